From an optimization exercise on the open Yosys and OpenROAD flow, aimed at small area, a short achievable clock period and few clock cycles; shortcuts taken in it are not production practice.
RTL that was checked went through simulation tests only; none was proved equivalent to the original.
The runs stand in the order in which they began. Some may have run side by side, so a run need not build on the results above it, and the first need not be the original design.
Not every run is shown, and edits may drop behaviour that the tests do not exercise.
For run 3, only the layout was checked, not whether the RTL still works.

==> design.v <==
 module fft_twiddle_rom #(
    parameter DATA_WIDTH = 16,      
    parameter FFT_POINTS = 64,      
    parameter ADDR_WIDTH = 6        
)(
    input                      clk,           
    input  [ADDR_WIDTH-1:0]    addr,          
    output [DATA_WIDTH-1:0]    twiddle_real,  
    output [DATA_WIDTH-1:0]    twiddle_imag   
);
    reg [DATA_WIDTH-1:0] rom_real;
    reg [DATA_WIDTH-1:0] rom_imag;
    reg [DATA_WIDTH-1:0] twiddle_real_reg;
    reg [DATA_WIDTH-1:0] twiddle_imag_reg;
    always @(*) begin
        case (addr[4:0])
            5'd0: begin rom_real = 16'h7FFF; rom_imag = 16'h0000; end
            5'd1: begin rom_real = 16'h7F62; rom_imag = 16'hF374; end
            5'd2: begin rom_real = 16'h7D8A; rom_imag = 16'hE707; end
            5'd3: begin rom_real = 16'h7A7D; rom_imag = 16'hDAD8; end
            5'd4: begin rom_real = 16'h7642; rom_imag = 16'hCF04; end
            5'd5: begin rom_real = 16'h70E3; rom_imag = 16'hC3A9; end
            5'd6: begin rom_real = 16'h6A6E; rom_imag = 16'hB8E3; end
            5'd7: begin rom_real = 16'h62F2; rom_imag = 16'hAECC; end
            5'd8: begin rom_real = 16'h5A82; rom_imag = 16'hA57E; end
            5'd9: begin rom_real = 16'h5134; rom_imag = 16'h9D0E; end
            5'd10: begin rom_real = 16'h471D; rom_imag = 16'h9592; end
            5'd11: begin rom_real = 16'h3C57; rom_imag = 16'h8F1D; end
            5'd12: begin rom_real = 16'h30FC; rom_imag = 16'h89BE; end
            5'd13: begin rom_real = 16'h2528; rom_imag = 16'h8583; end
            5'd14: begin rom_real = 16'h18F9; rom_imag = 16'h8276; end
            5'd15: begin rom_real = 16'h0C8C; rom_imag = 16'h809E; end
            5'd16: begin rom_real = 16'h0000; rom_imag = 16'h8000; end
            5'd17: begin rom_real = 16'hF374; rom_imag = 16'h809E; end
            5'd18: begin rom_real = 16'hE707; rom_imag = 16'h8276; end
            5'd19: begin rom_real = 16'hDAD8; rom_imag = 16'h8583; end
            5'd20: begin rom_real = 16'hCF04; rom_imag = 16'h89BE; end
            5'd21: begin rom_real = 16'hC3A9; rom_imag = 16'h8F1D; end
            5'd22: begin rom_real = 16'hB8E3; rom_imag = 16'h9592; end
            5'd23: begin rom_real = 16'hAECC; rom_imag = 16'h9D0E; end
            5'd24: begin rom_real = 16'hA57E; rom_imag = 16'hA57E; end
            5'd25: begin rom_real = 16'h9D0E; rom_imag = 16'hAECC; end
            5'd26: begin rom_real = 16'h9592; rom_imag = 16'hB8E3; end
            5'd27: begin rom_real = 16'h8F1D; rom_imag = 16'hC3A9; end
            5'd28: begin rom_real = 16'h89BE; rom_imag = 16'hCF04; end
            5'd29: begin rom_real = 16'h8583; rom_imag = 16'hDAD8; end
            5'd30: begin rom_real = 16'h8276; rom_imag = 16'hE707; end
            5'd31: begin rom_real = 16'h809E; rom_imag = 16'hF374; end
        endcase
    end
    always @(posedge clk) begin
        twiddle_real_reg <= rom_real;
        twiddle_imag_reg <= rom_imag;
    end
    assign twiddle_real = twiddle_real_reg;
    assign twiddle_imag = twiddle_imag_reg;
endmodule
 module fft_butterfly #(
    parameter DATA_WIDTH = 16      
)(
    input                      clk,             
    input                      rst_n,           
    input                      en,              
    input  [DATA_WIDTH-1:0]    data_a_real,     
    input  [DATA_WIDTH-1:0]    data_a_imag,     
    input  [DATA_WIDTH-1:0]    data_b_real,     
    input  [DATA_WIDTH-1:0]    data_b_imag,     
    input  [DATA_WIDTH-1:0]    twiddle_real,    
    input  [DATA_WIDTH-1:0]    twiddle_imag,    
    output [DATA_WIDTH-1:0]    out_a_real,      
    output [DATA_WIDTH-1:0]    out_a_imag,      
    output [DATA_WIDTH-1:0]    out_b_real,      
    output [DATA_WIDTH-1:0]    out_b_imag       
);
    localparam FRAC_BITS = DATA_WIDTH - 1;
    reg [DATA_WIDTH-1:0]    out_a_real_reg;
    reg [DATA_WIDTH-1:0]    out_a_imag_reg;
    reg [DATA_WIDTH-1:0]    out_b_real_reg;
    reg [DATA_WIDTH-1:0]    out_b_imag_reg;
    reg  [2*DATA_WIDTH-1:0] mult_temp_real;
    reg  [2*DATA_WIDTH-1:0] mult_temp_imag;
    wire [DATA_WIDTH-1:0]   b_twiddle_real;
    wire [DATA_WIDTH-1:0]   b_twiddle_imag;
    assign out_a_real = out_a_real_reg;
    assign out_a_imag = out_a_imag_reg;
    assign out_b_real = out_b_real_reg;
    assign out_b_imag = out_b_imag_reg;
    always @(*) begin
        mult_temp_real = ($signed(data_b_real) * $signed(twiddle_real) - 
                          $signed(data_b_imag) * $signed(twiddle_imag)) >>> FRAC_BITS;
        mult_temp_imag = ($signed(data_b_real) * $signed(twiddle_imag) + 
                          $signed(data_b_imag) * $signed(twiddle_real)) >>> FRAC_BITS;
    end
    function [DATA_WIDTH-1:0] saturate;
        input [2*DATA_WIDTH-1:0] value;
        begin
            if (value[2*DATA_WIDTH-1] == 0 && |value[2*DATA_WIDTH-2:DATA_WIDTH-1] != 0) begin
                saturate = {1'b0, {(DATA_WIDTH-1){1'b1}}};  
            end
            else if (value[2*DATA_WIDTH-1] == 1 && &value[2*DATA_WIDTH-2:DATA_WIDTH-1] != 1) begin
                saturate = {1'b1, {(DATA_WIDTH-1){1'b0}}};  
            end
            else begin
                saturate = value[DATA_WIDTH-1:0];
            end
        end
    endfunction
    assign b_twiddle_real = saturate(mult_temp_real);
    assign b_twiddle_imag = saturate(mult_temp_imag);
    always @(posedge clk or negedge rst_n) begin
        if (!rst_n) begin
            out_a_real_reg <= 0;
            out_a_imag_reg <= 0;
            out_b_real_reg <= 0;
            out_b_imag_reg <= 0;
        end else if (en) begin
            out_a_real_reg <= $signed(data_a_real) + $signed(b_twiddle_real);
            out_a_imag_reg <= $signed(data_a_imag) + $signed(b_twiddle_imag);
            out_b_real_reg <= $signed(data_a_real) - $signed(b_twiddle_real);
            out_b_imag_reg <= $signed(data_a_imag) - $signed(b_twiddle_imag);
        end
    end
endmodule
 module fft_memory #(
    parameter DATA_WIDTH = 16,      
    parameter FFT_POINTS = 64,      
    parameter ADDR_WIDTH = 6        
)(
    input                      clk,            
    input                      we,             
    input  [ADDR_WIDTH-1:0]    addr_in,        
    input  [ADDR_WIDTH-1:0]    addr_out,       
    input  [DATA_WIDTH-1:0]    data_in_real,   
    input  [DATA_WIDTH-1:0]    data_in_imag,   
    output [DATA_WIDTH-1:0]    data_out_real,  
    output [DATA_WIDTH-1:0]    data_out_imag   
);
    reg [DATA_WIDTH-1:0] mem_real [0:FFT_POINTS-1];
    reg [DATA_WIDTH-1:0] mem_imag [0:FFT_POINTS-1];
    reg [DATA_WIDTH-1:0] data_out_real_reg;
    reg [DATA_WIDTH-1:0] data_out_imag_reg;
    always @(posedge clk) begin
        if (we) begin
            mem_real[addr_in] <= data_in_real;
            mem_imag[addr_in] <= data_in_imag;
        end
    end
    always @(posedge clk) begin
        data_out_real_reg <= mem_real[addr_out];
        data_out_imag_reg <= mem_imag[addr_out];
    end
    assign data_out_real = data_out_real_reg;
    assign data_out_imag = data_out_imag_reg;
endmodule
 module fft_controller #(
    parameter DATA_WIDTH = 16,      
    parameter FFT_POINTS = 64,      
    parameter ADDR_WIDTH = 6        
)(
    input                       clk,               
    input                       rst_n,             
    input                       start,             
    input                       data_valid,        
    input  [DATA_WIDTH-1:0]     data_in_real,      
    input  [DATA_WIDTH-1:0]     data_in_imag,      
    input  [ADDR_WIDTH-1:0]     addr_in,           
    input                       rd_en,             
    input  [ADDR_WIDTH-1:0]     addr_out,          
    input  [DATA_WIDTH-1:0]     memory_data_out_real,  
    input  [DATA_WIDTH-1:0]     memory_data_out_imag,  
    output reg                  busy,              
    output reg                  done,              
    output reg                  memory_we,         
    output reg [ADDR_WIDTH-1:0] memory_addr_in,    
    output reg [ADDR_WIDTH-1:0] memory_addr_out,   
    output reg [DATA_WIDTH-1:0] memory_data_in_real,  
    output reg [DATA_WIDTH-1:0] memory_data_in_imag,  
    output reg [DATA_WIDTH-1:0] data_out_real,     
    output reg [DATA_WIDTH-1:0] data_out_imag      
);
    localparam IDLE = 3'd0;
    localparam LOAD = 3'd1;
    localparam COMPUTE = 3'd2;
    localparam OUTPUT = 3'd4;
    reg [2:0]               state;
    reg [2:0]               next_state;
    reg [2:0]               stage;
    reg [ADDR_WIDTH-2:0]    butterfly_count;
    reg [2:0]               phase;
    reg                     butterfly_en;
    reg [ADDR_WIDTH-1:0]    twiddle_addr;
    wire [ADDR_WIDTH-1:0]   butterfly_addr_a;
    wire [ADDR_WIDTH-1:0]   butterfly_addr_b;
    wire [ADDR_WIDTH-1:0]   butterfly_twiddle;
    wire [DATA_WIDTH-1:0]   butterfly_out_a_real;
    wire [DATA_WIDTH-1:0]   butterfly_out_a_imag;
    wire [DATA_WIDTH-1:0]   butterfly_out_b_real;
    wire [DATA_WIDTH-1:0]   butterfly_out_b_imag;
    wire [DATA_WIDTH-1:0]   twiddle_real;
    wire [DATA_WIDTH-1:0]   twiddle_imag;
    reg [DATA_WIDTH-1:0]    data_a_real;
    reg [DATA_WIDTH-1:0]    data_a_imag;
    reg [DATA_WIDTH-1:0]    data_b_real;
    reg [DATA_WIDTH-1:0]    data_b_imag;
    reg                     rd_d1;
    reg                     rd_d2;
    wire last_butterfly = (butterfly_count == FFT_POINTS/2 - 1);
    wire last_stage     = (stage == ADDR_WIDTH - 1);
    fft_twiddle_rom #(
        .DATA_WIDTH(DATA_WIDTH),
        .FFT_POINTS(FFT_POINTS),
        .ADDR_WIDTH(ADDR_WIDTH)
    ) twiddle_rom_inst (
        .clk(clk),
        .addr(twiddle_addr),
        .twiddle_real(twiddle_real),
        .twiddle_imag(twiddle_imag)
    );
    fft_butterfly #(
        .DATA_WIDTH(DATA_WIDTH)
    ) butterfly_inst (
        .clk(clk),
        .rst_n(rst_n),
        .en(butterfly_en),
        .data_a_real(data_a_real),
        .data_a_imag(data_a_imag),
        .data_b_real(data_b_real),
        .data_b_imag(data_b_imag),
        .twiddle_real(twiddle_real),
        .twiddle_imag(twiddle_imag),
        .out_a_real(butterfly_out_a_real),
        .out_a_imag(butterfly_out_a_imag),
        .out_b_real(butterfly_out_b_real),
        .out_b_imag(butterfly_out_b_imag)
    );
    function [ADDR_WIDTH-1:0] bit_reverse;
        input [ADDR_WIDTH-1:0] addr;
        integer i;
        begin
            bit_reverse = 0;
            for (i = 0; i < ADDR_WIDTH; i = i + 1) begin
                bit_reverse[ADDR_WIDTH-1-i] = addr[i];
            end
        end
    endfunction
    function [ADDR_WIDTH-1:0] insert_bit;
        input [ADDR_WIDTH-2:0] idx;
        input [2:0]            pos;
        input                  val;
        integer i;
        begin
            insert_bit = 0;
            for (i = 0; i < ADDR_WIDTH; i = i + 1) begin
                if (i < pos)
                    insert_bit[i] = idx[i];
                else if (i == pos)
                    insert_bit[i] = val;
                else
                    insert_bit[i] = idx[i-1];
            end
        end
    endfunction
    function [ADDR_WIDTH-1:0] twiddle_index;
        input [ADDR_WIDTH-2:0] idx;
        input [2:0]            pos;
        integer i;
        begin
            twiddle_index = 0;
            for (i = 0; i < ADDR_WIDTH - 1; i = i + 1) begin
                if (i < pos)
                    twiddle_index[i + ADDR_WIDTH - 1 - pos] = idx[i];
            end
        end
    endfunction
    assign butterfly_addr_a  = insert_bit(butterfly_count, stage, 1'b0);
    assign butterfly_addr_b  = insert_bit(butterfly_count, stage, 1'b1);
    assign butterfly_twiddle = twiddle_index(butterfly_count, stage);
    always @(posedge clk or negedge rst_n) begin
        if (!rst_n) begin
            state <= IDLE;
        end else begin
            state <= next_state;
        end
    end
    always @(*) begin
        next_state = state;
        case (state)
            IDLE: begin
                if (start) begin
                    next_state = LOAD;
                end
            end
            LOAD: begin
                if (!data_valid) begin
                    next_state = COMPUTE;
                end
            end
            COMPUTE: begin
                if (phase == 3'd6 && last_butterfly && last_stage) begin
                    next_state = OUTPUT;
                end
            end
            OUTPUT: begin
                if (start) begin
                    next_state = LOAD;
                end
            end
            default: next_state = IDLE;
        endcase
    end
    always @(posedge clk or negedge rst_n) begin
        if (!rst_n) begin
            busy <= 0;
            done <= 0;
            memory_we <= 0;
            memory_addr_in <= 0;
            memory_addr_out <= 0;
            memory_data_in_real <= 0;
            memory_data_in_imag <= 0;
            data_out_real <= 0;
            data_out_imag <= 0;
            stage <= 0;
            butterfly_count <= 0;
            phase <= 0;
            butterfly_en <= 0;
            twiddle_addr <= 0;
            data_a_real <= 0;
            data_a_imag <= 0;
            data_b_real <= 0;
            data_b_imag <= 0;
            rd_d1 <= 0;
            rd_d2 <= 0;
        end else begin
            memory_we <= 0;
            butterfly_en <= 0;
            rd_d1 <= (state == OUTPUT) && rd_en;
            rd_d2 <= rd_d1;
            if (rd_d2) begin
                data_out_real <= memory_data_out_real;
                data_out_imag <= memory_data_out_imag;
            end
            case (state)
                IDLE, OUTPUT: begin
                    stage <= 0;
                    butterfly_count <= 0;
                    phase <= 0;
                    if (start) begin
                        busy <= 1;
                        done <= 0;
                    end else if (state == OUTPUT && rd_en) begin
                        memory_addr_out <= addr_out;
                    end
                end
                LOAD: begin
                    if (data_valid) begin
                        memory_we <= 1;
                        memory_addr_in <= bit_reverse(addr_in);
                        memory_data_in_real <= data_in_real;
                        memory_data_in_imag <= data_in_imag;
                    end
                end
                COMPUTE: begin
                    case (phase)
                        3'd0: begin
                            memory_addr_out <= butterfly_addr_a;
                            twiddle_addr <= butterfly_twiddle;
                        end
                        3'd1: begin
                            memory_addr_out <= butterfly_addr_b;
                        end
                        3'd2: begin
                            data_a_real <= memory_data_out_real;
                            data_a_imag <= memory_data_out_imag;
                        end
                        3'd3: begin
                            data_b_real <= memory_data_out_real;
                            data_b_imag <= memory_data_out_imag;
                            butterfly_en <= 1;
                        end
                        3'd5: begin
                            memory_we <= 1;
                            memory_addr_in <= butterfly_addr_a;
                            memory_data_in_real <= butterfly_out_a_real;
                            memory_data_in_imag <= butterfly_out_a_imag;
                        end
                        3'd6: begin
                            memory_we <= 1;
                            memory_addr_in <= butterfly_addr_b;
                            memory_data_in_real <= butterfly_out_b_real;
                            memory_data_in_imag <= butterfly_out_b_imag;
                        end
                        default: ;
                    endcase
                    if (phase == 3'd6) begin
                        phase <= 0;
                        butterfly_count <= butterfly_count + 1;
                        if (last_butterfly) begin
                            stage <= stage + 1;
                            if (last_stage) begin
                                busy <= 0;
                                done <= 1;
                            end
                        end
                    end else begin
                        phase <= phase + 1;
                    end
                end
                default: ;
            endcase
        end
    end
endmodule
 module fft_top #(
    parameter DATA_WIDTH = 16,      
    parameter FFT_POINTS = 64,      
    parameter ADDR_WIDTH = 6        
)(
    input                       clk,           
    input                       rst_n,         
    input                       start,         
    input                       data_valid,    
    input  [DATA_WIDTH-1:0]     data_in_real,  
    input  [DATA_WIDTH-1:0]     data_in_imag,  
    input  [ADDR_WIDTH-1:0]     addr_in,       
    input                       rd_en,         
    input  [ADDR_WIDTH-1:0]     addr_out,      
    output                      busy,          
    output                      done,          
    output [DATA_WIDTH-1:0]     data_out_real, 
    output [DATA_WIDTH-1:0]     data_out_imag  
);
    wire                      memory_we;
    wire [ADDR_WIDTH-1:0]     memory_addr_in;
    wire [ADDR_WIDTH-1:0]     memory_addr_out;
    wire [DATA_WIDTH-1:0]     memory_data_in_real;
    wire [DATA_WIDTH-1:0]     memory_data_in_imag;
    wire [DATA_WIDTH-1:0]     memory_data_out_real;
    wire [DATA_WIDTH-1:0]     memory_data_out_imag;
    fft_controller #(
        .DATA_WIDTH(DATA_WIDTH),
        .FFT_POINTS(FFT_POINTS),
        .ADDR_WIDTH(ADDR_WIDTH)
    ) controller_inst (
        .clk(clk),
        .rst_n(rst_n),
        .start(start),
        .data_valid(data_valid),
        .data_in_real(data_in_real),
        .data_in_imag(data_in_imag),
        .addr_in(addr_in),
        .rd_en(rd_en),
        .addr_out(addr_out),
        .memory_data_out_real(memory_data_out_real),
        .memory_data_out_imag(memory_data_out_imag),
        .busy(busy),
        .done(done),
        .memory_we(memory_we),
        .memory_addr_in(memory_addr_in),
        .memory_addr_out(memory_addr_out),
        .memory_data_in_real(memory_data_in_real),
        .memory_data_in_imag(memory_data_in_imag),
        .data_out_real(data_out_real),
        .data_out_imag(data_out_imag)
    );
    fft_memory #(
        .DATA_WIDTH(DATA_WIDTH),
        .FFT_POINTS(FFT_POINTS),
        .ADDR_WIDTH(ADDR_WIDTH)
    ) memory_inst (
        .clk(clk),
        .we(memory_we),
        .addr_in(memory_addr_in),
        .addr_out(memory_addr_out),
        .data_in_real(memory_data_in_real),
        .data_in_imag(memory_data_in_imag),
        .data_out_real(memory_data_out_real),
        .data_out_imag(memory_data_out_imag)
    );
endmodule
==> run.sh <==
#!/bin/bash
# synth_recipe.tcl (not shown) runs the flow's synth.tcl, then flattens the netlist and writes it again
# the make line also repeats each setting of config.mk as NAME=value (left out here)
make -C /OpenROAD-flow-scripts/flow DESIGN_CONFIG=/design/flow/config.mk WORK_HOME=/design/flow/orfs CLKGATE_MAP_FILE= SYNTH_SCRIPT=/design/flow/synth_recipe.tcl finish
==> config.mk <==
export PLATFORM = sky130hd
export DESIGN_NAME = fft_top
export DESIGN_NICKNAME = fft_top
export VERILOG_FILES = /design/flow/design.v
export SDC_FILE = /design/flow/constraint.sdc
export NUM_CORES = 4
export LEC_CHECK = 0
export CAP_MARGIN = 20
export CORE_MARGIN = 2
export CORE_UTILIZATION = 40
export PLACE_DENSITY = 0.6
export SLEW_MARGIN = 20
==> constraint.sdc <==
create_clock -name core_clock -period 11.0 [get_ports {clk}]
set_input_delay 2.2000 -clock core_clock [delete_from_list [all_inputs] [get_ports {clk}]]
set_output_delay 2.2000 -clock core_clock [all_outputs]
set_load 0.01 [all_outputs]
==> results of run 1 <==
==> how the worst min path moves through the flow <==
stage,from,end,slack [ns],depth (start not counted)
after CTS,controller_inst.rd_d1,controller_inst.rd_d2,0.36,0
after global routing,controller_inst.rd_d1,controller_inst.rd_d2,0.36,0
after floorplan,controller_inst.rd_d1,controller_inst.rd_d2,0.33,0
final,controller_inst.rd_d1,controller_inst.rd_d2,0.35,0
after global placement,controller_inst.rd_d1,controller_inst.rd_d2,0.33,0
after detailed placement,controller_inst.rd_d1,controller_inst.rd_d2,0.35,0
==> metrics by stage <==
step           setup TNS, ns  instances  setup WS, ns  area (µm²)   util
5_1_grt                    0      13376       0.00643      147000  0.449
6_report                   0      13383         0.445      147000  0.449
4_1_cts                    0      13371        0.0338      147000  0.448
3_3_place_gp               0      12945       0.00839      139000  0.425
3_5_place_dp          -0.386      12945        -0.135      139000  0.425
2_1_floorplan              0       8719         0.748      132000      -
==> routing by layer <==
layer | share of wire | vias up | global-route usage
met5 | 0 | - | 0
met3 | 0.051 | 477 | 0.0220
li1 | - | 30570 | -
met1 | 0.39 | 38541 | 0.268
met2 | 0.52 | 2067 | 0.364
met4 | 0.040 | 0 | 0.0761
==> area by class of cell <==
type | instances | area share
Timing Repair Buffer | 339 | 0.0207
Clock buffer | 288 | 0.0420
Clock inverter | 138 | 0.0105
Sequential cell | 2339 | 0.466
Antenna cell | 9 | 0.000153
Tap cell | 4346 | 0.0369
Multi-Input combinational cell | 4705 | 0.393
Inverter | 1219 | 0.0311
==> critical path, delay by kind of cell, from the launching register on <==
family	cells	cell delay, ns
flip-flops	1	0.72
buffers and inverters	3	0.66
multiplexers	1	0.26
AND/OR/NAND/NOR	4	0.72
AO/OA/AOI/OAI	13	3.13
XOR/XNOR	1	0.27
adder cells (fa/ha/maj)	10	4.60
==> timing repair <==
item                       4_1_cts  5_1_grt
gates resized for setup          3       36
setup buffers                    0        2
setup endpoints to repair        4       16
cloned                           0        0
pin swaps                        0        1
hold buffers                     0        0
==> kinds of logic (layout without fill, tap and decap cells) <==
kind of cell | count (synthesis) | after routing | synth area share
buffers and inverters | 1675 | 1984 | 0.0478
multiplexers | 825 | 825 | 0.127
AND/OR/NAND/NOR | 1627 | 1627 | 0.0573
XOR/XNOR | 145 | 145 | 0.0105
other | 0 | 9 | 0
adder cells (fa/ha/maj) | 1577 | 1577 | 0.214
flip-flops | 2339 | 2339 | 0.518
AO/OA/AOI/OAI | 531 | 531 | 0.0247
==> placed cells by master, fill, tap and decap left out, types with 14 or more instances in the layout <==
master	n
a21o_1	30
a21oi_1	190
a31oi_1	15
and2_1	369
buf_12	20
buf_4	226
bufinv_16	31
clkbuf_1	43
clkbuf_16	235
clkdlybuf4s50_1	81
clkinv_1	46
clkinv_2	38
dfrtp_1	202
dfxtp_1	62
edfxtp_1	2048
fa_1	1152
ha_1	395
inv_1	1216
maj3_1	29
mux2_2	138
mux2i_1	21
mux4_2	665
nand2_1	798
nand2b_1	59
nand3_1	23
nor2_1	178
nor2_4	65
nor2b_1	24
nor3_1	30
o211ai_1	14
o21a_1	21
o21ai_0	133
xnor2_1	104
xor2_1	32
==> flow_summary.toml, run 1 <==
[yosys]
netlist_top_cells_count = "edfxtp_1, inv_1, fa_1, nand2_1, mux4_2"
ys_types = 84
async_reset_ff_frac = 0.0971
synth_edf_count = 2048
synth_area_per_cell_um2 = 15.1
synth_cells = 8719
yosysTopAreaCellShare = 0.466
synth_area_leader_cell = "edfxtp_1"
synth-seq-area-share = 0.518
synth_ff_type = "edfxtp_1"
synth_most_common_cell = "edfxtp_1"
ys_seq_elements = 2339
syn_area_um2 = 132000
synth_area_leaders = "edfxtp_1, fa_1, mux4_2"
synth.yosys.warnings = 8

[die]
chipWidth_um = 579
core.rowCount = 210
pin_count = 83
die_y_um = 579
start_util = 0.403
die_area_um2 = 335000
fp.coreArea_um2 = 328000

[setup_path]
rrSetupSlack_ns = 0.44
critPathMaxFanout = 19
worst_ep_arrival_time_ns = 11.32
crit_path_end_kind = "flip-flop"
cp_slowest_stage_delay_ns = 0.72
worstSetupPathType = "reg2reg"
worstSetupStartpoint = "controller_inst.data_b_imag[4]"
cp-start-kind = "flip-flop"
cp.required_ns = 11.77
r2r-start = "controller_inst.data_b_imag[4]"
cp_slowest_cell = "dfrtp_1"
ff2ff_path_depth = 32
path_common_cell = "fa_1"

[cells_and_area]
layout-drive-gt1-share = 0.170
fillCellCount = 28700
multi_input_area_um2 = 57900
regArea_um2 = 68500
area_delta_synth_final_pct = 11.5
final_nets = 10435

[job]
drv_cap = 0

[routing]
via_per_inst = 5.35
vias = 71655
antenna_left = 0
avgRoutedWirePerCell_um = 25.5
drt_iter0_drc = 6435
dr.pass1.iters = 6
drc = 0
wirelength_mm = 342

[clock_tree]
root_buffer = "clkbuf_16"
cts_made_buffers = 234
cts_tree = "built"
clkTransAtPathRegs_ns = 0.07
clock-sinks = 2339
clock_path_buffers = 4
clk-insertion-delay-late_ns = 0.90
h-tree-depth = 4

[sta]
finalHoldViolCount = 0
max-slew-margin-rel = 0.253
fin_skew_ns = 0.0485
period_needed_ns = 10.56
fmax_mhz = 94.7
finalSetupViolCount = 0
rsz0062_at_grt = "false"
hold_ws_ns = 0.351
fin_crit_sh = 0.960
maxSlewViolCount = 0
worstMarginPinSlew_ns = 1.12

[run_status]
status = "no timing/DRC/antenna violations"

[placed_design]
dp_hpwl_mm = 227
port-buffer-count = 82
gp_congestion = 0.890

[hold_path]
hp-class = "reg2reg"

[grt]
grt_pass1_vias = 76355
gr-usage-all-layers = 0.208
grt_max_degree = 135
overflow = 0
grt_pass1_wl_mm = 512
antenna_found_initial = 24
Testbench counts, summed over its fixed seeds: cycles 47,208.
Power of run 1 is not shown: default switching activity piles up to over one toggle a cycle in this logic, so the estimate is an artifact.
## Run 2: large edit since run 1, in outline
design.v: 479 -> 1899 lines; modules unchanged: 0
  fft_twiddle_rom: edited, 57 -> 44 lines
  fft_butterfly: edited, 66 -> 1595 lines, shown in part
  fft_memory: edited, 31 -> 20 lines
  fft_controller: edited, 258 -> 191 lines
  fft_top: edited, 67 -> 49 lines
==> module fft_twiddle_rom as of run 2 <==
module fft_twiddle_rom (
    input      [4:0]  addr,
    output reg [23:0] d_wr,    
    output reg [23:0] d_wi,    
    output reg [23:0] d_nwi    
);
    always @(*) begin
        case (addr)
            5'd0: begin d_wr = 24'h400005; d_wi = 24'h000000; d_nwi = 24'h000000; end  
            5'd1: begin d_wr = 24'h40558e; d_wi = 24'h14d548; d_nwi = 24'h069c68; end  
            5'd2: begin d_wr = 24'h42ac6e; d_wi = 24'h195015; d_nwi = 24'h0b1031; end  
            5'd3: begin d_wr = 24'h42e429; d_wi = 24'haadab0; d_nwi = 24'h389390; end  
            5'd4: begin d_wr = 24'h55620e; d_wi = 24'ha45008; d_nwi = 24'h341028; end  
            5'd5: begin d_wr = 24'h54118d; d_wi = 24'ha08b71; d_nwi = 24'h228255; end  
            5'd6: begin d_wr = 24'h56e546; d_wi = 24'ha3118d; d_nwi = 24'h2150a9; end  
            5'd7: begin d_wr = 24'h58d14e; d_wi = 24'hb45a68; d_nwi = 24'h241348; end  
            5'd8: begin d_wr = 24'h2adc0e; d_wi = 24'hb89406; d_nwi = 24'h2adc02; end  
            5'd9: begin d_wr = 24'h241348; d_wi = 24'hca9046; d_nwi = 24'h58d142; end  
            5'd10: begin d_wr = 24'h2150a9; d_wi = 24'hc4ac4e; d_nwi = 24'h56e56a; end  
            5'd11: begin d_wr = 24'h228255; d_wi = 24'hc450a9; d_nwi = 24'h54118d; end  
            5'd12: begin d_wr = 24'h341028; d_wi = 24'hc72a06; d_nwi = 24'h556202; end  
            5'd13: begin d_wr = 24'h389370; d_wi = 24'hc0ac0d; d_nwi = 24'h42e429; end  
            5'd14: begin d_wr = 24'h0b1031; d_wi = 24'hc0e556; d_nwi = 24'h42ac72; end  
            5'd15: begin d_wr = 24'h069c68; d_wi = 24'hc01c86; d_nwi = 24'h405582; end  
            5'd16: begin d_wr = 24'h000000; d_wi = 24'hc00000; d_nwi = 24'h400000; end  
            5'd17: begin d_wr = 24'h14d548; d_wi = 24'hc01c86; d_nwi = 24'h405582; end  
            5'd18: begin d_wr = 24'h195015; d_wi = 24'hc0e556; d_nwi = 24'h42ac72; end  
            5'd19: begin d_wr = 24'haadab0; d_wi = 24'hc0ac0d; d_nwi = 24'h42e429; end  
            5'd20: begin d_wr = 24'ha45008; d_wi = 24'hc72a06; d_nwi = 24'h556202; end  
            5'd21: begin d_wr = 24'ha08b71; d_wi = 24'hc450a9; d_nwi = 24'h54118d; end  
            5'd22: begin d_wr = 24'ha3118d; d_wi = 24'hc4ac4e; d_nwi = 24'h56e56a; end  
            5'd23: begin d_wr = 24'hb45a68; d_wi = 24'hca9046; d_nwi = 24'h58d142; end  
            5'd24: begin d_wr = 24'hb89406; d_wi = 24'hb89406; d_nwi = 24'h2adc02; end  
            5'd25: begin d_wr = 24'hca9046; d_wi = 24'hb45a68; d_nwi = 24'h241348; end  
            5'd26: begin d_wr = 24'hc4ac4e; d_wi = 24'ha3118d; d_nwi = 24'h2150a9; end  
            5'd27: begin d_wr = 24'hc450a9; d_wi = 24'ha08b71; d_nwi = 24'h228255; end  
            5'd28: begin d_wr = 24'hc72a06; d_wi = 24'ha45008; d_nwi = 24'h341028; end  
            5'd29: begin d_wr = 24'hc0ac0d; d_wi = 24'haadab0; d_nwi = 24'h389390; end  
            5'd30: begin d_wr = 24'hc0e556; d_wi = 24'h195015; d_nwi = 24'h0b1031; end  
            5'd31: begin d_wr = 24'hc01c86; d_wi = 24'h14d548; d_nwi = 24'h069c68; end  
            default: begin d_wr = 24'h0; d_wi = 24'h0; d_nwi = 24'h0; end
        endcase
    end
endmodule
==> module fft_butterfly, changes in run 2, first 40 of 1659 lines <==
@@ -1,66 +1,1595 @@
- module fft_butterfly #(
-    parameter DATA_WIDTH = 16      
-)(
-    input                      clk,             
-    input                      rst_n,           
-    input                      en,              
-    input  [DATA_WIDTH-1:0]    data_a_real,     
-    input  [DATA_WIDTH-1:0]    data_a_imag,     
-    input  [DATA_WIDTH-1:0]    data_b_real,     
-    input  [DATA_WIDTH-1:0]    data_b_imag,     
-    input  [DATA_WIDTH-1:0]    twiddle_real,    
-    input  [DATA_WIDTH-1:0]    twiddle_imag,    
-    output [DATA_WIDTH-1:0]    out_a_real,      
-    output [DATA_WIDTH-1:0]    out_a_imag,      
-    output [DATA_WIDTH-1:0]    out_b_real,      
-    output [DATA_WIDTH-1:0]    out_b_imag       
+module fft_butterfly (
+    input             clk,
+    input      [15:0] ar, ai, br, bi,
+    input      [23:0] d_wr, d_wi, d_nwi,
+    output     [15:0] oar, oai, obr, obi
 );
-    localparam FRAC_BITS = DATA_WIDTH - 1;
-    reg [DATA_WIDTH-1:0]    out_a_real_reg;
-    reg [DATA_WIDTH-1:0]    out_a_imag_reg;
-    reg [DATA_WIDTH-1:0]    out_b_real_reg;
-    reg [DATA_WIDTH-1:0]    out_b_imag_reg;
-    reg  [2*DATA_WIDTH-1:0] mult_temp_real;
-    reg  [2*DATA_WIDTH-1:0] mult_temp_imag;
-    wire [DATA_WIDTH-1:0]   b_twiddle_real;
-    wire [DATA_WIDTH-1:0]   b_twiddle_imag;
-    assign out_a_real = out_a_real_reg;
-    assign out_a_imag = out_a_imag_reg;
-    assign out_b_real = out_b_real_reg;
-    assign out_b_imag = out_b_imag_reg;
-    always @(*) begin
-        mult_temp_real = ($signed(data_b_real) * $signed(twiddle_real) - 
-                          $signed(data_b_imag) * $signed(twiddle_imag)) >>> FRAC_BITS;
-        mult_temp_imag = ($signed(data_b_real) * $signed(twiddle_imag) + 
==> module fft_memory as of run 2 <==
module fft_memory (
    input          clk,
    input  [3:0]   we,      
    input  [15:0]  wa,      
    input  [127:0] wd,      
    input  [15:0]  ra,      
    output [127:0] rd       
);
    genvar b;
    generate
        for (b = 0; b < 4; b = b + 1) begin : bank
            reg [31:0] mem [0:15];
            always @(posedge clk) begin
                if (we[b])
                    mem[wa[4*b +: 4]] <= wd[32*b +: 32];
            end
            assign rd[32*b +: 32] = mem[ra[4*b +: 4]];
        end
    endgenerate
endmodule
==> module fft_controller as of run 2 <==
module fft_controller (
    input              clk,
    input              rst_n,
    input              start,
    input              data_valid,
    input      [15:0]  data_in_real,
    input      [15:0]  data_in_imag,
    input      [5:0]   addr_in,
    input              rd_en,
    input      [5:0]   addr_out,
    input      [127:0] mem_rd,
    output reg         busy,
    output reg         done,
    output reg [3:0]   mem_we,
    output reg [15:0]  mem_wa,
    output reg [127:0] mem_wd,
    output reg [15:0]  mem_ra,
    output reg [15:0]  data_out_real,
    output reg [15:0]  data_out_imag
);
    localparam IDLE = 2'd0, LOAD = 2'd1, COMP = 2'd2, DONE = 2'd3;
    reg  [1:0]  state;
    reg  [6:0]  cnt;              
    reg  [6:0]  cnt1, cnt2;       
    reg         v1, v2;           
    reg         in_v;
    reg  [5:0]  in_a;             
    reg  [31:0] in_d;
    reg  [5:0]  ha;               
    reg  [31:0] rd_q [0:3];       
    function [5:0] bitrev6;
        input [5:0] x;
        bitrev6 = {x[0], x[1], x[2], x[3], x[4], x[5]};
    endfunction
    function [1:0] bank_of;
        input [5:0] x;
        bank_of = {x[5], ^x};
    endfunction
    function [5:0] slot_addr;
        input [6:0] sc;
        input [1:0] k;
        reg   [4:0] j;
        reg   [2:0] s;
        integer i;
        begin
            j = {k[1], sc[3:0]};
            s = sc[6:4];
            for (i = 0; i < 6; i = i + 1) begin
                if (i < s)
                    slot_addr[i] = j[i];
                else if (i == s)
                    slot_addr[i] = k[0];
                else
                    slot_addr[i] = j[i-1];
            end
        end
    endfunction
    function [4:0] tw_index;
        input [6:0] sc;
        input       u;
        reg   [4:0] j;
        begin
            j = {u, sc[3:0]};
            case (sc[6:4])
                3'd0: tw_index = 5'd0;
                3'd1: tw_index = {j[0], 4'b0};
                3'd2: tw_index = {j[1:0], 3'b0};
                3'd3: tw_index = {j[2:0], 2'b0};
                3'd4: tw_index = {j[3:0], 1'b0};
                default: tw_index = j;
            endcase
        end
    endfunction
    always @(posedge clk or negedge rst_n) begin
        if (!rst_n) begin
            state <= IDLE;
            busy  <= 1'b0;
            done  <= 1'b0;
            cnt   <= 7'd0;
            cnt1  <= 7'd0;
            cnt2  <= 7'd0;
            v1    <= 1'b0;
            v2    <= 1'b0;
            in_v  <= 1'b0;
        end else begin
            in_v <= (state == LOAD) && data_valid;
            v1   <= (state == COMP) && !(cnt[6] && cnt[5]);
            v2   <= v1;
            cnt1 <= cnt;
            cnt2 <= cnt1;
            case (state)
                IDLE, DONE: begin
                    if (start) begin
                        state <= LOAD;
                        busy  <= 1'b1;
                        done  <= 1'b0;
                    end
                end
                LOAD: begin
                    cnt <= 7'd0;
                    if (!data_valid)
                        state <= COMP;
                end
                default: begin  
                    cnt <= cnt + 7'd1;
                    if (cnt == 7'd96) begin
                        state <= DONE;
                        busy  <= 1'b0;
                        done  <= 1'b1;
                    end
                end
            endcase
        end
    end
    always @(posedge clk) begin
        in_a <= bitrev6(addr_in);
        in_d <= {data_in_real, data_in_imag};
        ha   <= addr_out;
    end
    reg [5:0] ra_slot [0:3];
    reg [1:0] rb_slot [0:3];
    integer k, b;
    always @(*) begin
        for (k = 0; k < 4; k = k + 1) begin
            ra_slot[k] = slot_addr(cnt, k[1:0]);
            rb_slot[k] = bank_of(ra_slot[k]);
        end
        if (state == DONE) begin
            rb_slot[0] = bank_of(ha);
            mem_ra = {4{ha[3:0]}};
        end else begin
            mem_ra = 16'd0;
            for (k = 0; k < 4; k = k + 1)
                for (b = 0; b < 4; b = b + 1)
                    if (rb_slot[k] == b)
                        mem_ra[4*b +: 4] = ra_slot[k][3:0];
        end
    end
    always @(posedge clk) begin
        for (k = 0; k < 4; k = k + 1)
            rd_q[k] <= mem_rd[32*rb_slot[k] +: 32];
        data_out_real <= rd_q[0][31:16];
        data_out_imag <= rd_q[0][15:0];
    end
    wire [23:0] d_wr0, d_wi0, d_nwi0, d_wr1, d_wi1, d_nwi1;
    wire [15:0] o_ar [0:1];
    wire [15:0] o_ai [0:1];
    wire [15:0] o_br [0:1];
    wire [15:0] o_bi [0:1];
    fft_twiddle_rom rom0 (.addr(tw_index(cnt1, 1'b0)), .d_wr(d_wr0), .d_wi(d_wi0), .d_nwi(d_nwi0));
    fft_twiddle_rom rom1 (.addr(tw_index(cnt1, 1'b1)), .d_wr(d_wr1), .d_wi(d_wi1), .d_nwi(d_nwi1));
    fft_butterfly bf0 (
        .clk(clk),
        .ar(rd_q[0][31:16]), .ai(rd_q[0][15:0]), .br(rd_q[1][31:16]), .bi(rd_q[1][15:0]),
        .d_wr(d_wr0), .d_wi(d_wi0), .d_nwi(d_nwi0),
        .oar(o_ar[0]), .oai(o_ai[0]), .obr(o_br[0]), .obi(o_bi[0])
    );
    fft_butterfly bf1 (
        .clk(clk),
        .ar(rd_q[2][31:16]), .ai(rd_q[2][15:0]), .br(rd_q[3][31:16]), .bi(rd_q[3][15:0]),
        .d_wr(d_wr1), .d_wi(d_wi1), .d_nwi(d_nwi1),
        .oar(o_ar[1]), .oai(o_ai[1]), .obr(o_br[1]), .obi(o_bi[1])
    );
    reg [31:0] res   [0:3];
    reg [5:0]  wa_slot [0:3];
    always @(*) begin
        res[0] = {o_ar[0], o_ai[0]};
        res[1] = {o_br[0], o_bi[0]};
        res[2] = {o_ar[1], o_ai[1]};
        res[3] = {o_br[1], o_bi[1]};
        for (k = 0; k < 4; k = k + 1)
            wa_slot[k] = slot_addr(cnt2, k[1:0]);
        if (in_v) begin
            for (b = 0; b < 4; b = b + 1) begin
                mem_we[b] = (bank_of(in_a) == b);
                mem_wa[4*b +: 4] = in_a[3:0];
                mem_wd[32*b +: 32] = in_d;
            end
        end else begin
            mem_we = {4{v2}};
            mem_wa = 16'd0;
            mem_wd = 128'd0;
            for (k = 0; k < 4; k = k + 1)
                for (b = 0; b < 4; b = b + 1)
                    if (bank_of(wa_slot[k]) == b) begin
                        mem_wa[4*b +: 4] = wa_slot[k][3:0];
                        mem_wd[32*b +: 32] = res[k];
                    end
        end
    end
endmodule
==> module fft_top as of run 2 <==
module fft_top (
    input         clk,
    input         rst_n,
    input         start,
    input         data_valid,
    input  [15:0] data_in_real,
    input  [15:0] data_in_imag,
    input  [5:0]  addr_in,
    input         rd_en,
    input  [5:0]  addr_out,
    output        busy,
    output        done,
    output [15:0] data_out_real,
    output [15:0] data_out_imag
);
    wire [3:0]   mem_we;
    wire [15:0]  mem_wa;
    wire [127:0] mem_wd;
    wire [15:0]  mem_ra;
    wire [127:0] mem_rd;
    fft_controller controller_inst (
        .clk(clk),
        .rst_n(rst_n),
        .start(start),
        .data_valid(data_valid),
        .data_in_real(data_in_real),
        .data_in_imag(data_in_imag),
        .addr_in(addr_in),
        .rd_en(rd_en),
        .addr_out(addr_out),
        .mem_rd(mem_rd),
        .busy(busy),
        .done(done),
        .mem_we(mem_we),
        .mem_wa(mem_wa),
        .mem_wd(mem_wd),
        .mem_ra(mem_ra),
        .data_out_real(data_out_real),
        .data_out_imag(data_out_imag)
    );
    fft_memory memory_inst (
        .clk(clk),
        .we(mem_we),
        .wa(mem_wa),
        .wd(mem_wd),
        .ra(mem_ra),
        .rd(mem_rd)
    );
endmodule
==> flow_summary.toml, run 2 <==
[yosys]
synth_edf_count = 2048
synth_area_per_cell_um2 = 11.4
synth_ff_type = "edfxtp_1"
synth_cells = 13786
ys_seq_elements = 2568
async_reset_ff_frac = 0.0109
synth_area_leader_cell = "edfxtp_1"
netlist_top_cells_count = "edfxtp_1, a22oi_1, fa_1, nand2_1, inv_1"
syn_area_um2 = 158000
synth-seq-area-share = 0.457
ys_types = 94
synth_area_leaders = "edfxtp_1, fa_1, dfxtp_1"
synth.yosys.warnings = 46
synth_most_common_cell = "edfxtp_1"
yosysTopAreaCellShare = 0.390

[clock_tree]
cts_tree = "built"
root_buffer = "clkbuf_16"
clock_path_buffers = 4
cts_made_buffers = 290
cts.repair.resized = 0
clock-sinks = 2568
clkTransAtPathRegs_ns = 0.07
cts_hold_buf = 0
cts_setup_buffers = 0
h-tree-depth = 5
clk-insertion-delay-late_ns = 0.96

[cells_and_area]
finalInstanceArea_um2 = 175000
largest_register_ffs = 2048
final_cell_mix = "edfxtp_1, a22oi_1, fa_1"
final_nets = 14810
area_delta_synth_final_pct = 11.2
layout-drive-gt1-share = 0.110
fillCellCount = 36175
final_common_cell = "edfxtp_1"

[die]
core.rowCount = 230
fp.coreArea_um2 = 392000
start_util = 0.402
die_area_um2 = 399000
pin_count = 83
die_y_um = 632
chipWidth_um = 632

[setup_path]
cp-start-kind = "flip-flop"
path_buf_inv = 1
worstSetupPathType = "reg2reg"
cp.required_ns = 11.50
worstSetupStartpoint = "controller_inst.bf1.pi_s_q[1]"
cp_slowest_cell = "a311oi_1"
r2r-start = "controller_inst.bf1.pi_s_q[1]"
cp_slowest_stage_delay_ns = 0.93
worst_ep_arrival_time_ns = 10.19
critPathTopFamily = "compound AO/OA/AOI/OAI gates"
crit_path_end_kind = "flip-flop"
critPathMaxFanout = 19

[sta]
fin_tns_setup_ns = 0
rsz0062_at_grt = "false"
period_needed_ns = 9.69
fin_skew_ns = 0.110
max-slew-margin-rel = 0.125
fmax_mhz = 103
fin_crit_sh = 0.881
worstMarginPinSlew_ns = 1.30
finalHoldViolCount = 0
setup_ws_ns = 1.31
maxSlewViolCount = 0
finalSetupViolCount = 0

[placed_design]
gp_congestion = 0.980
dp_hpwl_mm = 352
dp_slack_ns = 1.73
port-buffer-count = 81
placed_area_um2 = 166000

[job]
drv_cap = 0

[grt]
grt_pass1_vias = 113408
grt_max_degree = 186
grt_pass1_wl_mm = 804
antenna_found_initial = 20
gr-usage-all-layers = 0.276
overflow = 0

[routing]
dr.pass1.iters = 9
antenna_left = 0
drc = 0
via_per_inst = 6.10
vias = 115856
drt_iter0_drc = 13448
avgRoutedWirePerCell_um = 29.7
wirelength_mm = 564

[hold_path]
hold_start = "controller_inst.rd_q[0][25]"
hp-class = "reg2reg"

[run_status]
status = "no timing/DRC/antenna violations"
-- run 2: changes by cell type in the layout (fill, tap and decap cells not counted), sizes merged, moves of 393 or more --
cell   previous run  this run
a22oi             8       998
xnor2           105       707
mux4            665         1
dfxtp            64       492
mux2i            21       630
o21ai           137       562
inv            1223       830
nor2            243       792
xor2             32       501
-- run 2: worst register-to-register path, delay by kind of cell (launching register included) --
kind	cells	cell delay, ns
AO/OA/AOI/OAI	16	5.40
adder cells (fa/ha/maj)	4	1.70
AND/OR/NAND/NOR	5	0.92
XOR/XNOR	1	0.51
flip-flops	1	0.30
buffers and inverters	1	0.26
multiplexers	1	0.24
-- run 2: area by class of cell --
cell class	instances	area, µm²	area share
antenna	25	62.6	0.000357
clock buffer	378	7950	0.0454
clock inverter	146	1550	0.00884
inverter	821	3080	0.0176
multi-input combinational	9287	79600	0.454
sequential	2568	72100	0.411
tap	5220	6530	0.0373
timing repair buffer	536	4370	0.0249
-- run 2: metal layers --
metal  GRT usage  wire (µm)
met1       0.368     225000
met2       0.418     246000
met3      0.0578      55200
met4       0.154      37200
met5           0         88
-- run 2: metrics by stage --
stage / hold slack [ns] / util / cells
after global placement: 0.310 / 0.422 / 18429
after floorplan: 0.310 / - / 13786
final: 0.307 / 0.447 / 18981
after detailed placement: 0.312 / 0.422 / 18431
after CTS: 0.308 / 0.446 / 18955
after global routing: 0.316 / 0.446 / 18969
-- run 2: cells by family (layout without fill, tap and decap cells) --
family | after synthesis | after routing | share of synthesized area
multiplexers | 945 | 945 | 0.0628
AND/OR/NAND/NOR | 2620 | 2620 | 0.0774
other | 0 | 25 | 0
adder cells (fa/ha/maj) | 1257 | 1257 | 0.141
flip-flops | 2568 | 2568 | 0.457
XOR/XNOR | 1213 | 1213 | 0.0682
AO/OA/AOI/OAI | 3252 | 3252 | 0.144
buffers and inverters | 1931 | 1881 | 0.0490
-- run 2: final timing paths --
kind | end | slack [ns] | cells past startpoint
max in group asynchronous | controller_inst.in_v | 9.19 | 1
min | controller_inst.data_out_real[9] | 0.31 | 0
min reg2reg | controller_inst.data_out_real[9] | 0.31 | 0
max | memory_inst.bank[2].mem[12][14] | 1.31 | 28
min in group asynchronous | controller_inst.busy | 1.31 | 1
max reg2reg | memory_inst.bank[2].mem[12][14] | 1.31 | 28
Testbench counts for the RTL of run 2, summed over its fixed seeds: cycles 7,304.
Power of run 2 is left out for the same reason.
==> run 3: changes to the inputs <==
--- a/design.v
+++ b/design.v
@@ -1628,14 +1628,32 @@
         pi_s_q <= pi_s; pi_c_q <= pi_c;
         ar_q <= ar; ai_q <= ai;
     end
-    wire [31:0] pr = pr_s_q + pr_c_q;
-    wire [31:0] pi = pi_s_q + pi_c_q;
-    wire [15:0] vr = (pr[31] != pr[30]) ? {pr[31], {15{~pr[31]}}} : pr[30:15];
-    wire [15:0] vi = (pi[31] != pi[30]) ? {pi[31], {15{~pi[31]}}} : pi[30:15];
-    assign oar = ar_q + vr;
-    assign oai = ai_q + vi;
-    assign obr = ar_q - vr;
-    assign obi = ai_q - vi;
+    fft_bf_half hr (.a(ar_q), .s(pr_s_q), .c(pr_c_q), .oa(oar), .ob(obr));
+    fft_bf_half hi (.a(ai_q), .s(pi_s_q), .c(pi_c_q), .oa(oai), .ob(obi));
+endmodule
+module fft_bf_half (
+    input  [15:0] a,
+    input  [31:0] s, c,
+    output [15:0] oa, ob
+);
+    wire [31:0] p   = s + c;
+    wire        ovf = p[31] ^ p[30];
+    wire [31:0] xa  = {1'b0, a, 15'b0};
+    wire [31:0] sa  = s ^ c ^ xa;
+    wire [31:0] ca  = {((s[30:0] & c[30:0]) | (s[30:0] & xa[30:0]) | (c[30:0] & xa[30:0])), 1'b0};
+    wire [31:0] qa  = sa + ca;
+    wire [31:0] xb  = {1'b0, a, 15'h7fff};
+    wire [31:0] ns  = ~s;
+    wire [31:0] nc  = ~c;
+    wire [31:0] sb  = ns ^ nc ^ xb;
+    wire [31:0] cb  = {((ns[30:0] & nc[30:0]) | (ns[30:0] & xb[30:0]) | (nc[30:0] & xb[30:0])), 1'b1};
+    wire [31:0] qb  = sb + cb + 32'd1;
+    wire [15:0] a_m1 = a - 16'd1;
+    wire [15:0] a_p1 = a + 16'd1;
+    wire [15:0] sat_a = p[31] ? a : a_m1;
+    wire [15:0] sat_b = p[31] ? a : a_p1;
+    assign oa = ovf ? {~sat_a[15], sat_a[14:0]} : qa[30:15];
+    assign ob = ovf ? {~sat_b[15], sat_b[14:0]} : qb[30:15];
 endmodule
 module fft_memory (
     input          clk,
@@ -1806,18 +1824,23 @@
     wire [15:0] o_ai [0:1];
     wire [15:0] o_br [0:1];
     wire [15:0] o_bi [0:1];
-    fft_twiddle_rom rom0 (.addr(tw_index(cnt1, 1'b0)), .d_wr(d_wr0), .d_wi(d_wi0), .d_nwi(d_nwi0));
-    fft_twiddle_rom rom1 (.addr(tw_index(cnt1, 1'b1)), .d_wr(d_wr1), .d_wi(d_wi1), .d_nwi(d_nwi1));
+    fft_twiddle_rom rom0 (.addr(tw_index(cnt, 1'b0)), .d_wr(d_wr0), .d_wi(d_wi0), .d_nwi(d_nwi0));
+    fft_twiddle_rom rom1 (.addr(tw_index(cnt, 1'b1)), .d_wr(d_wr1), .d_wi(d_wi1), .d_nwi(d_nwi1));
+    reg [23:0] q_wr0, q_wi0, q_nwi0, q_wr1, q_wi1, q_nwi1;
+    always @(posedge clk) begin
+        q_wr0 <= d_wr0; q_wi0 <= d_wi0; q_nwi0 <= d_nwi0;
+        q_wr1 <= d_wr1; q_wi1 <= d_wi1; q_nwi1 <= d_nwi1;
+    end
     fft_butterfly bf0 (
         .clk(clk),
         .ar(rd_q[0][31:16]), .ai(rd_q[0][15:0]), .br(rd_q[1][31:16]), .bi(rd_q[1][15:0]),
-        .d_wr(d_wr0), .d_wi(d_wi0), .d_nwi(d_nwi0),
+        .d_wr(q_wr0), .d_wi(q_wi0), .d_nwi(q_nwi0),
         .oar(o_ar[0]), .oai(o_ai[0]), .obr(o_br[0]), .obi(o_bi[0])
     );
     fft_butterfly bf1 (
         .clk(clk),
         .ar(rd_q[2][31:16]), .ai(rd_q[2][15:0]), .br(rd_q[3][31:16]), .bi(rd_q[3][15:0]),
-        .d_wr(d_wr1), .d_wi(d_wi1), .d_nwi(d_nwi1),
+        .d_wr(q_wr1), .d_wi(q_wi1), .d_nwi(q_nwi1),
         .oar(o_ar[1]), .oai(o_ai[1]), .obr(o_br[1]), .obi(o_bi[1])
     );
     reg [31:0] res   [0:3];
--- a/config.mk
+++ b/config.mk
@@ -5,8 +5,10 @@
 export SDC_FILE = /design/flow/constraint.sdc
 export NUM_CORES = 4
 export LEC_CHECK = 0
+export ABC_CLOCK_PERIOD_IN_PS = 4000
 export CAP_MARGIN = 20
 export CORE_MARGIN = 2
 export CORE_UTILIZATION = 40
 export PLACE_DENSITY = 0.6
+export SETUP_SLACK_MARGIN = 5
 export SLEW_MARGIN = 20
==> flow_summary.toml, run 3 <==
[run_status]
status = "no timing/DRC/antenna violations"

[yosys]
synth-seq-area-share = 0.453
ys_seq_elements = 2678
synth_most_common_cell = "edfxtp_1"
async_reset_ff_frac = 0.0105
synth_area_leader_cell = "edfxtp_1"
synth_area_per_cell_um2 = 11.7
synth_edf_count = 2048
ys_types = 92
syn_area_um2 = 164000
yosysTopAreaCellShare = 0.375
synth.yosys.warnings = 46
synth_ff_type = "edfxtp_1"
netlist_top_cells_count = "edfxtp_1, nand2_1, inv_1, fa_1, a22oi_1"
synth_area_leaders = "edfxtp_1, fa_1, dfxtp_1"
synth_cells = 13993

[sta]
finalHoldViolCount = 0
fin_tns_setup_ns = 0
max-slew-margin-rel = 0.168
fin_skew_ns = 0.0815
fmax_mhz = 166
period_needed_ns = 6.02
fin_crit_sh = 0.547
worstMarginPinSlew_ns = 1.22
finalSetupViolCount = 0
maxSlewViolCount = 0
rsz0062_at_grt = "false"

[cells_and_area]
final_nets = 15451
fillCellCount = 37469
multi_input_area_um2 = 82900
regArea_um2 = 74300
area_delta_synth_final_pct = 11.1
layout-drive-gt1-share = 0.108
final_common_cell = "edfxtp_1"
final_cell_mix = "edfxtp_1, nand2_1, inv_1"
largest_register_ffs = 2048

[setup_path]
cp_cell_sequence = "ha_1 > inv_1 > fa_1 > a21boi_0 > a311o_1 > a211o_1 > a31oi_1 > or4_1 > and2_1 > xnor2_1 > buf_4 > o21ai_0 > a22oi_1 > a21oi_4"
cp_slowest_stage_delay_ns = 0.75
cp.required_ns = 11.61
cp-start-kind = "flip-flop"
worst_ep_arrival_time_ns = 6.63
critPathMaxFanout = 20
rrSetupSlack_ns = 4.98
r2r_end = "memory_inst.bank[0].mem[14][14]"
crit_path_end_kind = "flip-flop"
path_buf_inv = 2
worstSetupPathType = "reg2reg"
ff2ff_path_depth = 14
cp_slowest_cell = "o21ai_0"
critPathTopFamily = "compound AO/OA/AOI/OAI gates"
r2r-start = "controller_inst.bf0.pi_c_q[2]"

[routing]
vias = 116295
drt_iter0_drc = 14717
via_per_inst = 5.97
route.layer.met1.wl_mm = 227
dr.pass1.iters = 8
wirelength_mm = 582
wl_met2_mm = 253
drc = 0
antenna_left = 0
met3_length_mm = 62.5
avgRoutedWirePerCell_um = 29.9
maxUsedRoutingLayer = "met5"

[die]
chipWidth_um = 644
fp.coreArea_um2 = 409000
die_y_um = 644
core.rowCount = 235
pin_count = 83
start_util = 0.401
die_area_um2 = 415000

[grt]
gr-usage-all-layers = 0.275
grt_pass1_vias = 114490
grt_max_degree = 159
grt_pass1_wl_mm = 828
antenna_found_initial = 29
overflow = 0

[job]
drv_cap = 0

[hold_path]
hold_path_end = "controller_inst.data_out_real[15]"
hp-class = "reg2reg"
hold_path_depth = 0
hold_start = "controller_inst.rd_q[0][31]"

[clock_tree]
clock_path_buffers = 4
clock-sinks = 2678
cts_tree = "built"
clkTransAtPathRegs_ns = 0.07
root_buffer = "clkbuf_16"
clk-insertion-delay-late_ns = 0.96
h-tree-depth = 5
cts_hold_buf = 0
cts_made_buffers = 291

[placed_design]
dp_hpwl_mm = 374
gp_congestion = 1.01
port-buffer-count = 81
==> run 3: routing by layer <==
metal	vias up	global-route usage
li1	49281	-
met3	1533	0.0674
met1	58933	0.366
met4	2	0.155
met2	6546	0.412
met5	-	0
==> run 3: cells by family after synthesis <==
kind of cell | Yosys count | share of synthesized area
DFF | 2678 | 0.453
and+or+nand+nor | 2772 | 0.0764
buffers and inverters | 2136 | 0.0498
xor gates and xnor gates | 1262 | 0.0677
adders and majority gates | 1608 | 0.170
muxes | 649 | 0.0621
AOI/OAI and AO/OA | 2888 | 0.120
==> run 3: metrics by stage <==
stage	instance area [µm²]	hold slack, ns	util	setup slack (ns)	cells
global route	182000	0.330	0.445	5.01	19481
CTS	182000	0.323	0.444	5.00	19463
finish	182000	0.323	0.445	4.98	19490
floorplan	164000	0.310	-	6.15	13993
global placement	172000	0.310	0.421	4.47	18931
detailed placement	172000	0.312	0.421	4.68	18935
==> run 3: worst max-delay path by stage <==
| stage | endpoint | cells after the start | from | slack, ns |
|---|---|---|---|---|
| after CTS | memory_inst.bank[0].mem[10][5] | 13 | controller_inst.bf1.pi_c_q[27] | 5.00 |
| after detailed placement | memory_inst.bank[1].mem[15][23] | 13 | controller_inst.bf0.pr_c_q[6] | 4.68 |
| after global placement | memory_inst.bank[0].mem[6][14] | 13 | controller_inst.bf0.pi_c_q[3] | 4.47 |
| after global routing | memory_inst.bank[0].mem[4][8] | 14 | controller_inst.bf0.pi_c_q[3] | 5.01 |
| final | memory_inst.bank[0].mem[14][14] | 14 | controller_inst.bf0.pi_c_q[2] | 4.98 |
| after floorplan | memory_inst.bank[0].mem[0][31] | 13 | controller_inst.bf1.ar_q[0] | 6.15 |
==> run 3: cell type report <==
cell class | instances | share of cell area
well taps | 5451 | 0.0375
inverters | 1096 | 0.0226
clock buffers | 376 | 0.0431
repair buffers | 548 | 0.0251
flip-flops and latches | 2678 | 0.408
diodes | 12 | 0.000165
multi-input cells | 9179 | 0.455
clock inverters | 150 | 0.00795
==> run 3: what timing repair did <==
action                     in CTS  in global routing
buffers inserted                2                  8
pin swaps                       3                  5
gates resized for setup        10                 23
setup endpoints to repair     213                623
cloned                          0                  1
Power of run 3 is left out for the same reason.
==> run 4: changes to the inputs <==
--- a/design.v
+++ b/design.v
@@ -1698,8 +1698,8 @@
     localparam IDLE = 2'd0, LOAD = 2'd1, COMP = 2'd2, DONE = 2'd3;
     reg  [1:0]  state;
     reg  [6:0]  cnt;              
-    reg  [6:0]  cnt1, cnt2;       
-    reg         v1, v2;           
+    reg  [6:0]  cnt1, cnt2, cnt3;  
+    reg         v1, v2, v3;       
     reg         in_v;
     reg  [5:0]  in_a;             
     reg  [31:0] in_d;
@@ -1756,15 +1756,19 @@
             cnt   <= 7'd0;
             cnt1  <= 7'd0;
             cnt2  <= 7'd0;
+            cnt3  <= 7'd0;
             v1    <= 1'b0;
             v2    <= 1'b0;
+            v3    <= 1'b0;
             in_v  <= 1'b0;
         end else begin
             in_v <= (state == LOAD) && data_valid;
             v1   <= (state == COMP) && !(cnt[6] && cnt[5]);
             v2   <= v1;
+            v3   <= v2;
             cnt1 <= cnt;
             cnt2 <= cnt1;
+            cnt3 <= cnt2;
             case (state)
                 IDLE, DONE: begin
                     if (start) begin
@@ -1780,7 +1784,7 @@
                 end
                 default: begin  
                     cnt <= cnt + 7'd1;
-                    if (cnt == 7'd96) begin
+                    if (cnt == 7'd97) begin
                         state <= DONE;
                         busy  <= 1'b0;
                         done  <= 1'b1;
@@ -1845,13 +1849,15 @@
     );
     reg [31:0] res   [0:3];
     reg [5:0]  wa_slot [0:3];
+    always @(posedge clk) begin
+        res[0] <= {o_ar[0], o_ai[0]};
+        res[1] <= {o_br[0], o_bi[0]};
+        res[2] <= {o_ar[1], o_ai[1]};
+        res[3] <= {o_br[1], o_bi[1]};
+    end
     always @(*) begin
-        res[0] = {o_ar[0], o_ai[0]};
-        res[1] = {o_br[0], o_bi[0]};
-        res[2] = {o_ar[1], o_ai[1]};
-        res[3] = {o_br[1], o_bi[1]};
         for (k = 0; k < 4; k = k + 1)
-            wa_slot[k] = slot_addr(cnt2, k[1:0]);
+            wa_slot[k] = slot_addr(cnt3, k[1:0]);
         if (in_v) begin
             for (b = 0; b < 4; b = b + 1) begin
                 mem_we[b] = (bank_of(in_a) == b);
@@ -1859,7 +1865,7 @@
                 mem_wd[32*b +: 32] = in_d;
             end
         end else begin
-            mem_we = {4{v2}};
+            mem_we = {4{v3}};
             mem_wa = 16'd0;
             mem_wd = 128'd0;
             for (k = 0; k < 4; k = k + 1)
==> flow_summary.toml, run 4 <==
[run_status]
status = "no timing/DRC/antenna violations"

[routing]
wirelength_mm = 554
drc = 0
via_per_inst = 5.87
avgRoutedWirePerCell_um = 28.7
vias = 113396
drt_iter0_drc = 14515
dr.pass1.iters = 6
antenna_left = 0

[yosys]
synth_area_per_cell_um2 = 11.9
synth_ff_type = "edfxtp_1"
netlist_top_cells_count = "edfxtp_1, nand2_1, a22oi_1, fa_1, inv_1"
synth.yosys.warnings = 46
synth_area_leader_cell = "edfxtp_1"
ys_types = 99
synth-seq-area-share = 0.468
synth_area_leaders = "edfxtp_1, fa_1, dfxtp_1"
synth_edf_count = 2048
yosysTopAreaCellShare = 0.373
syn_area_um2 = 165000
ys_seq_elements = 2814
async_reset_ff_frac = 0.0128
synth_cells = 13796
synth_most_common_cell = "edfxtp_1"

[die]
start_util = 0.402
pin_count = 83
fp.coreArea_um2 = 410000
die_y_um = 646
die_area_um2 = 417000
chipWidth_um = 646
core.rowCount = 235

[clock_tree]
clkTransAtPathRegs_ns = 0.06
cts_made_buffers = 310
cts_tree = "built"
cts_hold_buf = 0
cts.repair.resized = 0
clk-insertion-delay-late_ns = 0.98
clock_path_buffers = 4
cts_setup_buffers = 0
clock-sinks = 2814
h-tree-depth = 5
root_buffer = "clkbuf_16"

[sta]
hold_ws_ns = 0.327
fmax_mhz = 171
period_needed_ns = 5.85
fin_tns_setup_ns = 0
rsz0062_at_grt = "false"
fin_crit_sh = 0.532
worstMarginPinSlew_ns = 1.40
max-slew-margin-rel = 0.0694
maxSlewViolCount = 0
finalSetupViolCount = 0
fin_skew_ns = 0.0809
finalHoldViolCount = 0

[grt]
grt_pass1_wl_mm = 792
grt_pass1_vias = 110185
overflow = 0
grt_max_degree = 148
antenna_found_initial = 34
gr-usage-all-layers = 0.261

[cells_and_area]
finalInstanceArea_um2 = 183000
layout-drive-gt1-share = 0.107
largest_register_ffs = 2048
final_common_cell = "edfxtp_1"
fillCellCount = 37550
final_nets = 15195
final_cell_mix = "edfxtp_1, nand2_1, a22oi_1"
fin_util = 0.445
area_delta_synth_final_pct = 10.8

[placed_design]
dp_hpwl_mm = 363
gp_congestion = 0.975
port-buffer-count = 81
placed_area_um2 = 172000

[setup_path]
worstSetupPathType = "reg2reg"
cp-start-kind = "flip-flop"
worst_ep_arrival_time_ns = 6.67
cp.required_ns = 11.82
crit_path_end_kind = "flip-flop"
critPathMaxFanout = 66

[hold_path]
hp-class = "reg2reg"

[job]
drv_cap = 0
[run 4: cell types whose count changed in the layout (fill, tap and decap cells not counted), sizes merged, moves of 115 or more]
cell    previous run  this run
nor2             409       749
nand3            428       260
a211oi           293       146
dfxtp            602       730
a22oi            973      1093
a21oi            444       329
[run 4: kinds of logic (layout without fill, tap and decap cells)]
| group | after synthesis | after routing | synth area share |
|---|---|---|---|
| AND/OR/NAND/NOR | 2710 | 2710 | 0.0715 |
| XOR/XNOR | 1278 | 1278 | 0.0682 |
| adder cells (fa/ha/maj) | 1588 | 1588 | 0.168 |
| other | 0 | 28 | 0 |
| flip-flops | 2814 | 2814 | 0.468 |
| buffers and inverters | 2041 | 2071 | 0.0489 |
| multiplexers | 656 | 656 | 0.0617 |
| AO/OA/AOI/OAI | 2709 | 2709 | 0.114 |
[run 4: layer usage]
layer | GRT usage | vias to the layer above | routed length, µm
met2 | 0.390 | 6194 | 241000
met3 | 0.0628 | 1205 | 57800
met1 | 0.353 | 57591 | 221000
met5 | 0.00127 | - | 141
li1 | - | 48394 | -
met4 | 0.138 | 12 | 34200
[run 4: metrics by stage]
step | worst slack, ns | instances
after detailed placement | 5.13 | 18696
after global routing | 5.01 | 19286
final | 5.15 | 19305
after floorplan | 6.48 | 13796
after CTS | 5.07 | 19272
after global placement | 5.14 | 18695
[run 4: worst paths after layout]
kind | cells past startpoint | start | end | slack [ns]
max | 12 | controller_inst.cnt[0] | controller_inst.rd_q[0][13] | 5.15
min | 0 | controller_inst.rd_q[0][24] | controller_inst.data_out_real[8] | 0.33
min reg2reg | 0 | controller_inst.rd_q[0][24] | controller_inst.data_out_real[8] | 0.33
max in group asynchronous | 1 | rst_n | controller_inst.in_v | 8.98
max reg2reg | 12 | controller_inst.cnt[0] | controller_inst.rd_q[0][13] | 5.15
min in group asynchronous | 1 | rst_n | controller_inst.done | 1.35
[run 4: layout make-up]
class | instances | area [µm²] | share of cell area
inverters | 1003 | 3760 | 0.0206
multi-input cells | 8941 | 80600 | 0.441
diodes | 28 | 70.1 | 0.000384
clock inverters | 182 | 2020 | 0.0110
flip-flops and latches | 2814 | 77000 | 0.422
well taps | 5451 | 6820 | 0.0374
clock buffers | 394 | 8280 | 0.0454
repair buffers | 492 | 3970 | 0.0217
[run 4: worst max-delay path, stage by stage, from the launching register on]
cell and delay, ns:
dfrtp_1 0.72, xnor3_2 0.47, xor2_4 0.49, buf_4 0.47, a21oi_1 0.17, o221ai_4 0.16
buf_4 0.52, buf_6 0.52, o21ai_0 0.59, mux4_2 0.64, nor2_1 0.44, a211oi_1 0.13
a211oi_2 0.24
Testbench counts for the RTL of run 4, summed over its fixed seeds: cycles 7,336.
Power of run 4 is left out for the same reason.
## Run 5: large edit since run 4, in outline
design.v: 1928 -> 1828 lines; modules unchanged: 3
  fft_twiddle_rom: edited, 44 -> 43 lines
  fft_butterfly: edited, 1589 -> 1472 lines, shown in part
  fft_controller: edited, 202 -> 220 lines
==> module fft_twiddle_rom as of run 5 <==
module fft_twiddle_rom (
    input      [4:0]  addr,
    output reg [23:0] d_wr,    
    output reg [23:0] d_wi     
);
    always @(*) begin
        case (addr)
            5'd0: begin d_wr = 24'h400005; d_wi = 24'h000000; end  
            5'd1: begin d_wr = 24'h40558e; d_wi = 24'h14d548; end  
            5'd2: begin d_wr = 24'h42ac6e; d_wi = 24'h195015; end  
            5'd3: begin d_wr = 24'h42e429; d_wi = 24'haadab0; end  
            5'd4: begin d_wr = 24'h55620e; d_wi = 24'ha45008; end  
            5'd5: begin d_wr = 24'h54118d; d_wi = 24'ha08b71; end  
            5'd6: begin d_wr = 24'h56e546; d_wi = 24'ha3118d; end  
            5'd7: begin d_wr = 24'h58d14e; d_wi = 24'hb45a68; end  
            5'd8: begin d_wr = 24'h2adc0e; d_wi = 24'hb89406; end  
            5'd9: begin d_wr = 24'h241348; d_wi = 24'hca9046; end  
            5'd10: begin d_wr = 24'h2150a9; d_wi = 24'hc4ac4e; end  
            5'd11: begin d_wr = 24'h228255; d_wi = 24'hc450a9; end  
            5'd12: begin d_wr = 24'h341028; d_wi = 24'hc72a06; end  
            5'd13: begin d_wr = 24'h389370; d_wi = 24'hc0ac0d; end  
            5'd14: begin d_wr = 24'h0b1031; d_wi = 24'hc0e556; end  
            5'd15: begin d_wr = 24'h069c68; d_wi = 24'hc01c86; end  
            5'd16: begin d_wr = 24'h000000; d_wi = 24'hc00000; end  
            5'd17: begin d_wr = 24'h14d548; d_wi = 24'hc01c86; end  
            5'd18: begin d_wr = 24'h195015; d_wi = 24'hc0e556; end  
            5'd19: begin d_wr = 24'haadab0; d_wi = 24'hc0ac0d; end  
            5'd20: begin d_wr = 24'ha45008; d_wi = 24'hc72a06; end  
            5'd21: begin d_wr = 24'ha08b71; d_wi = 24'hc450a9; end  
            5'd22: begin d_wr = 24'ha3118d; d_wi = 24'hc4ac4e; end  
            5'd23: begin d_wr = 24'hb45a68; d_wi = 24'hca9046; end  
            5'd24: begin d_wr = 24'hb89406; d_wi = 24'hb89406; end  
            5'd25: begin d_wr = 24'hca9046; d_wi = 24'hb45a68; end  
            5'd26: begin d_wr = 24'hc4ac4e; d_wi = 24'ha3118d; end  
            5'd27: begin d_wr = 24'hc450a9; d_wi = 24'ha08b71; end  
            5'd28: begin d_wr = 24'hc72a06; d_wi = 24'ha45008; end  
            5'd29: begin d_wr = 24'hc0ac0d; d_wi = 24'haadab0; end  
            5'd30: begin d_wr = 24'hc0e556; d_wi = 24'h195015; end  
            5'd31: begin d_wr = 24'hc01c86; d_wi = 24'h14d548; end  
            default: begin d_wr = 24'h0; d_wi = 24'h0; end
        endcase
    end
endmodule
==> module fft_butterfly as of run 5, first 31 of 1472 lines <==
module fft_butterfly (
    input             clk,
    input      [15:0] ar, ai, br, bi,
    input      [23:0] d_wr, d_wi,
    output     [15:0] oar, oai, obr, obi
);
    wire [23:0] d_nwi = d_wi ^ 24'o44444444;
    wire [31:0] pr_s, pr_c, pr_t, pi_s, pi_c, pi_t;
    wire t_0 = (d_wr[0] & br[0]) ^ d_wr[2];
    wire t_1 = ((d_wr[0] & br[1]) | (d_wr[1] & br[0])) ^ d_wr[2];
    wire t_2 = ((d_wr[0] & br[2]) | (d_wr[1] & br[1])) ^ d_wr[2];
    wire t_3 = ((d_wr[0] & br[3]) | (d_wr[1] & br[2])) ^ d_wr[2];
    wire t_4 = ((d_wr[0] & br[4]) | (d_wr[1] & br[3])) ^ d_wr[2];
    wire t_5 = ((d_wr[0] & br[5]) | (d_wr[1] & br[4])) ^ d_wr[2];
    wire t_6 = ((d_wr[0] & br[6]) | (d_wr[1] & br[5])) ^ d_wr[2];
    wire t_7 = ((d_wr[0] & br[7]) | (d_wr[1] & br[6])) ^ d_wr[2];
    wire t_8 = ((d_wr[0] & br[8]) | (d_wr[1] & br[7])) ^ d_wr[2];
    wire t_9 = ((d_wr[0] & br[9]) | (d_wr[1] & br[8])) ^ d_wr[2];
    wire t_10 = ((d_wr[0] & br[10]) | (d_wr[1] & br[9])) ^ d_wr[2];
    wire t_11 = ((d_wr[0] & br[11]) | (d_wr[1] & br[10])) ^ d_wr[2];
    wire t_12 = ((d_wr[0] & br[12]) | (d_wr[1] & br[11])) ^ d_wr[2];
    wire t_13 = ((d_wr[0] & br[13]) | (d_wr[1] & br[12])) ^ d_wr[2];
    wire t_14 = ((d_wr[0] & br[14]) | (d_wr[1] & br[13])) ^ d_wr[2];
    wire t_15 = ((d_wr[0] & br[15]) | (d_wr[1] & br[14])) ^ d_wr[2];
    wire t_16 = ~(((d_wr[0] & br[15]) | (d_wr[1] & br[15])) ^ d_wr[2]);
    wire t_17 = (d_wr[3] & br[0]) ^ d_wr[5];
    wire t_18 = ((d_wr[3] & br[1]) | (d_wr[4] & br[0])) ^ d_wr[5];
    wire t_19 = ((d_wr[3] & br[2]) | (d_wr[4] & br[1])) ^ d_wr[5];
    wire t_20 = ((d_wr[3] & br[3]) | (d_wr[4] & br[2])) ^ d_wr[5];
    wire t_21 = ((d_wr[3] & br[4]) | (d_wr[4] & br[3])) ^ d_wr[5];
    wire t_22 = ((d_wr[3] & br[5]) | (d_wr[4] & br[4])) ^ d_wr[5];
==> module fft_controller as of run 5 <==
module fft_controller (
    input              clk,
    input              rst_n,
    input              start,
    input              data_valid,
    input      [15:0]  data_in_real,
    input      [15:0]  data_in_imag,
    input      [5:0]   addr_in,
    input              rd_en,
    input      [5:0]   addr_out,
    input      [127:0] mem_rd,
    output reg         busy,
    output reg         done,
    output reg [3:0]   mem_we,
    output reg [15:0]  mem_wa,
    output reg [127:0] mem_wd,
    output reg [15:0]  mem_ra,
    output reg [15:0]  data_out_real,
    output reg [15:0]  data_out_imag
);
    localparam IDLE = 2'd0, LOAD = 2'd1, COMP = 2'd2, DONE = 2'd3;
    reg  [1:0]  state;
    reg  [6:0]  cnt;              
    reg  [6:0]  cnt1, cnt2;       
    reg         v1, v2, v3;       
    reg         in_v;
    reg  [5:0]  in_a;             
    reg  [31:0] in_d;
    reg  [31:0] rd_q [0:3];       
    function [5:0] bitrev6;
        input [5:0] x;
        bitrev6 = {x[0], x[1], x[2], x[3], x[4], x[5]};
    endfunction
    function [1:0] bank_of;
        input [5:0] x;
        bank_of = {x[5], ^x};
    endfunction
    function [5:0] slot_addr;
        input [6:0] sc;
        input [1:0] k;
        reg   [4:0] j;
        reg   [2:0] s;
        integer i;
        begin
            j = {k[1], sc[3:0]};
            s = sc[6:4];
            for (i = 0; i < 6; i = i + 1) begin
                if (i < s)
                    slot_addr[i] = j[i];
                else if (i == s)
                    slot_addr[i] = k[0];
                else
                    slot_addr[i] = j[i-1];
            end
        end
    endfunction
    function [4:0] tw_index;
        input [6:0] sc;
        input       u;
        reg   [4:0] j;
        begin
            j = {u, sc[3:0]};
            case (sc[6:4])
                3'd0: tw_index = 5'd0;
                3'd1: tw_index = {j[0], 4'b0};
                3'd2: tw_index = {j[1:0], 3'b0};
                3'd3: tw_index = {j[2:0], 2'b0};
                3'd4: tw_index = {j[3:0], 1'b0};
                default: tw_index = j;
            endcase
        end
    endfunction
    always @(posedge clk or negedge rst_n) begin
        if (!rst_n) begin
            state <= IDLE;
            busy  <= 1'b0;
            done  <= 1'b0;
            cnt   <= 7'd0;
            cnt1  <= 7'd0;
            cnt2  <= 7'd0;
            v1    <= 1'b0;
            v2    <= 1'b0;
            v3    <= 1'b0;
            in_v  <= 1'b0;
        end else begin
            in_v <= (state == LOAD) && data_valid;
            v1   <= (state == COMP) && !(cnt[6] && cnt[5]);
            v2   <= v1;
            v3   <= v2;
            cnt1 <= cnt;
            cnt2 <= cnt1;
            case (state)
                IDLE, DONE: begin
                    if (start) begin
                        state <= LOAD;
                        busy  <= 1'b1;
                        done  <= 1'b0;
                    end
                end
                LOAD: begin
                    cnt <= 7'd0;
                    if (!data_valid)
                        state <= COMP;
                end
                default: begin  
                    cnt <= cnt + 7'd1;
                    if (cnt == 7'd97) begin
                        state <= DONE;
                        busy  <= 1'b0;
                        done  <= 1'b1;
                    end
                end
            endcase
        end
    end
    always @(posedge clk) begin
        in_a <= bitrev6(addr_in);
        in_d <= {data_in_real, data_in_imag};
    end
    reg [15:0] ra_q;              
    reg [1:0]  rsel_q [0:3];      
    reg [6:0]  nc;
    reg [5:0]  na [0:3];
    reg [1:0]  nb [0:3];
    reg [15:0] nra;
    integer k, b;
    always @(*) begin
        nc = (state == COMP) ? cnt + 7'd1 : 7'd0;
        for (k = 0; k < 4; k = k + 1) begin
            na[k] = slot_addr(nc, k[1:0]);
            nb[k] = bank_of(na[k]);
        end
        nra = 16'd0;
        for (k = 0; k < 4; k = k + 1)
            for (b = 0; b < 4; b = b + 1)
                if (nb[k] == b)
                    nra[4*b +: 4] = na[k][3:0];
        if (state == DONE) begin
            nb[0] = bank_of(addr_out);
            nra   = {4{addr_out[3:0]}};
        end
    end
    always @(posedge clk) begin
        ra_q <= nra;
        for (k = 0; k < 4; k = k + 1)
            rsel_q[k] <= nb[k];
    end
    always @(*) mem_ra = ra_q;
    always @(posedge clk) begin
        for (k = 0; k < 4; k = k + 1)
            rd_q[k] <= mem_rd[32*rsel_q[k] +: 32];
        data_out_real <= rd_q[0][31:16];
        data_out_imag <= rd_q[0][15:0];
    end
    wire [23:0] d_wr0, d_wi0, d_wr1, d_wi1;
    wire [15:0] o_ar [0:1];
    wire [15:0] o_ai [0:1];
    wire [15:0] o_br [0:1];
    wire [15:0] o_bi [0:1];
    fft_twiddle_rom rom0 (.addr(tw_index(cnt, 1'b0)), .d_wr(d_wr0), .d_wi(d_wi0));
    fft_twiddle_rom rom1 (.addr(tw_index(cnt, 1'b1)), .d_wr(d_wr1), .d_wi(d_wi1));
    reg [23:0] q_wr0, q_wi0, q_wr1, q_wi1;
    always @(posedge clk) begin
        q_wr0 <= d_wr0; q_wi0 <= d_wi0;
        q_wr1 <= d_wr1; q_wi1 <= d_wi1;
    end
    fft_butterfly bf0 (
        .clk(clk),
        .ar(rd_q[0][31:16]), .ai(rd_q[0][15:0]), .br(rd_q[1][31:16]), .bi(rd_q[1][15:0]),
        .d_wr(q_wr0), .d_wi(q_wi0),
        .oar(o_ar[0]), .oai(o_ai[0]), .obr(o_br[0]), .obi(o_bi[0])
    );
    fft_butterfly bf1 (
        .clk(clk),
        .ar(rd_q[2][31:16]), .ai(rd_q[2][15:0]), .br(rd_q[3][31:16]), .bi(rd_q[3][15:0]),
        .d_wr(q_wr1), .d_wi(q_wi1),
        .oar(o_ar[1]), .oai(o_ai[1]), .obr(o_br[1]), .obi(o_bi[1])
    );
    reg [31:0] res   [0:3];
    reg [15:0] wa_q;              
    reg [1:0]  wsel_q [0:3];      
    reg [5:0]  wa_slot [0:3];
    reg [1:0]  nws [0:3];
    reg [15:0] nwa;
    always @(*) begin
        for (k = 0; k < 4; k = k + 1)
            wa_slot[k] = slot_addr(cnt2, k[1:0]);
        nwa = 16'd0;
        for (b = 0; b < 4; b = b + 1)
            nws[b] = 2'd0;
        for (k = 0; k < 4; k = k + 1)
            for (b = 0; b < 4; b = b + 1)
                if (bank_of(wa_slot[k]) == b) begin
                    nwa[4*b +: 4] = wa_slot[k][3:0];
                    nws[b] = k[1:0];
                end
    end
    always @(posedge clk) begin
        res[0] <= {o_ar[0], o_ai[0]};
        res[1] <= {o_br[0], o_bi[0]};
        res[2] <= {o_ar[1], o_ai[1]};
        res[3] <= {o_br[1], o_bi[1]};
        wa_q   <= nwa;
        for (b = 0; b < 4; b = b + 1)
            wsel_q[b] <= nws[b];
    end
    always @(*) begin
        for (b = 0; b < 4; b = b + 1) begin
            if (in_v) begin
                mem_we[b] = (bank_of(in_a) == b);
                mem_wa[4*b +: 4] = in_a[3:0];
                mem_wd[32*b +: 32] = in_d;
            end else begin
                mem_we[b] = v3;
                mem_wa[4*b +: 4] = wa_q[4*b +: 4];
                mem_wd[32*b +: 32] = res[wsel_q[b]];
            end
        end
    end
endmodule
==> flow_summary.toml, run 5 <==
[cells_and_area]
area_delta_synth_final_pct = 10.6
largest_register_ffs = 2048
fillCellCount = 37518
layout-drive-gt1-share = 0.148
final_cell_mix = "edfxtp_1, inv_1, xnor2_1"
final_common_cell = "edfxtp_1"
final_nets = 13875

[setup_path]
critPathMaxFanout = 45
path_buf_inv = 3
ff2ff_path_depth = 14
path_common_cell = "buf_4"
worstSetupPathType = "reg2reg"
cp-start-kind = "flip-flop"
cp_slowest_stage_delay_ns = 0.71
worst_ep_arrival_time_ns = 6.28
cp_cell_sequence = "inv_1 > fa_1 > xnor2_1 > or3_1 > or4_1 > nor4_2 > o21ai_1 > and3b_1 > a21oi_2 > xnor2_2 > buf_4 > xnor2_4 > buf_4 > mux2i_1"
crit_path_end_kind = "flip-flop"
cp_slowest_cell = "fa_1"
cp.required_ns = 11.74
critPathTopFamily = "simple AND/OR/NAND/NOR gates"
cp.depth = 14

[sta]
maxSlewViolCount = 0
fin_crit_sh = 0.504
finalSetupViolCount = 0
finalHoldViolCount = 0
setup_ws_ns = 5.46
rsz0062_at_grt = "false"
period_needed_ns = 5.54
fin_skew_ns = 0.0766
worstMarginPinSlew_ns = 1.16
max-slew-margin-rel = 0.220
fmax_mhz = 181
hold_ws_ns = 0.284
fin_tns_setup_ns = 0

[grt]
overflow = 0
antenna_found_initial = 23
grt_pass1_wl_mm = 777
grt_pass1_vias = 107434
grt_max_degree = 102
gr-usage-all-layers = 0.254

[die]
fp.coreArea_um2 = 416000
die_y_um = 651
chipWidth_um = 651
core.rowCount = 237
pin_count = 83
die_area_um2 = 423000
start_util = 0.402

[routing]
dr.pass1.iters = 6
avgRoutedWirePerCell_um = 29.9
drt_iter0_drc = 13502
vias = 107436
antenna_left = 0
maxUsedRoutingLayer = "met4"
drc = 0
route.layer.met1.wl_mm = 208
wl_met2_mm = 245
met3_length_mm = 57.6
via_per_inst = 5.90
wirelength_mm = 545

[clock_tree]
cts_made_buffers = 316
h-tree-depth = 5
cts_tree = "built"
clock_path_buffers = 4
root_buffer = "clkbuf_16"
cts_hold_buf = 0
clk-insertion-delay-late_ns = 0.95
clkTransAtPathRegs_ns = 0.06
cts_setup_buffers = 0
clock-sinks = 2950
cts.repair.resized = 0

[run_status]
status = "no timing/DRC/antenna violations"

[placed_design]
dp_slack_ns = 5.72
dp_hpwl_mm = 354
gp_congestion = 0.926
port-buffer-count = 81

[yosys]
synth_ff_type = "edfxtp_1"
async_reset_ff_frac = 0.00983
synth_edf_count = 2048
netlist_top_cells_count = "edfxtp_1, inv_1, xnor2_1, a22oi_1, fa_1"
syn_area_um2 = 167000
synth-seq-area-share = 0.477
synth_area_per_cell_um2 = 13.2
synth_cells = 12630
synth_area_leaders = "edfxtp_1, mux4_2, fa_1"
yosysTopAreaCellShare = 0.368
synth_area_leader_cell = "edfxtp_1"
ys_seq_elements = 2950
ys_types = 93
synth.yosys.warnings = 52
synth_most_common_cell = "edfxtp_1"

[hold_path]
hold_path_depth = 0
hp-class = "reg2reg"

[job]
drv_cap = 0
run 5: changes by cell type in the layout (fill, tap and decap cells not counted), sizes merged, moves of 143 or more:
cell,change
nor2,-372
mux4,+582
o21ai,-175
inv,+427
xor2,-267
dfxtp,+143
mux2i,-247
nand3,-174
nand2,-589
xnor2,+385
run 5: area by class of cell:
type,count,area (µm²),area share
flip-flops and latches,2950,79800,0.431
multi-input cells,7366,79300,0.429
clock buffers,410,8780,0.0475
well taps,5497,6880,0.0372
inverters,1433,5380,0.0291
repair buffers,375,3080,0.0166
clock inverters,162,1770,0.00959
diodes,8,20.0,0.000108
run 5: metrics by stage:
step | cells | util | instance area [µm²]
4_1_cts | 18191 | 0.444 | 185000
6_report | 18201 | 0.444 | 185000
3_5_place_dp | 17619 | 0.419 | 174000
2_1_floorplan | 12630 | - | 167000
3_3_place_gp | 17619 | 0.419 | 174000
5_1_grt | 18197 | 0.444 | 185000
run 5: final timing paths:
path / startpoint / to / slack [ns]
min: controller_inst.rd_q[2][15] / controller_inst.bf1.ai_q[15] / 0.28
max reg2reg: controller_inst.bf0.pi_s_q[19] / controller_inst.res[1][4] / 5.46
max: controller_inst.bf0.pi_s_q[19] / controller_inst.res[1][4] / 5.46
min reg2reg: controller_inst.rd_q[2][15] / controller_inst.bf1.ai_q[15] / 0.28
max in group asynchronous: rst_n / controller_inst.in_v / 9.16
min in group asynchronous: rst_n / controller_inst.done / 1.35
run 5: cells by family (layout without fill, tap and decap cells):
family,after synthesis,in the layout,synth area share
simple gates,1491,1491,0.0402
buf+inv,2314,2380,0.0522
other cells,0,8,0
fa+ha+maj,1443,1443,0.150
mux,997,997,0.125
compound gates,2038,2038,0.0830
xor+xnor,1397,1397,0.0735
flops,2950,2950,0.477
run 5: per-layer routing:
metal | track usage | vias to the layer above
li1 | - | 44711
met2 | 0.389 | 5929
met4 | 0.137 | 0
met5 | 0 | -
met1 | 0.334 | 55475
met3 | 0.0592 | 1321
Testbench counts for the RTL of run 5, summed over its fixed seeds: cycles 7,336.
Power of run 5 is not shown: the default activity estimate is doubtful for this run.
## Run 6: large edit since run 5, in outline
design.v: 1828 -> 2352 lines; modules unchanged: 2
  fft_twiddle_rom: edited, 43 -> 64 lines
  fft_butterfly: edited, 1472 -> 1972 lines, shown in part
  fft_bf_half: edited, 24 -> 30 lines
  fft_fa: new, 7 lines
  fft_ha: new, 7 lines
  fft_controller: edited, 220 -> 203 lines
==> module fft_twiddle_rom as of run 6 <==
module fft_twiddle_rom (
    input      [6:0]  sc,
    output     [23:0] d_wr0,   
    output     [23:0] d_wi0,   
    output     [23:0] d_wr1,   
    output     [23:0] d_wi1    
);
    function [47:0] rom;
        input [4:0] m;
        case (m)
            5'd0: rom = {24'h400005, 24'h000000};  
            5'd1: rom = {24'h40558e, 24'h14d548};  
            5'd2: rom = {24'h42ac6e, 24'h195015};  
            5'd3: rom = {24'h42e429, 24'haadab0};  
            5'd4: rom = {24'h55620e, 24'ha45008};  
            5'd5: rom = {24'h54118d, 24'ha08b71};  
            5'd6: rom = {24'h56e546, 24'ha3118d};  
            5'd7: rom = {24'h58d14e, 24'hb45a68};  
            5'd8: rom = {24'h2adc0e, 24'hb89406};  
            5'd9: rom = {24'h241348, 24'hca9046};  
            5'd10: rom = {24'h2150a9, 24'hc4ac4e};  
            5'd11: rom = {24'h228255, 24'hc450a9};  
            5'd12: rom = {24'h341028, 24'hc72a06};  
            5'd13: rom = {24'h389370, 24'hc0ac0d};  
            5'd14: rom = {24'h0b1031, 24'hc0e556};  
            5'd15: rom = {24'h069c68, 24'hc01c86};  
            5'd16: rom = {24'h000000, 24'hc00000};  
            5'd17: rom = {24'h14d548, 24'hc01c86};  
            5'd18: rom = {24'h195015, 24'hc0e556};  
            5'd19: rom = {24'haadab0, 24'hc0ac0d};  
            5'd20: rom = {24'ha45008, 24'hc72a06};  
            5'd21: rom = {24'ha08b71, 24'hc450a9};  
            5'd22: rom = {24'ha3118d, 24'hc4ac4e};  
            5'd23: rom = {24'hb45a68, 24'hca9046};  
            5'd24: rom = {24'hb89406, 24'hb89406};  
            5'd25: rom = {24'hca9046, 24'hb45a68};  
            5'd26: rom = {24'hc4ac4e, 24'ha3118d};  
            5'd27: rom = {24'hc450a9, 24'ha08b71};  
            5'd28: rom = {24'hc72a06, 24'ha45008};  
            5'd29: rom = {24'hc0ac0d, 24'haadab0};  
            5'd30: rom = {24'hc0e556, 24'h195015};  
            5'd31: rom = {24'hc01c86, 24'h14d548};  
            default: rom = 48'h0;
        endcase
    endfunction
    function [4:0] tw_index;
        input [6:0] sc;
        input       u;
        reg   [4:0] j;
        begin
            j = {u, sc[3:0]};
            case (sc[6:4])
                3'd0: tw_index = 5'd0;
                3'd1: tw_index = {j[0], 4'b0};
                3'd2: tw_index = {j[1:0], 3'b0};
                3'd3: tw_index = {j[2:0], 2'b0};
                3'd4: tw_index = {j[3:0], 1'b0};
                default: tw_index = j;
            endcase
        end
    endfunction
    assign {d_wr0, d_wi0} = rom(tw_index(sc, 1'b0));
    assign {d_wr1, d_wi1} = rom(tw_index(sc, 1'b1));
endmodule
==> module fft_butterfly as of run 6, first 31 of 1972 lines <==
module fft_butterfly (
    input             clk,
    input      [15:0] ar, ai, br, bi,
    input      [23:0] d_wr, d_wi,
    output     [15:0] oar, oai, obr, obi
);
    wire [23:0] d_nwi = d_wi ^ 24'o44444444;
    wire [31:0] pr_s, pr_c, pr_t, pi_s, pi_c, pi_t;
    wire t_0 = (d_wr[0] & br[0]) ^ d_wr[2];
    wire t_1 = ((d_wr[0] & br[1]) | (d_wr[1] & br[0])) ^ d_wr[2];
    wire t_2 = ((d_wr[0] & br[2]) | (d_wr[1] & br[1])) ^ d_wr[2];
    wire t_3 = ((d_wr[0] & br[3]) | (d_wr[1] & br[2])) ^ d_wr[2];
    wire t_4 = ((d_wr[0] & br[4]) | (d_wr[1] & br[3])) ^ d_wr[2];
    wire t_5 = ((d_wr[0] & br[5]) | (d_wr[1] & br[4])) ^ d_wr[2];
    wire t_6 = ((d_wr[0] & br[6]) | (d_wr[1] & br[5])) ^ d_wr[2];
    wire t_7 = ((d_wr[0] & br[7]) | (d_wr[1] & br[6])) ^ d_wr[2];
    wire t_8 = ((d_wr[0] & br[8]) | (d_wr[1] & br[7])) ^ d_wr[2];
    wire t_9 = ((d_wr[0] & br[9]) | (d_wr[1] & br[8])) ^ d_wr[2];
    wire t_10 = ((d_wr[0] & br[10]) | (d_wr[1] & br[9])) ^ d_wr[2];
    wire t_11 = ((d_wr[0] & br[11]) | (d_wr[1] & br[10])) ^ d_wr[2];
    wire t_12 = ((d_wr[0] & br[12]) | (d_wr[1] & br[11])) ^ d_wr[2];
    wire t_13 = ((d_wr[0] & br[13]) | (d_wr[1] & br[12])) ^ d_wr[2];
    wire t_14 = ((d_wr[0] & br[14]) | (d_wr[1] & br[13])) ^ d_wr[2];
    wire t_15 = ((d_wr[0] & br[15]) | (d_wr[1] & br[14])) ^ d_wr[2];
    wire t_16 = ~(((d_wr[0] & br[15]) | (d_wr[1] & br[15])) ^ d_wr[2]);
    wire t_17 = (d_wr[3] & br[0]) ^ d_wr[5];
    wire t_18 = ((d_wr[3] & br[1]) | (d_wr[4] & br[0])) ^ d_wr[5];
    wire t_19 = ((d_wr[3] & br[2]) | (d_wr[4] & br[1])) ^ d_wr[5];
    wire t_20 = ((d_wr[3] & br[3]) | (d_wr[4] & br[2])) ^ d_wr[5];
    wire t_21 = ((d_wr[3] & br[4]) | (d_wr[4] & br[3])) ^ d_wr[5];
    wire t_22 = ((d_wr[3] & br[5]) | (d_wr[4] & br[4])) ^ d_wr[5];
==> module fft_bf_half as of run 6 <==
module fft_bf_half (
    input  [15:0] a,
    input  [31:0] s, c,
    output [15:0] oa, ob
);
    wire [31:0] p   = s + c;
    wire        ovf = p[31] ^ p[30];
    wire [31:0] xa  = {1'b0, a, 15'b0};
    wire [31:0] sa, cah;
    assign sa[14:0]  = s[14:0] ^ c[14:0];
    assign cah[14:0] = s[14:0] & c[14:0];
    fft_fa csa_a [16:0] (.a(s[31:15]), .b(c[31:15]), .c(xa[31:15]), .s(sa[31:15]), .co(cah[31:15]));
    wire [31:0] ca  = {cah[30:0], 1'b0};
    wire [31:0] qa  = sa + ca;
    wire [31:0] xb  = {1'b0, a, 15'h7fff};
    wire [31:0] ns  = ~s;
    wire [31:0] nc  = ~c;
    wire [31:0] sb, cbh;
    assign sb[14:0]  = ~(ns[14:0] ^ nc[14:0]);
    assign cbh[14:0] = ns[14:0] | nc[14:0];
    fft_fa csa_b [16:0] (.a(ns[31:15]), .b(nc[31:15]), .c(xb[31:15]), .s(sb[31:15]), .co(cbh[31:15]));
    wire [31:0] cb  = {cbh[30:0], 1'b1};
    wire [31:0] qb  = sb + cb + 32'd1;
    wire [15:0] a_m1 = a - 16'd1;
    wire [15:0] a_p1 = a + 16'd1;
    wire [15:0] sat_a = p[31] ? a : a_m1;
    wire [15:0] sat_b = p[31] ? a : a_p1;
    assign oa = ovf ? {~sat_a[15], sat_a[14:0]} : qa[30:15];
    assign ob = ovf ? {~sat_b[15], sat_b[14:0]} : qb[30:15];
endmodule
==> module fft_fa as of run 6 <==
module fft_fa (
    input  a, b, c,
    output s, co
);
    assign s  = a ^ b ^ c;
    assign co = (a & b) | (a & c) | (b & c);
endmodule
==> module fft_ha as of run 6 <==
module fft_ha (
    input  a, b,
    output s, co
);
    assign s  = a ^ b;
    assign co = a & b;
endmodule
==> module fft_controller, changes in run 6 <==
@@ -54,22 +54,6 @@
             end
         end
     endfunction
-    function [4:0] tw_index;
-        input [6:0] sc;
-        input       u;
-        reg   [4:0] j;
-        begin
-            j = {u, sc[3:0]};
-            case (sc[6:4])
-                3'd0: tw_index = 5'd0;
-                3'd1: tw_index = {j[0], 4'b0};
-                3'd2: tw_index = {j[1:0], 3'b0};
-                3'd3: tw_index = {j[2:0], 2'b0};
-                3'd4: tw_index = {j[3:0], 1'b0};
-                default: tw_index = j;
-            endcase
-        end
-    endfunction
     always @(posedge clk or negedge rst_n) begin
         if (!rst_n) begin
             state <= IDLE;
@@ -157,8 +141,7 @@
     wire [15:0] o_ai [0:1];
     wire [15:0] o_br [0:1];
     wire [15:0] o_bi [0:1];
-    fft_twiddle_rom rom0 (.addr(tw_index(cnt, 1'b0)), .d_wr(d_wr0), .d_wi(d_wi0));
-    fft_twiddle_rom rom1 (.addr(tw_index(cnt, 1'b1)), .d_wr(d_wr1), .d_wi(d_wi1));
+    fft_twiddle_rom rom (.sc(cnt), .d_wr0(d_wr0), .d_wi0(d_wi0), .d_wr1(d_wr1), .d_wi1(d_wi1));
     reg [23:0] q_wr0, q_wi0, q_wr1, q_wi1;
     always @(posedge clk) begin
         q_wr0 <= d_wr0; q_wi0 <= d_wi0;
--- a/config.mk
+++ b/config.mk
@@ -12,3 +12,5 @@
 export PLACE_DENSITY = 0.6
 export SETUP_SLACK_MARGIN = 5
 export SLEW_MARGIN = 20
+export SYNTH_HIERARCHICAL = 1
+export SYNTH_MINIMUM_KEEP_SIZE = 0
==> flow_summary.toml, run 6 <==
[clock_tree]
cts_hold_buf = 0
cts_made_buffers = 323
clk-insertion-delay-late_ns = 0.98
cts_tree = "built"
clock-sinks = 2982
root_buffer = "clkbuf_16"
h-tree-depth = 5
clock_path_buffers = 4
cts_setup_buffers = 0
clkTransAtPathRegs_ns = 0.06
cts.repair.resized = 0

[sta]
fin_tns_setup_ns = 0
maxSlewViolCount = 0
finalHoldViolCount = 0
fin_crit_sh = 0.483
fmax_mhz = 188
worstMarginPinSlew_ns = 1.34
max-slew-margin-rel = 0.0953
rsz0062_at_grt = "false"
period_needed_ns = 5.31
finalSetupViolCount = 0
fin_skew_ns = 0.0908

[yosys]
synth_most_common_cell = "edfxtp_1"
synth_edf_count = 2048
synth.yosys.warnings = 58
synth_area_per_cell_um2 = 14.2
yosysTopAreaCellShare = 0.351
synth_area_leaders = "edfxtp_1, fa_1, dfxtp_1"
synth_cells = 12310
async_reset_ff_frac = 0.00973
synth_area_leader_cell = "edfxtp_1"
synth_ff_type = "edfxtp_1"
synth-seq-area-share = 0.459
ys_seq_elements = 2982
ys_types = 127
netlist_top_cells_count = "edfxtp_1, xnor2_1, fa_1, dfxtp_1, mux4_2"
syn_area_um2 = 175000

[die]
die_y_um = 666
core.rowCount = 242
die_area_um2 = 443000
fp.coreArea_um2 = 435000
start_util = 0.402
pin_count = 83
chipWidth_um = 666

[cells_and_area]
area_delta_synth_final_pct = 9.38
multi_input_area_um2 = 87000
fillCellCount = 38689
regArea_um2 = 80500
final_cell_mix = "edfxtp_1, xnor2_1, fa_1"
final_common_cell = "edfxtp_1"
largest_register_ffs = 2048
final_nets = 13871
layout-drive-gt1-share = 0.213

[setup_path]
worstSetupPathType = "reg2reg"
cp-start-kind = "flip-flop"
rrSetupSlack_ns = 5.69
worst_ep_arrival_time_ns = 6.16
ff2ff_path_depth = 12
r2r-start = "controller_inst.bf0.pr_s_q[13]"
crit_path_end_kind = "flip-flop"
critPathMaxFanout = 33
cp.required_ns = 11.84
r2r_end = "controller_inst.res[1][18]"

[routing]
avgRoutedWirePerCell_um = 32.0
antenna_left = 0
via_per_inst = 6.10
vias = 111543
wirelength_mm = 585
drt_iter0_drc = 13915
drc = 0
dr.pass1.iters = 5

[grt]
gr-usage-all-layers = 0.260
grt_pass1_vias = 112219
grt_pass1_wl_mm = 829
overflow = 0
antenna_found_initial = 43
grt_max_degree = 157

[placed_design]
port-buffer-count = 81
dp_hpwl_mm = 386
gp_congestion = 0.967

[hold_path]
hp-class = "reg2reg"
hold_start = "controller_inst.rd_q[2][3]"
hold_path_depth = 0
hold_path_end = "controller_inst.bf1.ai_q[3]"

[run_status]
status = "no timing/DRC/antenna violations"

[job]
drv_cap = 0
run 6: modules after synthesis (local to each module, per instance), a selection:
module / times used / cells / flip-flops and latches
fft_memory: 1 / 3224 / 2048
fft_controller: 1 / 1464 / 498
fft_butterfly: 2 / 1631 / 218
fft_bf_half: 4 / 717 / 0
fft_twiddle_rom: 1 / 368 / 0
fft_fa: 1036 / 1 / 0
fft_ha: 88 / 1 / 0
run 6: stage by stage:
step	instances	hold slack [ns]	utilization	setup slack, ns	instance area, µm²
2_1_floorplan	12326	0.310	-	6.73	175000
3_3_place_gp	17627	0.313	0.415	5.78	181000
3_5_place_dp	17627	0.315	0.415	5.77	181000
4_1_cts	18217	0.331	0.440	5.78	191000
5_1_grt	18242	0.335	0.440	5.40	191000
6_report	18272	0.328	0.440	5.69	191000
run 6: logic make-up (layout without fill, tap and decap cells):
kind of cell               count (synthesis)  count (layout)  synth area share
xor gates and xnor gates                1324            1324            0.0671
AOI/OAI and AO/OA                       2692            2692             0.124
muxes                                    840             840             0.101
other                                      4              73         0.0000857
DFF                                     2982            2982             0.459
buffers and inverters                   1467            1626            0.0489
and+or+nand+nor                         1395            1395            0.0388
adders and majority gates               1606            1606             0.161
run 6: cell type report:
cell class / count / area share
multi-input cells: 7877 / 0.454
flip-flops and latches: 2982 / 0.421
clock buffers: 395 / 0.0445
well taps: 5734 / 0.0375
repair buffers: 471 / 0.0198
clock inverters: 195 / 0.0114
inverters: 565 / 0.0112
diodes: 53 / 0.000693
run 6: worst max-delay path by stage:
stage,from,cells after the start,to
detailed placement,controller_inst.bf0.pr_s_q[6],12,controller_inst.res[1][18]
floorplan,controller_inst.in_a[5],6,memory_inst.bank[3].mem[0][0]
global route,controller_inst.bf0.pr_s_q[13],12,controller_inst.res[1][18]
global placement,controller_inst.bf0.pr_s_q[6],11,controller_inst.res[1][28]
CTS,controller_inst.bf0.pr_s_q[6],12,controller_inst.res[1][18]
finish,controller_inst.bf0.pr_s_q[13],12,controller_inst.res[1][18]
run 6: metal layers:
metal,global-route usage,share of wire,vias to the layer above
met5,0,0.00018,-
met4,0.131,0.058,14
met3,0.0626,0.10,1305
met2,0.390,0.44,6112
met1,0.352,0.40,58329
li1,-,-,45783
run 6: critical path, stage by stage (launching register included):
cell	delay [ns]
dfxtp_1	0.32
fa_1	0.56
ha_1	0.52
nand4_1	0.20
nor3_1	0.21
a31oi_1	0.16
o21ai_0	0.87
a21oi_1	0.19
o211ai_2	0.79
nand2_2	0.64
nand2_4	0.38
nor2_1	0.09
a221o_1	0.28
Testbench counts for the RTL of run 6, summed over its fixed seeds: cycles 7,336.
Power of run 6 is left out: the tool's default activity adds up to more than one toggle a clock period on the data nets, which glitch-free logic cannot reach.
==> run 7: changes to the inputs <==
==> flow/run.sh (new file) <==
#!/bin/bash
# Layout flow: the standard flow (standard.sh: the same synthesis and
# steps) run with a larger setup margin for the resizer's timing repair, so
# that repair keeps improving paths that already meet the clock period.
# The clock period and constraints are the standard flow's, unchanged.
# Each tool's output goes to a log file in this folder.
set -o pipefail
sed 's/SETUP_SLACK_MARGIN=[0-9.]*/SETUP_SLACK_MARGIN=6.8/' standard.sh > standard_margin.sh
cp standard_margin.sh standard_margin_sh.log
bash standard_margin.sh > standard.log 2>&1
==> standard.sh (new file) <==
#!/bin/bash
# synth_recipe.tcl (not shown) runs the flow's synth.tcl, then flattens the netlist and writes it again
# the make line also repeats each setting of config.mk as NAME=value (left out here)
make -C /OpenROAD-flow-scripts/flow DESIGN_CONFIG=/design/flow/config.mk WORK_HOME=/design/flow/orfs CLKGATE_MAP_FILE= SYNTH_SCRIPT=/design/flow/synth_recipe.tcl "${@:-finish}"
removed: run.sh
==> flow_summary.toml, run 7 <==
[run_status]
status = "no timing/DRC/antenna violations"

[cells_and_area]
final_common_cell = "edfxtp_1"
largest_register_ffs = 2048
final_cell_mix = "edfxtp_1, xnor2_1, fa_1"
layout-drive-gt1-share = 0.229
area_delta_synth_final_pct = 10.5
final_nets = 13920

[die]
fp.coreArea_um2 = 435000
die_y_um = 666
core.rowCount = 242
chipWidth_um = 666
pin_count = 83
die_area_um2 = 443000
start_util = 0.402

[clock_tree]
cts_tree = "built"
root_buffer = "clkbuf_16"
clk-insertion-delay-late_ns = 0.99
clock_path_buffers = 4
cts_hold_buf = 0
clock-sinks = 2982
cts_made_buffers = 319
clkTransAtPathRegs_ns = 0.07
h-tree-depth = 5

[routing]
vias = 110977
via_per_inst = 6.07
dr.pass1.iters = 9
drt_iter0_drc = 13189
drc = 0
avgRoutedWirePerCell_um = 31.9
antenna_left = 0
wirelength_mm = 583

[grt]
grt_pass1_wl_mm = 827
grt_pass1_vias = 112258
gr-usage-all-layers = 0.259
overflow = 0
antenna_found_initial = 44
grt_max_degree = 90

[sta]
max-slew-margin-rel = 0.171
maxSlewViolCount = 0
fin_skew_ns = 0.0881
fin_crit_sh = 0.379
worstMarginPinSlew_ns = 1.23
rsz0062_at_grt = "true"
hold_ws_ns = 0.330
fmax_mhz = 240
finalSetupViolCount = 0
period_needed_ns = 4.17
finalHoldViolCount = 0
fin_tns_setup_ns = 0

[setup_path]
cp_slowest_cell = "fa_1"
cp_slowest_stage_delay_ns = 0.68
ff2ff_path_depth = 15
r2r-start = "controller_inst.bf1.pr_s_q[13]"
cp-start-kind = "flip-flop"
critPathMaxFanout = 5
critPathTopFamily = "adder cells"
cp.required_ns = 11.79
worst_ep_arrival_time_ns = 4.96
worstSetupStartpoint = "controller_inst.bf1.pr_s_q[13]"
cp.depth = 15
endpoint = "controller_inst.res[2][24]"
rrSetupSlack_ns = 6.83
path_buf_inv = 3
worstSetupPathType = "reg2reg"
crit_path_end_kind = "flip-flop"
cp_cell_sequence = "fa_1 > ha_2 > inv_1 > fa_1 > inv_1 > nand4_1 > a2111oi_2 > a32oi_2 > buf_4 > a21oi_4 > a21o_1 > a21oi_1 > xor2_1 > a21oi_1 > o22a_1"
r2r_end = "controller_inst.res[2][24]"

[yosys]
synth_most_common_cell = "edfxtp_1"
yosysTopAreaCellShare = 0.351
ys_types = 127
synth_ff_type = "edfxtp_1"
synth.yosys.warnings = 58
netlist_top_cells_count = "edfxtp_1, xnor2_1, fa_1, dfxtp_1, mux4_2"
synth_cells = 12310
synth_area_leader_cell = "edfxtp_1"
synth_area_per_cell_um2 = 14.2
synth-seq-area-share = 0.459
synth_area_leaders = "edfxtp_1, fa_1, dfxtp_1"
async_reset_ff_frac = 0.00973
syn_area_um2 = 175000
ys_seq_elements = 2982
synth_edf_count = 2048

[hold_path]
hp-class = "reg2reg"

[placed_design]
gp_congestion = 0.954
dp_hpwl_mm = 384
port-buffer-count = 81

[job]
drv_cap = 0
## run 7: cell count changes in the layout (fill, tap and decap cells not counted), sizes merged
cell	change
clkinvlp	-9
inv	-8
nand2b	+4
clkinv	-10
buf	+49
clkbuf	+10
diode	-31
bufinv	+7
## run 7: how the worst min path moves through the flow
| stage | startpoint | end | slack, ns | depth (start not counted) |
|---|---|---|---|---|
| floorplan | controller_inst.rd_q[2][0] | controller_inst.bf1.ai_q[0] | 0.31 | 0 |
| global placement | controller_inst.rd_q[2][29] | controller_inst.bf1.ar_q[13] | 0.31 | 0 |
| detailed placement | controller_inst.rd_q[2][0] | controller_inst.bf1.ai_q[0] | 0.32 | 0 |
| CTS | controller_inst.rd_q[2][29] | controller_inst.bf1.ar_q[13] | 0.33 | 0 |
| global route | controller_inst.rd_q[2][29] | controller_inst.bf1.ar_q[13] | 0.33 | 0 |
| finish | controller_inst.rd_q[2][29] | controller_inst.bf1.ar_q[13] | 0.33 | 0 |
## run 7: kinds of logic (layout without fill, tap and decap cells)
group,count (synthesis),after routing,synth area share
DFF,2982,2982,0.459
AOI/OAI and AO/OA,2692,2692,0.124
adders and majority gates,1606,1606,0.161
buffers and inverters,1467,1665,0.0489
and+or+nand+nor,1395,1399,0.0388
xor gates and xnor gates,1324,1324,0.0671
muxes,840,840,0.101
other,4,42,0.0000857
## run 7: cell type report
cell class              count  area (µm²)
repair buffers            520        4380
flip-flops and latches   2982       80600
diodes                     22        55.1
clock inverters           175        2340
fillers                 38710      242000
inverters                 565        2150
well taps                5734        7170
multi-input cells        7881       88100
clock buffers             405        8620
## run 7: timing repair
item / in CTS / in global routing
buffers inserted: 18 / 45
gates resized for setup: 115 / 167
pin swaps: 15 / 37
cloned: 1 / 3
endpoints found under the setup margin: 1029 / 336
## run 7: per-stage QoR
| stage | instance area [µm²] | utilization | setup WS [ns] | cells |
|---|---|---|---|---|
| floorplan | 175000 | - | 7.00 | 12326 |
| global placement | 180000 | 0.415 | 5.86 | 17613 |
| detailed placement | 181000 | 0.415 | 5.88 | 17615 |
| CTS | 192000 | 0.442 | 6.76 | 18214 |
| global route | 193000 | 0.444 | 6.77 | 18266 |
| finish | 193000 | 0.444 | 6.83 | 18284 |
## run 7: per-layer routing
layer	track usage	vias to the layer above	share of wire
li1	-	45803	-
met1	0.346	58273	0.40
met2	0.392	5625	0.44
met3	0.0614	1242	0.099
met4	0.138	34	0.062
met5	0	-	0.00040
## run 7: Yosys stat by module (local to each module, per instance), a selection
module           flops+latches  area (µm²)  copies in the design  cells inside
fft_memory                2048       76800                     1          3224
fft_bf_half                  0        5080                     4           717
fft_controller             498       19300                     1          1464
fft_ha                       0        12.5                    88             1
fft_twiddle_rom              0        2620                     1           368
fft_fa                       0        20.0                  1036             1
fft_butterfly              218       17100                     2          1631
Power of run 7 is left out for the same reason.
==> run 8: changes to the inputs <==
--- a/design.v
+++ b/design.v
@@ -2083,7 +2083,7 @@
     input  [3:0]   we,      
     input  [15:0]  wa,      
     input  [127:0] wd,      
-    input  [15:0]  ra,      
+    input  [63:0]  ra,      
     output [127:0] rd       
 );
     genvar b;
@@ -2094,7 +2094,14 @@
                 if (we[b])
                     mem[wa[4*b +: 4]] <= wd[32*b +: 32];
             end
-            assign rd[32*b +: 32] = mem[ra[4*b +: 4]];
+            reg [31:0] r;
+            integer i;
+            always @(*) begin
+                r = 32'd0;
+                for (i = 0; i < 16; i = i + 1)
+                    r = r | (mem[i] & {32{ra[16*b + i]}});
+            end
+            assign rd[32*b +: 32] = r;
         end
     endgenerate
 endmodule
@@ -2114,7 +2121,7 @@
     output reg [3:0]   mem_we,
     output reg [15:0]  mem_wa,
     output reg [127:0] mem_wd,
-    output reg [15:0]  mem_ra,
+    output reg [63:0]  mem_ra,        
     output reg [15:0]  data_out_real,
     output reg [15:0]  data_out_imag
 );
@@ -2201,8 +2208,8 @@
         in_a <= bitrev6(addr_in);
         in_d <= {data_in_real, data_in_imag};
     end
-    reg [15:0] ra_q;              
-    reg [1:0]  rsel_q [0:3];      
+    reg [63:0] ra_q;              
+    reg [3:0]  rsel_q [0:3];      
     reg [6:0]  nc;
     reg [5:0]  na [0:3];
     reg [1:0]  nb [0:3];
@@ -2225,14 +2232,16 @@
         end
     end
     always @(posedge clk) begin
-        ra_q <= nra;
+        for (b = 0; b < 4; b = b + 1)
+            ra_q[16*b +: 16] <= 16'd1 << nra[4*b +: 4];
         for (k = 0; k < 4; k = k + 1)
-            rsel_q[k] <= nb[k];
+            rsel_q[k] <= 4'd1 << nb[k];
     end
     always @(*) mem_ra = ra_q;
     always @(posedge clk) begin
         for (k = 0; k < 4; k = k + 1)
-            rd_q[k] <= mem_rd[32*rsel_q[k] +: 32];
+            rd_q[k] <= ({32{rsel_q[k][0]}} & mem_rd[31:0])  | ({32{rsel_q[k][1]}} & mem_rd[63:32]) |
+                       ({32{rsel_q[k][2]}} & mem_rd[95:64]) | ({32{rsel_q[k][3]}} & mem_rd[127:96]);
         data_out_real <= rd_q[0][31:16];
         data_out_imag <= rd_q[0][15:0];
     end
@@ -2261,7 +2270,7 @@
     );
     reg [31:0] res   [0:3];
     reg [15:0] wa_q;              
-    reg [1:0]  wsel_q [0:3];      
+    reg [3:0]  wsel_q [0:3];      
     reg [5:0]  wa_slot [0:3];
     reg [1:0]  nws [0:3];
     reg [15:0] nwa;
@@ -2285,7 +2294,7 @@
         res[3] <= {o_br[1], o_bi[1]};
         wa_q   <= nwa;
         for (b = 0; b < 4; b = b + 1)
-            wsel_q[b] <= nws[b];
+            wsel_q[b] <= v2 ? (4'd1 << nws[b]) : 4'd0;
     end
     always @(*) begin
         for (b = 0; b < 4; b = b + 1) begin
@@ -2296,7 +2305,8 @@
             end else begin
                 mem_we[b] = v3;
                 mem_wa[4*b +: 4] = wa_q[4*b +: 4];
-                mem_wd[32*b +: 32] = res[wsel_q[b]];
+                mem_wd[32*b +: 32] = ({32{wsel_q[b][0]}} & res[0]) | ({32{wsel_q[b][1]}} & res[1]) |
+                                     ({32{wsel_q[b][2]}} & res[2]) | ({32{wsel_q[b][3]}} & res[3]);
             end
         end
     end
@@ -2319,7 +2329,7 @@
     wire [3:0]   mem_we;
     wire [15:0]  mem_wa;
     wire [127:0] mem_wd;
-    wire [15:0]  mem_ra;
+    wire [63:0]  mem_ra;
     wire [127:0] mem_rd;
     fft_controller controller_inst (
         .clk(clk),
--- a/flow/run.sh
+++ b/flow/run.sh
@@ -5,6 +5,6 @@
 # The clock period and constraints are the standard flow's, unchanged.
 # Each tool's output goes to a log file in this folder.
 set -o pipefail
-sed 's/SETUP_SLACK_MARGIN=[0-9.]*/SETUP_SLACK_MARGIN=6.8/' standard.sh > standard_margin.sh
+sed 's/SETUP_SLACK_MARGIN=[0-9.]*/SETUP_SLACK_MARGIN=7.1/' standard.sh > standard_margin.sh
 cp standard_margin.sh standard_margin_sh.log
 bash standard_margin.sh > standard.log 2>&1
--- a/config.mk
+++ b/config.mk
@@ -8,8 +8,8 @@
 export ABC_CLOCK_PERIOD_IN_PS = 4000
 export CAP_MARGIN = 20
 export CORE_MARGIN = 2
-export CORE_UTILIZATION = 40
-export PLACE_DENSITY = 0.6
+export CORE_UTILIZATION = 55
+export PLACE_DENSITY = 0.7
 export SETUP_SLACK_MARGIN = 5
 export SLEW_MARGIN = 20
 export SYNTH_HIERARCHICAL = 1
==> flow_summary.toml, run 8 <==
[sta]
fmax_mhz = 251
maxSlewViolCount = 0
rsz0062_at_grt = "true"
max-slew-margin-rel = 0.213
fin_tns_setup_ns = 0
finalHoldViolCount = 0
fin_skew_ns = 0.0894
worstMarginPinSlew_ns = 1.17
period_needed_ns = 3.99
finalSetupViolCount = 0
fin_crit_sh = 0.363

[cells_and_area]
regArea_um2 = 81800
largest_register_ffs = 2048
stdcell_count = 17434
final_common_cell = "edfxtp_1"
multi_input_area_um2 = 85000
final_cell_mix = "edfxtp_1, xnor2_1, fa_1"
layout-drive-gt1-share = 0.184
area_delta_synth_final_pct = 10.8
fillCellCount = 23446
final_nets = 14678

[routing]
dr.pass1.iters = 13
avgRoutedWirePerCell_um = 34.1
via_per_inst = 6.95
antenna_left = 0
drt_iter0_drc = 16925
vias = 121160
wirelength_mm = 594
drc = 0

[setup_path]
r2r_end = "controller_inst.res[3][15]"
r2r-start = "controller_inst.bf1.pi_s_q[12]"
cp-start-kind = "flip-flop"
cp.required_ns = 11.78
cp_slowest_stage_delay_ns = 0.72
worst_ep_arrival_time_ns = 4.77
crit_path_end_kind = "flip-flop"
path_buf_inv = 1
cp_slowest_cell = "fa_2"
rrSetupSlack_ns = 7.01
critPathMaxFanout = 3
ff2ff_path_depth = 13
path_common_cell = "fa_2"
cp_cell_sequence = "fa_2 > ha_4 > fa_2 > o2bb2ai_2 > or3_4 > o21a_1 > a32oi_2 > buf_6 > a21oi_2 > o31a_1 > o41ai_2 > o22ai_1 > and3_1"
worstSetupPathType = "reg2reg"
critPathTopFamily = "compound AO/OA/AOI/OAI gates"

[die]
fp.coreArea_um2 = 311000
die_area_um2 = 317000
die_y_um = 563
chipWidth_um = 563
core.rowCount = 205
pin_count = 83
start_util = 0.552

[placed_design]
placedCellCount = 16685
dp_hpwl_mm = 378
gp_congestion = 1.01
port-buffer-count = 81

[grt]
grt_pass1_wl_mm = 846
overflow = 0
gr-usage-all-layers = 0.368
grt_pass1_vias = 121525
grt_max_degree = 81
antenna_found_initial = 48

[yosys]
synth-seq-area-share = 0.475
ys_types = 124
synth_compound_gate_area_share = 0.189
synth_simple_gate_area_frac = 0.0480
synthXorXnorAreaFrac = 0.0674
muxShareOfSynthArea = 0.00498
synth_cells = 12969
synth_area_leader_cell = "edfxtp_1"
synthAdderAreaFrac = 0.165
synth_most_common_cell = "edfxtp_1"
synth_area_leaders = "edfxtp_1, fa_1, dfxtp_1"
synth.yosys.warnings = 58
netlist_top_cells_count = "edfxtp_1, xnor2_1, fa_1, dfxtp_1"
ys_seq_elements = 3045
async_reset_ff_frac = 0.00952
syn_area_um2 = 172000
synth_area_per_cell_um2 = 13.3
synth_edf_count = 2048
synth_top_family_by_area = "compound AO/OA/AOI/OAI gates"
yosysTopAreaCellShare = 0.358
synth_ff_type = "edfxtp_1"

[clock_tree]
cts_tree = "built"
clock_path_buffers = 4
clkTransAtPathRegs_ns = 0.07
root_buffer = "clkbuf_16"
cts_hold_buf = 0
clk-insertion-delay-late_ns = 0.95
cts_made_buffers = 318
clock-sinks = 3045
h-tree-depth = 5

[hold_path]
hp-class = "reg2reg"
hold_path_end = "controller_inst.bf1.ai_q[0]"
hold_path_depth = 0
hold_start = "controller_inst.rd_q[2][0]"

[run_status]
status = "no timing/DRC/antenna violations"

[job]
drv_cap = 0
[run 8: cell type report]
cell class | count | area share
Clock inverter | 175 | 0.00981
Multi-Input combinational cell | 8553 | 0.446
Tap cell | 4140 | 0.0272
Antenna cell | 9 | 0.000118
Sequential cell | 3045 | 0.429
Inverter | 436 | 0.00881
Timing Repair Buffer | 672 | 0.0335
Clock buffer | 404 | 0.0453
[run 8: modules after synthesis, one instance, submodules excluded, a selection]
| module | flops+latches | times used | area, µm² |
|---|---|---|---|
| fft_butterfly | 218 | 2 | 17100 |
| fft_controller | 561 | 1 | 19800 |
| fft_fa | 0 | 1036 | 20.0 |
| fft_memory | 2048 | 1 | 73200 |
| fft_twiddle_rom | 0 | 1 | 2660 |
| fft_ha | 0 | 88 | 12.5 |
| fft_bf_half | 0 | 4 | 5050 |
[run 8: worst max-delay path by stage]
stage,startpoint,end,slack [ns],cells after the start
after global routing,controller_inst.bf1.pi_t_q[15],controller_inst.res[3][15],6.91,13
after global placement,controller_inst.bf1.pi_s_q[11],controller_inst.res[3][8],5.75,11
after CTS,controller_inst.bf0.pr_s_q[6],controller_inst.res[0][31],7.08,12
after floorplan,controller_inst.bf0.pi_s_q[17],controller_inst.res[1][15],7.41,13
final,controller_inst.bf1.pi_s_q[12],controller_inst.res[3][15],7.01,13
after detailed placement,controller_inst.bf1.pi_s_q[11],controller_inst.res[3][8],5.69,11
[run 8: logic make-up (layout without fill, tap and decap cells)]
logic type | count (synthesis) | in the layout
AOI/OAI and AO/OA | 3930 | 3932
DFF | 3045 | 3045
adders and majority gates | 1619 | 1619
and+or+nand+nor | 1592 | 1592
buffers and inverters | 1394 | 1687
xor gates and xnor gates | 1303 | 1303
muxes | 81 | 81
other | 5 | 35
[run 8: timing repair]
item | 4_1_cts | 5_1_grt
resized for setup | 362 | 499
gates cloned | 2 | 1
endpoints found under the setup margin | 1234 | 287
pin swaps | 72 | 155
buffers inserted | 74 | 84
[run 8: stage by stage]
stage	worst slack, ns	hold slack [ns]	utilization	cell area, µm²
5_1_grt	6.91	0.328	0.612	191000
3_5_place_dp	5.69	0.312	0.562	175000
6_report	7.01	0.326	0.612	191000
2_1_floorplan	7.41	0.310	-	172000
3_3_place_gp	5.75	0.314	0.562	175000
4_1_cts	7.08	0.326	0.603	188000
[run 8: routing by layer]
metal  up-vias  track usage  part of all wire
li1      49285            -                 -
met1     61438        0.475              0.36
met2      8512        0.550              0.43
met3      1895       0.0990              0.13
met4        30        0.236             0.077
met5         -     0.000452           0.00039
[run 8: worst reg2reg max path: stages (launching register included)]
cell and delay [ns]:
dfxtp_1 0.32, fa_2 0.72, ha_4 0.18, fa_2 0.46
o2bb2ai_2 0.17, or3_4 0.34, o21a_1 0.23, a32oi_2 0.24
buf_6 0.17, a21oi_2 0.08, o31a_1 0.32, o41ai_2 0.32
o22ai_1 0.14, and3_1 0.18
Testbench counts for the RTL of run 8, summed over its fixed seeds: cycles 7,336.
Power of run 8 is left out for the same reason.
==> run 9: changes to the inputs <==
--- a/design.v
+++ b/design.v
@@ -2039,30 +2039,23 @@
     input  [31:0] s, c,
     output [15:0] oa, ob
 );
+    wire [15:0] lo  = {1'b0, s[14:0]} + {1'b0, c[14:0]};
+    wire        cl  = lo[15];
     wire [31:0] p   = s + c;
-    wire        ovf = p[31] ^ p[30];
-    wire [31:0] xa  = {1'b0, a, 15'b0};
-    wire [31:0] sa, cah;
-    assign sa[14:0]  = s[14:0] ^ c[14:0];
-    assign cah[14:0] = s[14:0] & c[14:0];
-    fft_fa csa_a [16:0] (.a(s[31:15]), .b(c[31:15]), .c(xa[31:15]), .s(sa[31:15]), .co(cah[31:15]));
-    wire [31:0] ca  = {cah[30:0], 1'b0};
-    wire [31:0] qa  = sa + ca;
-    wire [31:0] xb  = {1'b0, a, 15'h7fff};
-    wire [31:0] ns  = ~s;
-    wire [31:0] nc  = ~c;
-    wire [31:0] sb, cbh;
-    assign sb[14:0]  = ~(ns[14:0] ^ nc[14:0]);
-    assign cbh[14:0] = ns[14:0] | nc[14:0];
-    fft_fa csa_b [16:0] (.a(ns[31:15]), .b(nc[31:15]), .c(xb[31:15]), .s(sb[31:15]), .co(cbh[31:15]));
-    wire [31:0] cb  = {cbh[30:0], 1'b1};
-    wire [31:0] qb  = sb + cb + 32'd1;
+    wire [16:0] ph  = p[31:15];
+    wire        ovf = ph[16] ^ ph[15];
+    wire [15:0] sa, ca;
+    fft_fa csa_a [15:0] (.a(s[30:15]), .b(c[30:15]), .c(a), .s(sa), .co(ca));
+    wire [15:0] qa  = sa + {ca[14:0], 1'b0} + {15'd0, cl};
+    wire [15:0] sb, cb;
+    fft_fa csa_b [15:0] (.a(~s[30:15]), .b(~c[30:15]), .c(a), .s(sb), .co(cb));
+    wire [15:0] qb  = sb + {cb[14:0], 1'b1} + {15'd0, ~cl};
     wire [15:0] a_m1 = a - 16'd1;
     wire [15:0] a_p1 = a + 16'd1;
-    wire [15:0] sat_a = p[31] ? a : a_m1;
-    wire [15:0] sat_b = p[31] ? a : a_p1;
-    assign oa = ovf ? {~sat_a[15], sat_a[14:0]} : qa[30:15];
-    assign ob = ovf ? {~sat_b[15], sat_b[14:0]} : qb[30:15];
+    wire [15:0] sat_a = ph[16] ? a : a_m1;
+    wire [15:0] sat_b = ph[16] ? a : a_p1;
+    assign oa = ovf ? {~sat_a[15], sat_a[14:0]} : qa;
+    assign ob = ovf ? {~sat_b[15], sat_b[14:0]} : qb;
 endmodule
 module fft_fa (
     input  a, b, c,
@@ -2122,8 +2115,8 @@
     output reg [15:0]  mem_wa,
     output reg [127:0] mem_wd,
     output reg [63:0]  mem_ra,        
-    output reg [15:0]  data_out_real,
-    output reg [15:0]  data_out_imag
+    output     [15:0]  data_out_real,
+    output     [15:0]  data_out_imag
 );
     localparam IDLE = 2'd0, LOAD = 2'd1, COMP = 2'd2, DONE = 2'd3;
     reg  [1:0]  state;
@@ -2133,6 +2126,7 @@
     reg         in_v;
     reg  [5:0]  in_a;             
     reg  [31:0] in_d;
+    reg  [5:0]  ha;               
     reg  [31:0] rd_q [0:3];       
     function [5:0] bitrev6;
         input [5:0] x;
@@ -2195,7 +2189,7 @@
                 end
                 default: begin  
                     cnt <= cnt + 7'd1;
-                    if (cnt == 7'd97) begin
+                    if (cnt == 7'd96) begin
                         state <= DONE;
                         busy  <= 1'b0;
                         done  <= 1'b1;
@@ -2205,6 +2199,7 @@
         end
     end
     always @(posedge clk) begin
+        ha   <= addr_out;
         in_a <= bitrev6(addr_in);
         in_d <= {data_in_real, data_in_imag};
     end
@@ -2227,8 +2222,8 @@
                 if (nb[k] == b)
                     nra[4*b +: 4] = na[k][3:0];
         if (state == DONE) begin
-            nb[0] = bank_of(addr_out);
-            nra   = {4{addr_out[3:0]}};
+            nb[0] = bank_of(ha);
+            nra   = {4{ha[3:0]}};
         end
     end
     always @(posedge clk) begin
@@ -2238,12 +2233,12 @@
             rsel_q[k] <= 4'd1 << nb[k];
     end
     always @(*) mem_ra = ra_q;
+    assign data_out_real = rd_q[0][31:16];
+    assign data_out_imag = rd_q[0][15:0];
     always @(posedge clk) begin
         for (k = 0; k < 4; k = k + 1)
             rd_q[k] <= ({32{rsel_q[k][0]}} & mem_rd[31:0])  | ({32{rsel_q[k][1]}} & mem_rd[63:32]) |
                        ({32{rsel_q[k][2]}} & mem_rd[95:64]) | ({32{rsel_q[k][3]}} & mem_rd[127:96]);
-        data_out_real <= rd_q[0][31:16];
-        data_out_imag <= rd_q[0][15:0];
     end
     wire [23:0] d_wr0, d_wi0, d_wr1, d_wi1;
     wire [15:0] o_ar [0:1];
--- a/config.mk
+++ b/config.mk
@@ -8,8 +8,10 @@
 export ABC_CLOCK_PERIOD_IN_PS = 4000
 export CAP_MARGIN = 20
 export CORE_MARGIN = 2
-export CORE_UTILIZATION = 55
-export PLACE_DENSITY = 0.7
+export CORE_UTILIZATION = 60
+export CTS_CLUSTER_DIAMETER = 120
+export CTS_CLUSTER_SIZE = 20
+export PLACE_DENSITY = 0.72
 export SETUP_SLACK_MARGIN = 5
 export SLEW_MARGIN = 20
 export SYNTH_HIERARCHICAL = 1
==> flow_summary.toml, run 9 <==
[run_status]
status = "finished with violations"
so_faults = "antenna rules"

[hold_path]
hold_path_end = "controller_inst.bf1.ar_q[7]"
hp-class = "reg2reg"
hold_start = "controller_inst.rd_q[2][23]"
hold_path_depth = 0

[cells_and_area]
largest_register_ffs = 2048
final_cell_mix = "edfxtp_1, xnor2_1, fa_1"
fillCellCount = 19883
final_common_cell = "edfxtp_1"
final_nets = 13511
layout-drive-gt1-share = 0.178
area_delta_synth_final_pct = 7.41

[placed_design]
dp_hpwl_mm = 364
gp_congestion = 1.01
port-buffer-count = 81
dp_slack_ns = 5.76

[yosys]
ys_types = 131
synth-seq-area-share = 0.489
synth_cells = 12103
synth_area_per_cell_um2 = 13.7
synth_area_leader_cell = "edfxtp_1"
async_reset_ff_frac = 0.00961
ys_seq_elements = 3019
synth_ff_type = "edfxtp_1"
netlist_top_cells_count = "edfxtp_1, xnor2_1, fa_1, dfxtp_1, a22oi_2"
synth_most_common_cell = "edfxtp_1"
synth_edf_count = 2048
synth.yosys.warnings = 58
syn_area_um2 = 166000
yosysTopAreaCellShare = 0.371
synth_area_leaders = "edfxtp_1, fa_1, dfxtp_1"

[clock_tree]
cts_tree = "built"
clk-insertion-delay-late_ns = 0.94
h-tree-depth = 4
cts_hold_buf = 0
clock_path_buffers = 4
cts_made_buffers = 176
clkTransAtPathRegs_ns = 0.10
root_buffer = "clkbuf_16"
clock-sinks = 3019

[sta]
finalSetupViolCount = 0
fin_skew_ns = 0.0733
fmax_mhz = 235
finalHoldViolCount = 0
worstMarginPinSlew_ns = 1.25
max-slew-margin-rel = 0.169
hold_ws_ns = 0.308
period_needed_ns = 4.26
fin_tns_setup_ns = 0
fin_crit_sh = 0.387
rsz0062_at_grt = "true"
setup_ws_ns = 6.74
maxSlewViolCount = 0

[setup_path]
worst_ep_arrival_time_ns = 5.02
ff2ff_path_depth = 20
path_buf_inv = 4
cp_cell_sequence = "fa_1 > ha_4 > a21oi_2 > and2b_2 > o41ai_4 > buf_6 > a21oi_4 > buf_12 > ha_4 > inv_2 > fa_2 > nor2b_1 > o21a_1 > o21ai_2 > a21oi_2 > a211oi_2 > buf_4 > o21ai_2 > xnor2_2 > mux2i_1"
critPathMaxFanout = 3
worstSetupPathType = "reg2reg"
cp_slowest_stage_delay_ns = 0.58
rrSetupSlack_ns = 6.74
cp.required_ns = 11.77
r2r-start = "controller_inst.bf1.pr_t_q[4]"
critPathTopFamily = "compound AO/OA/AOI/OAI gates"
cp-start-kind = "flip-flop"
r2r_end = "controller_inst.res[2][30]"
crit_path_end_kind = "flip-flop"
cp_slowest_cell = "fa_1"

[routing]
drt_iter0_drc = 17788
vias = 113740
avgRoutedWirePerCell_um = 36.3
via_per_inst = 7.19
wirelength_mm = 575
antenna_left = 1
drc = 0
dr.pass1.iters = 15

[die]
pin_count = 83
chipWidth_um = 530
die_y_um = 530
fp.coreArea_um2 = 274000
start_util = 0.604
die_area_um2 = 281000
core.rowCount = 192

[grt]
antenna_found_initial = 27
grt_max_degree = 100
grt_pass1_vias = 113368
grt_pass1_wl_mm = 805
overflow = 0
gr-usage-all-layers = 0.401

[job]
drv_cap = 0
run 9: cell count changes after synthesis, sizes merged, moves of 32 or more:
cell,change
xnor2,+32
a21oi,-94
mux2i,+100
nand2,-74
nor4,-34
ha,-136
a21o,-77
o21ai,-86
nor3,-63
inv,-98
fa,-44
run 9: layout make-up:
cell class / instances / area, µm² / share of cell area
antenna: 19 / 47.5 / 0.000267
sequential: 3019 / 81400 / 0.457
inverter: 337 / 1310 / 0.00736
clock inverter: 19 / 304 / 0.00171
multi-input combinational: 7824 / 79000 / 0.443
clock buffer: 234 / 4670 / 0.0263
timing repair buffer: 681 / 6750 / 0.0379
tap: 3686 / 4610 / 0.0259
run 9: kinds of logic (layout without fill, tap and decap cells):
logic type / after synthesis / after routing / synth area share
AOI/OAI and AO/OA: 3511 / 3511 / 0.180
xor gates and xnor gates: 1338 / 1338 / 0.0718
adders and majority gates: 1423 / 1423 / 0.155
buffers and inverters: 1266 / 1271 / 0.0514
DFF: 3019 / 3019 / 0.489
muxes: 190 / 191 / 0.0119
other: 5 / 29 / 0.000113
and+or+nand+nor: 1351 / 1351 / 0.0414
run 9: per-layer routing:
layer / global-route usage / vias up / share of wire
li1: - / 45472 / -
met1: 0.536 / 57640 / 0.37
met2: 0.587 / 8702 / 0.43
met3: 0.111 / 1910 / 0.13
met4: 0.235 / 16 / 0.073
met5: 0.00427 / - / 0.00077
run 9: Yosys stat by module, one instance, submodules excluded, a selection:
module / flops+latches / times used
fft_memory: 2048 / 1
fft_controller: 535 / 1
fft_butterfly: 218 / 2
fft_bf_half: 0 / 4
fft_twiddle_rom: 0 / 1
fft_fa: 0 / 1036
fft_ha: 0 / 88
run 9: stage by stage:
step | util | cells | instance area, µm²
after global placement | 0.612 | 15351 | 168000
final | 0.649 | 15819 | 178000
after global routing | 0.649 | 15802 | 178000
after floorplan | - | 12108 | 166000
after CTS | 0.640 | 15722 | 176000
after detailed placement | 0.612 | 15351 | 168000
run 9: worst max path at each step:
| stage | slack, ns | cells past startpoint | start | end |
|---|---|---|---|---|
| floorplan | 7.24 | 15 | controller_inst.bf0.pi_s_q[4] | controller_inst.res[0][15] |
| global placement | 5.80 | 14 | controller_inst.bf1.pr_s_q[2] | controller_inst.res[2][31] |
| detailed placement | 5.76 | 14 | controller_inst.bf1.pr_s_q[2] | controller_inst.res[2][31] |
| CTS | 6.80 | 19 | controller_inst.bf1.pr_s_q[4] | controller_inst.res[3][30] |
| global route | 6.64 | 20 | controller_inst.bf1.pr_t_q[4] | controller_inst.res[2][30] |
| finish | 6.74 | 20 | controller_inst.bf1.pr_t_q[4] | controller_inst.res[2][30] |
run 9: worst reg2reg max path: cells and delay by family, from the launching register on:
kind	cells	cell delay, ns
AO/OA/AOI/OAI	8	1.38
adder cells (fa/ha/maj)	4	1.15
buffers and inverters	4	0.60
flip-flops	1	0.33
AND/OR/NAND/NOR	2	0.30
XOR/XNOR	1	0.25
multiplexers	1	0.12
run 9: timing repair:
item	in CTS	in global routing
gates cloned	0	9
setup endpoints to repair	650	280
pin swaps	138	123
buffers inserted	118	68
resized for setup	492	376
Testbench counts for the RTL of run 9, summed over its fixed seeds: cycles 7,304.
Power of run 9 is left out for the same reason.
==> run 10: changes to the inputs <==
--- a/design.v
+++ b/design.v
@@ -2039,23 +2039,30 @@
     input  [31:0] s, c,
     output [15:0] oa, ob
 );
-    wire [15:0] lo  = {1'b0, s[14:0]} + {1'b0, c[14:0]};
-    wire        cl  = lo[15];
     wire [31:0] p   = s + c;
-    wire [16:0] ph  = p[31:15];
-    wire        ovf = ph[16] ^ ph[15];
-    wire [15:0] sa, ca;
-    fft_fa csa_a [15:0] (.a(s[30:15]), .b(c[30:15]), .c(a), .s(sa), .co(ca));
-    wire [15:0] qa  = sa + {ca[14:0], 1'b0} + {15'd0, cl};
-    wire [15:0] sb, cb;
-    fft_fa csa_b [15:0] (.a(~s[30:15]), .b(~c[30:15]), .c(a), .s(sb), .co(cb));
-    wire [15:0] qb  = sb + {cb[14:0], 1'b1} + {15'd0, ~cl};
+    wire        ovf = p[31] ^ p[30];
+    wire [31:0] xa  = {1'b0, a, 15'b0};
+    wire [31:0] sa, cah;
+    assign sa[14:0]  = s[14:0] ^ c[14:0];
+    assign cah[14:0] = s[14:0] & c[14:0];
+    fft_fa csa_a [16:0] (.a(s[31:15]), .b(c[31:15]), .c(xa[31:15]), .s(sa[31:15]), .co(cah[31:15]));
+    wire [31:0] ca  = {cah[30:0], 1'b0};
+    wire [31:0] qa  = sa + ca;
+    wire [31:0] xb  = {1'b0, a, 15'h7fff};
+    wire [31:0] ns  = ~s;
+    wire [31:0] nc  = ~c;
+    wire [31:0] sb, cbh;
+    assign sb[14:0]  = ~(ns[14:0] ^ nc[14:0]);
+    assign cbh[14:0] = ns[14:0] | nc[14:0];
+    fft_fa csa_b [16:0] (.a(ns[31:15]), .b(nc[31:15]), .c(xb[31:15]), .s(sb[31:15]), .co(cbh[31:15]));
+    wire [31:0] cb  = {cbh[30:0], 1'b1};
+    wire [31:0] qb  = sb + cb + 32'd1;
     wire [15:0] a_m1 = a - 16'd1;
     wire [15:0] a_p1 = a + 16'd1;
-    wire [15:0] sat_a = ph[16] ? a : a_m1;
-    wire [15:0] sat_b = ph[16] ? a : a_p1;
-    assign oa = ovf ? {~sat_a[15], sat_a[14:0]} : qa;
-    assign ob = ovf ? {~sat_b[15], sat_b[14:0]} : qb;
+    wire [15:0] sat_a = p[31] ? a : a_m1;
+    wire [15:0] sat_b = p[31] ? a : a_p1;
+    assign oa = ovf ? {~sat_a[15], sat_a[14:0]} : qa[30:15];
+    assign ob = ovf ? {~sat_b[15], sat_b[14:0]} : qb[30:15];
 endmodule
 module fft_fa (
     input  a, b, c,
==> flow_summary.toml, run 10 <==
[routing]
dr.pass1.iters = 20
drc = 0
antenna_left = 0
vias = 120750
wirelength_mm = 616
via_per_inst = 7.19
avgRoutedWirePerCell_um = 36.6
drt_iter0_drc = 17536

[cells_and_area]
area_delta_synth_final_pct = 7.98
layout-drive-gt1-share = 0.174
finalInstanceArea_um2 = 185000
fillCellCount = 20780
final_nets = 14564
final_cell_mix = "edfxtp_1, xnor2_1, fa_1"
largest_register_ffs = 2048
final_common_cell = "edfxtp_1"

[sta]
maxSlewViolCount = 0
fin_crit_sh = 0.362
worstMarginPinSlew_ns = 1.24
finalHoldViolCount = 0
finalSetupViolCount = 0
period_needed_ns = 3.98
fin_skew_ns = 0.0639
setup_ws_ns = 7.02
hold_ws_ns = 0.335
rsz0062_at_grt = "true"
max-slew-margin-rel = 0.172
fmax_mhz = 251
fin_tns_setup_ns = 0

[yosys]
synth_edf_count = 2048
synth-seq-area-share = 0.473
async_reset_ff_frac = 0.00961
synth_area_per_cell_um2 = 13.2
synth.yosys.warnings = 58
synth_cells = 12973
synth_area_leaders = "edfxtp_1, fa_1, dfxtp_1"
synth_ff_type = "edfxtp_1"
synth_area_leader_cell = "edfxtp_1"
ys_types = 123
syn_area_um2 = 171000
ys_seq_elements = 3019
synth_most_common_cell = "edfxtp_1"
yosysTopAreaCellShare = 0.359
netlist_top_cells_count = "edfxtp_1, xnor2_1, fa_1, dfxtp_1, a21oi_1"

[grt]
overflow = 0
grt_pass1_wl_mm = 864
grt_pass1_vias = 119148
antenna_found_initial = 27
grt_max_degree = 88
gr-usage-all-layers = 0.414

[die]
fp.coreArea_um2 = 285000
core.rowCount = 196
die_area_um2 = 290000
die_y_um = 538
chipWidth_um = 538
start_util = 0.602
pin_count = 83

[clock_tree]
clk-insertion-delay-late_ns = 0.92
clkTransAtPathRegs_ns = 0.09
root_buffer = "clkbuf_16"
cts_tree = "built"
cts_made_buffers = 177
clock-sinks = 3019
clock_path_buffers = 4
h-tree-depth = 4

[setup_path]
critPathMaxFanout = 32
cp.required_ns = 11.65
path_buf_inv = 1
cp_slowest_stage_delay_ns = 0.65
crit_path_end_kind = "flip-flop"
worst_ep_arrival_time_ns = 4.63
cp-start-kind = "flip-flop"
cp_cell_sequence = "buf_6 > or3b_1 > a21bo_2 > ha_1 > nand2b_1 > a21oi_1 > a21oi_1 > mux2i_1"
critPathTopFamily = "compound AO/OA/AOI/OAI gates"
worstSetupPathType = "reg2reg"
cp_slowest_cell = "ha_1"
path_common_cell = "a21oi_1"

[job]
drv_cap = 0

[placed_design]
gp_congestion = 1.03
dp_slack_ns = 5.84
port-buffer-count = 81
dp_hpwl_mm = 403
placed_area_um2 = 174000

[run_status]
status = "no timing/DRC/antenna violations"

[hold_path]
hp-class = "reg2reg"
-- run 10: timing repair --
action                     4_1_cts  5_1_grt
hold buffers                     0        0
buffers inserted                86       66
gates cloned                     1        6
pin swaps                       78      176
resized for setup              510      526
setup endpoints to repair      446      266
-- run 10: per-module statistics from Yosys (local to each module, per instance), excerpt --
module / copies in the design / flops+latches
fft_butterfly: 2 / 218
fft_bf_half: 4 / 0
fft_ha: 88 / 0
fft_controller: 1 / 535
fft_memory: 1 / 2048
fft_twiddle_rom: 1 / 0
fft_fa: 1036 / 0
-- run 10: cell type report --
type	count	area, µm²	share of cell area
Sequential cell	3019	81400	0.440
Multi-Input combinational cell	8589	85500	0.462
Inverter	432	1670	0.00901
Antenna cell	11	27.5	0.000149
Timing Repair Buffer	693	6630	0.0358
Clock inverter	26	373	0.00201
Tap cell	3762	4710	0.0254
Clock buffer	266	4790	0.0259
-- run 10: cells by family (layout without fill, tap and decap cells) --
kind of cell | after synthesis | in the layout | share of synthesized area
muxes | 74 | 74 | 0.00448
DFF | 3019 | 3019 | 0.473
other | 5 | 37 | 0.000110
buffers and inverters | 1388 | 1417 | 0.0509
and+or+nand+nor | 1625 | 1625 | 0.0482
adders and majority gates | 1619 | 1619 | 0.166
xor gates and xnor gates | 1306 | 1306 | 0.0681
AOI/OAI and AO/OA | 3937 | 3939 | 0.189
-- run 10: path summary, 6_finish.rpt --
| kind | from | end | slack, ns | depth (start not counted) |
|---|---|---|---|---|
| worst max-delay path | controller_inst.cnt[5] | controller_inst.q_wi1[15] | 7.02 | 8 |
| worst min-delay path | controller_inst.rd_q[2][25] | controller_inst.bf1.ar_q[9] | 0.34 | 0 |
| worst max register to register | controller_inst.cnt[5] | controller_inst.q_wi1[15] | 7.02 | 8 |
| worst min register to register | controller_inst.rd_q[2][25] | controller_inst.bf1.ar_q[9] | 0.34 | 0 |
| max in group asynchronous | rst_n | controller_inst.cnt[2] | 8.90 | 2 |
| min in group asynchronous | rst_n | controller_inst.done | 1.75 | 2 |
-- run 10: stage by stage --
step	instances	utilization
after CTS	16715	0.640
after floorplan	12994	-
final	16798	0.650
after global routing	16790	0.650
after global placement	16335	0.611
after detailed placement	16336	0.612
-- run 10: layer usage --
layer  vias to the layer above  routed length, µm  global-route usage  part of all wire
met5                         -                154            0.000164           0.00025
met4                        16              44900               0.244             0.073
met3                      1913              82000               0.121              0.13
met2                      8702             262000               0.602              0.43
met1                     61223             226000               0.553              0.37
li1                      48896                  -                   -                 -
Testbench counts for the RTL of run 10, summed over its fixed seeds: cycles 7,304.
Power of run 10 is left out for the same reason.
==> run 11: changes to the inputs <==
--- a/config.mk
+++ b/config.mk
@@ -8,10 +8,10 @@
 export ABC_CLOCK_PERIOD_IN_PS = 4000
 export CAP_MARGIN = 20
 export CORE_MARGIN = 2
-export CORE_UTILIZATION = 60
+export CORE_UTILIZATION = 55
 export CTS_CLUSTER_DIAMETER = 120
 export CTS_CLUSTER_SIZE = 20
-export PLACE_DENSITY = 0.72
+export PLACE_DENSITY = 0.7
 export SETUP_SLACK_MARGIN = 5
 export SLEW_MARGIN = 20
 export SYNTH_HIERARCHICAL = 1
==> flow_summary.toml, run 11 <==
[routing]
wirelength_mm = 596
avgRoutedWirePerCell_um = 34.7
drc = 0
antenna_left = 0
maxUsedRoutingLayer = "met5"
via_per_inst = 6.98
dr.pass1.iters = 16
wl_met2_mm = 263
vias = 119863
met3_length_mm = 71.4
route.layer.met1.wl_mm = 217
drt_iter0_drc = 17696

[sta]
rsz0062_at_grt = "true"
fin_skew_ns = 0.0791
period_needed_ns = 3.90
worstMarginPinSlew_ns = 1.22
finalHoldViolCount = 0
maxSlewViolCount = 0
fin_crit_sh = 0.355
finalSetupViolCount = 0
fmax_mhz = 256
max-slew-margin-rel = 0.189
fin_tns_setup_ns = 0

[placed_design]
dp_hpwl_mm = 385
port-buffer-count = 81
placedCellCount = 16688
placed_area_um2 = 174000
gp_congestion = 0.992

[yosys]
synth.yosys.warnings = 58
synth-seq-area-share = 0.473
synth_area_leader_cell = "edfxtp_1"
synth_most_common_cell = "edfxtp_1"
synth_cells = 12973
synth_area_per_cell_um2 = 13.2
netlist_top_cells_count = "edfxtp_1, xnor2_1, fa_1, dfxtp_1, a21oi_1"
async_reset_ff_frac = 0.00961
synth_edf_count = 2048
yosysTopAreaCellShare = 0.359
ys_seq_elements = 3019
ys_types = 123
synth_ff_type = "edfxtp_1"
syn_area_um2 = 171000
synth_area_leaders = "edfxtp_1, fa_1, dfxtp_1"

[clock_tree]
clock-sinks = 3019
clk-insertion-delay-late_ns = 0.93
clock_path_buffers = 4
root_buffer = "clkbuf_16"
clkTransAtPathRegs_ns = 0.09
cts_made_buffers = 178
h-tree-depth = 4
cts_tree = "built"

[grt]
gr-usage-all-layers = 0.367
antenna_found_initial = 37
grt_max_degree = 73
grt_pass1_wl_mm = 838
overflow = 0
grt_pass1_vias = 118663

[die]
die_y_um = 562
fp.coreArea_um2 = 309000
core.rowCount = 204
start_util = 0.554
pin_count = 83
die_area_um2 = 316000
chipWidth_um = 562

[setup_path]
worstSetupPathType = "reg2reg"
crit_path_end_kind = "flip-flop"
worst_ep_arrival_time_ns = 4.71
cp.required_ns = 11.81
cp-start-kind = "flip-flop"
critPathMaxFanout = 5

[hold_path]
hp-class = "reg2reg"

[run_status]
status = "no timing/DRC/antenna violations"

[cells_and_area]
fin_util = 0.599
area_delta_synth_final_pct = 8.20
layout-drive-gt1-share = 0.172
largest_register_ffs = 2048
stdcell_count = 17175
final_common_cell = "edfxtp_1"
finalInstanceArea_um2 = 185000
final_nets = 14575
final_cell_mix = "edfxtp_1, xnor2_1, fa_1"

[job]
drv_cap = 0
-- run 11: cell counts after synthesis --
No cell type changed its count.
-- run 11: final timing paths --
| check | from | slack, ns | endpoint | cells past startpoint |
|---|---|---|---|---|
| setup / recovery | controller_inst.bf0.pi_s_q[13] | 7.10 | controller_inst.res[0][14] | 15 |
| hold / removal | controller_inst.rd_q[2][0] | 0.33 | controller_inst.bf1.ai_q[0] | 0 |
| setup reg to reg | controller_inst.bf0.pi_s_q[13] | 7.10 | controller_inst.res[0][14] | 15 |
| hold reg to reg | controller_inst.rd_q[2][0] | 0.33 | controller_inst.bf1.ai_q[0] | 0 |
| max in group asynchronous | rst_n | 9.03 | controller_inst.in_v | 2 |
| min in group asynchronous | rst_n | 1.65 | controller_inst.cnt2[2] | 2 |
-- run 11: what timing repair did --
action | in CTS | in global routing
buffers inserted | 73 | 85
pin swaps | 76 | 206
resized for setup | 429 | 542
hold buffers | 0 | 0
setup endpoints to repair | 298 | 257
cloned | 0 | 9
hold endpoints to repair | 0 | 0
-- run 11: critical path, stage by stage, from the launching register on --
cell      delay, ns
dfxtp_2        0.33
fa_1           0.58
ha_2           0.20
inv_2          0.05
fa_2           0.58
inv_2          0.07
a311o_1        0.27
a31o_2         0.24
a211oi_4       0.26
buf_4          0.19
o31a_1         0.23
buf_6          0.15
o21ai_4        0.09
a21oi_2        0.20
xor2_2         0.11
a221oi_2       0.26
-- run 11: Yosys stat by module (local to each module, per instance), excerpt --
module           times used  cell area, µm²
fft_bf_half               4            5050
fft_butterfly             2           17100
fft_controller            1           19300
fft_fa                 1036            20.0
fft_ha                   88            12.5
fft_memory                1           73200
fft_twiddle_rom           1            2660
-- run 11: final cells by class --
cell class	count	area (µm²)
antenna	20	50.0
clock buffer	271	4920
clock inverter	21	299
fill	23886	124000
inverter	432	1660
multi-input combinational	8591	85400
sequential	3019	81300
tap	4120	5150
timing repair buffer	701	6670
-- run 11: logic make-up after synthesis --
kind of cell | share of synthesized area
AO/OA/AOI/OAI | 0.189
XOR/XNOR | 0.0681
adder cells (fa/ha/maj) | 0.166
buffers and inverters | 0.0509
flip-flops | 0.473
multiplexers | 0.00448
other | 0.000110
AND/OR/NAND/NOR | 0.0482
-- run 11: metal layers --
layer / track usage / vias up
met5: 0 / -
met4: 0.219 / 14
met3: 0.0879 / 1767
met2: 0.556 / 8158
met1: 0.480 / 60973
li1: - / 48951
-- run 11: metrics by stage --
step	worst slack [ns]	hold WS, ns
after CTS	7.03	0.326
after global placement	5.75	0.316
after floorplan	7.41	0.310
after detailed placement	5.73	0.314
after global routing	7.00	0.329
final	7.10	0.328
Power of run 11 is left out for the same reason.
==> run 12: changes to the inputs <==
--- a/config.mk
+++ b/config.mk
@@ -8,10 +8,10 @@
 export ABC_CLOCK_PERIOD_IN_PS = 4000
 export CAP_MARGIN = 20
 export CORE_MARGIN = 2
-export CORE_UTILIZATION = 55
+export CORE_UTILIZATION = 50
 export CTS_CLUSTER_DIAMETER = 120
 export CTS_CLUSTER_SIZE = 20
-export PLACE_DENSITY = 0.7
+export PLACE_DENSITY = 0.65
 export SETUP_SLACK_MARGIN = 5
 export SLEW_MARGIN = 20
 export SYNTH_HIERARCHICAL = 1
==> flow_summary.toml, run 12 <==
[cells_and_area]
area_delta_synth_final_pct = 8.88
layout-drive-gt1-share = 0.175
largest_register_ffs = 2048
final_cell_mix = "edfxtp_1, xnor2_1, fa_1"
final_common_cell = "edfxtp_1"
final_nets = 14617

[yosys]
yosysTopAreaCellShare = 0.359
async_reset_ff_frac = 0.00961
synth_cells = 12973
synth-seq-area-share = 0.473
synth_area_leader_cell = "edfxtp_1"
ys_types = 123
synth_ff_type = "edfxtp_1"
synth_edf_count = 2048
synth.yosys.warnings = 58
synth_area_per_cell_um2 = 13.2
synth_area_leaders = "edfxtp_1, fa_1, dfxtp_1"
ys_seq_elements = 3019
synth_most_common_cell = "edfxtp_1"
syn_area_um2 = 171000
netlist_top_cells_count = "edfxtp_1, xnor2_1, fa_1, dfxtp_1, a21oi_1"

[die]
die_area_um2 = 347000
chipWidth_um = 589
pin_count = 83
start_util = 0.503
fp.coreArea_um2 = 341000
die_y_um = 589
core.rowCount = 214

[setup_path]
worstSetupStartpoint = "controller_inst.bf1.pi_s_q[2]"
cp.required_ns = 11.76
crit_path_end_kind = "flip-flop"
rrSetupSlack_ns = 7.05
cp-start-kind = "flip-flop"
critPathMaxFanout = 3
r2r-start = "controller_inst.bf1.pi_s_q[2]"
worstSetupPathType = "reg2reg"
worst_ep_arrival_time_ns = 4.71

[clock_tree]
cts_hold_buf = 0
clock_path_buffers = 4
clock-sinks = 3019
root_buffer = "clkbuf_16"
h-tree-depth = 4
cts_tree = "built"
clk-insertion-delay-late_ns = 0.95
cts_made_buffers = 179
clkTransAtPathRegs_ns = 0.09

[grt]
antenna_found_initial = 37
use_met3 = 0.0737
grt_pass1_wl_mm = 855
grt_max_degree = 94
top_usage_layer = "met2"
grt_pass1_vias = 119616
use_met2 = 0.524
overflow = 0
gr-usage-met1 = 0.443
gr-usage-all-layers = 0.340

[placed_design]
dp_hpwl_mm = 389
port-buffer-count = 81
gp_congestion = 0.990

[routing]
wirelength_mm = 612
antenna_left = 0
vias = 119812
drt_iter0_drc = 16165
dr.pass1.iters = 15
avgRoutedWirePerCell_um = 34.7
drc = 0
via_per_inst = 6.80

[sta]
fin_skew_ns = 0.0839
finalHoldViolCount = 0
worstMarginPinSlew_ns = 1.13
maxSlewViolCount = 0
fmax_mhz = 253
fin_crit_sh = 0.359
fin_tns_setup_ns = 0
max-slew-margin-rel = 0.248
period_needed_ns = 3.95
rsz0062_at_grt = "true"
finalSetupViolCount = 0

[job]
drv_cap = 0

[hold_path]
hold_start = "controller_inst.rd_q[2][6]"
hp-class = "reg2reg"

[run_status]
status = "no timing/DRC/antenna violations"
run 12: kinds of logic after synthesis:
group                      count (synthesis)  share of synthesized area
and+or+nand+nor                         1625                     0.0482
adders and majority gates               1619                      0.166
other                                      5                   0.000110
AOI/OAI and AO/OA                       3937                      0.189
muxes                                     74                    0.00448
DFF                                     3019                      0.473
buffers and inverters                   1388                     0.0509
xor gates and xnor gates                1306                     0.0681
run 12: worst paths after layout:
path	depth (start not counted)	end
max in group asynchronous	1	controller_inst.in_v
hold reg to reg	0	controller_inst.bf1.ai_q[6]
hold / removal	0	controller_inst.bf1.ai_q[6]
setup reg to reg	14	controller_inst.res[3][7]
min in group asynchronous	1	controller_inst.cnt1[5]
setup / recovery	14	controller_inst.res[3][7]
run 12: final cells by class:
cell class | count | area, µm²
flip-flops and latches | 3019 | 81400
multi-input cells | 8591 | 85200
clock buffers | 267 | 4830
well taps | 4536 | 5680
inverters | 432 | 1670
clock inverters | 24 | 392
fillers | 27885 | 154000
diodes | 7 | 17.5
repair buffers | 742 | 7490
run 12: critical path: stages (launching register included):
cell,delay (ns)
dfxtp_1,0.32
fa_2,0.59
ha_1,0.22
fa_1,0.47
a21o_1,0.20
a31oi_1,0.33
o211ai_1,0.27
nand3b_1,0.16
buf_4,0.17
buf_4,0.12
nand2_2,0.07
o21ai_0,0.16
nand2b_1,0.10
xnor2_1,0.21
a211oi_1,0.41
run 12: per-stage QoR:
step	utilization	hold WS, ns	std cells	area [µm²]	setup slack (ns)
after floorplan	-	0.310	12994	172000	7.41
after global placement	0.514	0.317	17092	175000	5.56
after detailed placement	0.514	0.312	17093	175000	5.46
after CTS	0.537	0.309	17464	183000	6.99
after global routing	0.548	0.323	17613	187000	6.98
final	0.548	0.302	17618	187000	7.05
run 12: Yosys stat by module, one instance, submodules excluded, a selection:
| module | area [µm²] | times used | cells inside |
|---|---|---|---|
| fft_memory | 73200 | 1 | 3484 |
| fft_controller | 19300 | 1 | 1853 |
| fft_butterfly | 17100 | 2 | 1631 |
| fft_bf_half | 5050 | 4 | 711 |
| fft_twiddle_rom | 2660 | 1 | 406 |
| fft_fa | 20.0 | 1036 | 1 |
| fft_ha | 12.5 | 88 | 1 |
run 12: repair_timing:
action	in CTS	in global routing
endpoints found under the setup margin	721	262
resized for setup	482	517
cloned	2	26
buffers inserted	78	119
pin swaps	67	175
hold endpoints to repair	0	0
run 12: per-layer routing:
metal | vias up | share of wire
met1 | 61411 | 0.37
met5 | - | 0.00016
li1 | 49033 | -
met3 | 1662 | 0.11
met2 | 7692 | 0.44
met4 | 14 | 0.073
Power of run 12 is left out for the same reason.
==> run 13: changes to the inputs <==
--- a/config.mk
+++ b/config.mk
@@ -8,10 +8,10 @@
 export ABC_CLOCK_PERIOD_IN_PS = 4000
 export CAP_MARGIN = 20
 export CORE_MARGIN = 2
-export CORE_UTILIZATION = 50
-export CTS_CLUSTER_DIAMETER = 120
-export CTS_CLUSTER_SIZE = 20
-export PLACE_DENSITY = 0.65
+export CORE_UTILIZATION = 55
+export CTS_CLUSTER_DIAMETER = 110
+export CTS_CLUSTER_SIZE = 24
+export PLACE_DENSITY = 0.7
 export SETUP_SLACK_MARGIN = 5
 export SLEW_MARGIN = 20
 export SYNTH_HIERARCHICAL = 1
==> flow_summary.toml, run 13 <==
[setup_path]
critPathMaxFanout = 34
crit_path_end_kind = "flip-flop"
cp.required_ns = 11.82
worst_ep_arrival_time_ns = 4.75
r2r-start = "controller_inst.q_wi0[12]"
cp-start-kind = "flip-flop"
worstSetupPathType = "reg2reg"
worstSetupStartpoint = "controller_inst.q_wi0[12]"

[yosys]
synth_area_per_cell_um2 = 13.2
synth_ff_type = "edfxtp_1"
synth_area_leader_cell = "edfxtp_1"
ys_seq_elements = 3019
muxShareOfSynthArea = 0.00448
synth.yosys.warnings = 58
synth_area_leaders = "edfxtp_1, fa_1, dfxtp_1"
synth_most_common_cell = "edfxtp_1"
synth_compound_gate_area_share = 0.189
synthXorXnorAreaFrac = 0.0681
ys_types = 123
netlist_top_cells_count = "edfxtp_1, xnor2_1, fa_1, dfxtp_1, a21oi_1"
async_reset_ff_frac = 0.00961
syn_area_um2 = 171000
synthAdderAreaFrac = 0.166
yosysTopAreaCellShare = 0.359
synth-seq-area-share = 0.473
synth_top_family_by_area = "compound AO/OA/AOI/OAI gates"
synth_simple_gate_area_frac = 0.0482
synth_edf_count = 2048
synth_cells = 12973

[routing]
route.layer.met1.wl_mm = 215
drc = 0
maxUsedRoutingLayer = "met5"
vias = 119534
via_per_inst = 6.98
wirelength_mm = 595
dr.pass1.iters = 15
wl_met2_mm = 262
met3_length_mm = 72.7
antenna_left = 0
drt_iter0_drc = 17414
avgRoutedWirePerCell_um = 34.7

[sta]
worstMarginPinSlew_ns = 1.25
max-slew-margin-rel = 0.169
period_needed_ns = 3.93
fin_tns_setup_ns = 0
rsz0062_at_grt = "true"
hold_ws_ns = 0.335
fin_crit_sh = 0.357
finalHoldViolCount = 0
fmax_mhz = 255
fin_skew_ns = 0.0851
finalSetupViolCount = 0
maxSlewViolCount = 0

[clock_tree]
h-tree-depth = 4
clk-insertion-delay-late_ns = 0.93
cts_made_buffers = 159
clock_path_buffers = 4
clkTransAtPathRegs_ns = 0.10
cts_tree = "built"
clock-sinks = 3019
root_buffer = "clkbuf_16"
cts_hold_buf = 0

[cells_and_area]
largest_register_ffs = 2048
final_cell_mix = "edfxtp_1, xnor2_1, fa_1"
stdcell_count = 17136
fillCellCount = 23963
final_nets = 14549
fin_util = 0.597
layout-drive-gt1-share = 0.169
area_delta_synth_final_pct = 7.83
final_common_cell = "edfxtp_1"

[grt]
grt_max_degree = 73
antenna_found_initial = 35
gr-usage-all-layers = 0.366
grt_pass1_wl_mm = 836
grt_pass1_vias = 118320
overflow = 0

[placed_design]
port-buffer-count = 81
placedCellCount = 16688
dp_hpwl_mm = 385
gp_congestion = 0.992

[die]
chipWidth_um = 562
core.rowCount = 204
pin_count = 83
fp.coreArea_um2 = 309000
die_area_um2 = 316000
start_util = 0.554
die_y_um = 562

[hold_path]
hp-class = "reg2reg"
hold_start = "controller_inst.rd_q[2][16]"

[job]
drv_cap = 0

[run_status]
status = "no timing/DRC/antenna violations"
run 13: cells by family after synthesis:
family	Yosys count
AO/OA/AOI/OAI	3937
XOR/XNOR	1306
adder cells (fa/ha/maj)	1619
buffers and inverters	1388
flip-flops	3019
multiplexers	74
other	5
AND/OR/NAND/NOR	1625
run 13: worst paths after layout:
kind / end / cells after the start / slack, ns
min in group asynchronous: controller_inst.v1 / 2 / 1.66
worst min register to register: controller_inst.bf1.ar_q[0] / 0 / 0.33
worst max register to register: controller_inst.bf0.pi_c_q[19] / 8 / 7.07
worst max-delay path: controller_inst.bf0.pi_c_q[19] / 8 / 7.07
max in group asynchronous: controller_inst.in_v / 2 / 9.05
worst min-delay path: controller_inst.bf1.ar_q[0] / 0 / 0.33
run 13: metrics by stage:
step / setup slack, ns / instance area, µm²
2_1_floorplan: 7.41 / 172000
3_5_place_dp: 5.73 / 174000
5_1_grt: 6.99 / 185000
4_1_cts: 6.97 / 182000
3_3_place_gp: 5.75 / 174000
6_report: 7.07 / 185000
run 13: area by class of cell:
cell class                      count  area, µm²  area share
Sequential cell                  3019      81300       0.440
Timing Repair Buffer              696       6660      0.0360
Antenna cell                       14       35.0    0.000190
Clock inverter                     35        520     0.00282
Inverter                          432       1670     0.00902
Multi-Input combinational cell   8589      85100       0.460
Tap cell                         4120       5150      0.0279
Clock buffer                      231       4360      0.0236
run 13: per-module statistics from Yosys, one instance, submodules excluded, a selection:
module           flops+latches  cells inside  cell area (µm²)  times used
fft_bf_half                  0           711             5050           4
fft_ha                       0             1             12.5          88
fft_controller             535          1853            19300           1
fft_fa                       0             1             20.0        1036
fft_memory                2048          3484            73200           1
fft_butterfly              218          1631            17100           2
fft_twiddle_rom              0           406             2660           1
run 13: routing by layer:
layer / track usage / up-vias
li1: - / 48856
met1: 0.476 / 60717
met2: 0.557 / 8148
met3: 0.0883 / 1789
met4: 0.220 / 24
met5: 0 / -
run 13: critical path, stage by stage (launching register included):
cell     delay [ns]
dfxtp_2        0.33
buf_6          0.41
a22oi_1        0.17
xnor2_1        0.26
fa_1           0.49
fa_1           0.63
fa_1           0.47
fa_1           0.51
fa_1           0.54
run 13: repair_timing:
item                       in CTS  in global routing
gates resized for setup       422                486
gates cloned                    1                  7
setup buffers                  69                 83
setup endpoints to repair     301                262
pin swaps                      73                160
Power of run 13 is left out for the same reason.

[port drivers added, routing unchanged]
The flow's constraints put no driver on any port. The routed layouts listed below were extracted and timed again, unchanged, in two steps.
Step 1 (the two cells are an assumption about what drives the block):
set clk [get_ports {clk}]
set_driving_cell -lib_cell sky130_fd_sc_hd__clkbuf_16 $clk
set_driving_cell -lib_cell sky130_fd_sc_hd__buf_2 [delete_from_list [all_inputs] $clk]
Step 2 also shifts input and output timing later by t, the mid clock arrival at the registers, as if the neighbouring blocks saw the same clock.
Slacks: ideal ports / drivers / drivers and shift; pairs: ideal ports / drivers.
run	t, ns	slack for setup (ns)	worst setup path at the end	worst register clock-pin slew, ns	worst slew at a driven data input, ns
run 1	0.953	0.445 / 0.445 / 0.445	register to register	0.07 / 0.07	0.14
run 2	1.027	1.314 / 1.314 / 1.314	register to register	0.07 / 0.07	0.09
run 3	1.042	4.983 / 4.983 / 4.983	register to register	0.08 / 0.08	0.07
run 4	1.067	5.147 / 5.147 / 5.147	register to register	0.07 / 0.07	0.06
run 5	1.029	5.461 / 5.461 / 5.461	register to register	0.07 / 0.07	0.18
run 6	1.060	5.687 / 5.687 / 5.687	register to register	0.07 / 0.07	0.04
run 7	1.052	6.832 / 6.764 / 6.244	input to register	0.07 / 0.07	0.07
run 8	1.006	7.009 / 7.009 / 6.778	input to register	0.08 / 0.08	0.06
run 9	1.016	6.742 / 6.742 / 6.742	register to register	0.10 / 0.10	0.08
run 10	0.992	7.020 / 7.020 / 7.020	register to register	0.10 / 0.10	0.07
run 11	1.009	7.097 / 7.049 / 7.097	register to register	0.10 / 0.10	0.07
run 12	1.022	7.049 / 7.012 / 7.049	register to register	0.10 / 0.10	0.05
run 13	0.992	7.072 / 7.051 / 7.072	register to register	0.11 / 0.11	0.07
For run 7, which loses most, drivers alone change the setup slack by -0.068 ns; drivers and shift together by -0.588 ns.
